What follows belongs to an exercise in optimizing a design on an open flow for small area and a short achievable clock period; a production flow would make more cautious choices.
RTL that was checked went through simulation tests only; none was proved equivalent to the original.
The runs stand in the order in which they began. Some may have run side by side, so a run need not build on the results above it, and the first need not be the original design.
Not every run is shown, and edits may drop behaviour that the tests do not exercise.
For run 5, only the layout was checked, not whether the RTL still works.
Power and IR drop assume default switching activity.

### design/flow/run.sh
#!/bin/bash
# synth_recipe.tcl (not shown) runs the flow's synth.tcl, then flattens the netlist and writes it again
# the make line also repeats each setting of config.mk as NAME=value (left out here)
make -C /OpenROAD-flow-scripts/flow DESIGN_CONFIG=/design/flow/config.mk WORK_HOME=/design/flow/orfs CLKGATE_MAP_FILE= SYNTH_SCRIPT=/design/flow/synth_recipe.tcl finish
### design/flow/config.mk
export PLATFORM = sky130hd
export DESIGN_NAME = thinpad_cpu
export DESIGN_NICKNAME = thinpad_cpu
export VERILOG_FILES = /design/flow/design.v
export SDC_FILE = /design/flow/constraint.sdc
export NUM_CORES = 4
export LEC_CHECK = 0
export CAP_MARGIN = 20
export CORE_MARGIN = 2
export CORE_UTILIZATION = 30
export PLACE_DENSITY = 0.5
export SLEW_MARGIN = 20
### design/flow/constraint.sdc
create_clock -name core_clock -period 11.0 [get_ports {clk}]
set_input_delay 2.2000 -clock core_clock [delete_from_list [all_inputs] [get_ports {clk}]]
set_output_delay 2.2000 -clock core_clock [all_outputs]
set_load 0.01 [all_outputs]
### design/flow/design.v
module ALU(in1, in2, ALUCtl, Sign, OpCode, out, Branch);
	input [31:0] in1, in2; 
	input [4:0] ALUCtl;
	input Sign;
    input [5:0] OpCode; 
	output [31:0] out;
	output Branch;
	assign Branch = 
	    (OpCode == 6'h04)? (out == 0): 
        (OpCode == 6'h05)? (out != 0): 
        (OpCode == 6'h07)? (out > 0): 0; 
	wire ss;
	assign ss = {in1[31], in2[31]}; 
	wire lt_31;
	assign lt_31 = (in1[30:0] < in2[30:0]); 
	wire lt_signed;
	assign lt_signed = (in1[31] ^ in2[31])? 
		((ss == 2'b01)? 0: 1): lt_31;
    assign out = 
        (ALUCtl == 5'b00000)? in1 & in2:
		(ALUCtl == 5'b00001)? in1 | in2:
		(ALUCtl == 5'b00010)? in1 + in2:
		(ALUCtl == 5'b00110)? in1 - in2:
		(ALUCtl == 5'b00111)? {31'h00000000, Sign? lt_signed: (in1 < in2)}:
		(ALUCtl == 5'b01100)? ~(in1 | in2):
		(ALUCtl == 5'b01101)? in1 ^ in2:
		(ALUCtl == 5'b10000)? (in2 << in1[4:0]):
		(ALUCtl == 5'b11000)? (in2 >> in1[4:0]):
		(ALUCtl == 5'b11001)? ({{32{in2[31]}}, in2} >> in1[4:0]):
        (ALUCtl == 5'b11010)? in1:
		32'h00000000;
endmodule
module ALUControl(ALUOp, Funct, ALUCtl, Sign); 
	input [3:0] ALUOp; 
	input [5:0] Funct; 
	output reg [4:0] ALUCtl; 
	output Sign; 
	parameter aluAND = 5'b00000;
	parameter aluOR  = 5'b00001;
	parameter aluADD = 5'b00010;
	parameter aluSUB = 5'b00110;
	parameter aluXOR = 5'b01101;
	parameter aluSLL = 5'b10000;
	parameter aluSRL = 5'b11000;
	parameter aluSRA = 5'b11001;
    parameter aluMOV = 5'b11010;
	assign Sign = (ALUOp[2:0] == 3'b010)? ~Funct[0]: ~ALUOp[3];
	reg [4:0] aluFunct;
	always @(*)
		case (Funct)
			6'b00_0000: aluFunct <= aluSLL; 
			6'b00_0010: aluFunct <= aluSRL;
			6'b00_0011: aluFunct <= aluSRA;
			6'b00_0110: aluFunct <= aluSRL;
			6'b00_1011: aluFunct <= aluMOV;
			6'b00_0110: aluFunct <= aluSRL;
			6'b10_0000: aluFunct <= aluADD;
			6'b10_0001: aluFunct <= aluADD;
			6'b10_0010: aluFunct <= aluSUB;
			6'b10_0011: aluFunct <= aluSUB;
			6'b10_0100: aluFunct <= aluAND;
			6'b10_0101: aluFunct <= aluOR;
			6'b10_0110: aluFunct <= aluXOR;
			default: aluFunct <= aluADD;
		endcase
	always @(*)
		case (ALUOp[2:0])
			3'b000: ALUCtl <= aluADD; 
			3'b001: ALUCtl <= aluSUB; 
			3'b010: ALUCtl <= aluOR; 
			3'b011: ALUCtl <= aluXOR; 
			3'b100: ALUCtl <= aluFunct; 
			default: ALUCtl <= aluADD;
		endcase
endmodule
module Control(
    input [31:0] Instruction,
    input PC_31,
	output [2:0] PCSrc, 
    output [1:0] RegDst, 
    output RegWrite, 
	output MemRead, 
    output MemWrite, 
    output [1:0] MemtoReg,
    output ALUSrc1,
    output ALUSrc2,
    output ExtOp,
    output LuOp,
    output [3:0] ALUOp,
    output Exception,
    output DoRead);
    wire [5:0] OpCode, Function;
    assign OpCode = Instruction[31:26]; 
    assign Function = Instruction[5:0]; 
    assign Exception = ~PC_31 &
                    ~(OpCode == 6'h00 &(
                        Function == 6'h21 | Function == 6'h24 |
                        Function == 6'h08 | Function == 6'h0b |
                        Function == 6'h25 | Function == 6'h00 |
                        Function == 6'h03 | Function == 6'h02 |
                        Function == 6'h06 | Function == 6'h26 ))&
                    ~(  OpCode == 6'h09 | OpCode == 6'h0c |
                        OpCode == 6'h04 | OpCode == 6'h07 |
                        OpCode == 6'h02 | OpCode == 6'h03 |
                        OpCode == 6'h20 | OpCode == 6'h0f |
                        OpCode == 6'h23 | OpCode == 6'h0d |
                        OpCode == 6'h28 | OpCode == 6'h2b |
                        OpCode == 6'h0e | OpCode == 6'h05 );
    assign PCSrc[2:0]=Exception? 3'b101:
            ( OpCode == 6'h04 | OpCode == 6'h05 | OpCode == 6'h07 &Instruction[20:16] == 5'b00 )?
        3'b001:
            ( OpCode == 6'h03 | OpCode == 6'h02 )?
        3'b010:
            ( OpCode == 6'h00 & Function == 6'h08 )?
        3'b011: 3'b000; 
    assign RegWrite = (Exception)?1:
            ( OpCode == 6'h04 | OpCode == 6'h07 |
            OpCode == 6'h05 | OpCode == 6'h02 |
            OpCode == 6'h03 | OpCode == 6'h2b | OpCode == 6'h28 |
            (OpCode == 6'h00 & Function == 6'h08))? 0:1; 
    assign RegDst[1:0] = 
            ( Exception )? 2'b11:
            ( OpCode == 6'h09 | OpCode == 6'h0c |
            OpCode == 6'h20 | OpCode == 6'h0f |
            OpCode == 6'h23 | OpCode == 6'h0d |
            OpCode == 6'h28 | OpCode == 6'h0e )? 2'b01:
            ( OpCode == 6'h03 )? 2'b10: 2'b00;
    assign MemRead = ( OpCode == 6'h23 || OpCode==6'h20 )? 1:0;
    assign MemWrite = ( OpCode == 6'h2b || OpCode == 6'h28 )? 1:0;
    assign MemtoReg[1:0] = ( OpCode == 6'h03 | Exception )?2'b10:
        ( OpCode == 6'h23 | OpCode == 6'h20 )? 2'b01: 2'b00;
    assign ALUSrc1 = ( OpCode == 6'h00 & ( Function == 6'h00 | 
        Function == 6'h03 | Function == 6'h02 ))?1:0;
    assign ALUSrc2 = ( OpCode == 6'h09 | OpCode == 6'h0c | OpCode == 6'h20 |
            OpCode == 6'h23 | OpCode == 6'h0d | OpCode == 6'h28 | OpCode == 6'h0f |
            OpCode == 6'h2b | OpCode == 6'h0e )?1:0;
    assign ExtOp = ( OpCode == 6'h0c | OpCode == 6'h0d |OpCode == 6'h0e | OpCode == 6'h04 | 
        OpCode == 6'h07 | OpCode == 6'h05)?0: 1; 
    assign LuOp = ( OpCode == 6'h0f )? 1: 0;
    assign ALUOp[2:0] = ( OpCode == 6'h00)?3'b100:
        (OpCode == 6'h04 | OpCode == 6'h05 | OpCode == 6'h06 | OpCode == 6'h07)? 3'b001:
        (OpCode == 6'h0c)? 3'b010:(OpCode == 6'h0d)? 3'b011: 3'b000; 
    assign ALUOp[3] = OpCode[0];
    assign DoRead = (OpCode == 6'h02 | OpCode == 6'h03
        | OpCode == 6'h0f )? 0:1;
endmodule
module RegisterFile(reset, clk, RegWrite, Read_register1, Read_register2, Write_register, Write_data, Read_data1, Read_data2, DoRead);
	input reset, clk;
	input RegWrite, DoRead; 
	input [4:0] Read_register1, Read_register2, Write_register;
	input [31:0] Write_data;
	output [31:0] Read_data1, Read_data2;
	reg [31:0] RF_data[31:1];
	assign Read_data1 = (Read_register1 != 5'b00000 & DoRead )? RF_data[Read_register1]: 32'h00000000 ;
	assign Read_data2 = (Read_register2 != 5'b00000 & DoRead )? RF_data[Read_register2]: 32'h00000000 ;
	integer i;
	always @(posedge reset or posedge clk)
		if (reset)
			for (i = 1; i < 32; i = i + 1) 
				if (i != 29) RF_data[i] <= 32'h00000000;
                else RF_data[i] <= 32'h00000800;
		else if (RegWrite & (Write_register != 5'b00000)) 
			RF_data[Write_register] <= Write_data; 
endmodule
module IF_ID(reset, clk, Flush, Stall, IF_PC, IF_PC_plus_4, IF_Instruction, ID_Instruction, ID_PC_plus_4);
    input reset, clk, Flush, Stall;
    input [31:0] IF_PC, IF_PC_plus_4, IF_Instruction;
    output reg [31:0] ID_Instruction, ID_PC_plus_4;
    always @(posedge reset or posedge clk) 
        if (reset) begin 
            ID_Instruction <= 32'b0; 
            ID_PC_plus_4 <= 32'h80000000; 
        end
        else if (Flush) begin 
            ID_Instruction <= 32'b0; 
            ID_PC_plus_4 <= IF_PC;
        end
        else if (Stall) begin
            ID_Instruction <= ID_Instruction;
            ID_PC_plus_4 <= ID_PC_plus_4; 
        end
        else begin
            ID_Instruction <= IF_Instruction; 
            ID_PC_plus_4 <= IF_PC_plus_4;
        end
endmodule
module ID_EX(reset, clk, Stall, Flush_IF_and_ID, LastFlush,
        ID_PCSrc, ID_ALUOp, ID_Instruction, ID_PC_plus_4 ,ID_LU_out, ID_Databus1, ID_Databus2, 
        ID_ALUSrc1, ID_ALUSrc2, ID_MemRead, ID_MemWrite, ID_MemtoReg, ID_RegWrite, ID_RegDst, MovNoWrite_ID,
        EX_PCSrc, EX_ALUOp, EX_Instruction, EX_PC_plus_4, EX_LU_out,EX_Databus1, EX_Databus2, 
        EX_ALUSrc1, EX_ALUSrc2, EX_MemRead, EX_MemWrite, EX_MemtoReg, EX_RegWrite, EX_RegDst, MovNoWrite_EX);
    input reset, clk, Stall, Flush_IF_and_ID, ID_ALUSrc1, ID_ALUSrc2, ID_MemRead, ID_MemWrite, ID_RegWrite, MovNoWrite_ID; 
    output reg EX_ALUSrc1, EX_ALUSrc2, EX_MemRead, EX_MemWrite, EX_RegWrite, MovNoWrite_EX, LastFlush;
    input [1:0] ID_MemtoReg, ID_RegDst;
    output reg [1:0] EX_MemtoReg, EX_RegDst;
    input [2:0] ID_PCSrc;
    output reg [2:0] EX_PCSrc;
    input [3:0] ID_ALUOp;
    output reg [3:0] EX_ALUOp;
    input [31:0] ID_Instruction, ID_Databus1, ID_Databus2, ID_PC_plus_4, ID_LU_out;
    output reg [31:0] EX_Instruction, EX_Databus1, EX_Databus2, EX_PC_plus_4, EX_LU_out;
    always @(posedge reset or posedge clk)
        if (reset) begin
            LastFlush <= 0;
            EX_ALUSrc1 <= 0; 
            EX_ALUSrc2 <= 0; 
            EX_MemRead <= 0;
            EX_MemWrite <= 0; 
            EX_RegWrite <= 0;
            EX_MemtoReg <= 2'b0; 
            EX_RegDst <= 2'b0; 
            EX_PCSrc <= 2'b0;
            EX_ALUOp <= 4'b0;
            EX_Databus1 <= 32'b0;
            EX_Databus2 <= 32'b0;
            EX_LU_out <= 32'b0; 
            EX_Instruction <= 32'h00000000;
            EX_PC_plus_4 <= 32'h80000008; 
            MovNoWrite_EX <= 0;
        end
        else if (Stall | Flush_IF_and_ID) begin
            EX_ALUSrc1 <= ID_ALUSrc1; 
            EX_ALUSrc2 <= ID_ALUSrc2;
            LastFlush <= Flush_IF_and_ID;
            EX_MemRead <= 0; 
            EX_MemWrite <= 0; 
            EX_RegWrite <= 0; 
            MovNoWrite_EX <= MovNoWrite_ID;
            EX_MemtoReg <= ID_MemtoReg; 
            EX_RegDst <= ID_RegDst;
            EX_PCSrc <= ID_PCSrc;
            EX_ALUOp <= ID_ALUOp;
            EX_Databus1 <= ID_Databus1;
            EX_Databus2 <= ID_Databus2;
            EX_LU_out <= ID_LU_out; 
            EX_Instruction <= ID_Instruction; 
            EX_PC_plus_4 <= ID_PC_plus_4;
        end
        else begin
            EX_ALUSrc1 <= ID_ALUSrc1; 
            EX_ALUSrc2 <= ID_ALUSrc2; 
            LastFlush <= 0;
            EX_MemRead <= ID_MemRead; 
            EX_MemWrite <= ID_MemWrite;
            EX_RegWrite <= ID_RegWrite;
            EX_MemtoReg <= ID_MemtoReg; 
            EX_RegDst <= ID_RegDst;
            EX_PCSrc <= ID_PCSrc;
            EX_ALUOp <= ID_ALUOp;
            EX_Databus1 <= ID_Databus1;
            EX_Databus2 <= ID_Databus2;
            EX_LU_out <= ID_LU_out;
            EX_Instruction <= ID_Instruction;
            EX_PC_plus_4 <= ID_PC_plus_4;
            MovNoWrite_EX <= MovNoWrite_ID;
        end
endmodule
module EX_MEM(reset, clk, EX_Instruction, EX_MemRead, EX_MemWrite, EX_RegWrite, EX_MemtoReg, EX_Write_register, EX_ALU_out, EX_Databus2, EX_PC_plus_4, MovNoWrite_EX,
    MEM_MemRead, MEM_MemWrite, MEM_Instruction, MEM_RegWrite, MEM_MemtoReg, MEM_Write_register, MEM_ALU_out, MEM_Databus2, MEM_PC_plus_4, MovNoWrite_MEM);
    input reset, clk, EX_MemRead, EX_MemWrite, EX_RegWrite, MovNoWrite_EX; 
    output reg MEM_MemRead, MEM_MemWrite, MEM_RegWrite, MovNoWrite_MEM;
    input [1:0] EX_MemtoReg;
    output reg [1:0] MEM_MemtoReg;
    input [4:0] EX_Write_register;
    output reg [4:0] MEM_Write_register;
    input [31:0] EX_ALU_out, EX_Databus2, EX_PC_plus_4 ,EX_Instruction;
    output reg [31:0] MEM_ALU_out, MEM_Databus2, MEM_PC_plus_4,MEM_Instruction;
    always @(posedge reset or posedge clk)
        if (reset) begin
            MEM_Instruction <= 32'b0;
            MEM_MemRead <= 0;
            MEM_MemWrite <= 0;
            MEM_RegWrite <= 0;
            MEM_MemtoReg <= 2'b0;
            MEM_Write_register <= 5'b0;
            MEM_ALU_out <= 32'b0;
            MEM_Databus2 <= 32'b0;
            MEM_PC_plus_4 <= 32'b0;
            MovNoWrite_MEM <= 0;
        end
        else begin
            MEM_Instruction <= EX_Instruction;
            MEM_MemRead <= EX_MemRead;
            MEM_MemWrite <= EX_MemWrite;
            MEM_RegWrite <= EX_RegWrite;
            MEM_MemtoReg <= EX_MemtoReg;
            MEM_Write_register <= EX_Write_register;
            MEM_ALU_out <= EX_ALU_out;
            MEM_Databus2 <= EX_Databus2;
            MEM_PC_plus_4 <= EX_PC_plus_4;
            MovNoWrite_MEM <= MovNoWrite_EX;
        end
endmodule
module MEM_WB(reset, clk, MEM_RegWrite, MEM_MemtoReg, MEM_Write_register, MEM_ALU_out, MEM_ReadData, MEM_PC_plus_4, MovNoWrite_MEM,
    WB_RegWrite, WB_MemtoReg, WB_Write_register, WB_ALU_out, WB_ReadData, WB_PC_plus_4, MovNoWrite_WB);
    input reset, clk, MEM_RegWrite, MovNoWrite_MEM;
    output reg WB_RegWrite, MovNoWrite_WB;
    input [1:0] MEM_MemtoReg;
    output reg [1:0] WB_MemtoReg;
    input [4:0] MEM_Write_register;
    output reg [4:0] WB_Write_register;
    input [31:0] MEM_ALU_out, MEM_ReadData, MEM_PC_plus_4;
    output reg [31:0] WB_ALU_out, WB_ReadData, WB_PC_plus_4;
    always @(posedge reset or posedge clk)
        if (reset) begin 
            WB_RegWrite <= 0;
            WB_MemtoReg <= 2'b0;
            WB_Write_register <= 5'b0;
            WB_ALU_out <= 32'b0;
            WB_ReadData <= 32'b0;
            WB_PC_plus_4 <= 32'b0;
            MovNoWrite_WB <= 0;
        end
        else begin 
            WB_RegWrite <= MovNoWrite_MEM ? 0: MEM_RegWrite;
            WB_MemtoReg <= MEM_MemtoReg;
            WB_Write_register <= MEM_Write_register;
            WB_ALU_out <= MEM_ALU_out;
            WB_ReadData <= MEM_ReadData;
            WB_PC_plus_4 <= MEM_PC_plus_4;
            MovNoWrite_WB <= MovNoWrite_MEM;
        end
endmodule
module ram(
    input wire                 rst,
    input wire                 inst_ce,
    input wire[31:0]           inst_addr,
    output wire[31:0]          inst,
    input wire                 mem_ce,   
    input wire                 mem_we,   
    input wire[31:0]           mem_addr, 
    input wire[31:0]           mem_data_i,  
    output reg[31:0]           mem_data_o,  
    input wire[31:0]           base_ram_data_i,
    output wire[31:0]          base_ram_data_o,
    output wire                base_ram_data_oe,
    output wire[19:0]          base_ram_addr, 
    output wire[3:0]           base_ram_be_n, 
    output wire                base_ram_ce_n,
    output wire                base_ram_oe_n,
    output wire                base_ram_we_n,
    input wire[31:0]           ext_ram_data_i,
    output wire[31:0]          ext_ram_data_o,
    output wire                ext_ram_data_oe,
    output wire[19:0]          ext_ram_addr,
    output wire[3:0]           ext_ram_be_n,
    output wire                ext_ram_ce_n,
    output wire                ext_ram_oe_n,
    output wire                ext_ram_we_n,
    input wire[5:0]            Op,
    input wire                 stall,
    output wire                uart_rdn,         
    output wire                uart_wrn,         
    input wire                 uart_dataready,    
    input wire                 uart_tbre,         
    input wire                 uart_tsre         
);
    reg base_ram_ce_n_reg ;
    reg base_ram_oe_n_reg;
    reg base_ram_we_n_reg;
    reg [3:0] base_ram_be_n_reg;
    reg ext_ram_ce_n_reg;
    reg ext_ram_oe_n_reg;
    reg ext_ram_we_n_reg;
    reg [3:0] ext_ram_be_n_reg;
    reg [31:0] inner_ram_data;
    reg [31:0] inst_reg;
    reg write_flag;
    reg base_ext_sel;  
    wire[31:0] read_from_ram_data;
    reg uart_read_or_write;  
    reg uart_rdn_reg;
    reg uart_wrn_reg;
    reg uart_reading_flag;  
    wire uart_writable;
    assign uart_rdn = uart_rdn_reg;
    assign uart_wrn = uart_wrn_reg;
    assign uart_writable = (uart_tbre == 1'b1 && uart_tsre == 1'b1) ? 1'b1 : 1'b0;
    assign base_ram_data_o = inner_ram_data;
    assign base_ram_data_oe = write_flag && base_ext_sel;
    assign base_ram_addr = (inst_ce == 1'b1 && stall == 0) ? inst_addr[21:2] : mem_addr[21:2]; 
    assign base_ram_be_n = base_ram_be_n_reg;   
    assign base_ram_ce_n = base_ram_ce_n_reg;
    assign base_ram_oe_n = base_ram_oe_n_reg;
    assign base_ram_we_n = base_ram_we_n_reg;
    assign ext_ram_data_o = inner_ram_data;
    assign ext_ram_data_oe = write_flag && !base_ext_sel;
    assign ext_ram_addr = (inst_ce == 1'b1 && stall == 0) ? inst_addr[21:2] : mem_addr[21:2];
    assign ext_ram_be_n = ext_ram_be_n_reg;
    assign ext_ram_ce_n = ext_ram_ce_n_reg;
    assign ext_ram_oe_n = ext_ram_oe_n_reg;
    assign ext_ram_we_n = ext_ram_we_n_reg;
    assign inst = inst_reg;
    assign read_from_ram_data = base_ext_sel ? base_ram_data_i : ext_ram_data_i;
    always @ (*) begin
        base_ext_sel <= 1'b1;
        if (mem_ce) begin
            if (mem_addr >= 32'h80000000 && mem_addr < 32'h80400000 ) begin         
                base_ext_sel <= 1'b1;                                                
            end else if (mem_addr >= 32'h80400000 && mem_addr < 32'h80800000) begin 
                base_ext_sel <= 1'b0;
            end
        end
        else if (inst_ce) begin 
            if (inst_addr >= 32'h80000000 && inst_addr < 32'h80400000) begin
                base_ext_sel <= 1'b1;
            end else if (inst_addr >= 32'h80400000 && inst_addr < 32'h80800000) begin
                base_ext_sel <= 1'b0;
             end
        end 
    end
always @ (*) begin
        if (rst == 1'b1) begin  
            uart_wrn_reg <= 1'b1;
            uart_rdn_reg <= 1'b1;
            base_ram_ce_n_reg <= 1'b1;
            base_ram_oe_n_reg <= 1'b1;
            base_ram_we_n_reg <= 1'b1;
            base_ram_be_n_reg <= 4'b1111;
            ext_ram_ce_n_reg <= 1'b1;
            ext_ram_oe_n_reg <= 1'b1;
            ext_ram_we_n_reg <= 1'b1;
            ext_ram_be_n_reg <= 4'b1111;
            inner_ram_data <= 32'b0;
            write_flag <= 1'b0;
        end else begin
            uart_wrn_reg <= 1'b1;
            uart_rdn_reg <= 1'b1;
            base_ram_ce_n_reg <= 1'b1;
            base_ram_we_n_reg <= 1'b1;
            base_ram_oe_n_reg <= 1'b1;
            base_ram_be_n_reg <= 4'b1111;
            ext_ram_ce_n_reg <= 1'b1;
            ext_ram_oe_n_reg <= 1'b1;
            ext_ram_we_n_reg <= 1'b1;
            ext_ram_be_n_reg <= 4'b1111;
            inner_ram_data <= 32'b0;
            write_flag <= 1'b0;
            if (mem_ce == 1'b1) begin                                        
                if (mem_addr == 32'hbfd003f8 || mem_addr == 32'hbfd003fc) begin
                    if (mem_we && mem_addr == 32'hbfd003f8) begin                   
                        write_flag <= 1'b1;
                        inner_ram_data <= {24'b0, mem_data_i[7:0]};
                        uart_wrn_reg <= 1'b0;
                    end else begin                                                   
                        if (mem_addr == 32'hbfd003f8) begin                          
                            uart_rdn_reg <= 1'b0;
                        end
                    end
                end else begin
                    if (base_ext_sel) begin                                          
                        base_ram_ce_n_reg <= 1'b0;
                        if(mem_we) begin
                            inner_ram_data <= 32'b0;
                            case (Op)
                                6'b101000 : begin
                                    if(mem_addr[1:0]==2'b11) begin
                                        base_ram_be_n_reg <= 4'b0111;
                                        inner_ram_data[31:24] <= mem_data_i[7:0];
                                    end else if(mem_addr[1:0]==2'b10) begin
                                        base_ram_be_n_reg <= 4'b1011;
                                        inner_ram_data[23:16] <= mem_data_i[7:0];
                                    end else if(mem_addr[1:0]== 2'b01) begin
                                        base_ram_be_n_reg <= 4'b1101;
                                        inner_ram_data[15:8] <= mem_data_i[7:0];
                                    end else begin
                                        base_ram_be_n_reg <= 4'b1110;
                                        inner_ram_data[7:0] <= mem_data_i[7:0];
                                    end
                                end
                                6'b101011: begin
                                    base_ram_be_n_reg <= 4'b0000;
                                    inner_ram_data <= mem_data_i;
                                end
                            endcase
                            base_ram_oe_n_reg <= 1'b1;
                            base_ram_we_n_reg <= 1'b0;
                            write_flag <= 1'b1;
                        end else begin                       
                            base_ram_be_n_reg <= 4'b0000;
                            base_ram_oe_n_reg <= 1'b0;
                            base_ram_we_n_reg <= 1'b1;
                            write_flag <= 1'b0;
                        end
                    end else begin                           
                        ext_ram_ce_n_reg <= 1'b0;
                        if(mem_we) begin
                            inner_ram_data <= 32'b0;
                            case (Op)
                                6'b101000 : begin
                                    if(mem_addr[1:0]==2'b11) begin
                                        ext_ram_be_n_reg <= 4'b0111;
                                        inner_ram_data[31:24] <= mem_data_i[7:0];
                                    end else if(mem_addr[1:0]==2'b10) begin
                                        ext_ram_be_n_reg <= 4'b1011;
                                        inner_ram_data[23:16] <= mem_data_i[7:0];
                                    end else if(mem_addr[1:0]== 2'b01) begin
                                        ext_ram_be_n_reg <= 4'b1101;
                                        inner_ram_data[15:8] <= mem_data_i[7:0];
                                    end else begin
                                        ext_ram_be_n_reg <= 4'b1110;
                                        inner_ram_data[7:0] <= mem_data_i[7:0];
                                    end
                                end
                                6'b101011: begin
                                    ext_ram_be_n_reg <= 4'b0000;
                                    inner_ram_data <= mem_data_i;
                                end
                            endcase
                            ext_ram_oe_n_reg <= 1'b1;
                            ext_ram_we_n_reg <= 1'b0;
                            write_flag <= 1'b1;
                        end else begin                       
                            ext_ram_be_n_reg <= 4'b0000;
                            ext_ram_oe_n_reg <= 1'b0;
                            ext_ram_we_n_reg <= 1'b1;
                            write_flag <= 1'b0;
                        end
                    end
                end
            end else if (inst_ce == 1'b1) begin   
                uart_wrn_reg <= 1'b1;
                uart_rdn_reg <= 1'b1;
                write_flag <= 1'b0;
                if (base_ext_sel) begin                  
                    base_ram_be_n_reg <= 4'b0000;
                    base_ram_ce_n_reg <= 1'b0;
                    base_ram_we_n_reg <= 1'b1;
                    base_ram_oe_n_reg <= 1'b0;
                    ext_ram_ce_n_reg <= 1'b1;
                    ext_ram_oe_n_reg <= 1'b1;
                    ext_ram_we_n_reg <= 1'b1;
                    ext_ram_be_n_reg <= 4'b0000;
                end else begin                           
                    ext_ram_be_n_reg <= 4'b0000;
                    ext_ram_ce_n_reg <= 1'b0;
                    ext_ram_we_n_reg <= 1'b1;
                    ext_ram_oe_n_reg <= 1'b0;
                    base_ram_ce_n_reg <= 1'b1;
                    base_ram_we_n_reg <= 1'b1;
                    base_ram_oe_n_reg <= 1'b1;
                    base_ram_be_n_reg <= 4'b0000;
                end
            end
        end
    end
    always @* begin
        if (rst == 1'b1 || inst_ce == 1'b0) begin
            inst_reg <= 32'b0;
        end else if(inst_ce == 1'b1 && mem_ce == 1'b0 && stall == 0) begin
            inst_reg <= read_from_ram_data;
        end else begin
            inst_reg <= 32'b0;
        end
    end
always @* begin
        if (rst == 1'b1 || mem_ce == 1'b0) begin
            mem_data_o <= 32'b0;
        end else if (mem_addr == 32'hbfd003fc && mem_we == 1'b0) begin  
            mem_data_o <= {30'b0, uart_dataready, uart_writable};
        end else if (mem_addr == 32'hbfd003f8 && mem_we == 1'b0) begin  
            mem_data_o <= {24'b0, base_ram_data_i[7:0]};
        end else if(mem_we == 1'b0) begin  
            case (Op)
                6'b100000: begin 
                    if(mem_addr[1:0]==2'b11) begin
                        mem_data_o <= {{24{read_from_ram_data[31]}}, read_from_ram_data[31:24]};
                    end else if(mem_addr[1:0]==2'b10) begin
                        mem_data_o <= {{24{read_from_ram_data[23]}}, read_from_ram_data[23:16]};
                    end else if(mem_addr[1:0]== 2'b01) begin
                        mem_data_o <= {{24{read_from_ram_data[15]}}, read_from_ram_data[15:8]};
                    end else begin
                        mem_data_o <= {{24{read_from_ram_data[7]}}, read_from_ram_data[7:0]};
                    end
                end
                6'b100011: begin
                    mem_data_o <= read_from_ram_data;
                end
                default: mem_data_o <= 32'h00000000;
            endcase
        end else begin  
            mem_data_o <= 32'b0;
        end
end
endmodule
`default_nettype none
module thinpad_cpu(
    input wire clk,
    input wire rst,
    output wire uart_rdn,
    output wire uart_wrn,
    input wire uart_dataready,
    input wire uart_tbre,
    input wire uart_tsre,
    input  wire[31:0] base_ram_data_i,
    output wire[31:0] base_ram_data_o,
    output wire base_ram_data_oe,
    output wire[19:0] base_ram_addr,
    output wire[3:0] base_ram_be_n,
    output wire base_ram_ce_n,
    output wire base_ram_oe_n,
    output wire base_ram_we_n,
    input  wire[31:0] ext_ram_data_i,
    output wire[31:0] ext_ram_data_o,
    output wire ext_ram_data_oe,
    output wire[19:0] ext_ram_addr,
    output wire[3:0] ext_ram_be_n,
    output wire ext_ram_ce_n,
    output wire ext_ram_oe_n,
    output wire ext_ram_we_n
);
wire Exception, Branch, Flush_IF, Flush_IF_and_ID;
wire ExtOp, LuOp;
wire ID_MemRead, EX_MemRead, MEM_MemRead;
wire ID_MemWrite, EX_MemWrite, MEM_MemWrite;
wire ID_RegWrite, EX_RegWrite, MEM_RegWrite, WB_RegWrite;
wire ID_ALUSrc1, EX_ALUSrc1, ID_ALUSrc2, EX_ALUSrc2;
wire [2:0] ID_PCSrc, EX_PCSrc;
wire [1:0] ID_RegDst, EX_RegDst;
wire [1:0] ID_MemtoReg, EX_MemtoReg, MEM_MemtoReg, WB_MemtoReg;
wire [3:0] ID_ALUOp, EX_ALUOp;
wire [31:0] PC_next;
wire [31:0] IF_PC;
reg [31:0] PC;
wire Stall;
wire reset;
wire DoRead;
assign reset = rst;
assign IF_PC = Stall? PC: PC_next;
reg ce;
always @(*) begin
    if(reset) begin
        ce <= 1'b0;
    end else begin
        ce <= 1'b1;
    end
end
always @(posedge reset or posedge clk)
    if (reset) begin
		PC <= 32'h80000000;
	end else begin
		PC <= IF_PC;
    end
wire [31:0] IF_PC_4, ID_PC_4, EX_PC_4, MEM_PC_4, WB_PC_4;
assign IF_PC_4[30:0] = PC[30:0] +3'd4;
assign IF_PC_4[31] = PC[31];
wire [31:0] IF_Instruction, ID_Instruction, EX_Instruction ,MEM_Instruction;
wire LastFlush;
    assign Flush_IF = (ID_PCSrc == 3'b010) | (ID_PCSrc == 3'b011) ;
    assign Flush_IF_and_ID = Branch & ( EX_PCSrc == 3'b001 ) & (~LastFlush);
    assign Stall = EX_MemRead &
        ((EX_Instruction[20:16] == ID_Instruction[25:21]) |
        (EX_Instruction[20:16] == ID_Instruction[20:16])) | (MEM_MemRead | MEM_MemWrite) | (ID_MemRead & EX_MemWrite) |(ID_MemWrite & EX_MemWrite)
        ;
    IF_ID IF_ID(.reset(reset), .clk(clk), .Flush( Flush_IF || Flush_IF_and_ID), .Stall(Stall),
         .IF_PC(IF_PC), .IF_PC_plus_4(IF_PC_4), .IF_Instruction(IF_Instruction), .ID_Instruction(ID_Instruction), .ID_PC_plus_4(ID_PC_4));
    Control control1(.Instruction(ID_Instruction), .PC_31(ID_PC_4[31]),
		.PCSrc(ID_PCSrc), .RegDst(ID_RegDst), .RegWrite(ID_RegWrite), 
		.MemRead(ID_MemRead), .MemWrite(ID_MemWrite), .MemtoReg(ID_MemtoReg),
		.ALUSrc1(ID_ALUSrc1), .ALUSrc2(ID_ALUSrc2), .ExtOp(ExtOp), .LuOp(LuOp), .ALUOp(ID_ALUOp), .Exception(Exception),
        .DoRead(DoRead));
    wire [31:0] ID_Data1, ID_Data2, ID_Data3;
    wire [31:0] EX_Data1, EX_Data2, EX_Data1w, EX_Data2w, EX_Data3;
    wire [31:0] MEM_Data2, MEM_Data3;
    wire [4:0] EX_Registerw, MEM_Registerw, WB_Registerw;
    RegisterFile register( .reset(reset), .clk(clk), .RegWrite(WB_RegWrite), .Read_register1(ID_Instruction[25:21]), 
        .Read_register2(ID_Instruction[20:16]), .Write_register(WB_Registerw), 
        .Write_data(ID_Data3), .Read_data1(ID_Data1), .Read_data2(ID_Data2), .DoRead(DoRead));
    wire [31:0] Ext_out;
    assign Ext_out = {ExtOp? 16'h0000 : {16{ID_Instruction[15]}}, ID_Instruction[15:0]};
    wire [31:0] ID_LU_out, EX_LU_out;
	assign ID_LU_out = LuOp? {ID_Instruction[15:0], 16'h0000}: Ext_out;
    wire [31:0] Jump_target;
	assign Jump_target = {ID_PC_4[31:28], ID_Instruction[25:0], 2'b00};
    wire MovNoWrite_ID, MovNoWrite_EX, MovNoWrite_MEM, MovNoWrite_WB;
    assign MovNoWrite_ID = (ID_Instruction[31:26] == 6'h00 & ID_Instruction[5:0] == 6'h0b & EX_Data2w == 32'h00000000 );
    ID_EX ID_EX(reset, clk, Stall, Flush_IF_and_ID, LastFlush,
        ID_PCSrc, ID_ALUOp, ID_Instruction, ID_PC_4 ,ID_LU_out, EX_Data1w, EX_Data2w,
        ID_ALUSrc1, ID_ALUSrc2, ID_MemRead, ID_MemWrite, ID_MemtoReg, ID_RegWrite, ID_RegDst, MovNoWrite_ID,
        EX_PCSrc, EX_ALUOp, EX_Instruction, EX_PC_4, EX_LU_out, EX_Data1, EX_Data2, 
        EX_ALUSrc1, EX_ALUSrc2, EX_MemRead, EX_MemWrite, EX_MemtoReg, EX_RegWrite, EX_RegDst, MovNoWrite_EX);
    wire [4:0] ALUToken;
    wire Signed;
    ALUControl aluctrl(.ALUOp(EX_ALUOp), .Funct(EX_Instruction[5:0]), .ALUCtl(ALUToken), .Sign(Signed));
    wire[31:0] ALU_in1, ALU_in2, EX_ALU_out, MEM_ALU_out, WB_ALU_out;
    assign ALU_in1 = EX_ALUSrc1 ?{27'h00000, EX_Instruction[10:6]}: EX_Data1;
    assign ALU_in2 = EX_ALUSrc2? EX_LU_out: EX_Data2;
    ALU alu(.in1(ALU_in1), .in2(ALU_in2), .ALUCtl(ALUToken), .Sign(Signed), .OpCode(EX_Instruction[31:26]), .out(EX_ALU_out), .Branch(Branch));
    wire [31:0] Branch_target;
	assign Branch_target = Branch? EX_PC_4 + {EX_LU_out[29:0], 2'b00}: EX_PC_4;
    assign PC_next = (EX_PCSrc == 3'b001 & Branch)? Branch_target:
            (ID_PCSrc == 3'b000 | ID_PCSrc == 3'b001)? IF_PC_4:
            (ID_PCSrc == 3'b010)? Jump_target:
            (ID_PCSrc == 3'b011)? EX_Data1w:
            (ID_PCSrc == 3'b100)? 32'h80000004:
            (ID_PCSrc == 3'b101)? 32'h80000008 : IF_PC_4;
    assign EX_Registerw = 
        (EX_RegDst == 2'b00)? EX_Instruction[15:11]:
        (EX_RegDst == 2'b01)? EX_Instruction[20:16]:
        (EX_RegDst == 2'b10)? 5'd31:
        (EX_RegDst == 2'b11)? 5'd26: 5'd26;
    EX_MEM EX_MEM(reset, clk, EX_Instruction, EX_MemRead, EX_MemWrite, EX_RegWrite, EX_MemtoReg, EX_Registerw, EX_ALU_out, EX_Data2, EX_PC_4,MovNoWrite_EX, 
        MEM_MemRead, MEM_MemWrite, MEM_Instruction, MEM_RegWrite, MEM_MemtoReg, MEM_Registerw, MEM_ALU_out, MEM_Data2, MEM_PC_4, MovNoWrite_MEM);    
    wire [31:0] MEM_ReadData, WB_ReadData;
    wire MovNoWrite;
    assign MovNoWrite = (MEM_Instruction[31:26] == 6'h00 & MEM_Instruction[5:0] == 6'h0b & MEM_Data2 == 32'h00000000 );
    MEM_WB MEM_WB(reset, clk, MEM_RegWrite, MEM_MemtoReg, MEM_Registerw, MEM_ALU_out, MEM_ReadData, MEM_PC_4, MovNoWrite_MEM,
        WB_RegWrite, WB_MemtoReg, WB_Registerw, WB_ALU_out, WB_ReadData, WB_PC_4, MovNoWrite_WB);
    assign ID_Data3 = (WB_MemtoReg == 2'b00)? WB_ALU_out: (WB_MemtoReg == 2'b01)? WB_ReadData: {1'b0, WB_PC_4[30:0]};
    assign EX_Data3 = (EX_MemtoReg == 2'b00)? EX_ALU_out: {1'b0, EX_PC_4[30:0]};
    assign MEM_Data3 = (MEM_MemtoReg == 2'b00)? MEM_ALU_out: (MEM_MemtoReg == 2'b01)? MEM_ReadData: {1'b0, MEM_PC_4[30:0]};
    wire [1:0] ForwardA, ForwardB;
    assign ForwardA = (~(MovNoWrite_EX) & EX_RegWrite & (EX_Registerw != 0 ) & (EX_Registerw == ID_Instruction[25:21]))? 2'b01:
                    (~(MovNoWrite_MEM) & MEM_RegWrite & (MEM_Registerw != 0) & (MEM_Registerw == ID_Instruction[25:21]))? 2'b10:
                    (~(MovNoWrite_WB) & WB_RegWrite & (WB_Registerw != 0) & (WB_Registerw == ID_Instruction[25:21]))? 2'b11: 2'b00;
    assign ForwardB = ( ~(MovNoWrite_EX) & EX_RegWrite & (EX_Registerw != 0) & (EX_Registerw == ID_Instruction[20:16]))? 2'b01:
                    ( ~(MovNoWrite_MEM) & MEM_RegWrite &(MEM_Registerw != 0 )& (MEM_Registerw == ID_Instruction[20:16]))? 2'b10:
                    (~(MovNoWrite_WB) & WB_RegWrite & (WB_Registerw != 0) & (WB_Registerw == ID_Instruction[20:16]))? 2'b11: 2'b00;
    assign EX_Data1w = 
        (ForwardA == 2'b01)? EX_Data3: 
        (ForwardA == 2'b10)? MEM_Data3:
        (ForwardA == 2'b11)? ID_Data3: ID_Data1; 
    assign EX_Data2w = 
        (ForwardB == 2'b01)? EX_Data3: 
        (ForwardB == 2'b10)? MEM_Data3: 
        (ForwardB == 2'b11)? ID_Data3: ID_Data2;
    ram ram( .rst(reset), .inst_ce(ce), .inst_addr(PC), .inst(IF_Instruction), .mem_ce( MEM_MemRead | MEM_MemWrite ), .mem_we(MEM_MemWrite),
        .mem_addr(MEM_ALU_out), .mem_data_i(MEM_Data2), .mem_data_o(MEM_ReadData),
        .base_ram_data_i(base_ram_data_i), .base_ram_data_o(base_ram_data_o), .base_ram_data_oe(base_ram_data_oe), .base_ram_addr(base_ram_addr),
        .base_ram_be_n(base_ram_be_n), .base_ram_ce_n(base_ram_ce_n), .base_ram_oe_n(base_ram_oe_n), .base_ram_we_n(base_ram_we_n),
        .ext_ram_data_i(ext_ram_data_i), .ext_ram_data_o(ext_ram_data_o), .ext_ram_data_oe(ext_ram_data_oe), .ext_ram_addr(ext_ram_addr),
        .ext_ram_be_n(ext_ram_be_n), .ext_ram_ce_n(ext_ram_ce_n), .ext_ram_oe_n(ext_ram_oe_n), .ext_ram_we_n(ext_ram_we_n),
        .Op(MEM_Instruction[31:26]), .stall(Stall),
        .uart_rdn(uart_rdn), .uart_wrn(uart_wrn), .uart_dataready(uart_dataready), .uart_tbre(uart_tbre), .uart_tsre(uart_tsre));
endmodule
`default_nettype wire
==> results of run 1 <==
-- stage by stage --
stage | area [um2] | setup slack [ns] | instances | hold WS (ns)
2_1_floorplan | 80900 | -16.06 | 9165 | 0.346
3_3_place_gp | 87200 | 2.19 | 12400 | 0.358
3_5_place_dp | 87300 | 2.18 | 12400 | 0.359
4_1_cts | 93000 | 2.36 | 12700 | 0.372
5_1_grt | 93100 | 1.83 | 12700 | 0.386
6_report | 93100 | 1.95 | 12700 | 0.370
-- worst max-delay path by stage --
stage,startpoint,endpoint,slack (ns),cells past startpoint
final,ID_EX.EX_ALUSrc2,IF_ID.ID_PC_plus_4[13],1.95,21
after CTS,ID_EX.EX_ALUSrc2,IF_ID.ID_PC_plus_4[13],2.36,21
after global routing,ID_EX.EX_ALUSrc2,IF_ID.ID_PC_plus_4[5],1.83,21
after global placement,rst,IF_ID.ID_PC_plus_4[7],2.19,19
after detailed placement,rst,ID_EX.MovNoWrite_EX,2.18,18
after floorplan,rst,ext_ram_ce_n,-16.06,2
-- worst max-delay path, cell delays in order (launching register included) --
cell and delay (ns):
dfrtp_2 0.58, mux2i_1 0.85, inv_1 0.21, ha_1 0.43
fa_1 0.52, nor2_1 0.16, o211ai_1 0.20, a21oi_1 0.44
a211oi_1 0.27, nor4b_1 0.88, or3_1 0.30, o21ai_0 0.15
a221oi_2 0.59, o21ai_0 0.19, nor4_1 0.49, nand4_1 0.29
nor3_4 0.64, mux2i_4 0.60, buf_4 0.41, mux2_2 0.39
mux2i_1 0.15, a211oi_1 0.09
-- cell families (layout without fill, tap and decap cells) --
| logic type | after synthesis | after routing | share of synthesized area [%] |
|---|---|---|---|
| XOR/XNOR | 114 | 114 | 1.23 |
| other | 0 | 15 | 0 |
| AND/OR/NAND/NOR | 2896 | 2896 | 15.7 |
| multiplexers | 312 | 312 | 4.24 |
| AO/OA/AOI/OAI | 3241 | 3241 | 26.1 |
| buffers and inverters | 997 | 966 | 5.02 |
| flip-flops | 1476 | 1476 | 45.7 |
| adder cells (fa/ha/maj) | 129 | 129 | 2.02 |
-- layer usage --
metal / vias to the layer above / GRT usage, %
met5: - / 0.173
met4: 22 / 20.9
met3: 1790 / 11.9
met2: 6953 / 45.0
met1: 40700 / 43.8
li1: 33000 / -
-- placed cells by master (no fill, tap or decap), drive strengths merged, types with 17 or more instances in the layout --
cell | Yosys | routed
buf | 161 | 305
o21a | 55 | 55
a31oi | 37 | 37
nor4 | 66 | 66
nor3 | 210 | 210
xor2 | 32 | 32
a21o | 50 | 50
nand2b | 62 | 62
and2 | 27 | 27
inv | 173 | 179
o221ai | 30 | 30
xnor2 | 82 | 82
nor2 | 467 | 467
clkbuf | 661 | 216
nand3 | 171 | 171
a22oi | 661 | 661
a2111oi | 19 | 19
ha | 126 | 126
nand4 | 106 | 106
a21oi | 373 | 373
or2 | 21 | 21
or4 | 21 | 21
a22o | 187 | 187
clkinv | 2 | 45
a211o | 17 | 17
or3 | 22 | 22
o211ai | 40 | 40
bufinv | 0 | 22
o31ai | 26 | 26
a221oi | 212 | 212
nand2 | 1587 | 1587
dfrtp | 1471 | 1471
a211oi | 82 | 82
mux2 | 41 | 41
nor2b | 60 | 60
o22ai | 49 | 49
o21ai | 1230 | 1230
clkdlybuf4s50 | 0 | 190
mux2i | 258 | 258
-- area by class of cell --
class,count,share of cell area [%]
Clock inverter,80,1.26
Tap cell,3552,4.77
Antenna cell,15,0.0403
Multi-Input combinational cell,6692,44.0
Timing Repair Buffer,495,4.64
Clock buffer,216,4.87
Sequential cell,1476,39.7
Inverter,175,0.711
-- where the power goes --
group	internal, uW	switching [uW]	leakage [uW]
Combinational	3900	10200	0.0176
Clock	3440	2510	0.00279
Sequential	7520	2360	0.0194
==> impl_results.md, run 1 <==
* Hold_buf cts at 0
* WHS Endpoint: ID_EX.EX_PC_plus_4[13]
* CTS Sinks at around 1.5k
* Count leader, synth: nand2_1
* Synth Flop Type: dfrtp_1
* Slew Limit Fails at 0
* Mean routed wirelength per cell at 36.6 um
* Die X at 523 um
* Worst Min Path Start: IF_ID.ID_PC_plus_4[13]
* Met2 WL at ~180 mm
* CTS tree: built
* Area of the multi-input gates at ~41,000 um2
* F_max at between 0.1 and 0.15 GHz
* Post-synthesis instance area at a little over 80,000 um2
* Final core utilization at approximately a third
* Core Area at between 200,000 and 300,000 um2
* Number of cell rows at 190
* Synth top cells by count: nand2_1 (1,587), dfrtp_1 (1,471), o21ai_0 (1,224)
* EDFF count, synth at 0
* Relative slew margins at about an eighth
* Top fanout value on the critical path at 22
* Worst Hold Class: reg2reg
* Worst r2r path cells at 21
* Share of cells above drive strength 1 at 9.58%
* Routed WL at approximately 470 mm
* Peak supply drop at between 0.15 and 0.2 mV
* Initial antenna violation count at 28
* Via-to-Cell Ratio at 6.50
* Synth Net Count at roughly 9.4k
* Fin crit share at between 80% and 90%
* Synth Warn # at 9
* FFs w/ async S/R, synth at between 90% and 100%
* GRT Total Usage at approximately a third
* Buffers on Ports at between 150 and 200
* Remaining antenna violation count at 0
* Reg2Reg Setup Slack at 1.95 ns
* Drc violations at 0
* Reg2Reg Launch Point: ID_EX.EX_ALUSrc2
* CTS Buf Count at between 150 and 200
* Hold Fails Final Rpt at 0
* Run status: no timing/DRC/antenna violations
* Synth area leader: dfrtp_1
* Sequential cell area at ~37,000 um2
* Highest routed layer: met5
* Slew of the pin with the lowest slew margin at 1.30 ns
* First-pass GRT wire length at between 600 and 700 mm
* Synth top area cells: dfrtp_1 (46%), o21ai_0 (7.6%), nand2_1 (7.4%)
* Synth top area share at a little under half
* Area added between synthesis and finish at 15.1%
* RSZ-0062 raised after global routing: false
* Clock latency on the worst-skew pair at between 0.8 and 0.9 ns
* DR iter-0 viols at about 15k
* WHS Path Cells at 0
* R2R Path End: IF_ID.ID_PC_plus_4[13]
* DIE AREA at between 200,000 and 300,000 um2
* Vias at approximately 82k
* Power Total at 29,900 uW
* Congestion Overflow GR at 0
* Most flop-heavy register: register.RF_data
* Post-DP HPWL at around 300 mm
* Clock root cell: clkbuf_16
* Setup violators final at 0
* Mean Syn Cell Area at 8.83 um2
* Power per Cell Area at ~320 nW/um2
* CTS-repair resized insts at 0
* Filler instances at 27.6k
* Vias in the first global route at roughly 77k
* IO Pins at around 190
* Met3 WL at around 64 mm
* Synth Instances at roughly 9.2k
* Leakage at approximately 0.040 uW
* Setup TNS at 0 ns
* Starting Density at a little under a third
* Critical Path AT at approximately 9.7 ns
* Library cells used by synthesis at 104
* Final clock skew at just under 0.07 ns
* Largest register FFs at between 900 and 1k
* CTS Buffer Depth at 3
* Final #Nets at 9,200
* Critical Path End Type: flop
* Die height at around 520 um
* Maxcap violations at 0
* Pre-antenna DRT Iters at 9
* Largest net degree at the start of global routing at between 150 and 200
* Reg clk slew, reported paths at around 0.060 ns
* M1 WL at about 180 mm
* Post-CTS Setup Repair Bufs at 0
* Routability cong. at 1.01
* Number of H-tree levels at 4
* Min Tclk post-route at about 9 ns
* Startpoint class of the critical path: flop
* Worst EP required at ~12 ns
* Seq/Total Area, Yosys at 45.7%
* #FFs+latches synth at approximately 1.5k
* Crit Path Class: reg2reg
==> run 2: changes to the inputs <==
==> design/flow/design.v (replaced) <==
`default_nettype none
module thinpad_cpu(
    input wire clk,
    input wire rst,
    output wire uart_rdn,
    output wire uart_wrn,
    input wire uart_dataready,
    input wire uart_tbre,
    input wire uart_tsre,
    input  wire[31:0] base_ram_data_i,
    output wire[31:0] base_ram_data_o,
    output wire base_ram_data_oe,
    output wire[19:0] base_ram_addr,
    output wire[3:0] base_ram_be_n,
    output wire base_ram_ce_n,
    output wire base_ram_oe_n,
    output wire base_ram_we_n,
    input  wire[31:0] ext_ram_data_i,
    output wire[31:0] ext_ram_data_o,
    output wire ext_ram_data_oe,
    output wire[19:0] ext_ram_addr,
    output wire[3:0] ext_ram_be_n,
    output wire ext_ram_ce_n,
    output wire ext_ram_oe_n,
    output wire ext_ram_we_n
);
    reg [31:0] PC;
    reg [31:0] ID_Instruction;
    reg [31:0] ID_PC_4;             
    reg        EX_MemRead, EX_MemWrite, EX_rw, EX_isBr, LastFlush;
    reg        EX_beq, EX_ismovn, EX_fwdALU, EX_op0;
    reg        EX_sADD, EX_sub, EX_sAND, EX_sOR, EX_sXOR, EX_sSL, EX_sSR, EX_sMOV, EX_fill;
    reg [1:0]  EX_m2r;
    reg [4:0]  EX_Rw;
    reg [31:0] EX_in1, EX_in2, EX_D2, EX_PCX;
    reg        MEM_MemRead, MEM_MemWrite, MEM_wen;
    reg        MEM_op0;
    reg [1:0]  MEM_m2r;
    reg [4:0]  MEM_Rw;
    reg [31:0] MEM_ALU, MEM_D2;
    reg [30:0] MEM_link;
    reg        WB_wen;
    reg [4:0]  WB_Rw;
    reg [31:0] WB_D3;
    wire [5:0] op = ID_Instruction[31:26];
    wire [5:0] fn = ID_Instruction[5:0];
    wire [4:0] rs = ID_Instruction[25:21];
    wire [4:0] rt = ID_Instruction[20:16];
    wire [4:0] rd = ID_Instruction[15:11];
    wire [15:0] imm = ID_Instruction[15:0];
    wire opz = (op == 6'h00);
    wire Exception = ~ID_PC_4[31] &
        ~(opz & (fn == 6'h21 | fn == 6'h24 | fn == 6'h08 | fn == 6'h0b |
                 fn == 6'h25 | fn == 6'h00 | fn == 6'h03 | fn == 6'h02 |
                 fn == 6'h06 | fn == 6'h26)) &
        ~(op == 6'h09 | op == 6'h0c | op == 6'h04 | op == 6'h07 |
          op == 6'h02 | op == 6'h03 | op == 6'h20 | op == 6'h0f |
          op == 6'h23 | op == 6'h0d | op == 6'h28 | op == 6'h2b |
          op == 6'h0e | op == 6'h05);
    wire ID_isBr  = ~Exception & (op == 6'h04 | op == 6'h05 | (op == 6'h07 & rt == 5'd0));
    wire ID_isJ   = ~Exception & ~ID_isBr & (op == 6'h03 | op == 6'h02);
    wire ID_isJR  = ~Exception & ~ID_isBr & ~(op == 6'h03 | op == 6'h02) & opz & fn == 6'h08;
    wire ID_RegWrite = Exception |
        ~(op == 6'h04 | op == 6'h07 | op == 6'h05 | op == 6'h02 |
          op == 6'h03 | op == 6'h2b | op == 6'h28 | (opz & fn == 6'h08));
    wire rd_rt = (op == 6'h09 | op == 6'h0c | op == 6'h20 | op == 6'h0f |
                  op == 6'h23 | op == 6'h0d | op == 6'h28 | op == 6'h0e);
    wire [4:0] ID_Rw = Exception ? 5'd26 : rd_rt ? rt : (op == 6'h03) ? 5'd31 : rd;
    wire ID_MemRead  = (op == 6'h23 | op == 6'h20);
    wire ID_MemWrite = (op == 6'h2b | op == 6'h28);
    wire [1:0] ID_m2r = (op == 6'h03 | Exception) ? 2'b10 : ID_MemRead ? 2'b01 : 2'b00;
    wire ALUSrc1 = opz & (fn == 6'h00 | fn == 6'h03 | fn == 6'h02);
    wire ALUSrc2 = (op == 6'h09 | op == 6'h0c | op == 6'h20 | op == 6'h23 | op == 6'h0d |
                    op == 6'h28 | op == 6'h0f | op == 6'h2b | op == 6'h0e);
    wire ExtOp = ~(op == 6'h0c | op == 6'h0d | op == 6'h0e | op == 6'h04 |
                   op == 6'h07 | op == 6'h05);
    wire LuOp = (op == 6'h0f);
    wire DoRead = ~(op == 6'h02 | op == 6'h03 | op == 6'h0f);
    wire [31:0] LU = LuOp ? {imm, 16'h0000} : {ExtOp ? 16'h0000 : {16{imm[15]}}, imm};
    wire opBr = (op == 6'h04 | op == 6'h05 | op == 6'h06 | op == 6'h07);
    wire fSL  = opz & (fn == 6'h00);
    wire fSRL = opz & (fn == 6'h02 | fn == 6'h06);
    wire fSRA = opz & (fn == 6'h03);
    wire fMOV = opz & (fn == 6'h0b);
    wire fSUB = opz & (fn == 6'h22 | fn == 6'h23);
    wire fAND = opz & (fn == 6'h24);
    wire fOR  = opz & (fn == 6'h25);
    wire fXOR = opz & (fn == 6'h26);
    wire ID_sub  = fSUB | opBr;
    wire ID_sAND = fAND;
    wire ID_sOR  = fOR | (op == 6'h0c);
    wire ID_sXOR = fXOR | (op == 6'h0d);
    wire ID_sSL  = fSL;
    wire ID_sSR  = fSRL | fSRA;
    wire ID_sMOV = fMOV;
    wire ID_sADD = ~(ID_sAND | ID_sOR | ID_sXOR | ID_sSL | ID_sSR | ID_sMOV);
    reg [31:0] rf [1:31];
    reg [31:1] rf_valid;
    always @(posedge clk)
        if (WB_wen) rf[WB_Rw] <= WB_D3;
    always @(posedge clk or posedge rst)
        if (rst) rf_valid <= 31'b0;
        else if (WB_wen) rf_valid[WB_Rw] <= 1'b1;
    wire [31:0] rf_r1 = rf[rs];
    wire [31:0] rf_r2 = rf[rt];
    wire v1 = rf_valid[rs];
    wire v2 = rf_valid[rt];
    wire [31:0] ID_Data1 = (rs != 5'd0 & DoRead & v1) ? rf_r1 :
                           (DoRead & rs == 5'd29) ? 32'h00000800 : 32'h0;
    wire [31:0] ID_Data2 = (rt != 5'd0 & DoRead & v2) ? rf_r2 :
                           (DoRead & rt == 5'd29) ? 32'h00000800 : 32'h0;
    wire [32:0] sum33 = {EX_in1, EX_sub} + {EX_in2, EX_sub};
    wire [31:0] sum = sum33[32:1];
    wire [63:0] shx = {{32{EX_fill & EX_in2[31]}}, EX_in2} >> EX_in1[4:0];
    wire [31:0] shr = shx[31:0];
    wire [31:0] shl;
    genvar g;
    generate for (g = 0; g < 32; g = g + 1) begin : rev
        assign shl[g] = shr[31-g];
    end endgenerate
    wire [31:0] ALU_out =
        ({32{EX_sADD}} & sum) |
        ({32{EX_sAND}} & (EX_in1 & EX_in2)) |
        ({32{EX_sOR}}  & (EX_in1 | EX_in2)) |
        ({32{EX_sXOR}} & (EX_in1 ^ EX_in2)) |
        ({32{EX_sSL}}  & shl) |
        ({32{EX_sSR}}  & shr) |
        ({32{EX_sMOV}} & EX_in1);
    wire eq = &(EX_in1 ^ EX_in2);      
    wire take = EX_isBr & (EX_beq ? eq : ~eq);
    wire Flush_IF_and_ID = take & ~LastFlush;
    wire EX_mnw = EX_ismovn & (EX_D2 == 32'h0);
    wire EX_fwd = EX_rw & ~EX_mnw;
    wire [31:0] EX_Data3 = EX_fwdALU ? ALU_out : {1'b0, EX_PCX[30:0]};
    wire mem_ce = MEM_MemRead | MEM_MemWrite;
    wire u_f8 = (MEM_ALU == 32'hbfd003f8);
    wire u_fc = (MEM_ALU == 32'hbfd003fc);
    wire isuart = u_f8 | u_fc;
    wire pc_base  = ~(PC[31:22] == 10'b1000000001);
    wire mem_base = ~(MEM_ALU[31:22] == 10'b1000000001);
    wire sel = mem_ce ? mem_base : pc_base;
    wire Stall;
    wire on = ~rst;
    wire mem_acc = mem_ce & ~isuart;
    wire wr = MEM_MemWrite;
    wire fetch_oe = on & ~(mem_ce & (isuart | wr));
    assign base_ram_ce_n = ~(on & sel & ~(mem_ce & isuart));
    assign ext_ram_ce_n  = ~(on & ~sel & ~(mem_ce & isuart));
    assign base_ram_we_n = ~(on & mem_acc & wr & sel);
    assign ext_ram_we_n  = ~(on & mem_acc & wr & ~sel);
    assign base_ram_oe_n = ~(fetch_oe & sel);
    assign ext_ram_oe_n  = ~(fetch_oe & ~sel);
    wire [3:0] lane = (MEM_ALU[1:0] == 2'b11) ? 4'b0111 :
                      (MEM_ALU[1:0] == 2'b10) ? 4'b1011 :
                      (MEM_ALU[1:0] == 2'b01) ? 4'b1101 : 4'b1110;
    wire [3:0] be_n = (mem_ce & wr & ~MEM_op0) ? lane : 4'b0000;
    assign base_ram_be_n = be_n;
    assign ext_ram_be_n = be_n;
    wire [19:0] addr = Stall ? MEM_ALU[21:2] : PC[21:2];
    assign base_ram_addr = addr;
    assign ext_ram_addr = addr;
    wire write_flag = on & mem_ce & wr & (u_f8 | ~isuart);
    assign base_ram_data_oe = write_flag & sel;
    assign ext_ram_data_oe = write_flag & ~sel;
    wire [31:0] wdata = MEM_op0 ? MEM_D2 : {4{MEM_D2[7:0]}};
    assign base_ram_data_o = wdata;
    assign ext_ram_data_o = wdata;
    assign uart_wrn = ~(on & mem_ce & wr & u_f8);
    assign uart_rdn = ~(on & mem_ce & ~wr & u_f8);
    wire [31:0] rdata = mem_base ? base_ram_data_i : ext_ram_data_i;
    wire [7:0] rbyte = (MEM_ALU[1:0] == 2'b11) ? rdata[31:24] :
                       (MEM_ALU[1:0] == 2'b10) ? rdata[23:16] :
                       (MEM_ALU[1:0] == 2'b01) ? rdata[15:8] : rdata[7:0];
    wire [31:0] ldata = u_fc ? {30'b0, uart_dataready, uart_tbre & uart_tsre} :
                        u_f8 ? {24'b0, base_ram_data_i[7:0]} :
                        MEM_op0 ? rdata : {{24{rbyte[7]}}, rbyte};
    wire [31:0] MEM_Data3 = MEM_m2r[1] ? {1'b0, MEM_link} :
                            MEM_m2r[0] ? ldata : MEM_ALU;
    wire fA_ex  = EX_fwd  & (EX_Rw == rs);
    wire fA_mem = MEM_wen & (MEM_Rw == rs);
    wire fA_wb  = WB_wen  & (WB_Rw == rs);
    wire fB_ex  = EX_fwd  & (EX_Rw == rt);
    wire fB_mem = MEM_wen & (MEM_Rw == rt);
    wire fB_wb  = WB_wen  & (WB_Rw == rt);
    wire [31:0] Data1w = fA_ex ? EX_Data3 : fA_mem ? MEM_Data3 : fA_wb ? WB_D3 : ID_Data1;
    wire [31:0] Data2w = fB_ex ? EX_Data3 : fB_mem ? MEM_Data3 : fB_wb ? WB_D3 : ID_Data2;
    assign Stall = (EX_MemRead & ((EX_Rw == rs) | (EX_Rw == rt))) | mem_ce |
                   ((ID_MemRead | ID_MemWrite) & EX_MemWrite);
    wire kill = Stall | Flush_IF_and_ID;
    wire [31:0] IF_PC_4 = {PC[31], PC[30:0] + 31'd4};
    wire [31:0] Jump_target = {ID_PC_4[31:28], ID_Instruction[25:0], 2'b00};
    wire [31:0] PC_next = take ? EX_PCX :
                          ID_isJ ? Jump_target :
                          ID_isJR ? Data1w :
                          Exception ? 32'h80000008 : IF_PC_4;
    wire [31:0] IF_PC = Stall ? PC : PC_next;
    wire Flush = ID_isJ | ID_isJR | Flush_IF_and_ID;
    wire [31:0] IF_Instruction = pc_base ? base_ram_data_i : ext_ram_data_i;
    always @(posedge clk or posedge rst)
        if (rst) PC <= 32'h80000000;
        else PC <= IF_PC;
    always @(posedge clk or posedge rst)
        if (rst) ID_Instruction <= 32'b0;
        else if (Flush) ID_Instruction <= 32'b0;
        else if (!Stall) ID_Instruction <= IF_Instruction;
    always @(posedge clk)
        if (Flush) ID_PC_4 <= IF_PC;
        else if (!Stall) ID_PC_4 <= IF_PC_4;
    wire [31:0] src2 = ALUSrc2 ? LU : Data2w;
    wire [31:0] rev2;
    generate for (g = 0; g < 32; g = g + 1) begin : rv2
        assign rev2[g] = Data2w[31-g];
    end endgenerate
    always @(posedge clk or posedge rst)
        if (rst) begin
            EX_MemRead <= 1'b0; EX_MemWrite <= 1'b0; EX_rw <= 1'b0;
            EX_isBr <= 1'b0; LastFlush <= 1'b0;
        end else begin
            EX_MemRead <= ID_MemRead & ~kill;
            EX_MemWrite <= ID_MemWrite & ~kill;
            EX_rw <= ID_RegWrite & ~kill & (ID_Rw != 5'd0);
            EX_isBr <= ID_isBr;
            LastFlush <= Flush_IF_and_ID;
        end
    always @(posedge clk) begin
        EX_beq <= (op == 6'h04);
        EX_ismovn <= fMOV;
        EX_fwdALU <= (ID_m2r == 2'b00);
        EX_m2r <= ID_m2r;
        EX_op0 <= op[0];
        EX_Rw <= ID_Rw;
        EX_sADD <= ID_sADD; EX_sub <= ID_sub; EX_sAND <= ID_sAND; EX_sOR <= ID_sOR;
        EX_sXOR <= ID_sXOR; EX_sSL <= ID_sSL; EX_sSR <= ID_sSR; EX_sMOV <= ID_sMOV;
        EX_fill <= fSRA;
        EX_in1 <= ALUSrc1 ? {27'b0, ID_Instruction[10:6]} : Data1w;
        EX_in2 <= fSL ? rev2 : ID_sub ? ~src2 : src2;
        EX_D2 <= Data2w;
        EX_PCX <= ID_isBr ? ID_PC_4 + {LU[29:0], 2'b00} : ID_PC_4;
    end
    always @(posedge clk or posedge rst)
        if (rst) begin
            MEM_MemRead <= 1'b0; MEM_MemWrite <= 1'b0; MEM_wen <= 1'b0; WB_wen <= 1'b0;
        end else begin
            MEM_MemRead <= EX_MemRead; MEM_MemWrite <= EX_MemWrite; MEM_wen <= EX_fwd;
            WB_wen <= MEM_wen;
        end
    always @(posedge clk) begin
        MEM_op0 <= EX_op0;
        MEM_m2r <= EX_m2r;
        MEM_Rw <= EX_Rw;
        MEM_ALU <= ALU_out;
        MEM_D2 <= EX_D2;
        MEM_link <= EX_PCX[30:0];
        WB_Rw <= MEM_Rw;
        WB_D3 <= MEM_Data3;
    end
endmodule
`default_nettype wire
==> impl_results.md, run 2 <==
* Routed WL at 325 mm (was 465 mm)
* Fin crit share at 62.9% (was 82.3%)
* CTS Buffer Depth at 3 (unchanged)
* Max stage delay on crit path at 0.86 ns (was 0.88 ns)
* EDFF count, synth at 1,024 (was 0)
* Final clock skew at 0.0749 ns (was 0.0686 ns)
* DIE AREA at 259,000 um2 (was 274,000 um2)
* Number of H-tree levels at 4 (unchanged)
* Routability cong. at 1.00 (was 1.01)
* Power per Cell Area at 354 nW/um2 (was 321 nW/um2)
* Final core utilization at 34.3% (was 34.7%)
* Clock power share at 18.0% (was 19.9%)
* Synth Instances at 5,917 (was 9,165)
* Reg clk slew, reported paths at 0.06 ns (about the same)
* GRT Total Usage at 24.5% (was 33.0%)
* Most flop-heavy register: rf (was register.RF_data)
* Hold Fails Final Rpt at 0 (unchanged)
* Congestion Overflow GR at 0 (unchanged)
* RSZ-0062 raised after global routing: false (unchanged)
* Mean Syn Cell Area at 12.9 um2 (was 8.83 um2)
* Synth Warn # at 1 (was 9)
* Leakage at 0.0300 uW (was 0.0398 uW)
* Internal power at 16,300 uW (was 14,900 uW)
* Startpoint class of the critical path: flop (unchanged)
* Worst setup margin at 4.08 ns (was 1.95 ns)
* Worst Min Path Start: EX_op0 (was IF_ID.ID_PC_plus_4[13])
* Buffers on Ports at 190 (unchanged)
* Synth area leader: edfxtp_1 (was dfrtp_1)
* DR iter-0 viols at 7,351 (was 14.5k)
* Slew of the pin with the lowest slew margin at 1.30 ns (about the same)
* CTS Buf Count at 165 (was 162)
* Critical Path AT at 4.72 ns (was 9.74 ns)
* Remaining antenna violation count at 0 (unchanged)
* CTS Sinks at 1,415 (was 1,476)
* Min Tclk post-route at 6.92 ns (was 9.05 ns)
* Switch share at 46.9% (was 50.3%)
* Initial antenna violation count at 12 (was 28)
* F_max at 0.145 GHz (was 0.110 GHz)
* Starting Density at 30.1% (was 30.2%)
* Die height at 509 um (was 523 um)
* Largest net degree at the start of global routing at 127 (was 166)
* Post-synthesis instance area at 76,500 um2 (was 80,900 um2)
* Synth top area cells: edfxtp_1 (40%), mux4_2 (16%), dfxtp_1 (7.5%) (was dfrtp_1 (46%), o21ai_0 (7.6%), nand2_1 (7.4%))
* Final #Nets at 6,111 (was 9,200)
* Commonest non-fill, non-tap cell in the layout: edfxtp_1 (was nand2_1)
* Largest register FFs at 992 (unchanged)
* Maxcap violations at 0 (unchanged)
* Synth top cells by count: edfxtp_1 (1,024), mux4_2 (544), nand2_1 (544) (was nand2_1 (1,587), dfrtp_1 (1,471), o21ai_0 (1,224))
* Library cells used by synthesis at 124 (was 104)
* Final Cell Area at 87,000 um2 (was 93,100 um2)
* Clock latency on the worst-skew pair at 0.87 ns (was 0.89 ns)
* WHS Path Cells at 0 (unchanged)
* Synth top area share at 40.2% (was 45.5%)
* Most frequent cells in the layout: edfxtp_1 (1,024), mux4_2 (544), nand2_1 (543) (was nand2_1 (1,563), dfrtp_1 (1,466), o21ai_0 (1,224))
* Area added between synthesis and finish at 13.7% (was 15.1%)
* Synth Net Count at 6,098 (was 9,363)
* Post-CTS Setup Repair Bufs at 0 (unchanged)
* Synth Flop Type: edfxtp_1 (was dfrtp_1)
* Peak supply drop at 0.193 mV (was 0.154 mV)
* Crit path from: ID_Instruction[23] (was ID_EX.EX_ALUSrc2)
* Pre-antenna DRT Iters at 9 (unchanged)
* Seq/Total Area, Yosys at 51.1% (was 45.7%)
* IO Pins at 191 (unchanged)
* Count leader, synth: edfxtp_1 (was nand2_1)
* Top fanout value on the critical path at 44 (was 22)
* Crit Path Class: reg2out (was reg2reg)
* Worst Hold Class: reg2reg (unchanged)
* Vias at 56.7k (was 82.5k)
* Mean routed wirelength per cell at 34.4 um (was 36.6 um)
* Combinational share of power at 52.1% (was 47.0%)
* Placed cell area at 81,500 um2 (was 87,300 um2)
* Die X at 509 um (was 523 um)
* Reg2Reg Launch Point: ID_Instruction[31] (was ID_EX.EX_ALUSrc2)
* DP Cell Count at 9,129 (was 12.4k)
* #FFs+latches synth at 1,415 (was 1,476)
* Sequential share of power at 29.9% (was 33.0%)
* Drc violations at 0 (unchanged)
* Number of cell rows at 185 (was 190)
* Finished Layout Cells at 9,439 (was 12.7k)
* Vias in the first global route at 54.9k (was 77.3k)
* CTS-repair resized insts at 0 (unchanged)
* Worst slack, placed at 4.22 ns (was 2.18 ns)
* Run status: no timing/DRC/antenna violations (unchanged)
* Worst EP required at 8.80 ns (was 11.69 ns)
* CTS tree: built (unchanged)
* Slew Limit Fails at 0 (unchanged)
* Switching pwr at 14,400 uW (was 15,000 uW)
* Critical Path End Type: output port (was flop)
* Worst r2r path cells at 18 (was 21)
* Relative slew margins at 13.7% (was 12.6%)
* FFs w/ async S/R, synth at 7.35% (was 100%)
* Crit-path cells: xor2_1, nor3_1, nand3_1, nand2_1, a221o_2, buf_4, o21ai_0, clkdlybuf4s50_1 (was mux2i_1, inv_1, ha_1, fa_1, nor2_1, o211ai_1, a21oi_1, a211oi_1, nor4b_1, or3_1, o21ai_0, a221oi_2, o21ai_0, nor4_1, nand4_1, nor3_4, mux2i_4, buf_4, mux2_2, mux2i_1, a211oi_1)
* Setup violators final at 0 (unchanged)
* Post-DP HPWL at 215 mm (was 299 mm)
* Core Area at 254,000 um2 (was 268,000 um2)
* Hold_buf cts at 0 (unchanged)
* Clock root cell: clkbuf_16 (unchanged)
* Share of cells above drive strength 1 at 19.0% (was 9.58%)
* Via-to-Cell Ratio at 6.00 (was 6.50)
* Crit-path slowest cell: dfrtp_4 (was nor4b_1)
* First-pass GRT wire length at 447 mm (was 636 mm)
* Setup TNS at 0 ns (unchanged)
## run 2: worst paths after layout
path / end / slack [ns]
worst max register to register: EX_PCX[30] / 4.78
max in group asynchronous: PC[13] / 7.55
worst min register to register: MEM_op0 / 0.32
worst max-delay path: ext_ram_addr[10] / 4.08
min in group asynchronous: rf_valid[3] / 1.90
worst min-delay path: MEM_op0 / 0.32
## run 2: cells by family (layout without fill, tap and decap cells)
group	Yosys count	after routing	share of synthesized area, %
XOR/XNOR	103	103	1.18
AND/OR/NAND/NOR	1447	1447	8.80
adder cells (fa/ha/maj)	112	112	1.85
flip-flops	1415	1415	51.1
other	0	8	0
AO/OA/AOI/OAI	1347	1347	12.2
multiplexers	830	830	20.3
buffers and inverters	663	811	4.52
## run 2: layout make-up
class | count | area (um2)
sequential | 1415 | 39200
timing repair buffer | 369 | 3310
inverter | 140 | 529
clock inverter | 80 | 913
clock buffer | 222 | 4510
tap | 3366 | 4210
fill | 24600 | 167000
multi-input combinational | 3839 | 34300
antenna | 8 | 20.0
## run 2: stage by stage
| stage | hold WS (ns) | power, uW |
|---|---|---|
| floorplan | 0.310 | 18100 |
| global placement | 0.313 | 24800 |
| detailed placement | 0.314 | 24800 |
| CTS | 0.327 | 30400 |
| global route | 0.333 | 31700 |
| finish | 0.319 | 30700 |
## run 2: worst max-delay path: cells and delay by family (launching register included)
| kind | cells | cell delay (ns) |
|---|---|---|
| flops | 1 | 0.86 |
| buf+inv | 2 | 1.00 |
| simple gates | 3 | 0.47 |
| xor+xnor | 1 | 0.21 |
| compound gates | 2 | 1.26 |
## run 2: power by group through the flow
stage          Sequential, uW  Clock, uW  Combinational [uW]
2_1_floorplan            8240          0                9890
3_3_place_gp             9190          0               15600
3_5_place_dp             9230          0               15600
4_1_cts                  9130       5610               15700
5_1_grt                  9290       5800               16600
6_report                 9180       5530               16000
## run 2: routing by layer
metal / share of wire, % / track usage (%) / up-vias
met1: 40 / 32.5 / 29600
met3: 8.5 / 4.88 / 648
met2: 45 / 38.0 / 3089
met4: 6.0 / 12.8 / 6
met5: 0.016 / 0 / -
li1: - / - / 23300
==> run 3: changes to the inputs <==
--- a/design/flow/design.v
+++ b/design/flow/design.v
@@ -26,2 +26,3 @@
 );
+    genvar g;
     reg [31:0] PC;
@@ -43,3 +44,2 @@
     reg [4:0]  WB_Rw;
-    reg [31:0] WB_D3;
     wire [5:0] op = ID_Instruction[31:26];
@@ -99,14 +99,27 @@
     always @(posedge clk)
-        if (WB_wen) rf[WB_Rw] <= WB_D3;
+        if (MEM_wen) rf[MEM_Rw] <= MEM_Data3;
     always @(posedge clk or posedge rst)
         if (rst) rf_valid <= 31'b0;
-        else if (WB_wen) rf_valid[WB_Rw] <= 1'b1;
-    wire [31:0] rf_r1 = rf[rs];
-    wire [31:0] rf_r2 = rf[rt];
-    wire v1 = rf_valid[rs];
-    wire v2 = rf_valid[rt];
-    wire [31:0] ID_Data1 = (rs != 5'd0 & DoRead & v1) ? rf_r1 :
-                           (DoRead & rs == 5'd29) ? 32'h00000800 : 32'h0;
-    wire [31:0] ID_Data2 = (rt != 5'd0 & DoRead & v2) ? rf_r2 :
-                           (DoRead & rt == 5'd29) ? 32'h00000800 : 32'h0;
+        else if (MEM_wen) rf_valid[MEM_Rw] <= 1'b1;
+    wire [31:1] dec1, dec2;
+    generate for (g = 1; g < 32; g = g + 1) begin : dec
+        assign dec1[g] = (rs == g);
+        assign dec2[g] = (rt == g);
+    end endgenerate
+    reg [31:0] rf_r1, rf_r2;
+    reg v1, v2;
+    integer k;
+    always @(*) begin
+        rf_r1 = 32'h0; rf_r2 = 32'h0; v1 = 1'b0; v2 = 1'b0;
+        for (k = 1; k < 32; k = k + 1) begin
+            rf_r1 = rf_r1 | ({32{dec1[k]}} & rf[k]);
+            rf_r2 = rf_r2 | ({32{dec2[k]}} & rf[k]);
+            v1 = v1 | (dec1[k] & rf_valid[k]);
+            v2 = v2 | (dec2[k] & rf_valid[k]);
+        end
+    end
+    wire rd1 = DoRead | (WB_wen & WB_Rw == rs);
+    wire rd2 = DoRead | (WB_wen & WB_Rw == rt);
+    wire [31:0] ID_Data1 = (rd1 & v1) ? rf_r1 : (rd1 & rs == 5'd29) ? 32'h00000800 : 32'h0;
+    wire [31:0] ID_Data2 = (rd2 & v2) ? rf_r2 : (rd2 & rt == 5'd29) ? 32'h00000800 : 32'h0;
     wire [32:0] sum33 = {EX_in1, EX_sub} + {EX_in2, EX_sub};
@@ -116,3 +129,2 @@
     wire [31:0] shl;
-    genvar g;
     generate for (g = 0; g < 32; g = g + 1) begin : rev
@@ -180,8 +192,6 @@
     wire fA_mem = MEM_wen & (MEM_Rw == rs);
-    wire fA_wb  = WB_wen  & (WB_Rw == rs);
     wire fB_ex  = EX_fwd  & (EX_Rw == rt);
     wire fB_mem = MEM_wen & (MEM_Rw == rt);
-    wire fB_wb  = WB_wen  & (WB_Rw == rt);
-    wire [31:0] Data1w = fA_ex ? EX_Data3 : fA_mem ? MEM_Data3 : fA_wb ? WB_D3 : ID_Data1;
-    wire [31:0] Data2w = fB_ex ? EX_Data3 : fB_mem ? MEM_Data3 : fB_wb ? WB_D3 : ID_Data2;
+    wire [31:0] Data1w = fA_ex ? EX_Data3 : fA_mem ? MEM_Data3 : ID_Data1;
+    wire [31:0] Data2w = fB_ex ? EX_Data3 : fB_mem ? MEM_Data3 : ID_Data2;
     assign Stall = (EX_MemRead & ((EX_Rw == rs) | (EX_Rw == rt))) | mem_ce |
@@ -254,3 +264,2 @@
         WB_Rw <= MEM_Rw;
-        WB_D3 <= MEM_Data3;
     end
==> impl_results.md, run 3 <==
* Run status: no timing/DRC/antenna violations (unchanged)
* Crit path from: ID_Instruction[21] (was ID_Instruction[23])
* Finished Layout Cells at 9,573 (was 9,439)
* Startpoint class of the critical path: flop (unchanged)
* RSZ-0062 raised after global routing: false (unchanged)
* Via-to-Cell Ratio at 6.84 (was 6.00)
* Peak supply drop at 0.213 mV (was 0.193 mV)
* R2R Path End: ID_PC_4[29] (was EX_PCX[30])
* Clock root cell: clkbuf_16 (unchanged)
* GRT Total Usage at 32.6% (was 24.5%)
* Final #Nets at 6,564 (was 6,111)
* Routed WL at 402 mm (was 325 mm)
* Power per Cell Area at 346 nW/um2 (was 354 nW/um2)
* WHS Path Cells at 0 (unchanged)
* Remaining antenna violation count at 0 (unchanged)
* Worst Min Path Start: EX_op0 (unchanged)
* Worst r2r path cells at 13 (was 18)
* Reg2Reg Launch Point: EX_in1[3] (was ID_Instruction[31])
* Congestion Overflow GR at 0 (unchanged)
* Worst EP required at 8.80 ns (about the same)
* Seq/Total Area, Yosys at 54.8% (was 51.1%)
* Synth Flop Type: edfxtp_1 (unchanged)
* Top fanout value on the critical path at 59 (was 44)
* Post-DP HPWL at 250 mm (was 215 mm)
* Critical Path End Type: output port (unchanged)
* Synth Net Count at 6,532 (was 6,098)
* EDFF count, synth at 1,024 (unchanged)
* First-pass GRT wire length at 533 mm (was 447 mm)
* Most flop-heavy register: rf (unchanged)
* Synth top area share at 43.8% (was 40.2%)
* Count leader, synth: edfxtp_1 (unchanged)
* CTS Buffer Depth at 3 (unchanged)
* Crit Path Class: reg2out (unchanged)
* Worst Hold Class: reg2reg (unchanged)
* Synth area leader: edfxtp_1 (unchanged)
* Library cells used by synthesis at 98 (was 124)
* Largest register FFs at 992 (unchanged)
* Vias in the first global route at 60.3k (was 54.9k)
* Die X at 488 um (was 509 um)
* Clock latency on the worst-skew pair at 0.84 ns (was 0.87 ns)
* Post-CTS Setup Repair Bufs at 0 (unchanged)
* Die height at 488 um (was 509 um)
* Hold Fails Final Rpt at 0 (unchanged)
* Drc violations at 0 (unchanged)
* Area added between synthesis and finish at 15.8% (was 13.7%)
* Post-synthesis instance area at 70,200 um2 (was 76,500 um2)
* Maxcap violations at 0 (unchanged)
* Starting Density at 30.2% (was 30.1%)
* Leakage at 0.0292 uW (was 0.0300 uW)
* Commonest non-fill, non-tap cell in the layout: edfxtp_1 (unchanged)
* CTS tree: built (unchanged)
* Synth Warn # at 1 (unchanged)
* Synth top cells by count: edfxtp_1 (1,024), a22oi_1 (758), nand2_1 (591) (was edfxtp_1 (1,024), mux4_2 (544), nand2_1 (544))
* Setup violators final at 0 (unchanged)
* Min Tclk post-route at 6.84 ns (was 6.92 ns)
* Critical Path AT at 4.64 ns (was 4.72 ns)
* Largest net degree at the start of global routing at 71 (was 127)
* Final clock skew at 0.0583 ns (was 0.0749 ns)
* Core Area at 233,000 um2 (was 254,000 um2)
* Buffers on Ports at 190 (unchanged)
* Most frequent cells in the layout: edfxtp_1 (1,024), a22oi_1 (758), nand2_1 (590) (was edfxtp_1 (1,024), mux4_2 (544), nand2_1 (543))
* WHS Endpoint: MEM_op0 (unchanged)
* Fin crit share at 62.2% (was 62.9%)
* Pre-antenna DRT Iters at 9 (unchanged)
* Slew Limit Fails at 0 (unchanged)
* F_max at 0.146 GHz (was 0.145 GHz)
* Share of cells above drive strength 1 at 11.4% (was 19.0%)
* DR iter-0 viols at 13.4k (was 7,351)
* Synth top area cells: edfxtp_1 (44%), a22oi_1 (8.1%), dfxtp_1 (7.3%) (was edfxtp_1 (40%), mux4_2 (16%), dfxtp_1 (7.5%))
* CTS Sinks at 1,383 (was 1,415)
* #FFs+latches synth at 1,383 (was 1,415)
* Relative slew margins at 13.9% (was 13.7%)
* Vias at 65.5k (was 56.7k)
* Mean routed wirelength per cell at 42.0 um (was 34.4 um)
* CTS-repair resized insts at 0 (unchanged)
* Initial antenna violation count at 38 (was 12)
* DP Cell Count at 9,277 (was 9,129)
* FFs w/ async S/R, synth at 7.52% (was 7.35%)
* Number of cell rows at 177 (was 185)
* IO Pins at 191 (unchanged)
* DIE AREA at 238,000 um2 (was 259,000 um2)
* Reg clk slew, reported paths at 0.05 ns (was 0.06 ns)
* Number of H-tree levels at 4 (unchanged)
* Slew of the pin with the lowest slew margin at 1.27 ns (was 1.30 ns)
* Mean Syn Cell Area at 11.0 um2 (was 12.9 um2)
* Synth Instances at 6,354 (was 5,917)
* Hold_buf cts at 0 (unchanged)
* Reg2Reg Setup Slack at 5.03 ns (was 4.78 ns)
* Setup TNS at 0 ns (unchanged)
* Routability cong. at 1.01 (was 1.00)
* CTS Buf Count at 150 (was 165)
==> run 3: worst max-delay path by stage <==
stage / cells past startpoint / to / slack, ns
3_3_place_gp: 6 / base_ram_we_n / 4.27
4_1_cts: 11 / base_ram_addr[16] / 4.12
5_1_grt: 11 / ext_ram_addr[10] / 3.88
2_1_floorplan: 3 / ext_ram_data_oe / 3.58
3_5_place_dp: 6 / base_ram_we_n / 4.29
6_report: 11 / base_ram_addr[16] / 4.16
==> run 3: stage by stage <==
stage	worst slack [ns]	cell area [um2]	power (uW)	hold slack, ns	utilization [%]
3_3_place_gp	4.27	76100	21800	0.312	32.7
2_1_floorplan	3.58	70200	14900	0.310	-
5_1_grt	3.88	81300	28500	0.336	35.0
4_1_cts	4.12	81200	27200	0.327	34.9
3_5_place_dp	4.29	76100	21800	0.315	32.7
6_report	4.16	81300	28100	0.326	35.0
==> run 3: layout make-up <==
type / count / area [um2]
antenna: 22 / 55.1
clock buffer: 187 / 4040
clock inverter: 87 / 1130
fill: 23000 / 151000
inverter: 137 / 519
multi-input combinational: 4284 / 29600
sequential: 1383 / 38500
tap: 3043 / 3810
timing repair buffer: 430 / 3700
==> run 3: worst max-delay path, stage by stage, from the launching register on <==
cell and delay [ns]:
dfrtp_1 0.32, buf_4 0.43, xnor2_1 0.14, nand3_1 0.12, nor3_1 0.10, o21ai_0 0.27, nand2_1 0.16, a21oi_4 0.71
buf_4 0.71, nand2_1 0.16, nand2_1 0.13, clkdlybuf4s50_1 0.54
==> run 3: power breakdown <==
group          internal [uW]  switching (uW)
clock network           3110            2350
registers               7540            1270
logic                   3750           10100
==> run 3: metal layers <==
layer,wire length [um],global-route usage [%]
met3,58500,11.9
met1,143000,40.2
met2,167000,47.4
met5,106,0
met4,33400,21.8
==> run 3: cell families after synthesis <==
group | after synthesis | share of synthesized area, %
and+or+nand+nor | 1962 | 14.0
AOI/OAI and AO/OA | 1932 | 20.4
DFF | 1383 | 54.8
buffers and inverters | 687 | 4.12
muxes | 183 | 3.54
adders and majority gates | 109 | 1.96
xor gates and xnor gates | 98 | 1.22
==> run 4: changes to the inputs <==
--- a/design/flow/config.mk
+++ b/design/flow/config.mk
@@ -11,2 +11,3 @@
 export PLACE_DENSITY = 0.5
+export SETUP_SLACK_MARGIN = 5
 export SLEW_MARGIN = 20
==> impl_results.md, run 4 <==
* Crit Path Class: reg2out (unchanged)
* Reg clk slew, reported paths at 0.06 ns (was 0.05 ns)
* Relative slew margins at 6.87% (was 13.9%)
* Synth Warn # at 1 (unchanged)
* Core Area at 233,000 um2 (unchanged)
* Starting Density at 30.2% (unchanged)
* Mean routed wirelength per cell at 42.2 um (was 42.0 um)
* Crit-path cells: nand4_1, or4_1, nor2_4, nand2_1, nand3_1, nor2_1, o21ai_2, clkdlybuf4s50_1 (was buf_4, xnor2_1, nand3_1, nor3_1, o21ai_0, nand2_1, a21oi_4, buf_4, nand2_1, nand2_1, clkdlybuf4s50_1)
* Worst Min Path Start: EX_m2r[1] (was EX_op0)
* Commonest non-fill, non-tap cell in the layout: edfxtp_1 (unchanged)
* Clock latency on the worst-skew pair at 0.84 ns (about the same)
* Post-synthesis instance area at 70,200 um2 (unchanged)
* #FFs+latches synth at 1,383 (unchanged)
* Startpoint class of the critical path: flop (unchanged)
* Leakage at 0.0292 uW (about the same)
* Post-DP HPWL at 247 mm (was 250 mm)
* Clock root cell: clkbuf_16 (unchanged)
* Synth top cells by count: edfxtp_1 (1,024), a22oi_1 (758), nand2_1 (591) (unchanged)
* Setup TNS at 0 ns (unchanged)
* Adder-cell share of the synthesized area at 1.96% (unchanged)
* Vias in the first global route at 60.4k (was 60.3k)
* CTS Buffer Depth at 3 (unchanged)
* R2R Path End: EX_in2[4] (was ID_PC_4[29])
* Largest register FFs at 992 (unchanged)
* Remaining antenna violation count at 0 (unchanged)
* Final #Nets at 6,581 (was 6,564)
* Main combinational cell family by area after synthesis: compound AO/OA/AOI/OAI gates (unchanged)
* Max stage delay on crit path at 0.75 ns (was 0.71 ns)
* Mean Syn Cell Area at 11.0 um2 (unchanged)
* Synth area leader: edfxtp_1 (unchanged)
* IO Pins at 191 (unchanged)
* Power per Cell Area at 344 nW/um2 (was 346 nW/um2)
* XOR/XNOR Fraction of Synth Area at 1.22% (unchanged)
* Routed WL at 404 mm (was 402 mm)
* Synth top area share at 43.8% (unchanged)
* Via-to-Cell Ratio at 6.86 (was 6.84)
* Final clock skew at 0.0435 ns (was 0.0583 ns)
* EDFF count, synth at 1,024 (unchanged)
* Critical Path End Type: output port (unchanged)
* Crit-path slowest cell: or4_1 (was a21oi_4)
* Setup violators final at 0 (unchanged)
* CTS tree: built (unchanged)
* CTS Buf Count at 152 (was 150)
* Hold_buf cts at 0 (unchanged)
* WHS Endpoint: MEM_m2r[1] (was MEM_op0)
* CP bufs+invs at 1 (was 3)
* Slew Limit Fails at 0 (unchanged)
* Routability cong. at 1.01 (about the same)
* Initial antenna violation count at 29 (was 38)
* GRT Total Usage at 32.7% (was 32.6%)
* Number of cell rows at 177 (unchanged)
* Drc violations at 0 (unchanged)
* Count leader, synth: edfxtp_1 (unchanged)
* RSZ-0062 raised after global routing: false (unchanged)
* Worst path top cell family by delay: simple AND/OR/NAND/NOR gates (was buffers and inverters)
* Hold Fails Final Rpt at 0 (unchanged)
* Synth Net Count at 6,532 (unchanged)
* Critical Path AT at 3.74 ns (was 4.64 ns)
* Worst Hold Class: reg2reg (unchanged)
* Most frequent cells in the layout: edfxtp_1 (1,024), a22oi_1 (758), nand2_1 (589) (was edfxtp_1 (1,024), a22oi_1 (758), nand2_1 (590))
* Worst EP required at 8.80 ns (about the same)
* Slew of the pin with the lowest slew margin at 1.40 ns (was 1.27 ns)
* Largest net degree at the start of global routing at 65 (was 71)
* Pre-antenna DRT Iters at 18 (was 9)
* Top fanout value on the critical path at 7 (was 59)
* Fin crit share at 54.0% (was 62.2%)
* Min Tclk post-route at 5.94 ns (was 6.84 ns)
* Most flop-heavy register: rf (unchanged)
* Library cells used by synthesis at 98 (unchanged)
* Run status: no timing/DRC/antenna violations (unchanged)
* Synth Flop Type: edfxtp_1 (unchanged)
* First-pass GRT wire length at 533 mm (about the same)
* Compound-cell area share of the yosys netlist at 20.4% (unchanged)
* Peak supply drop at 0.293 mV (was 0.213 mV)
* Synth top area cells: edfxtp_1 (44%), a22oi_1 (8.1%), dfxtp_1 (7.3%) (unchanged)
* Number of H-tree levels at 4 (unchanged)
* DIE AREA at 238,000 um2 (unchanged)
* Vias at 65.7k (was 65.5k)
* Die X at 488 um (unchanged)
* DR iter-0 viols at 12.9k (was 13.4k)
* FFs w/ async S/R, synth at 7.52% (unchanged)
* Reg2Reg Launch Point: ID_Instruction[20] (was EX_in1[3])
* Area added between synthesis and finish at 15.9% (was 15.8%)
* Share of cells above drive strength 1 at 11.5% (was 11.4%)
* Reg2Reg Setup Slack at 5.18 ns (was 5.03 ns)
* Worst r2r path cells at 14 (was 13)
* CTS Sinks at 1,383 (unchanged)
* WHS Path Cells at 0 (unchanged)
* Maxcap violations at 0 (unchanged)
* F_max at 0.168 GHz (was 0.146 GHz)
* Seq/Total Area, Yosys at 54.8% (unchanged)
* Synth Instances at 6,354 (unchanged)
* Multiplexer share of the synthesized area at 3.54% (unchanged)
* Die height at 488 um (unchanged)
* Congestion Overflow GR at 0 (unchanged)
* WHS at 0.330 ns (was 0.326 ns)
* Simple-gate share of the synthesized area at 14.0% (unchanged)
* Buffers on Ports at 190 (unchanged)
[run 4: final cells by class]
class                   count  area [um2]
inverters                 137         518
fillers                 22900      151000
repair inverters            1        5.00
clock inverters            68         742
flip-flops and latches   1383       38500
multi-input cells        4285       29700
repair buffers            443        3930
clock buffers             202        4160
diodes                     21        52.6
well taps                3043        3810
[run 4: through the flow]
stage / setup slack, ns / power [uW] / cell area, um2 / std cells / util, %
4_1_cts: 5.00 / 27000 / 81200 / 9559 / 34.9
5_1_grt: 5.00 / 28300 / 81400 / 9565 / 35.0
2_1_floorplan: 4.46 / 14900 / 70200 / 6354 / -
3_3_place_gp: 3.79 / 21700 / 76100 / 9281 / 32.7
6_report: 5.06 / 28000 / 81400 / 9583 / 35.0
3_5_place_dp: 3.82 / 21800 / 76100 / 9281 / 32.7
[run 4: worst register-to-register path, stage by stage (launching register included)]
cell and delay (ns):
dfrtp_2 0.36, buf_4 0.47, nand3_1 0.51, nor2_4 0.79, buf_4 0.70, a22o_1 0.23
a2111oi_0 0.07, buf_4 0.18, a21boi_4 0.11, buf_4 0.51, o31ai_1 0.57, a31oi_1 0.70
mux2i_1 0.20, nand2_1 0.11, o221ai_1 0.15
[run 4: cells by family (layout without fill, tap and decap cells)]
family                     Yosys count  after routing
DFF                               1383           1383
buffers and inverters              687            851
adders and majority gates          109            109
AOI/OAI and AO/OA                 1932           1932
and+or+nand+nor                   1962           1963
xor gates and xnor gates            98             98
muxes                              183            183
other                                0             21
[run 4: routing by layer]
metal | share of wire (%) | vias to the layer above | wire, um | global-route usage (%)
met3 | 14 | 1698 | 57100 | 11.8
li1 | - | 25100 | - | -
met1 | 35 | 32700 | 143000 | 40.0
met5 | 0.019 | - | 77 | 0.0612
met2 | 42 | 6253 | 169000 | 47.8
met4 | 8.6 | 10 | 34900 | 22.7
[run 4: repair_timing]
item,CTS,global route
gates cloned,3,1
gates resized for setup,25,9
endpoints found under the setup margin,49,44
pin swaps,3,0
buffers inserted,5,1
[run 4: worst max-delay path by stage]
stage | startpoint | to | slack (ns) | cells past startpoint
CTS | rst | base_ram_we_n | 5.00 | 7
global placement | rst | base_ram_we_n | 3.79 | 7
detailed placement | rst | base_ram_we_n | 3.82 | 7
floorplan | rst | ext_ram_data_oe | 4.46 | 3
finish | MEM_ALU[3] | base_ram_we_n | 5.06 | 8
global route | ID_Instruction[25] | ext_ram_addr[19] | 5.00 | 11
[run 4: report_power, final]
part           internal [uW]  switching (uW)  total (uW)
Clock                   2910            2300        5210
Sequential              7540            1210        8750
Combinational           3810           10200       14000
Total                  14300           13700       28000
==> run 5: changes to the inputs <==
--- a/design/flow/design.v
+++ b/design/flow/design.v
@@ -153,3 +153,3 @@
     wire sel = mem_ce ? mem_base : pc_base;
-    wire Stall;
+    reg Stall;    
     wire on = ~rst;
@@ -196,4 +196,12 @@
     wire [31:0] Data2w = fB_ex ? EX_Data3 : fB_mem ? MEM_Data3 : ID_Data2;
-    assign Stall = (EX_MemRead & ((EX_Rw == rs) | (EX_Rw == rt))) | mem_ce |
-                   ((ID_MemRead | ID_MemWrite) & EX_MemWrite);
+    wire [31:0] IF_Instruction = pc_base ? base_ram_data_i : ext_ram_data_i;
+    wire [5:0] n_op = IF_Instruction[31:26];
+    wire n_isMem = (n_op == 6'h23 | n_op == 6'h20 | n_op == 6'h2b | n_op == 6'h28);
+    wire Stall_next = EX_MemRead | EX_MemWrite |
+        (~Stall & ~Flush_IF_and_ID &
+         ((ID_MemRead & ((ID_Rw == IF_Instruction[25:21]) | (ID_Rw == IF_Instruction[20:16]))) |
+          (ID_MemWrite & n_isMem)));
+    always @(posedge clk or posedge rst)
+        if (rst) Stall <= 1'b0;
+        else Stall <= Stall_next;
     wire kill = Stall | Flush_IF_and_ID;
@@ -207,3 +215,2 @@
     wire Flush = ID_isJ | ID_isJR | Flush_IF_and_ID;
-    wire [31:0] IF_Instruction = pc_base ? base_ram_data_i : ext_ram_data_i;
     always @(posedge clk or posedge rst)
@@ -247,3 +254,3 @@
         EX_D2 <= Data2w;
-        EX_PCX <= ID_isBr ? ID_PC_4 + {LU[29:0], 2'b00} : ID_PC_4;
+        EX_PCX <= ID_isBr ? ID_PC_4 + {{14{imm[15]}}, imm, 2'b00} : ID_PC_4;
     end
==> design/flow/flow/run.sh (new file) <==
#!/bin/bash
set -euo pipefail
bash standard.sh SETUP_SLACK_MARGIN=6.0 finish > standard_flow.log 2>&1
==> design/flow/standard.sh (new file) <==
#!/bin/bash
# synth_recipe.tcl (not shown) runs the flow's synth.tcl, then flattens the netlist and writes it again
# the make line also repeats each setting of config.mk as NAME=value (left out here)
make -C /OpenROAD-flow-scripts/flow DESIGN_CONFIG=/design/flow/config.mk WORK_HOME=/design/flow/orfs CLKGATE_MAP_FILE= SYNTH_SCRIPT=/design/flow/synth_recipe.tcl "${@:-finish}"
--- a/design/flow/config.mk
+++ b/design/flow/config.mk
@@ -11,3 +11,2 @@
 export PLACE_DENSITY = 0.5
-export SETUP_SLACK_MARGIN = 5
 export SLEW_MARGIN = 20
removed: design/flow/run.sh
==> impl_results.md, run 5 <==
* Fin crit share at 48.3% (was 54.0%)
* Worst r2r path cells at 11 (was 14)
* Commonest non-fill, non-tap cell in the layout: edfxtp_1 (unchanged)
* IO Pins at 191 (unchanged)
* Slew Limit Fails at 0 (unchanged)
* Synth top area share at 42.7% (was 43.8%)
* Synth top cells by count: edfxtp_1 (1,024), a22oi_1 (695), nand2_1 (499) (was edfxtp_1 (1,024), a22oi_1 (758), nand2_1 (591))
* Initial antenna violation count at 44 (was 29)
* Count leader, synth: edfxtp_1 (unchanged)
* Clock latency on the worst-skew pair at 0.86 ns (was 0.84 ns)
* Hold_buf cts at 0 (unchanged)
* Worst Min Path Start: EX_op0 (was EX_m2r[1])
* Relative slew margins at 8.27% (was 6.87%)
* Synth top area cells: edfxtp_1 (43%), a22oi_1 (7.3%), dfxtp_1 (7.1%) (was edfxtp_1 (44%), a22oi_1 (8.1%), dfxtp_1 (7.3%))
* Largest register FFs at 992 (unchanged)
* Most flop-heavy register: rf (unchanged)
* Peak supply drop at 0.259 mV (was 0.293 mV)
* Synth Flop Type: edfxtp_1 (unchanged)
* Mean Syn Cell Area at 11.0 um2 (about the same)
* Worst EP required at 11.72 ns (was 8.80 ns)
* WHS Path Cells at 0 (unchanged)
* Hold Fails Final Rpt at 0 (unchanged)
* CP bufs+invs at 2 (was 1)
* Sequential cell area at 38,500 um2 (about the same)
* Critical Path AT at 6.03 ns (was 3.74 ns)
* CP Depth at 11 (was 8)
* Seq/Total Area, Yosys at 53.5% (was 54.8%)
* Synth Net Count at 6,740 (was 6,532)
* CTS Sinks at 1,384 (was 1,383)
* Maxcap violations at 0 (unchanged)
* Remaining antenna violation count at 0 (unchanged)
* Pre-antenna DRT Iters at 10 (was 18)
* Final #Nets at 6,832 (was 6,581)
* Worst Hold Class: reg2reg (unchanged)
* Buffers on Ports at 190 (unchanged)
* Worst path top cell family by delay: simple AND/OR/NAND/NOR gates (unchanged)
* Top fanout value on the critical path at 20 (was 7)
* DIE AREA at 244,000 um2 (was 238,000 um2)
* F_max at 0.188 GHz (was 0.168 GHz)
* Crit-path slowest cell: nor2_4 (was or4_1)
* Most frequent cells in the layout: edfxtp_1 (1,024), a22oi_1 (693), nand2_1 (491) (was edfxtp_1 (1,024), a22oi_1 (758), nand2_1 (589))
* GRT Total Usage at 32.8% (was 32.7%)
* Final clock skew at 0.0536 ns (was 0.0435 ns)
* Post-synthesis instance area at 71,900 um2 (was 70,200 um2)
* Filler instances at 23.3k (was 22.9k)
* RSZ-0062 raised after global routing: true (was false)
* Die height at 494 um (was 488 um)
* Die X at 494 um (was 488 um)
* Mean routed wirelength per cell at 41.8 um (was 42.2 um)
* Finished Layout Cells at 9,975 (was 9,583)
* Via-to-Cell Ratio at 6.90 (was 6.86)
* WHS at 0.327 ns (was 0.330 ns)
* WHS Endpoint: MEM_op0 (was MEM_m2r[1])
* Slew of the pin with the lowest slew margin at 1.36 ns (was 1.40 ns)
* CTS tree: built (unchanged)
* Share of cells above drive strength 1 at 13.8% (was 11.5%)
* Largest net degree at the start of global routing at 70 (was 65)
* Vias in the first global route at 62.8k (was 60.4k)
* Area added between synthesis and finish at 17.0% (was 15.9%)
* Synth Instances at 6,562 (was 6,354)
* FFs w/ async S/R, synth at 7.59% (was 7.52%)
* Critical Path End Type: flop (was output port)
* Min Tclk post-route at 5.31 ns (was 5.94 ns)
* R2R Path End: PC[8] (was EX_in2[4])
* Reg clk slew, reported paths at 0.06 ns (about the same)
* Routed WL at 417 mm (was 404 mm)
* Vias at 68.9k (was 65.7k)
* Startpoint class of the critical path: flop (unchanged)
* First-pass GRT wire length at 551 mm (was 533 mm)
* Reg2Reg Launch Point: ID_Instruction[23] (was ID_Instruction[20])
* DP Cell Count at 9,628 (was 9,281)
* Core Area at 238,000 um2 (was 233,000 um2)
* Routability cong. at 0.991 (was 1.01)
* Congestion Overflow GR at 0 (unchanged)
* Library cells used by synthesis at 117 (was 98)
* Post-DP HPWL at 258 mm (was 247 mm)
* Synth area leader: edfxtp_1 (unchanged)
* Reg2Reg Setup Slack at 5.69 ns (was 5.18 ns)
* Crit Path Class: reg2reg (was reg2out)
* Synth Warn # at 1 (unchanged)
* EDFF count, synth at 1,024 (unchanged)
* Number of H-tree levels at 4 (unchanged)
* Clock root cell: clkbuf_16 (unchanged)
* CTS Buf Count at 152 (unchanged)
* Setup TNS at 0 ns (unchanged)
* Power per Cell Area at 327 nW/um2 (was 344 nW/um2)
* CTS Buffer Depth at 3 (unchanged)
* #FFs+latches synth at 1,384 (was 1,383)
* Area of the multi-input gates at 31,600 um2 (was 29,700 um2)
* Crit-path cells: buf_4, or3b_2, nor2_4, buf_4, a22oi_1, nand3_1, or4_1, a21oi_1, a22oi_1, a222oi_1, a221oi_1 (was nand4_1, or4_1, nor2_4, nand2_1, nand3_1, nor2_1, o21ai_2, clkdlybuf4s50_1)
* Drc violations at 0 (unchanged)
* Leakage at 0.0303 uW (was 0.0292 uW)
* Starting Density at 30.2% (about the same)
* Number of cell rows at 179 (was 177)
* DR iter-0 viols at 14.5k (was 12.9k)
* Max stage delay on crit path at 0.87 ns (was 0.75 ns)
* Power Total at 27,500 uW (was 28,000 uW)
* Setup violators final at 0 (unchanged)
* Run status: no timing/DRC/antenna violations (unchanged)
-- run 5: cell types whose count changed in the layout (fill, tap and decap cells not counted), moves of 26 or more --
cell       previous run  this run
a2111oi_0            45        97
and3_1              182       359
a22o_1               75        46
nand3_1             226       253
buf_4               240       285
a22oi_1             758       693
a21oi_1             181       240
nand2_1             589       491
nor3b_1              13        40
nor2_1              274       326
a221oi_1            108        82
-- run 5: how the worst max path moves through the flow --
stage	slack (ns)	to	startpoint
2_1_floorplan	4.37	ext_ram_oe_n	rst
3_3_place_gp	4.89	ext_ram_data_oe	rst
3_5_place_dp	4.94	ext_ram_data_oe	rst
4_1_cts	5.88	base_ram_ce_n	MEM_ALU[24]
5_1_grt	5.89	ext_ram_data_oe	rst
6_report	5.69	PC[8]	ID_Instruction[23]
-- run 5: kinds of logic (layout without fill, tap and decap cells) --
family	count (synthesis)	in the layout	share of synthesized area (%)
mux	174	174	3.26
buf+inv	703	915	4.42
simple gates	2127	2127	15.4
fa+ha+maj	110	110	1.93
xor+xnor	105	105	1.28
other cells	0	34	0
compound gates	1959	1959	20.2
flops	1384	1384	53.5
-- run 5: metal layers --
layer	global-route usage, %	vias up	part of all wire (%)
met3	11.7	2005	14
met5	0.352	-	0.040
met4	24.5	18	9.7
met2	48.0	7019	41
li1	-	26100	-
met1	39.4	33700	35
-- run 5: through the flow --
step           utilization (%)  setup slack [ns]  instance area [um2]
2_1_floorplan                -              4.37                72000
3_3_place_gp              32.8              4.89                78200
3_5_place_dp              32.9              4.94                78200
4_1_cts                   35.1              5.88                83600
5_1_grt                   35.3              5.89                84100
6_report                  35.3              5.69                84100
-- run 5: timing repair --
action / 4_1_cts / 5_1_grt
pin swaps: 6 / 8
buffers inserted: 12 / 22
resized for setup: 108 / 54
gates cloned: 1 / 3
endpoints found under the setup margin: 216 / 112
-- run 5: area by class of cell --
cell class	instances	area share, %
repair buffers	493	5.14
well taps	3167	4.71
diodes	34	0.101
clock buffers	194	4.87
clock inverters	80	1.13
flip-flops and latches	1384	45.8
multi-input cells	4475	37.6
inverters	147	0.680
repair inverters	1	0.00595
-- run 5: power breakdown --
group	switching, uW	internal (uW)
combinational	9830	3630
clock	2360	2950
sequential	1150	7610
==> run 6: changes to the inputs <==
--- a/design/flow/design.v
+++ b/design/flow/design.v
@@ -37,3 +37,3 @@
     reg        MEM_MemRead, MEM_MemWrite, MEM_wen;
-    reg        MEM_op0;
+    reg        MEM_op0, MEM_uf8, MEM_ufc, MEM_base;
     reg [1:0]  MEM_m2r;
@@ -147,7 +147,7 @@
     wire mem_ce = MEM_MemRead | MEM_MemWrite;
-    wire u_f8 = (MEM_ALU == 32'hbfd003f8);
-    wire u_fc = (MEM_ALU == 32'hbfd003fc);
+    wire u_f8 = MEM_uf8;
+    wire u_fc = MEM_ufc;
     wire isuart = u_f8 | u_fc;
     wire pc_base  = ~(PC[31:22] == 10'b1000000001);
-    wire mem_base = ~(MEM_ALU[31:22] == 10'b1000000001);
+    wire mem_base = MEM_base;
     wire sel = mem_ce ? mem_base : pc_base;
@@ -176,8 +176,7 @@
     assign ext_ram_data_oe = write_flag & ~sel;
-    wire [31:0] wdata = MEM_op0 ? MEM_D2 : {4{MEM_D2[7:0]}};
-    assign base_ram_data_o = wdata;
-    assign ext_ram_data_o = wdata;
+    assign base_ram_data_o = MEM_D2;
+    assign ext_ram_data_o = MEM_D2;
     assign uart_wrn = ~(on & mem_ce & wr & u_f8);
     assign uart_rdn = ~(on & mem_ce & ~wr & u_f8);
-    wire [31:0] rdata = mem_base ? base_ram_data_i : ext_ram_data_i;
+    wire [31:0] rdata = sel ? base_ram_data_i : ext_ram_data_i;
     wire [7:0] rbyte = (MEM_ALU[1:0] == 2'b11) ? rdata[31:24] :
@@ -196,3 +195,3 @@
     wire [31:0] Data2w = fB_ex ? EX_Data3 : fB_mem ? MEM_Data3 : ID_Data2;
-    wire [31:0] IF_Instruction = pc_base ? base_ram_data_i : ext_ram_data_i;
+    wire [31:0] IF_Instruction = rdata;
     wire [5:0] n_op = IF_Instruction[31:26];
@@ -268,3 +267,6 @@
         MEM_ALU <= ALU_out;
-        MEM_D2 <= EX_D2;
+        MEM_D2 <= EX_op0 ? EX_D2 : {4{EX_D2[7:0]}};
+        MEM_uf8 <= (ALU_out == 32'hbfd003f8);
+        MEM_ufc <= (ALU_out == 32'hbfd003fc);
+        MEM_base <= ~(ALU_out[31:22] == 10'b1000000001);
         MEM_link <= EX_PCX[30:0];
==> design/flow/flow/run.sh (replaced) <==
#!/bin/bash
set -euo pipefail
bash standard.sh SETUP_SLACK_MARGIN=6.4 \
  "BUFFER_PORTS_ARGS=-buffer_cell sky130_fd_sc_hd__buf_2" \
  "CTS_ARGS=-sink_clustering_enable -repair_clock_nets -dont_use_dummy_load -sink_clustering_size 20 -sink_clustering_max_diameter 60 -buf_list sky130_fd_sc_hd__clkbuf_16" \
  finish > standard_flow.log 2>&1
==> impl_results.md, run 6 <==
* Synth Net Count at 6,516 (was 6,740)
* Starting Density at 30.2% (about the same)
* DIE AREA at 236,000 um2 (was 244,000 um2)
* Worst path top cell family by delay: compound AO/OA/AOI/OAI gates (was simple AND/OR/NAND/NOR gates)
* DR iter-0 viols at 14.2k (was 14.5k)
* Critical Path End Type: flop (unchanged)
* CP bufs+invs at 2 (unchanged)
* Via-to-Cell Ratio at 6.91 (was 6.90)
* Share of cells above drive strength 1 at 17.5% (was 13.8%)
* Setup TNS at 0 ns (unchanged)
* Worst r2r path cells at 13 (was 11)
* Seq/Total Area, Yosys at 55.4% (was 53.5%)
* Final #Nets at 6,696 (was 6,832)
* Routability cong. at 1.00 (was 0.991)
* Most flop-heavy register: rf (unchanged)
* Library cells used by synthesis at 101 (was 117)
* Post-DP HPWL at 246 mm (was 258 mm)
* CTS tree: built (unchanged)
* Area of the multi-input gates at 30,400 um2 (was 31,600 um2)
* Top fanout value on the critical path at 28 (was 20)
* Maxcap violations at 0 (unchanged)
* FFs w/ async S/R, synth at 7.57% (was 7.59%)
* Sequential cell area at 38,600 um2 (was 38,500 um2)
* Placed cell area at 75,500 um2 (was 78,200 um2)
* Power per Cell Area at 343 nW/um2 (was 327 nW/um2)
* Synth top area cells: edfxtp_1 (44%), a22oi_1 (9.4%), dfxtp_1 (7.4%) (was edfxtp_1 (43%), a22oi_1 (7.3%), dfxtp_1 (7.1%))
* Remaining antenna violation count at 0 (unchanged)
* Final Cell Area at 80,500 um2 (was 84,100 um2)
* Number of cell rows at 176 (was 179)
* Leakage at 0.0287 uW (was 0.0303 uW)
* Peak supply drop at 0.299 mV (was 0.259 mV)
* Largest net degree at the start of global routing at 58 (was 70)
* Die height at 485 um (was 494 um)
* Worst EP required at 11.53 ns (was 11.72 ns)
* R2R Path End: EX_in2[29] (was PC[8])
* CP Depth at 13 (was 11)
* Max stage delay on crit path at 0.58 ns (was 0.87 ns)
* Reg2Reg Launch Point: EX_in1[1] (was ID_Instruction[23])
* Final clock skew at 0.129 ns (was 0.0536 ns)
* Core Area at 230,000 um2 (was 238,000 um2)
* Synth Instances at 6,338 (was 6,562)
* Hold Fails Final Rpt at 0 (unchanged)
* Worst Hold Class: reg2reg (unchanged)
* Slew Limit Fails at 0 (unchanged)
* Hold_buf cts at 0 (unchanged)
* Crit path from: EX_in1[1] (was ID_Instruction[23])
* Area added between synthesis and finish at 15.7% (was 17.0%)
* Drc violations at 0 (unchanged)
* Synth area leader: edfxtp_1 (unchanged)
* Synth top area share at 44.2% (was 42.7%)
* GRT Total Usage at 33.0% (was 32.8%)
* Commonest non-fill, non-tap cell in the layout: edfxtp_1 (unchanged)
* First-pass GRT wire length at 537 mm (was 551 mm)
* Clock latency on the worst-skew pair at 0.83 ns (was 0.86 ns)
* Reg2Reg Setup Slack at 5.95 ns (was 5.69 ns)
* CTS Buffer Depth at 3 (unchanged)
* Mean Syn Cell Area at 11.0 um2 (about the same)
* Largest register FFs at 992 (unchanged)
* Mean routed wirelength per cell at 42.7 um (was 41.8 um)
* Count leader, synth: edfxtp_1 (unchanged)
* RSZ-0062 raised after global routing: true (unchanged)
* Crit-path cells: buf_12, buf_12, mux2_4, a22oi_2, a21oi_1, mux4_2, a221o_1, a311o_1, o32a_2, a211oi_1, o21bai_4, mux2_1, o31ai_4 (was buf_4, or3b_2, nor2_4, buf_4, a22oi_1, nand3_1, or4_1, a21oi_1, a22oi_1, a222oi_1, a221oi_1)
* Crit Path Class: reg2reg (unchanged)
* #FFs+latches synth at 1,387 (was 1,384)
* Synth Warn # at 1 (unchanged)
* Initial antenna violation count at 37 (was 44)
* Routed WL at 408 mm (was 417 mm)
* Post-synthesis instance area at 69,500 um2 (was 71,900 um2)
* Run status: no timing/DRC/antenna violations (unchanged)
* Worst path most repeated cell: buf_12
* Reg clk slew, reported paths at 0.07 ns (was 0.06 ns)
* Number of H-tree levels at 3 (was 4)
* Critical Path AT at 5.58 ns (was 6.03 ns)
* Pre-antenna DRT Iters at 21 (was 10)
* Fin crit share at 45.9% (was 48.3%)
* EDFF count, synth at 1,024 (unchanged)
* IO Pins at 191 (unchanged)
* Clock root cell: clkbuf_16 (unchanged)
* Buffers on Ports at 190 (unchanged)
* Vias at 66.1k (was 68.9k)
* Synth top cells by count: edfxtp_1 (1,024), a22oi_1 (874), nand2_1 (626) (was edfxtp_1 (1,024), a22oi_1 (695), nand2_1 (499))
* Synth Flop Type: edfxtp_1 (unchanged)
* Crit-path slowest cell: o31ai_4 (was nor2_4)
* CP endpoint: EX_in2[29] (was PC[8])
* Min Tclk post-route at 5.05 ns (was 5.31 ns)
* Vias in the first global route at 60.0k (was 62.8k)
* F_max at 0.198 GHz (was 0.188 GHz)
* Congestion Overflow GR at 0 (unchanged)
* Startpoint class of the critical path: flop (unchanged)
* Relative slew margins at 10.3% (was 8.27%)
* Setup violators final at 0 (unchanged)
* Most frequent cells in the layout: edfxtp_1 (1,024), a22oi_1 (872), nand2_1 (620) (was edfxtp_1 (1,024), a22oi_1 (693), nand2_1 (491))
* Filler instances at 22.6k (was 23.3k)
* CTS Buf Count at 117 (was 152)
* Die X at 485 um (was 494 um)
* CTS Sinks at 1,387 (was 1,384)
* Slew of the pin with the lowest slew margin at 1.34 ns (was 1.36 ns)
[run 6: kinds of logic (layout without fill, tap and decap cells)]
kind of cell             count (synthesis)  after routing  share of synthesized area (%)
adder cells (fa/ha/maj)                109            109                           1.98
flip-flops                            1387           1387                           55.4
buffers and inverters                  658            821                           3.92
XOR/XNOR                               116            116                           1.46
AND/OR/NAND/NOR                       1838           1839                           12.5
AO/OA/AOI/OAI                         2052           2066                           21.2
multiplexers                           178            178                           3.59
other                                    0             18                              0
[run 6: repair_timing]
item / CTS / global route
endpoints found under the hold margin: 0 / 0
gates resized for setup: 151 / 76
cloned: 17 / 6
endpoints found under the setup margin: 250 / 118
setup buffers: 48 / 38
pin swaps: 35 / 27
[run 6: per-layer routing]
layer,routed length (um),vias to the layer above,share of wire (%),global-route usage (%)
met5,369,-,0.090,0.347
met4,35000,34,8.6,21.1
met3,65000,1759,16,14.0
met2,164000,6761,40,47.3
met1,144000,32600,35,40.6
li1,-,25000,-,-
[run 6: worst min path at each step]
stage / start / endpoint / slack [ns] / cells past startpoint
detailed placement: EX_m2r[1] / MEM_m2r[1] / 0.31 / 0
floorplan: EX_m2r[0] / MEM_m2r[0] / 0.31 / 0
CTS: EX_m2r[1] / MEM_m2r[1] / 0.32 / 0
global placement: EX_m2r[1] / MEM_m2r[1] / 0.32 / 0
global route: EX_m2r[1] / MEM_m2r[1] / 0.34 / 0
finish: EX_m2r[1] / MEM_m2r[1] / 0.32 / 0
[run 6: area by class of cell]
cell class | count | area share (%)
well taps | 3026 | 4.70
multi-input cells | 4308 | 37.7
flip-flops and latches | 1387 | 47.9
diodes | 18 | 0.0560
clock buffers | 117 | 3.64
inverters | 154 | 0.756
repair buffers | 550 | 5.17
[run 6: power by group]
part / switching, uW / internal (uW)
Combinational: 11000 / 4200
Sequential: 1060 / 7620
Clock: 1920 / 1850
Total: 14000 / 13700
[run 6: worst reg2reg max path, stage by stage, from the launching register on]
cell and delay [ns]:
dfxtp_4 0.42, buf_12 0.19, buf_12 0.22, mux2_4 0.34, a22oi_2 0.23, a21oi_1 0.17
mux4_2 0.55, a221o_1 0.44, a311o_1 0.29, o32a_2 0.47, a211oi_1 0.28, o21bai_4 0.24
mux2_1 0.41, o31ai_4 0.58
[run 6: stage by stage]
stage	hold slack [ns]	utilization (%)	worst slack (ns)	std cells	power, uW
global placement	0.316	32.7	4.42	9300	21800
global route	0.341	35.0	5.94	9544	28000
finish	0.323	35.0	5.95	9560	27600
detailed placement	0.312	32.8	4.85	9314	21900
CTS	0.323	34.6	5.99	9496	26300
floorplan	0.310	-	6.09	6338	15200
==> run 7: changes to the inputs <==
==> design/flow/flow/run.sh (replaced) <==
#!/bin/bash
set -euo pipefail
bash standard.sh SETUP_SLACK_MARGIN=6.4 \
  "BUFFER_PORTS_ARGS=-buffer_cell sky130_fd_sc_hd__buf_2" \
  finish > standard_flow.log 2>&1
==> impl_results.md, run 7 <==
* Critical Path AT at 2.80 ns (was 5.58 ns)
* Count leader, synth: edfxtp_1 (unchanged)
* Synth top area cells: edfxtp_1 (44%), a22oi_1 (9.4%), dfxtp_1 (7.4%) (unchanged)
* Clock latency on the worst-skew pair at 0.85 ns (was 0.83 ns)
* Commonest non-fill, non-tap cell in the layout: edfxtp_1 (unchanged)
* #FFs+latches synth at 1,387 (unchanged)
* Vias at 66.9k (was 66.1k)
* Buffers on Ports at 190 (unchanged)
* Most frequent cells in the layout: edfxtp_1 (1,024), a22oi_1 (872), nand2_1 (620) (unchanged)
* Mean Syn Cell Area at 11.0 um2 (unchanged)
* Slew Limit Fails at 0 (unchanged)
* Vias in the first global route at 60.7k (was 60.0k)
* Library cells used by synthesis at 101 (unchanged)
* Share of cells above drive strength 1 at 19.0% (was 17.5%)
* M1 GR Usage at 40.4% (was 40.6%)
* Worst slack, placed at 4.85 ns (unchanged)
* Crit Path Class: in2out (was reg2reg)
* GR Layer Usage met3 at 15.1% (was 14.0%)
* CTS Buffer Depth at 3 (unchanged)
* Run status: no timing/DRC/antenna violations (unchanged)
* DR iter-0 viols at 14.2k (about the same)
* Top fanout value on the critical path at 3 (was 28)
* Mean routed wirelength per cell at 42.3 um (was 42.7 um)
* Via-to-Cell Ratio at 6.87 (was 6.91)
* Synth top area share at 44.2% (unchanged)
* CTS Sinks at 1,387 (unchanged)
* Initial antenna violation count at 41 (was 37)
* Crit path from: rst (was EX_in1[1])
* Hold Fails Final Rpt at 0 (unchanged)
* Remaining antenna violation count at 0 (unchanged)
* Reg2Reg Launch Point: ID_Instruction[20] (was EX_in1[1])
* Critical Path End Type: output port (was flop)
* Number of cell rows at 176 (unchanged)
* EDFF count, synth at 1,024 (unchanged)
* Worst EP required at 8.80 ns (was 11.53 ns)
* Worst Min Path Start: EX_m2r[0] (was EX_m2r[1])
* Fin crit share at 45.5% (was 45.9%)
* Area added between synthesis and finish at 19.1% (was 15.7%)
* Largest register FFs at 992 (unchanged)
* Leakage at 0.0298 uW (was 0.0287 uW)
* Post-DP HPWL at 246 mm (unchanged)
* Synth Net Count at 6,516 (unchanged)
* Drc violations at 0 (unchanged)
* Worst Hold Class: reg2reg (unchanged)
* Pre-antenna DRT Iters at 12 (was 21)
* Setup violators final at 0 (unchanged)
* CTS Buf Count at 150 (was 117)
* Synth Warn # at 1 (unchanged)
* Die height at 485 um (unchanged)
* Min Tclk post-route at 5.00 ns (was 5.05 ns)
* Final clock skew at 0.0427 ns (was 0.129 ns)
* FFs w/ async S/R, synth at 7.57% (unchanged)
* Clock root cell: clkbuf_16 (unchanged)
* Number of H-tree levels at 4 (was 3)
* Slew of the pin with the lowest slew margin at 1.29 ns (was 1.34 ns)
* IO Pins at 191 (unchanged)
* GRT Total Usage at 33.3% (was 33.0%)
* Power per Cell Area at 353 nW/um2 (was 343 nW/um2)
* Congestion Overflow GR at 0 (unchanged)
* Setup TNS at 0 ns (unchanged)
* Met2 usage at 47.4% (was 47.3%)
* Post-synthesis instance area at 69,500 um2 (unchanged)
* F_max at 0.200 GHz (was 0.198 GHz)
* Worst setup margin at 6.00 ns (was 5.95 ns)
* CTS tree: built (unchanged)
* Filler instances at 22.5k (was 22.6k)
* GRT Max-Usage Layer: met2 (unchanged)
* Relative slew margins at 14.2% (was 10.3%)
* First-pass GRT wire length at 541 mm (was 537 mm)
* Starting Density at 30.2% (unchanged)
* Peak supply drop at 0.301 mV (was 0.299 mV)
* Hold_buf cts at 0 (unchanged)
* Power Total at 29,200 uW (was 27,600 uW)
* RSZ-0062 raised after global routing: true (unchanged)
* Synth Flop Type: edfxtp_1 (unchanged)
* Synth Instances at 6,338 (unchanged)
* Seq/Total Area, Yosys at 55.4% (unchanged)
* Routability cong. at 1.00 (unchanged)
* Reg clk slew, reported paths at 0.06 ns (was 0.07 ns)
* Synth top cells by count: edfxtp_1 (1,024), a22oi_1 (874), nand2_1 (626) (unchanged)
* Routed WL at 412 mm (was 408 mm)
* Synth area leader: edfxtp_1 (unchanged)
* Core Area at 230,000 um2 (unchanged)
* Maxcap violations at 0 (unchanged)
* Largest net degree at the start of global routing at 58 (unchanged)
* Most flop-heavy register: rf (unchanged)
* Final #Nets at 6,749 (was 6,696)
* Die X at 485 um (unchanged)
* DIE AREA at 236,000 um2 (unchanged)
* Startpoint class of the critical path: primary input (was flop)
==> run 7: cell types whose count changed in the layout (fill, tap and decap cells not counted), sizes merged, moves of 6 or more <==
cell / previous run / this run
clkbuf: 122 / 194
clkinv: 3 / 58
buf: 542 / 559
bufinv: 0 / 12
bufbuf: 3 / 9
diode: 18 / 24
==> run 7: repair_timing <==
action	CTS	global route
buffers inserted	58	44
cloned	22	5
gates resized for setup	172	88
pin swaps	34	31
setup endpoints to repair	221	113
==> run 7: kinds of logic (layout without fill, tap and decap cells) <==
| family | after synthesis | after routing | synth area share [%] |
|---|---|---|---|
| AOI/OAI and AO/OA | 2052 | 2065 | 21.2 |
| and+or+nand+nor | 1838 | 1840 | 12.5 |
| DFF | 1387 | 1387 | 55.4 |
| buffers and inverters | 658 | 992 | 3.92 |
| muxes | 178 | 178 | 3.59 |
| xor gates and xnor gates | 116 | 116 | 1.46 |
| adders and majority gates | 109 | 109 | 1.98 |
| other | 0 | 24 | 0 |
==> run 7: worst paths after layout <==
| kind | end | slack [ns] | depth (start not counted) |
|---|---|---|---|
| min in group asynchronous | ID_Instruction[30] | 1.95 | 5 |
| max in group asynchronous | Stall | 7.67 | 6 |
| min | MEM_m2r[0] | 0.33 | 0 |
| max reg2reg | EX_in2[29] | 6.26 | 13 |
| min reg2reg | MEM_m2r[0] | 0.33 | 0 |
| max | ext_ram_we_n | 6.00 | 5 |
==> run 7: worst max-delay path: stages <==
cell     delay [ns]
buf_12         0.11
nor2b_4        0.15
buf_6          0.13
nand3_2        0.06
buf_6          0.16
==> run 7: final cells by class <==
type                    instances  area [um2]  share of cell area (%)
flip-flops and latches       1387       38600                    46.6
repair buffers                570        4520                    5.46
diodes                         24        60.1                  0.0725
clock buffers                 192        3990                    4.82
well taps                    3026        3790                    4.57
inverters                     154         613                   0.740
clock inverters                76         866                    1.05
multi-input cells            4308       30400                    36.7
==> run 7: where the power goes <==
part,switching [uW],internal [uW]
registers,1060,7630
clock network,2320,2870
logic,11000,4300
total,14400,14800
==> run 7: per-stage QoR <==
stage | hold WS, ns | cells | util, % | area, um2
after floorplan | 0.310 | 6338 | - | 70000
after global placement | 0.316 | 9300 | 32.7 | 75200
after detailed placement | 0.312 | 9314 | 32.8 | 75500
after CTS | 0.329 | 9662 | 35.6 | 82000
after global routing | 0.338 | 9716 | 36.0 | 82800
final | 0.331 | 9737 | 36.0 | 82800
==> run 7: metal layers <==
layer | vias to the layer above | wire, um
li1 | 25300 | -
met1 | 33000 | 144000
met2 | 6787 | 165000
met3 | 1785 | 66200
met4 | 58 | 35400
met5 | - | 653
==> run 8: changes to the inputs <==
==> design/flow/flow/run.sh (replaced) <==
#!/bin/bash
set -euo pipefail
bash standard.sh SETUP_SLACK_MARGIN=6.1 \
  "BUFFER_PORTS_ARGS=-buffer_cell sky130_fd_sc_hd__buf_2" \
  "CTS_ARGS=-sink_clustering_enable -repair_clock_nets -dont_use_dummy_load -sink_clustering_size 20 -sink_clustering_max_diameter 60 -buf_list sky130_fd_sc_hd__clkbuf_16" \
  finish > standard_flow.log 2>&1
==> impl_results.md, run 8 <==
* Largest register FFs at 992 (unchanged)
* Reg clk slew, reported paths at 0.07 ns (was 0.06 ns)
* Maxcap violations at 0 (unchanged)
* GRT Total Usage at 32.0% (was 33.3%)
* Drc violations at 0 (unchanged)
* EDFF count, synth at 1,024 (unchanged)
* Mean routed wirelength per cell at 41.7 um (was 42.3 um)
* Reg2Reg Launch Point: ID_Instruction[25] (was ID_Instruction[20])
* Via-to-Cell Ratio at 6.85 (was 6.87)
* Final clock skew at 0.111 ns (was 0.0427 ns)
* Mean Syn Cell Area at 11.0 um2 (unchanged)
* Simple-gate share of the synthesized area at 12.5% (unchanged)
* Share of cells above drive strength 1 at 15.6% (was 19.0%)
* Synth Flop Type: edfxtp_1 (unchanged)
* Synth Warn # at 1 (unchanged)
* Post-synthesis instance area at 69,500 um2 (unchanged)
* Congestion Overflow GR at 0 (unchanged)
* Adder-cell share of the synthesized area at 1.98% (unchanged)
* Routability cong. at 0.999 (was 1.00)
* Leakage at 0.0281 uW (was 0.0298 uW)
* Peak supply drop at 0.321 mV (was 0.301 mV)
* Count leader, synth: edfxtp_1 (unchanged)
* Placed cell area at 75,100 um2 (was 75,500 um2)
* Run status: no timing/DRC/antenna violations (unchanged)
* Hold Fails Final Rpt at 0 (unchanged)
* Slew of the pin with the lowest slew margin at 1.19 ns (was 1.29 ns)
* Slew Limit Fails at 0 (unchanged)
* Initial antenna violation count at 31 (was 41)
* Commonest non-fill, non-tap cell in the layout: edfxtp_1 (unchanged)
* Setup TNS at 0 ns (unchanged)
* XOR/XNOR Fraction of Synth Area at 1.46% (unchanged)
* DP Cell Count at 9,310 (was 9,314)
* Pre-antenna DRT Iters at 10 (was 12)
* Core Area at 230,000 um2 (unchanged)
* Routed WL at 397 mm (was 412 mm)
* IO Pins at 191 (unchanged)
* F_max at 0.198 GHz (was 0.200 GHz)
* Synth top area share at 44.2% (unchanged)
* Worst r2r path cells at 12 (was 13)
* Area added between synthesis and finish at 13.8% (was 19.1%)
* #FFs+latches synth at 1,387 (unchanged)
* Final #Nets at 6,637 (was 6,749)
* Power per Cell Area at 335 nW/um2 (was 353 nW/um2)
* Worst Hold Class: reg2reg (unchanged)
* Library cells used by synthesis at 101 (unchanged)
* WHS Endpoint: MEM_m2r[1] (was MEM_m2r[0])
* Worst Min Path Start: EX_m2r[1] (was EX_m2r[0])
* Critical Path End Type: flop (was output port)
* CTS tree: built (unchanged)
* Final Cell Area at 79,100 um2 (was 82,800 um2)
* Filler instances at 22.7k (was 22.5k)
* Die height at 485 um (unchanged)
* Vias at 65.1k (was 66.9k)
* Synth top cells by count: edfxtp_1 (1,024), a22oi_1 (874), nand2_1 (626) (unchanged)
* Clock latency on the worst-skew pair at 0.83 ns (was 0.85 ns)
* Clock root cell: clkbuf_16 (unchanged)
* WHS Path Cells at 0 (unchanged)
* Min Tclk post-route at 5.06 ns (was 5.00 ns)
* Buffers on Ports at 190 (unchanged)
* Worst EP required at 11.60 ns (was 8.80 ns)
* WHS at 0.335 ns (was 0.331 ns)
* First-pass GRT wire length at 523 mm (was 541 mm)
* Vias in the first global route at 59.2k (was 60.7k)
* Compound-cell area share of the yosys netlist at 21.2% (unchanged)
* Finished Layout Cells at 9,506 (was 9,737)
* DR iter-0 viols at 13.9k (was 14.2k)
* Fin crit share at 46.0% (was 45.5%)
* Relative slew margins at 20.8% (was 14.2%)
* Seq/Total Area, Yosys at 55.4% (unchanged)
* Synth Instances at 6,338 (unchanged)
* FFs w/ async S/R, synth at 7.57% (unchanged)
* Startpoint class of the critical path: flop (was primary input)
* RSZ-0062 raised after global routing: true (unchanged)
* CTS Sinks at 1,387 (unchanged)
* Crit Path Class: reg2reg (was in2out)
* DIE AREA at 236,000 um2 (unchanged)
* Reg2Reg Setup Slack at 5.94 ns (was 6.26 ns)
* Critical Path AT at 5.67 ns (was 2.80 ns)
* Synth Net Count at 6,516 (unchanged)
* Synth area leader: edfxtp_1 (unchanged)
* CTS Buffer Depth at 3 (unchanged)
* Largest net degree at the start of global routing at 61 (was 58)
* CTS Buf Count at 112 (was 150)
* Number of H-tree levels at 3 (was 4)
* Die X at 485 um (unchanged)
* Number of cell rows at 176 (unchanged)
* Most flop-heavy register: rf (unchanged)
* Most frequent cells in the layout: edfxtp_1 (1,024), a22oi_1 (872), nand2_1 (622) (was edfxtp_1 (1,024), a22oi_1 (872), nand2_1 (620))
* Power Total at 26,500 uW (was 29,200 uW)
* Multiplexer share of the synthesized area at 3.59% (unchanged)
* Main combinational cell family by area after synthesis: compound AO/OA/AOI/OAI gates (unchanged)
* Post-DP HPWL at 241 mm (was 246 mm)
* Starting Density at 30.2% (unchanged)
* Setup violators final at 0 (unchanged)
* Top fanout value on the critical path at 30 (was 3)
* R2R Path End: ID_PC_4[1] (was EX_in2[29])
* Synth top area cells: edfxtp_1 (44%), a22oi_1 (9.4%), dfxtp_1 (7.4%) (unchanged)
* Remaining antenna violation count at 0 (unchanged)
-- run 8: cell count changes in the layout (fill, tap and decap cells not counted), moves of 10 or more --
cell       delta
buf_4        -27
buf_6        -26
bufinv_16    -12
clkbuf_1     -35
clkbuf_16    -41
clkinv_1     -18
clkinv_2     -23
nor2_2       -10
nor4_1       +10
-- run 8: how the worst max path moves through the flow --
stage	from	endpoint	slack, ns	cells after the start
6_report	ID_Instruction[25]	ID_PC_4[1]	5.94	12
5_1_grt	rst	base_ram_oe_n	5.95	5
4_1_cts	Stall	ext_ram_addr[14]	5.96	4
3_5_place_dp	ID_Instruction[16]	EX_in2[31]	4.87	11
3_3_place_gp	ID_Instruction[16]	EX_in2[31]	4.45	11
2_1_floorplan	base_ram_data_i[23]	ID_PC_4[22]	5.94	10
-- run 8: power by group --
| part | internal, uW | switching, uW | total, uW |
|---|---|---|---|
| Combinational | 3840 | 10300 | 14100 |
| Sequential | 7620 | 1100 | 8720 |
| Clock | 1780 | 1900 | 3670 |
-- run 8: what timing repair did --
item                                    4_1_cts  5_1_grt
pin swaps                                    14       16
endpoints found under the setup margin      199      139
cloned                                        2        3
hold buffers                                  0        0
endpoints found under the hold margin         0        0
buffers inserted                             33       23
resized for setup                            89       51
-- run 8: layout make-up --
| type | count | area, um2 | area share [%] |
|---|---|---|---|
| Timing Repair Buffer | 506 | 3530 | 4.46 |
| Timing Repair inverter | 1 | 5.00 | 0.00633 |
| Sequential cell | 1387 | 38600 | 48.8 |
| Antenna cell | 23 | 57.6 | 0.0728 |
| Multi-Input combinational cell | 4297 | 29800 | 37.6 |
| Tap cell | 3026 | 3790 | 4.79 |
| Clock buffer | 112 | 2800 | 3.54 |
| Inverter | 154 | 597 | 0.755 |
-- run 8: layer usage --
metal | vias to the layer above | GRT usage (%) | wire (um)
li1 | 24900 | - | -
met1 | 32100 | 39.9 | 140000
met2 | 6470 | 45.5 | 161000
met3 | 1594 | 12.7 | 62100
met4 | 18 | 21.4 | 33100
met5 | - | 0.347 | 323
-- run 8: logic make-up (layout without fill, tap and decap cells) --
family | after synthesis | in the layout
AOI/OAI and AO/OA | 2052 | 2056
other | 0 | 23
muxes | 178 | 178
and+or+nand+nor | 1838 | 1838
adders and majority gates | 109 | 109
xor gates and xnor gates | 116 | 116
buffers and inverters | 658 | 773
DFF | 1387 | 1387
-- run 8: worst max-delay path, stage by stage, from the launching register on --
cell,delay (ns)
dfrtp_1,0.33
buf_4,0.39
nand3_1,0.41
nor2_4,0.78
buf_4,0.65
a22oi_1,0.18
nand3_1,0.13
nor2_1,0.05
a21oi_1,0.82
a21oi_1,0.27
a21oi_1,0.44
a21oi_1,0.16
o31ai_1,0.23
-- run 8: through the flow --
step	setup slack (ns)	utilization, %
6_report	5.94	34.4
2_1_floorplan	5.94	-
3_3_place_gp	4.45	32.6
3_5_place_dp	4.87	32.6
5_1_grt	5.95	34.4
4_1_cts	5.96	34.1
==> run 9: changes to the inputs <==
==> design/flow/flow/run.sh (replaced) <==
#!/bin/bash
set -euo pipefail
bash standard.sh SETUP_SLACK_MARGIN=6.1 \
  "BUFFER_PORTS_ARGS=-buffer_cell sky130_fd_sc_hd__buf_2" \
  "CTS_ARGS=-sink_clustering_enable -repair_clock_nets -dont_use_dummy_load -sink_clustering_size 28 -sink_clustering_max_diameter 80 -buf_list sky130_fd_sc_hd__clkbuf_16" \
  finish > standard_flow.log 2>&1
==> impl_results.md, run 9 <==
* Run status: no timing/DRC/antenna violations (unchanged)
* Synth top area cells: edfxtp_1 (44%), a22oi_1 (9.4%), dfxtp_1 (7.4%) (unchanged)
* Post-synthesis instance area at 69,500 um2 (unchanged)
* Synth Flop Type: edfxtp_1 (unchanged)
* CTS Sinks at 1,387 (unchanged)
* Synth area leader: edfxtp_1 (unchanged)
* Finished Layout Cells at 9,476 (was 9,506)
* WHS Endpoint: MEM_m2r[1] (unchanged)
* Number of cell rows at 176 (unchanged)
* Min Tclk post-route at 5.07 ns (was 5.06 ns)
* Vias at 65.1k (about the same)
* Highest routed layer: met5 (unchanged)
* Share of cells above drive strength 1 at 15.2% (was 15.6%)
* Synth top area share at 44.2% (unchanged)
* Routability cong. at 0.999 (unchanged)
* Worst path top cell family by delay: compound AO/OA/AOI/OAI gates (unchanged)
* Initial antenna violation count at 30 (was 31)
* Met3 WL at 61.0 mm (was 62.1 mm)
* Slew of the pin with the lowest slew margin at 1.20 ns (was 1.19 ns)
* Mean routed wirelength per cell at 41.9 um (was 41.7 um)
* Critical Path AT at 5.64 ns (was 5.67 ns)
* Starting Density at 30.2% (unchanged)
* Seq/Total Area, Yosys at 55.4% (unchanged)
* Power per Cell Area at 331 nW/um2 (was 335 nW/um2)
* Synth Net Count at 6,516 (unchanged)
* Peak supply drop at 0.329 mV (was 0.321 mV)
* Mean Syn Cell Area at 11.0 um2 (unchanged)
* Synth Instances at 6,338 (unchanged)
* Reg2Reg Setup Slack at 5.93 ns (was 5.94 ns)
* Fin crit share at 46.1% (was 46.0%)
* Clock root cell: clkbuf_16 (unchanged)
* Crit-path slowest cell: a21oi_1 (unchanged)
* CP Depth at 14 (was 12)
* Filler instances at 22.8k (was 22.7k)
* #FFs+latches synth at 1,387 (unchanged)
* DR iter-0 viols at 14.0k (was 13.9k)
* Die X at 485 um (unchanged)
* CTS tree: built (unchanged)
* First-pass GRT wire length at 523 mm (about the same)
* Worst path most repeated cell: a21oi_1 (unchanged)
* Worst r2r path cells at 14 (was 12)
* Reg clk slew, reported paths at 0.07 ns (about the same)
* Pre-antenna DRT Iters at 11 (was 10)
* Final clock skew at 0.142 ns (was 0.111 ns)
* Number of H-tree levels at 3 (unchanged)
* Synth Warn # at 1 (unchanged)
* Relative slew margins at 20.1% (was 20.8%)
* Setup TNS at 0 ns (unchanged)
* GRT Total Usage at 32.0% (about the same)
* Routed WL at 397 mm (about the same)
* Startpoint class of the critical path: flop (unchanged)
* Most frequent cells in the layout: edfxtp_1 (1,024), a22oi_1 (872), nand2_1 (622) (unchanged)
* DP Cell Count at 9,310 (unchanged)
* Setup violators final at 0 (unchanged)
* Count leader, synth: edfxtp_1 (unchanged)
* Maxcap violations at 0 (unchanged)
* Worst Min Path Start: EX_m2r[1] (unchanged)
* RSZ-0062 raised after global routing: true (unchanged)
* Core Area at 230,000 um2 (unchanged)
* DIE AREA at 236,000 um2 (unchanged)
* Top fanout value on the critical path at 22 (was 30)
* WHS Path Cells at 0 (unchanged)
* Via-to-Cell Ratio at 6.87 (was 6.85)
* Congestion Overflow GR at 0 (unchanged)
* IO Pins at 191 (unchanged)
* Drc violations at 0 (unchanged)
* Library cells used by synthesis at 101 (unchanged)
* Buffers on Ports at 190 (unchanged)
* Worst EP required at 11.57 ns (was 11.60 ns)
* Crit Path Class: reg2reg (unchanged)
* Most flop-heavy register: rf (unchanged)
* Slew Limit Fails at 0 (unchanged)
* F_max at 0.197 GHz (was 0.198 GHz)
* R2R Path End: EX_in2[8] (was ID_PC_4[1])
* EDFF count, synth at 1,024 (unchanged)
* Power Total at 25,900 uW (was 26,500 uW)
* Clock latency on the worst-skew pair at 0.82 ns (was 0.83 ns)
* Vias in the first global route at 58.9k (was 59.2k)
* Final core utilization at 34.0% (was 34.4%)
* Reg2Reg Launch Point: ID_Instruction[20] (was ID_Instruction[25])
* Synth top cells by count: edfxtp_1 (1,024), a22oi_1 (874), nand2_1 (626) (unchanged)
* Remaining antenna violation count at 0 (unchanged)
* Critical Path End Type: flop (unchanged)
* Crit path from: ID_Instruction[20] (was ID_Instruction[25])
* Area added between synthesis and finish at 12.5% (was 13.8%)
* Hold Fails Final Rpt at 0 (unchanged)
* Die height at 485 um (unchanged)
* Crit-path cells: buf_4, nand3b_1, nor2_4, buf_4, buf_4, a22oi_1, nand4_1, nor3_1, a21oi_1, a21oi_1, o21ai_0, nor2_1, a21oi_1, a21oi_1 (was buf_4, nand3_1, nor2_4, buf_4, a22oi_1, nand3_1, nor2_1, a21oi_1, a21oi_1, a21oi_1, a21oi_1, o31ai_1)
* M1 WL at 142 mm (was 140 mm)
* Largest register FFs at 992 (unchanged)
* Met2 WL at 160 mm (was 161 mm)
* CTS Buf Count at 78 (was 112)
* Worst Hold Class: reg2reg (unchanged)
* Final #Nets at 6,603 (was 6,637)
* CP bufs+invs at 3 (was 2)
* Post-DP HPWL at 241 mm (unchanged)
* CTS Buffer Depth at 3 (unchanged)
* Leakage at 0.0276 uW (was 0.0281 uW)
* Commonest non-fill, non-tap cell in the layout: edfxtp_1 (unchanged)
* Max stage delay on crit path at 0.77 ns (was 0.82 ns)
* Largest net degree at the start of global routing at 61 (unchanged)
* FFs w/ async S/R, synth at 7.57% (unchanged)
[run 9: cell counts after synthesis]
Identical to the previous run, type by type.
[run 9: through the flow]
step	area, um2	worst slack, ns	hold WS [ns]
CTS	77700	5.98	0.336
floorplan	69700	5.94	0.310
global route	78200	5.95	0.347
detailed placement	75100	4.87	0.321
finish	78200	5.93	0.336
global placement	75100	4.45	0.313
[run 9: kinds of logic after synthesis]
kind of cell | Yosys count | share of synthesized area (%)
compound gates | 2052 | 21.2
simple gates | 1838 | 12.5
flops | 1387 | 55.4
buf+inv | 658 | 3.92
mux | 178 | 3.59
xor+xnor | 116 | 1.46
fa+ha+maj | 109 | 1.98
[run 9: worst max path at each step]
stage | slack [ns] | endpoint
3_5_place_dp | 4.87 | EX_in2[31]
3_3_place_gp | 4.45 | EX_in2[31]
5_1_grt | 5.95 | base_ram_data_oe
2_1_floorplan | 5.94 | ID_PC_4[22]
6_report | 5.93 | EX_in2[8]
4_1_cts | 5.98 | base_ram_data_oe
[run 9: metal layers]
layer  vias to the layer above  track usage, %
met1                     32100            40.4
met5                         -          0.0816
met3                      1631            11.8
li1                      24800               -
met2                      6532            45.6
met4                        22            21.4
[run 9: what timing repair did]
action / in CTS / in global routing
setup buffers: 34 / 19
endpoints found under the setup margin: 198 / 148
gates cloned: 4 / 4
hold buffers: 0 / 0
gates resized for setup: 78 / 63
pin swaps: 20 / 18
[run 9: cell type report]
| type | count | area [um2] | area share, % |
|---|---|---|---|
| Sequential cell | 1387 | 38600 | 49.3 |
| Multi-Input combinational cell | 4300 | 29800 | 38.0 |
| Tap cell | 3026 | 3790 | 4.84 |
| Timing Repair Buffer | 503 | 3490 | 4.46 |
| Clock buffer | 78 | 1950 | 2.50 |
| Inverter | 154 | 599 | 0.766 |
| Antenna cell | 27 | 67.6 | 0.0864 |
| Timing Repair inverter | 1 | 5.00 | 0.00640 |
[run 9: power breakdown]
part           internal (uW)  switching (uW)  total, uW
sequential              7610            1100       8720
combinational           3840           10300      14100
clock                   1270            1790       3060
total                  12700           13200      25900
==> run 10: changes to the inputs <==
--- a/design/flow/config.mk
+++ b/design/flow/config.mk
@@ -7,3 +7,3 @@
 export LEC_CHECK = 0
-export CAP_MARGIN = 20
+export CAP_MARGIN = 5
 export CORE_MARGIN = 2
@@ -11,2 +11,2 @@
 export PLACE_DENSITY = 0.5
-export SLEW_MARGIN = 20
+export SLEW_MARGIN = 5
==> impl_results.md, run 10 <==
* Run status: no timing/DRC/antenna violations (unchanged)
* Relative slew margins at 3.76% (was 20.1%)
* R2R Path End: ID_PC_4[8] (was EX_in2[8])
* Worst setup margin at 5.94 ns (was 5.93 ns)
* Min Tclk post-route at 5.06 ns (was 5.07 ns)
* Maxcap violations at 0 (unchanged)
* Reg2Reg Launch Point: ID_Instruction[25] (was ID_Instruction[20])
* Die X at 485 um (unchanged)
* Reg clk slew, reported paths at 0.11 ns (was 0.07 ns)
* GR Layer Usage met3 at 12.2% (was 11.8%)
* Synth top cells by count: edfxtp_1 (1,024), a22oi_1 (874), nand2_1 (626) (unchanged)
* Internal power at 12,800 uW (was 12,700 uW)
* Library cells used by synthesis at 101 (unchanged)
* Switching pwr at 13,100 uW (was 13,200 uW)
* Largest net degree at the start of global routing at 61 (unchanged)
* Synth top area cells: edfxtp_1 (44%), a22oi_1 (9.4%), dfxtp_1 (7.4%) (unchanged)
* Synth Instances at 6,338 (unchanged)
* Worst slack, placed at 4.48 ns (was 4.87 ns)
* Die height at 485 um (unchanged)
* Final clock skew at 0.143 ns (was 0.142 ns)
* Crit-path cells: buf_4, nand3b_1, nor2_4, buf_4, a22oi_1, nand4_1, nor2_1, a21oi_1, a21oi_1, o21ai_1, a221oi_1, a21oi_1, o2bb2ai_1 (was buf_4, nand3b_1, nor2_4, buf_4, buf_4, a22oi_1, nand4_1, nor3_1, a21oi_1, a21oi_1, o21ai_0, nor2_1, a21oi_1, a21oi_1)
* WHS Path Cells at 0 (unchanged)
* Worst Min Path Start: EX_m2r[1] (unchanged)
* Synth Net Count at 6,516 (unchanged)
* GRT Max-Usage Layer: met2 (unchanged)
* Most frequent cells in the layout: edfxtp_1 (1,024), a22oi_1 (872), nand2_1 (622) (unchanged)
* GRT Total Usage at 31.9% (was 32.0%)
* Critical Path AT at 5.69 ns (was 5.64 ns)
* F_max at 0.198 GHz (was 0.197 GHz)
* Mean Syn Cell Area at 11.0 um2 (unchanged)
* Power per Cell Area at 331 nW/um2 (about the same)
* Synth Warn # at 1 (unchanged)
* Hold_buf cts at 0 (unchanged)
* Clock power share at 11.9% (was 11.8%)
* Most flop-heavy register: rf (unchanged)
* Post-DP HPWL at 241 mm (about the same)
* Starting Density at 30.2% (unchanged)
* Peak supply drop at 0.328 mV (was 0.329 mV)
* Top fanout value on the critical path at 30 (was 22)
* Area added between synthesis and finish at 12.5% (about the same)
* Post-synthesis instance area at 69,500 um2 (unchanged)
* Critical Path End Type: flop (unchanged)
* Reg2Reg Setup Slack at 5.94 ns (was 5.93 ns)
* Final #Nets at 6,598 (was 6,603)
* Core Area at 230,000 um2 (unchanged)
* Mean routed wirelength per cell at 41.8 um (was 41.9 um)
* Commonest non-fill, non-tap cell in the layout: edfxtp_1 (unchanged)
* Met2 usage at 45.6% (about the same)
* Synth area leader: edfxtp_1 (unchanged)
* Combinational share of power at 54.4% (was 54.5%)
* #FFs+latches synth at 1,387 (unchanged)
* Routability cong. at 0.999 (unchanged)
* Max stage delay on crit path at 0.80 ns (was 0.77 ns)
* Final core utilization at 34.0% (about the same)
* Fin crit share at 46.0% (was 46.1%)
* Clock root cell: clkbuf_16 (unchanged)
* Worst path most repeated cell: a21oi_1 (unchanged)
* RSZ-0062 raised after global routing: true (unchanged)
* Count leader, synth: edfxtp_1 (unchanged)
* Worst Hold Class: reg2reg (unchanged)
* Crit-path slowest cell: a21oi_1 (unchanged)
* Power Total at 25,900 uW (about the same)
* Switch share at 50.7% (was 50.9%)
* Seq/Total Area, Yosys at 55.4% (unchanged)
* EDFF count, synth at 1,024 (unchanged)
* Synth Flop Type: edfxtp_1 (unchanged)
* DIE AREA at 236,000 um2 (unchanged)
* IO Pins at 191 (unchanged)
* First-pass GRT wire length at 521 mm (was 523 mm)
* Congestion Overflow GR at 0 (unchanged)
* Vias at 64.9k (was 65.1k)
* Buffers on Ports at 190 (unchanged)
* FFs w/ async S/R, synth at 7.57% (unchanged)
* Startpoint class of the critical path: flop (unchanged)
* M1 GR Usage at 40.1% (was 40.4%)
* Initial antenna violation count at 34 (was 30)
* Number of cell rows at 176 (unchanged)
* Setup TNS at 0 ns (unchanged)
* Sequential share of power at 33.7% (about the same)
* Slew of the pin with the lowest slew margin at 1.43 ns (was 1.20 ns)
* Routed WL at 395 mm (was 397 mm)
* CTS Buffer Depth at 3 (unchanged)
* Number of H-tree levels at 3 (unchanged)
* WHS Endpoint: MEM_m2r[1] (unchanged)
* Synth top area share at 44.2% (unchanged)
* Vias in the first global route at 58.9k (about the same)
* Leakage at 0.0277 uW (was 0.0276 uW)
* Drc violations at 0 (unchanged)
* Crit Path Class: reg2reg (unchanged)
* Remaining antenna violation count at 0 (unchanged)
* Slew Limit Fails at 0 (unchanged)
* Via-to-Cell Ratio at 6.86 (was 6.87)
* CTS Sinks at 1,387 (unchanged)
* CTS tree: built (unchanged)
* CTS Buf Count at 80 (was 78)
* Pre-antenna DRT Iters at 10 (was 11)
* Worst EP required at 11.62 ns (was 11.57 ns)
* Setup violators final at 0 (unchanged)
* DR iter-0 viols at 13.7k (was 14.0k)
* Share of cells above drive strength 1 at 15.2% (about the same)
* Clock latency on the worst-skew pair at 0.81 ns (was 0.82 ns)
* Worst r2r path cells at 13 (was 14)
* Largest register FFs at 992 (unchanged)
* Hold Fails Final Rpt at 0 (unchanged)
## run 10: area by class of cell
cell class              count  area [um2]
inverters                 154         594
well taps                3026        3790
clock buffers              80        2000
diodes                     13        32.5
repair buffers            498        3480
multi-input cells        4298       29800
flip-flops and latches   1387       38600
repair inverters            1        5.00
fillers                 22700      152000
## run 10: cell families (layout without fill, tap and decap cells)
kind of cell | Yosys count | in the layout | synth area share [%]
XOR/XNOR | 116 | 116 | 1.46
AND/OR/NAND/NOR | 1838 | 1838 | 12.5
multiplexers | 178 | 178 | 3.59
flip-flops | 1387 | 1387 | 55.4
AO/OA/AOI/OAI | 2052 | 2057 | 21.2
other | 0 | 13 | 0
buffers and inverters | 658 | 733 | 3.92
adder cells (fa/ha/maj) | 109 | 109 | 1.98
## run 10: how the worst max path moves through the flow
| stage | from | end | slack, ns | cells past startpoint |
|---|---|---|---|---|
| 2_1_floorplan | base_ram_data_i[23] | ID_PC_4[22] | 5.94 | 10 |
| 3_5_place_dp | ID_Instruction[16] | EX_in2[31] | 4.48 | 11 |
| 4_1_cts | Stall | ext_ram_addr[14] | 5.93 | 4 |
| 3_3_place_gp | ID_Instruction[16] | EX_in2[31] | 4.45 | 11 |
| 5_1_grt | rst | base_ram_oe_n | 5.95 | 5 |
| 6_report | ID_Instruction[25] | ID_PC_4[8] | 5.94 | 13 |
## run 10: per-layer routing
layer | routed length (um) | part of all wire, %
met2 | 160000 | 40
met1 | 140000 | 35
met4 | 32800 | 8.3
met3 | 62100 | 16
met5 | 257 | 0.065
## run 10: power groups by stage
stage	Clock [uW]	Sequential, uW	Combinational (uW)
after CTS	3070	8640	13000
after detailed placement	0	8750	12800
after global routing	3240	8770	14300
after floorplan	0	8190	6940
final	3080	8720	14100
after global placement	0	8760	12800
## run 10: critical path, delay by kind of cell, from the launching register on
family | cells | cell delay [ns]
buffers and inverters | 2 | 1.08
and+or+nand+nor | 4 | 1.59
AOI/OAI and AO/OA | 7 | 1.88
DFF | 1 | 0.34
## run 10: timing repair
action / CTS / global route
pin swaps: 12 / 18
resized for setup: 92 / 67
buffers inserted: 25 / 23
setup endpoints to repair: 198 / 99
gates cloned: 2 / 5
## run 10: metrics by stage
| stage | hold WS (ns) | instances | instance area [um2] |
|---|---|---|---|
| final | 0.329 | 9457 | 78300 |
| after CTS | 0.328 | 9416 | 77700 |
| after detailed placement | 0.312 | 9309 | 75100 |
| after floorplan | 0.310 | 6338 | 69700 |
| after global placement | 0.313 | 9309 | 75100 |
| after global routing | 0.337 | 9447 | 78200 |
==> run 11: changes to the inputs <==
==> design/flow/flow/run.sh (replaced) <==
#!/bin/bash
set -euo pipefail
bash standard.sh SETUP_SLACK_MARGIN=6.2 \
  "BUFFER_PORTS_ARGS=-buffer_cell sky130_fd_sc_hd__buf_2" \
  "CTS_ARGS=-sink_clustering_enable -repair_clock_nets -dont_use_dummy_load -sink_clustering_size 20 -sink_clustering_max_diameter 60 -buf_list sky130_fd_sc_hd__clkbuf_16" \
  finish > standard_flow.log 2>&1
--- a/design/flow/config.mk
+++ b/design/flow/config.mk
@@ -7,3 +7,3 @@
 export LEC_CHECK = 0
-export CAP_MARGIN = 5
+export CAP_MARGIN = 20
 export CORE_MARGIN = 2
@@ -11,2 +11,2 @@
 export PLACE_DENSITY = 0.5
-export SLEW_MARGIN = 5
+export SLEW_MARGIN = 20
==> impl_results.md, run 11 <==
* Post-synthesis instance area at 69,500 um2 (unchanged)
* Critical Path End Type: output port (was flop)
* Synth Net Count at 6,516 (unchanged)
* DR iter-0 viols at 14.1k (was 13.7k)
* Slew Limit Fails at 0 (unchanged)
* Post-DP HPWL at 239 mm (was 241 mm)
* Worst EP required at 8.80 ns (was 11.62 ns)
* Seq/Total Area, Yosys at 55.4% (unchanged)
* Drc violations at 0 (unchanged)
* Buffers on Ports at 190 (unchanged)
* Commonest non-fill, non-tap cell in the layout: edfxtp_1 (unchanged)
* Reg2Reg Launch Point: ID_Instruction[21] (was ID_Instruction[25])
* Number of H-tree levels at 3 (unchanged)
* Final clock skew at 0.118 ns (was 0.143 ns)
* Congestion Overflow GR at 0 (unchanged)
* Die X at 485 um (unchanged)
* Crit path from: rst (was ID_Instruction[25])
* Critical Path AT at 2.91 ns (was 5.69 ns)
* Synth top area cells: edfxtp_1 (44%), a22oi_1 (9.4%), dfxtp_1 (7.4%) (unchanged)
* Max stage delay on crit path at 0.26 ns (was 0.80 ns)
* Largest register FFs at 992 (unchanged)
* Crit-path slowest cell: a21boi_4 (was a21oi_1)
* Remaining antenna violation count at 0 (unchanged)
* Starting Density at 30.2% (unchanged)
* Largest net degree at the start of global routing at 68 (was 61)
* CTS tree: built (unchanged)
* Most frequent cells in the layout: edfxtp_1 (1,024), a22oi_1 (872), nand2_1 (622) (unchanged)
* Die height at 485 um (unchanged)
* Crit Path Class: in2out (was reg2reg)
* CTS Buffer Depth at 3 (unchanged)
* Setup TNS at 0 ns (unchanged)
* Synth top area share at 44.2% (unchanged)
* Switch share at 50.1% (was 50.7%)
* Combinational share of power at 53.6% (was 54.4%)
* Clock power share at 13.9% (was 11.9%)
* Vias in the first global route at 59.3k (was 58.9k)
* Core Area at 230,000 um2 (unchanged)
* Initial antenna violation count at 39 (was 34)
* Synth area leader: edfxtp_1 (unchanged)
* Leakage at 0.0281 uW (was 0.0277 uW)
* Worst Hold Class: reg2reg (unchanged)
* Library cells used by synthesis at 101 (unchanged)
* DIE AREA at 236,000 um2 (unchanged)
* Switching pwr at 13,400 uW (was 13,100 uW)
* Run status: no timing/DRC/antenna violations (unchanged)
* Crit-path cells: buf_12, nor2_4, a21boi_4, nand2_1, buf_2 (was buf_4, nand3b_1, nor2_4, buf_4, a22oi_1, nand4_1, nor2_1, a21oi_1, a21oi_1, o21ai_1, a221oi_1, a21oi_1, o2bb2ai_1)
* EDFF count, synth at 1,024 (unchanged)
* Synth Flop Type: edfxtp_1 (unchanged)
* Clock latency on the worst-skew pair at 0.85 ns (was 0.81 ns)
* Relative slew margins at 19.7% (was 3.76%)
* RSZ-0062 raised after global routing: true (unchanged)
* Final #Nets at 6,636 (was 6,598)
* Startpoint class of the critical path: primary input (was flop)
* F_max at 0.196 GHz (was 0.198 GHz)
* Number of cell rows at 176 (unchanged)
* Vias at 65.4k (was 64.9k)
* Mean routed wirelength per cell at 42.1 um (was 41.8 um)
* First-pass GRT wire length at 522 mm (was 521 mm)
* Share of cells above drive strength 1 at 15.8% (was 15.2%)
* Power Total at 26,800 uW (was 25,900 uW)
* Synth Instances at 6,338 (unchanged)
* Routed WL at 400 mm (was 395 mm)
* Internal power at 13,400 uW (was 12,800 uW)
* CTS Sinks at 1,387 (unchanged)
* Setup violators final at 0 (unchanged)
* IO Pins at 191 (unchanged)
* Synth top cells by count: edfxtp_1 (1,024), a22oi_1 (874), nand2_1 (626) (unchanged)
* GRT Total Usage at 32.1% (was 31.9%)
* Sequential share of power at 32.5% (was 33.7%)
* Slew of the pin with the lowest slew margin at 1.21 ns (was 1.43 ns)
* #FFs+latches synth at 1,387 (unchanged)
* CTS Buf Count at 115 (was 80)
* Synth Warn # at 1 (unchanged)
* Mean Syn Cell Area at 11.0 um2 (unchanged)
* Worst Min Path Start: EX_m2r[1] (unchanged)
* FFs w/ async S/R, synth at 7.57% (unchanged)
* Peak supply drop at 0.286 mV (was 0.328 mV)
* Top fanout value on the critical path at 4 (was 30)
* Hold Fails Final Rpt at 0 (unchanged)
* Min Tclk post-route at 5.11 ns (was 5.06 ns)
* Maxcap violations at 0 (unchanged)
* Fin crit share at 46.5% (was 46.0%)
* Count leader, synth: edfxtp_1 (unchanged)
* Power per Cell Area at 338 nW/um2 (was 331 nW/um2)
* Pre-antenna DRT Iters at 11 (was 10)
* Via-to-Cell Ratio at 6.89 (was 6.86)
* Routability cong. at 0.986 (was 0.999)
* Clock root cell: clkbuf_16 (unchanged)
* Most flop-heavy register: rf (unchanged)
* Area added between synthesis and finish at 14.3% (was 12.5%)
* Reg clk slew, reported paths at 0.06 ns (was 0.11 ns)
-- run 11: kinds of logic (layout without fill, tap and decap cells) --
logic type | count (synthesis) | count (layout) | synth area share, %
xor gates and xnor gates | 116 | 116 | 1.46
and+or+nand+nor | 1838 | 1839 | 12.5
AOI/OAI and AO/OA | 2052 | 2062 | 21.2
other | 0 | 17 | 0
buffers and inverters | 658 | 765 | 3.92
DFF | 1387 | 1387 | 55.4
adders and majority gates | 109 | 109 | 1.98
muxes | 178 | 178 | 3.59
-- run 11: area by class of cell --
cell class	count	area [um2]
timing repair buffer	494	3550
timing repair inverter	2	10.0
tap	3026	3790
multi-input combinational	4304	30000
inverter	154	602
antenna	17	42.5
fill	22700	151000
sequential	1387	38600
clock buffer	115	2880
-- run 11: worst paths after layout --
path	to	slack [ns]	cells after the start
max	base_ram_oe_n	5.89	5
min	MEM_m2r[1]	0.33	0
max reg2reg	ID_PC_4[13]	6.02	12
min reg2reg	MEM_m2r[1]	0.33	0
max in group asynchronous	PC[14]	7.54	5
min in group asynchronous	rf_valid[26]	1.61	3
-- run 11: worst max-delay path: cells and delay by family --
family	cells	cell delay [ns]
buffers and inverters	2	0.27
AO/OA/AOI/OAI	1	0.26
AND/OR/NAND/NOR	2	0.17
-- run 11: power by group through the flow --
stage / Combinational, uW / Sequential (uW) / Clock [uW]
after floorplan: 6980 / 8190 / 0
after CTS: 13100 / 8650 / 3720
final: 14400 / 8740 / 3730
after global routing: 14600 / 8770 / 3900
after global placement: 12700 / 8750 / 0
after detailed placement: 12800 / 8740 / 0
-- run 11: timing repair --
item | CTS | global route
gates resized for setup | 96 | 86
cloned | 4 | 13
pin swaps | 15 | 32
hold buffers | 0 | 0
setup endpoints to repair | 225 | 111
buffers inserted | 18 | 38
hold endpoints to repair | 0 | 0
-- run 11: per-layer routing --
metal,share of wire [%],vias up,wire [um],global-route usage [%]
met4,8.4,38,33800,21.3
li1,-,24800,-,-
met5,0.088,-,352,0.490
met3,15,1682,61200,11.6
met2,40,6498,161000,45.7
met1,36,32400,143000,40.5
-- run 11: stage by stage --
step | setup WS, ns | cells | cell area, um2 | hold WS (ns) | utilization, %
floorplan | 5.96 | 6338 | 69800 | 0.310 | -
global placement | 4.73 | 9291 | 75000 | 0.316 | 32.6
detailed placement | 4.85 | 9292 | 75000 | 0.312 | 32.6
CTS | 5.87 | 9429 | 78500 | 0.326 | 34.1
global route | 5.82 | 9488 | 79400 | 0.336 | 34.5
finish | 5.89 | 9499 | 79400 | 0.326 | 34.5

[separate check: timing with driven ports]
The flow's constraints put no driver on any port. The routed layouts listed below were extracted and timed again, unchanged, in two steps. Step 1, drivers: a clkbuf_16 drives clk and a buf_2 each remaining input, both assumed. Step 2 also shifts input and output timing later by t, the mid clock arrival at the registers, as if the neighbouring blocks saw the same clock. a / b / c = no drivers / after step 1 / after step 2; a / b = the first two.
run | t, ns | slack for setup (ns) | worst hold slack (ns)
run 1 | 0.949 | 1.947 / 1.947 / 1.874 | 0.370 / 0.370 / 0.370
run 2 | 0.918 | 4.083 / 3.993 / 4.272 | 0.319 / 0.319 / 0.319
run 3 | 0.899 | 4.158 / 4.066 / 4.515 | 0.326 / 0.326 / 0.326
run 4 | 0.915 | 5.062 / 4.967 / 4.852 | 0.330 / 0.330 / 0.330
run 5 | 0.928 | 5.685 / 5.685 / 5.209 | 0.327 / 0.327 / 0.327
run 6 | 0.860 | 5.948 / 5.923 / 5.343 | 0.323 / 0.323 / 0.323
run 7 | 0.920 | 5.997 / 5.946 / 5.388 | 0.331 / 0.331 / 0.331
run 8 | 0.869 | 5.939 / 5.928 / 5.313 | 0.335 / 0.335 / 0.335
run 9 | 0.826 | 5.926 / 5.926 / 5.279 | 0.336 / 0.336 / 0.336
run 10 | 0.830 | 5.938 / 5.934 / 5.309 | 0.329 / 0.329 / 0.329
run 11 | 0.880 | 5.889 / 5.823 / 5.339 | 0.326 / 0.326 / 0.326
After both steps setup and hold are still met in every run listed. The setup slack of run 9, which loses most, moves by 0.000 ns with the drivers and by -0.647 ns with both steps.
